Source: an optimization exercise on an open RTL-to-GDS flow (aim: small area and a short achievable clock period). Production flows keep margins and buffers that such runs may drop. The RTL was checked by simulation tests, not by an equivalence proof against the original design. Runs are listed by start time; runs that overlapped did not see each other's results, and the first one shown may already differ from the original design. Not every run is shown, and edits may drop behaviour that the tests do not exercise. Power is estimated from default activity; no workload was simulated.

### flow/design.v
`timescale 1ns / 1ps
 `timescale 1ns / 1ps
module ysyx_22040365_if(
  input                               clk           ,
  input                               rst           ,
  input	                              B_flush       ,
  input  [63 : 0]     pc_change     ,
  input 	                            stall_mem_ex  ,
  input                               stall_mem_ex1 ,
  input                               stall_mem_ex2 ,
  output                              if_flush      ,
  output reg [63 : 0] pc_12         ,
  output     [31 : 0]                 inst_12       ,
  input      [63 : 0]                 imem_rdata
);
parameter PC_START_RESET = 64'h00000000_80000000 - 4;
reg   B_flush1;
wire  flush_valid_lj;    
wire  stall_valid;
wire  flush_valid_lb; 
wire  ch_pc_valid;
always@(posedge clk)begin
  B_flush1  <=  B_flush;
end
assign flush_valid_lj = (stall_mem_ex2) ? B_flush1 : B_flush;
assign flush_valid_lb = B_flush && stall_mem_ex2;
assign ch_pc_valid    = flush_valid_lj || flush_valid_lb;
assign stall_valid    = (stall_mem_ex == 1'b1)||(stall_mem_ex1 == 1'b1);
assign if_flush       = (stall_mem_ex1)||((stall_mem_ex2)&&(B_flush1));
always@( posedge clk )
begin
  if(rst)
  begin 
    pc_12 <= PC_START_RESET;
  end
  else if(!stall_valid)
  begin
 	 case(ch_pc_valid)
 	 1'b0:   begin    pc_12 <= pc_12 + 4;  end
	 1'b1:   begin    pc_12 <= pc_change;  end
	 default:         pc_12 <= pc_12 + 4;
	 endcase
  end
  else begin
	pc_12 <= pc_12;
  end
end
wire [63:0] rdata = imem_rdata;
assign inst_12 = pc_12[2] ? rdata[63 : 32] : rdata[31 : 0];
endmodule
 `timescale 1ns / 1ps
module ysyx_22040365_ifid_reg( 
  input                               rst,
  input                               clk,
  input                               B_flush, 
  input                               if_flush,
  input                               stall_mem_ex,
  input  [63 : 0]     pc_12,
  input  [31 : 0] 	                  inst_12,
  output reg	                        rs1_en_23,
  output reg [4 : 0]                  rs1_addr_23,
  output reg	                        rs2_en_23,
  output reg [4 : 0]                  rs2_addr_23,
  output reg	                        rd_en_23,
  output reg [4 : 0]                  rd_addr_23,
  output reg [63 : 0] imm_23,
  output reg [63 : 0]	pc_23,
  output reg [31 : 0]	                inst_23,
  output reg [7 : 0]                  inst_opcode_23,
  output reg [6 : 0]                  inst_type_23
);
wire    pc_reset;
assign  pc_reset = B_flush||if_flush;
wire [7  : 0]inst_opcode;  
wire [6  : 0]opcode;
wire [4  : 0]rd;
wire [2  : 0]func3;
wire [4  : 0]rs1;
wire [4  : 0]rs2;
wire [6  : 0]func7;  
wire [6  : 0]inst_type;
assign opcode    = inst_12[6  :  0];
assign rd        = inst_12[11 :  7];
assign func3     = inst_12[14 : 12];
assign rs1       = inst_12[19 : 15];
assign rs2       = inst_12[24 : 20];
assign func7     = inst_12[31 : 25];
assign inst_type = {1'b0, S_type, U_type, J_type, B_type, R_type, I_type}; 
wire [63 : 0]  immI; 
wire [63 : 0]  immB;
wire [63 : 0]  immU;
wire [63 : 0]  immS;
wire [63 : 0]  immJ;
assign immI =( (rst == 1'b1) || (pc_reset == 1'b1) ) ? 0 :(  { {52{inst_12[31]}}, inst_12[31:20]} );
assign immB =( (rst == 1'b1) || (pc_reset == 1'b1) ) ? 0 :(  { {52{inst_12[31]}}, inst_12[7], inst_12[30:25], inst_12[11:8], 1'b0});
assign immU =( (rst == 1'b1) || (pc_reset == 1'b1) ) ? 0 :(  { {33{inst_12[31]}}, inst_12[30:20], inst_12[19:12], {12{1'b0}} });
assign immS =( (rst == 1'b1) || (pc_reset == 1'b1) ) ? 0 :(  { {53{inst_12[31]}}, inst_12[30:25], inst_12[11:7] });
assign immJ =( (rst == 1'b1) || (pc_reset == 1'b1) ) ? 0 :(  { {44{inst_12[31]}}, inst_12[19:12], inst_12[20], inst_12[30:25], inst_12[24:21], 1'b0});
always@(posedge clk) begin
  if(rst || pc_reset)begin
    rs1_addr_23     <= 5'd0;
    rs2_addr_23     <= 5'd0;
    rd_addr_23      <= 5'd0;
    pc_23           <= 64'd0;
    inst_23         <= 32'd0;
    inst_opcode_23  <= 8'd0;
    inst_type_23    <= 7'd0;
  end
  else if(stall_mem_ex)begin
    rs1_addr_23     <= rs1_addr_23   ;
    rs2_addr_23     <= rs2_addr_23   ;
    rd_addr_23      <= rd_addr_23    ;
    pc_23           <= pc_23         ;
    inst_23         <= inst_23       ;
    inst_opcode_23  <= inst_opcode_23;
    inst_type_23    <= inst_type_23  ;
  end
  else begin
    rs1_addr_23     <= rs1;
    rs2_addr_23     <= rs2;
    rd_addr_23      <= rd;
    pc_23           <= pc_12;
    inst_23         <= inst_12;
    inst_opcode_23  <= inst_opcode;
    inst_type_23    <= inst_type;
  end
end
always@(posedge clk) begin
  if(rst || pc_reset) begin
    rs1_en_23       <= 1'b0;
    rs2_en_23       <= 1'b0;
    rd_en_23        <= 1'b0;
    imm_23          <= 64'd0;
  end
  else if(stall_mem_ex)begin
    rs1_en_23       <= rs1_en_23 ;
    rs2_en_23       <= rs2_en_23 ;
    rd_en_23        <= rd_en_23  ;
    imm_23          <= imm_23    ;
  end
  else begin
  case (inst_type)
  7'b0000001: begin  
    rs1_en_23       <= 1'b1;
    rs2_en_23       <= 1'b0;
    rd_en_23        <= 1'b1;
    imm_23          <= immI;
  end
   7'b0000010: begin  
    rs1_en_23       <= 1'b1;
    rs2_en_23       <= 1'b1;
    rd_en_23        <= 1'b1;
    imm_23          <= 64'd0;
  end
   7'b0000100: begin  
    rs1_en_23       <= 1'b1;
    rs2_en_23       <= 1'b1;
    rd_en_23        <= 1'b0;
    imm_23          <= immB;
  end
  7'b0001000: begin  
    rs1_en_23       <= 1'b0;
    rs2_en_23       <= 1'b0;
    rd_en_23        <= 1'b1;
    imm_23          <= immJ;
  end
  7'b0010000: begin  
    rs1_en_23       <= 1'b0;
    rs2_en_23       <= 1'b0;
    rd_en_23        <= 1'b1;
    imm_23          <= immU;
  end
  7'b0100000: begin  
    rs1_en_23       <= 1'b1;
    rs2_en_23       <= 1'b1;
    rd_en_23        <= 1'b0;
    imm_23          <= immS;
  end
  default: begin  
    rs1_en_23       <= 1'b0;
    rs2_en_23       <= 1'b0;
    rd_en_23        <= 1'b0;
    imm_23          <= 64'd0;
  end
  endcase
  end
end
assign inst_opcode[0] = (inst_addi||inst_addiw||inst_bne ||inst_auipc||inst_addw||inst_and  ||inst_bge ||inst_blt||inst_jalr||inst_or   ||inst_slliw
||inst_sll||inst_slti||inst_sltu||inst_sraiw||inst_sraw||inst_srliw||inst_srlw||inst_xor||inst_ld||inst_lbu||inst_lhu||inst_lwu||inst_sw||inst_sb
||inst_mulh||inst_mulhsu||inst_div||inst_rem||inst_divw||inst_remw) ;
assign inst_opcode[1] = (inst_lui ||inst_addiw||inst_jal ||inst_auipc||inst_andi||inst_and  ||inst_bgeu||inst_blt||inst_sub ||inst_or   ||inst_sllw
||inst_sll||inst_sltiu||inst_sltu||inst_sra||inst_sraw||inst_srl||inst_srlw||inst_xori||inst_ld||inst_lh ||inst_lhu  ||inst_sd||inst_sw ||inst_mul
||inst_mulh||inst_mulw||inst_div ||inst_remu||inst_divw||inst_remuw) ;
assign inst_opcode[2] = (inst_slli||inst_bne  ||inst_jal ||inst_auipc||inst_beq ||inst_bge  ||inst_bgeu||inst_blt||inst_ori ||inst_slliw||inst_sllw
||inst_sll||inst_srai||inst_sraiw||inst_sra||inst_sraw||inst_subw||inst_xor||inst_xori||inst_ld||inst_lw||inst_lwu ||inst_sd||inst_sw
||inst_mulhu||inst_mulhsu||inst_mulw||inst_div||inst_divuw||inst_remw||inst_remuw) ;
assign inst_opcode[3] = (inst_add ||inst_addw ||inst_andi||inst_and  ||inst_beq ||inst_bge  ||inst_bgeu||inst_blt||inst_slt ||inst_slti ||inst_sltiu
||inst_sltu||inst_srai||inst_sraiw||inst_sra||inst_sraw||inst_lb||inst_lbu||inst_lh||inst_lhu ||inst_lw||inst_lwu||inst_sd||inst_sw ||inst_divu
||inst_rem ||inst_remu||inst_divw||inst_divuw||inst_remw||inst_remuw) ;
assign inst_opcode[4] = (inst_bltu||inst_jalr ||inst_sub ||inst_or   ||inst_ori ||inst_slliw||inst_sllw||inst_sll||inst_slt ||inst_slti ||inst_sltiu
||inst_sltu||inst_srai||inst_sraiw||inst_sra||inst_sraw||inst_sh||inst_sb||inst_mul||inst_mulh||inst_mulhu||inst_mulhsu||inst_mulw||inst_div||inst_divu
||inst_rem ||inst_remu||inst_divw||inst_divuw||inst_remw||inst_remuw);
assign inst_opcode[5] = (inst_srli||inst_srliw||inst_srl ||inst_srlw ||inst_subw||inst_xor  ||inst_xori||inst_ld ||inst_lb  ||inst_lbu||inst_lh
||inst_lhu||inst_lw||inst_lwu||inst_sd||inst_sw||inst_sh||inst_sb ||inst_mul||inst_mulh||inst_mulhu||inst_mulhsu ||inst_mulw||inst_div||inst_divu
||inst_rem||inst_remu||inst_divw||inst_divuw||inst_remw||inst_remuw);
assign inst_opcode[6] =  0;
assign inst_opcode[7] =  0;
wire U_type   =  (inst_auipc | inst_lui);
wire I_type   =  (inst_addi  | inst_addiw | inst_srli | inst_srliw | inst_srai | inst_sraiw | inst_slli | inst_slliw | inst_xori | inst_ori | inst_andi
                 | inst_slti | inst_sltiu | inst_jalr | inst_lhu | inst_lh | inst_lbu | inst_lb | inst_lw | inst_lwu | inst_ld);
wire B_type   =  (inst_beq | inst_bne | inst_bge | inst_bgeu | inst_blt | inst_bltu);
wire J_type   =  (inst_jal);
wire R_type   =  (inst_add | inst_addw | inst_sub | inst_subw | inst_sraw | inst_srlw | inst_sll | inst_sllw | inst_xor | inst_or | inst_and | inst_sltu
                | inst_slt | inst_srl  | inst_sra | inst_mul  | inst_mulh | inst_mulhu| inst_mulhsu|inst_mulw|inst_div  |inst_divu| inst_rem | inst_remu
                | inst_divw| inst_divuw| inst_remw| inst_remuw);
wire S_type   =  (inst_sd | inst_sw | inst_sb | inst_sh);
wire  inst_ld =    ~opcode[2] & ~opcode[3] & ~opcode[4] & ~opcode[5] & ~opcode[6]
                 & func3[0] & func3[1] & ~func3[2];
wire inst_addi   =   ~opcode[2] & ~opcode[3] & opcode[4] & ~opcode[5] & ~opcode[6]
                 & ~func3[0] & ~func3[1] & ~func3[2];
wire  inst_lui   =    opcode[2] & ~opcode[3] & opcode[4] & opcode[5] & ~opcode[6] ;
wire  inst_addiw =    ~opcode[2] & opcode[3] & opcode[4] & ~opcode[5] & ~opcode[6]
                 & ~func3[0] & ~func3[1] & ~func3[2];
wire  inst_slli  =    ~opcode[2] & ~opcode[3] & opcode[4] & ~opcode[5] & ~opcode[6]
                 & func3[0] & ~func3[1] & ~func3[2]
                 & ~func7[1] & ~func7[2]& ~func7[3]& ~func7[4]& ~func7[5]& ~func7[6];
wire  inst_bne   =    ~opcode[2] & ~opcode[3] & ~opcode[4] & opcode[5] & opcode[6]
                 & func3[0] & ~func3[1] & ~func3[2];
wire  inst_jal	 =     opcode[2] & opcode[3] & ~opcode[4] & opcode[5] & opcode[6] ;
wire  inst_auipc =    opcode[2] & ~opcode[3] & opcode[4] & ~opcode[5] & ~opcode[6] ;
wire  inst_add   =   ~opcode[2] & ~opcode[3] & opcode[4] & opcode[5] & ~opcode[6]
                 & ~func3[0] & ~func3[1] & ~func3[2] 
                 & ~func7[0] & ~func7[1] & ~func7[2]& ~func7[3]& ~func7[4]& ~func7[5]& ~func7[6];
wire  inst_addw  =   ~opcode[2] & opcode[3] & opcode[4] & opcode[5] & ~opcode[6]
                 & ~func3[0] & ~func3[1] & ~func3[2]     
                 & ~func7[0] & ~func7[1] & ~func7[2]& ~func7[3]& ~func7[4]& ~func7[5]& ~func7[6];
wire  inst_andi  =   ~opcode[2] & ~opcode[3] & opcode[4] & ~opcode[5] & ~opcode[6]
                 & func3[0] & func3[1] & func3[2];
wire  inst_and   =   ~opcode[2] & ~opcode[3] & opcode[4] &  opcode[5] & ~opcode[6]
                 & func3[0] & func3[1] & func3[2]
                 & ~func7[0] & ~func7[1] & ~func7[2]& ~func7[3]& ~func7[4]& ~func7[5]& ~func7[6];
wire  inst_beq   =  ~opcode[2] & ~opcode[3] & ~opcode[4] &  opcode[5] & opcode[6]
                 & ~func3[0] & ~func3[1] & ~func3[2];
wire  inst_bge   =  ~opcode[2] & ~opcode[3] & ~opcode[4] &  opcode[5] & opcode[6]
                 & func3[0] & ~func3[1] & func3[2];
wire  inst_bgeu  =  ~opcode[2] & ~opcode[3] & ~opcode[4] &  opcode[5] & opcode[6]
                 & func3[0] & func3[1] & func3[2];
wire  inst_blt   =  ~opcode[2] & ~opcode[3] & ~opcode[4] &  opcode[5] & opcode[6]
                 & ~func3[0] & ~func3[1] & func3[2];
wire  inst_bltu  =  ~opcode[2] & ~opcode[3] & ~opcode[4] &  opcode[5] & opcode[6]
                 & ~func3[0] & func3[1] & func3[2];
wire  inst_jalr  =  opcode[2] & ~opcode[3] & ~opcode[4] &  opcode[5] & opcode[6]
                 & ~func3[0] & ~func3[1] & ~func3[2];
wire  inst_sub   =  ~opcode[2] & ~opcode[3] & opcode[4] &  opcode[5] & ~opcode[6]
                 & ~func3[0] & ~func3[1] & ~func3[2]      
                 & ~func7[0] & ~func7[1] & ~func7[2]& ~func7[3]& ~func7[4]& func7[5]& ~func7[6];
wire  inst_or    =  ~opcode[2] & ~opcode[3] & opcode[4] &  opcode[5] & ~opcode[6]
                 & ~func3[0] & func3[1] & func3[2]   
                 & ~func7[0] & ~func7[1] & ~func7[2]& ~func7[3]& ~func7[4]& ~func7[5]& ~func7[6];
wire  inst_ori   =  ~opcode[2] & ~opcode[3] & opcode[4] &  ~opcode[5] & ~opcode[6]
                 & ~func3[0] & func3[1] & func3[2]        ;
wire  inst_slliw =  ~opcode[2] & opcode[3] & opcode[4] &  ~opcode[5] & ~opcode[6]
                 & func3[0] & ~func3[1] & ~func3[2]       
                 & ~func7[0] & ~func7[1] & ~func7[2]& ~func7[3]& ~func7[4]& ~func7[5]& ~func7[6];
wire  inst_sllw  =  ~opcode[2] & opcode[3] & opcode[4] &  opcode[5] & ~opcode[6]
                 & func3[0] & ~func3[1] & ~func3[2]        
                 & ~func7[0] & ~func7[1] & ~func7[2]& ~func7[3]& ~func7[4]& ~func7[5]& ~func7[6];
wire  inst_sll  =  ~opcode[2] & ~opcode[3] & opcode[4] &  opcode[5] & ~opcode[6]
                 & func3[0] & ~func3[1] & ~func3[2]        
                 & ~func7[0] & ~func7[1] & ~func7[2]& ~func7[3]& ~func7[4]& ~func7[5]& ~func7[6];
wire  inst_slt  =  ~opcode[2] & ~opcode[3] & opcode[4] &  opcode[5] & ~opcode[6]
                 & ~func3[0] & func3[1] & ~func3[2]        
                 & ~func7[0] & ~func7[1] & ~func7[2]& ~func7[3]& ~func7[4]& ~func7[5]& ~func7[6];
wire  inst_slti =  ~opcode[2] & ~opcode[3] & opcode[4] &  ~opcode[5] & ~opcode[6]
                 & ~func3[0] & func3[1] & ~func3[2]        ;
wire  inst_sltiu=  ~opcode[2] & ~opcode[3] & opcode[4] &  ~opcode[5] & ~opcode[6]
                 & func3[0] & func3[1] & ~func3[2]        ;
wire  inst_sltu =  ~opcode[2] & ~opcode[3] & opcode[4] &  opcode[5] & ~opcode[6]
                 & func3[0] & func3[1] & ~func3[2]        
                 & ~func7[0] & ~func7[1] & ~func7[2]& ~func7[3]& ~func7[4]& ~func7[5]& ~func7[6];
wire  inst_srai =  ~opcode[2] & ~opcode[3] & opcode[4] &  ~opcode[5] & ~opcode[6]
                 & func3[0] & ~func3[1] & func3[2] 
                 & ~func7[1] & ~func7[2]& ~func7[3]& ~func7[4]& func7[5]& ~func7[6];
wire  inst_sraiw =  ~opcode[2] & opcode[3] & opcode[4] &  ~opcode[5] & ~opcode[6]
                 & func3[0] & ~func3[1] & func3[2]
                 & ~func7[0] & ~func7[1] & ~func7[2]& ~func7[3]& ~func7[4]& func7[5]& ~func7[6];
wire  inst_sra   =  ~opcode[2] & ~opcode[3] & opcode[4] &  opcode[5] & ~opcode[6]
                 & func3[0] & ~func3[1] & func3[2] & inst_12[30]       ;
wire  inst_sraw  =  ~opcode[2] & opcode[3] & opcode[4] &  opcode[5] & ~opcode[6]
                 & func3[0] & ~func3[1] & func3[2]
                 & ~func7[0]&~func7[1] & ~func7[2]& ~func7[3]& ~func7[4]& func7[5]& ~func7[6];
wire  inst_srli  =  ~opcode[2] & ~opcode[3] & opcode[4] &  ~opcode[5] & ~opcode[6]
                 & func3[0] & ~func3[1] & func3[2] 
                 & ~func7[1] & ~func7[2]& ~func7[3]& ~func7[4]& ~func7[5]& ~func7[6];
wire  inst_srliw =  ~opcode[2] & opcode[3] & opcode[4] &  ~opcode[5] & ~opcode[6]
                 & func3[0] & ~func3[1] & func3[2] 
                 & ~func7[0]& ~func7[1] & ~func7[2]& ~func7[3]& ~func7[4]& ~func7[5]& ~func7[6];
wire  inst_srl   =  ~opcode[2] & ~opcode[3] & opcode[4] &  opcode[5] & ~opcode[6]
                 & func3[0] & ~func3[1] & func3[2] & ~inst_12[30]       ;
wire  inst_srlw  =  ~opcode[2] & opcode[3] & opcode[4] &  opcode[5] & ~opcode[6]
                 & func3[0] & ~func3[1] & func3[2]
                 & ~func7[0]& ~func7[1] & ~func7[2]& ~func7[3]& ~func7[4]& ~func7[5]& ~func7[6];
wire  inst_subw  =  ~opcode[2] & opcode[3] & opcode[4] &  opcode[5] & ~opcode[6]
                 & ~func3[0] & ~func3[1] & ~func3[2]    
                 & ~func7[0] & ~func7[1] & ~func7[2]& ~func7[3]& ~func7[4]& func7[5]& ~func7[6];
wire  inst_xor  =  ~opcode[2] & ~opcode[3] & opcode[4] &  opcode[5] & ~opcode[6]
                 & ~func3[0] & ~func3[1] & func3[2] 
                 & ~func7[0] & ~func7[1] & ~func7[2]& ~func7[3]& ~func7[4]& ~func7[5]& ~func7[6];
wire  inst_xori =  ~opcode[2] & ~opcode[3] & opcode[4] &  ~opcode[5] & ~opcode[6]
                 & ~func3[0] & ~func3[1] & func3[2]     ;
wire  inst_lb =  ~opcode[2] & ~opcode[3] & ~opcode[4] &  ~opcode[5] & ~opcode[6]
                 & ~func3[0] & ~func3[1] & ~func3[2]     ;
wire  inst_lbu =  ~opcode[2] & ~opcode[3] & ~opcode[4] &  ~opcode[5] & ~opcode[6]
                 & ~func3[0] & ~func3[1] & func3[2]     ;
wire  inst_lh =  ~opcode[2] & ~opcode[3] & ~opcode[4] &  ~opcode[5] & ~opcode[6]
                 & func3[0] & ~func3[1] & ~func3[2]     ;
wire  inst_lhu =  ~opcode[2] & ~opcode[3] & ~opcode[4] &  ~opcode[5] & ~opcode[6]
                 & func3[0] & ~func3[1] & func3[2]     ;
wire  inst_lw =  ~opcode[2] & ~opcode[3] & ~opcode[4] &  ~opcode[5] & ~opcode[6]
                 & ~func3[0] & func3[1] & ~func3[2]     ;
wire  inst_lwu =  ~opcode[2] & ~opcode[3] & ~opcode[4] &  ~opcode[5] & ~opcode[6]
                 & ~func3[0] & func3[1] & func3[2]     ;
wire  inst_sd =  ~opcode[2] & ~opcode[3] & ~opcode[4] &  opcode[5] & ~opcode[6]
                 & func3[0] & func3[1] & ~func3[2]     ;
wire  inst_sw =  ~opcode[2] & ~opcode[3] & ~opcode[4] &  opcode[5] & ~opcode[6]
                 & ~func3[0] & func3[1] & ~func3[2]     ;
wire  inst_sh =  ~opcode[2] & ~opcode[3] & ~opcode[4] &  opcode[5] & ~opcode[6]
                 & func3[0] & ~func3[1] & ~func3[2]     ;
wire  inst_sb =  ~opcode[2] & ~opcode[3] & ~opcode[4] &  opcode[5] & ~opcode[6]
                 & ~func3[0] & ~func3[1] & ~func3[2]     ;
wire  inst_mul=  ~opcode[2] & ~opcode[3] & opcode[4] &  opcode[5] & ~opcode[6]
                 & ~func3[0] & ~func3[1] & ~func3[2]     
                 & func7[0]  & ~func7[1] & ~func7[2]& ~func7[3]& ~func7[4]& ~func7[5]& ~func7[6];
wire  inst_mulh= ~opcode[2] & ~opcode[3] & opcode[4] &  opcode[5] & ~opcode[6]
                 & func3[0] & ~func3[1] & ~func3[2]     
                 & func7[0]  & ~func7[1] & ~func7[2]& ~func7[3]& ~func7[4]& ~func7[5]& ~func7[6];
wire  inst_mulhu= ~opcode[2] & ~opcode[3] & opcode[4] &  opcode[5] & ~opcode[6]
                 & func3[0] & func3[1] & ~func3[2]     
                 & func7[0]  & ~func7[1] & ~func7[2]& ~func7[3]& ~func7[4]& ~func7[5]& ~func7[6];                 
wire  inst_mulhsu= ~opcode[2] & ~opcode[3] & opcode[4] &  opcode[5] & ~opcode[6]
                 & ~func3[0] & func3[1] & ~func3[2]     
                 & func7[0]  & ~func7[1] & ~func7[2]& ~func7[3]& ~func7[4]& ~func7[5]& ~func7[6];
wire  inst_mulw= ~opcode[2] & opcode[3] & opcode[4] &  opcode[5] & ~opcode[6]
                 & func3[0] & func3[1]  & func3[2]     
                 & func7[0] & ~func7[1] & ~func7[2]& ~func7[3]& ~func7[4]& ~func7[5]& ~func7[6];
wire  inst_div = ~opcode[2] & ~opcode[3] & opcode[4] &  opcode[5] & ~opcode[6]
                 & ~func3[0] & ~func3[1]  & func3[2]     
                 & func7[0] & ~func7[1] & ~func7[2]& ~func7[3]& ~func7[4]& ~func7[5]& ~func7[6];
wire  inst_divu = ~opcode[2] & ~opcode[3] & opcode[4] &  opcode[5] & ~opcode[6]
                 & func3[0]  & ~func3[1]  & func3[2]     
                 & func7[0] & ~func7[1] & ~func7[2]& ~func7[3]& ~func7[4]& ~func7[5]& ~func7[6];
wire  inst_rem  = ~opcode[2] & ~opcode[3] & opcode[4] &  opcode[5] & ~opcode[6]
                 & ~func3[0]  & func3[1]  & func3[2]     
                 & func7[0] & ~func7[1] & ~func7[2]& ~func7[3]& ~func7[4]& ~func7[5]& ~func7[6];
wire  inst_remu= ~opcode[2] & ~opcode[3] & opcode[4] &  opcode[5] & ~opcode[6]
                 & func3[0] & func3[1]  & func3[2]     
                 & func7[0] & ~func7[1] & ~func7[2]& ~func7[3]& ~func7[4]& ~func7[5]& ~func7[6];
wire  inst_divw= ~opcode[2] & opcode[3] & opcode[4] &  opcode[5] & ~opcode[6]
                 & ~func3[0]  & ~func3[1]  & func3[2]     
                 & func7[0] & ~func7[1] & ~func7[2]& ~func7[3]& ~func7[4]& ~func7[5]& ~func7[6];
wire  inst_divuw= ~opcode[2] & opcode[3] & opcode[4] &  opcode[5] & ~opcode[6]
                 & func3[0] & ~func3[1] & func3[2]     
                 & func7[0] & ~func7[1] & ~func7[2]& ~func7[3]& ~func7[4]& ~func7[5]& ~func7[6];
wire  inst_remw = ~opcode[2] & opcode[3] & opcode[4] &  opcode[5] & ~opcode[6]
                 & ~func3[0] & func3[1]  & func3[2]     
                 & func7[0] & ~func7[1] & ~func7[2]& ~func7[3]& ~func7[4]& ~func7[5]& ~func7[6];
wire  inst_remuw= ~opcode[2] & opcode[3] & opcode[4] &  opcode[5] & ~opcode[6]
                 & func3[0]  & func3[1]  & func3[2]     
                 & func7[0] & ~func7[1] & ~func7[2]& ~func7[3]& ~func7[4]& ~func7[5]& ~func7[6];
endmodule
 `timescale 1ns / 1ps
module ysyx_22040365_regfile  (
  input                                   clk,
	input                                   rst,
	input                                   stall_mem_ex,
  input                                   stall_mem_ex1,
  input   		                            w_ena,  
	input        [4  : 0]                   w_addr, 
	input        [63 : 0]   w_data, 
  input   		                            rs1_en_23,
	input        [4  : 0]                   rs1_addr_23,
  output reg   [4  : 0]                   rs1_addr_34,
  output reg   [63 : 0]   rs1_data_34,
  input   		                            rs2_en_23,
	input        [4  : 0]                   rs2_addr_23,
  output reg   [4  : 0]                   rs2_addr_34,
  output reg   [63 : 0]   rs2_data_34,
  input  	                                 rd_en_23,
  input        [4 : 0]                     rd_addr_23,
  input        [63 : 0]    imm_23,
  input        [63 : 0]	   pc_23,
  input        [31: 0]	                   inst_23,
  input        [7 : 0]                     inst_opcode_23,
  input        [6 : 0]                     inst_type_23,
  output reg                               rd_en_34,
  output reg   [4 : 0]                     rd_addr_34,
  output reg   [63 : 0]    imm_34,
  output reg   [63 : 0]	   pc_34,
  output reg   [31: 0]	                   inst_34,
  output reg   [7 : 0]                     inst_opcode_34,
  output reg   [6 : 0]                     inst_type_34
);
	reg [63 : 0] 	regs[0:31];
  always @(posedge clk) begin
    if(rst) begin
      rs1_data_34 <= 64'h00000000_00000000;
    end
    else if(stall_mem_ex)begin
      rs1_data_34 <= rs1_data_34;
    end
    else if((rs1_en_23==1'b1) &&(rs1_addr_23!=5'd0))begin
      if((w_ena==1'b1)&&(w_addr==rs1_addr_23))begin
        rs1_data_34 <= w_data;
      end
      else begin
        rs1_data_34 <= regs[rs1_addr_23];
      end
    end
    else begin
      rs1_data_34 <= 64'h00000000_00000000;
    end
  end
  always @(posedge clk) begin
    if(rst) begin
      rs2_data_34 <= 64'h00000000_00000000;
    end
    else if(stall_mem_ex)begin
      rs2_data_34 <= rs2_data_34;
    end
    else if((rs2_en_23==1'b1)&&(rs2_addr_23!=5'd0))begin
      if((w_ena==1'b1)&&(w_addr==rs2_addr_23))begin
        rs2_data_34 <= w_data;
      end
      else begin
        rs2_data_34 <= regs[rs2_addr_23];
      end
    end
    else begin
      rs2_data_34 <= 64'h00000000_00000000;
    end
  end
  always @(posedge clk) begin
    if(!stall_mem_ex) begin  
      rd_en_34        <=  rd_en_23;
      rd_addr_34      <=  rd_addr_23;
      imm_34          <=  imm_23;
      pc_34           <=  pc_23;
      inst_34         <=  inst_23;
      inst_opcode_34  <=  inst_opcode_23;
      inst_type_34    <=  inst_type_23;
      rs1_addr_34     <=  rs1_addr_23;
      rs2_addr_34     <=  rs2_addr_23;
    end
    else begin  
      rd_en_34        <=  rd_en_34;
      rd_addr_34      <=  rd_addr_34;
      imm_34          <=  imm_34;
      pc_34           <=  pc_34;
      inst_34         <=  inst_34;
      inst_opcode_34  <=  inst_opcode_34;
      inst_type_34    <=  inst_type_34;
      rs1_addr_34     <=  rs1_addr_34;
      rs2_addr_34     <=  rs2_addr_34;
    end
  end
  always @(posedge clk) begin
    if(rst) begin
    	regs[ 0] <= 64'h00000000_00000000;
			regs[ 1] <= 64'h00000000_00000000;
			regs[ 2] <= 64'h00000000_00000000;
			regs[ 3] <= 64'h00000000_00000000;
			regs[ 4] <= 64'h00000000_00000000;
			regs[ 5] <= 64'h00000000_00000000;
			regs[ 6] <= 64'h00000000_00000000;
			regs[ 7] <= 64'h00000000_00000000;
			regs[ 8] <= 64'h00000000_00000000;
			regs[ 9] <= 64'h00000000_00000000;
			regs[10] <= 64'h00000000_00000000;
			regs[11] <= 64'h00000000_00000000;
			regs[12] <= 64'h00000000_00000000;
			regs[13] <= 64'h00000000_00000000;
			regs[14] <= 64'h00000000_00000000;
			regs[15] <= 64'h00000000_00000000;
			regs[16] <= 64'h00000000_00000000;
			regs[17] <= 64'h00000000_00000000;
			regs[18] <= 64'h00000000_00000000;
			regs[19] <= 64'h00000000_00000000;
			regs[20] <= 64'h00000000_00000000;
			regs[21] <= 64'h00000000_00000000;
			regs[22] <= 64'h00000000_00000000;
			regs[23] <= 64'h00000000_00000000;
			regs[24] <= 64'h00000000_00000000;
			regs[25] <= 64'h00000000_00000000;
			regs[26] <= 64'h00000000_00000000;
			regs[27] <= 64'h00000000_00000000;
			regs[28] <= 64'h00000000_00000000;
			regs[29] <= 64'h00000000_00000000;
			regs[30] <= 64'h00000000_00000000;
			regs[31] <= 64'h00000000_00000000;
    end
    else begin
			if ((w_ena == 1'b1) && (w_addr != 5'h00))	
				regs[w_addr] <= w_data;
		end
  end
endmodule
 `timescale 1ns / 1ps
module ysyx_22040365_idex_reg (
  input  rst,
  input  clk,
  input  B_flush,  
  input  stall_mem_ex,
  input  stall_mem_ex1,  
  input        [63 : 0]   rs1_data_34,
  input        [63 : 0]   rs2_data_34,
  input        [63 : 0]   imm_34,
  input        [63 : 0]   pc_34,
  input        [7 : 0]                    inst_opcode_34,
  input        [6 : 0]                    inst_type_34,
  output  reg  [3 : 0]                    op_type_45,
  output  reg  [63 : 0]   op1_45,
  output  reg  [63 : 0]   op2_45,
  output  reg  [63 : 0]   op3_45,
  output  reg                             bit_w,
  output  reg  [6 : 0]                    inst_type_45,
  input	                            rd_en_34,
  input        [4 : 0]                    rd_addr_34,       
  input        [31: 0]                    inst_34,
  output reg   [7 : 0]                    inst_opcode_45,
  output reg                              rd_en_45,
  output reg   [4 : 0]                    rd_addr_45,       
  output reg   [31: 0]                    inst_45,
  output reg   [63 : 0]   pc_45,         
  input        [4  : 0]                   rs1_addr_34,
  input        [4  : 0]                   rs2_addr_34,
  input                                   rd_en_56,
  input        [4  : 0]                   rd_addr_56,
  input        [63 : 0]   ex_data_56,  
  input        [63 : 0]   result_78,
  input                                   rd_en_78,
  input        [4 : 0]                    rd_addr_78
);
wire    pc_reset;
reg     B_flush1;
always@(posedge clk)begin
  B_flush1    <=    B_flush; 
end
assign  pc_reset = (B_flush||B_flush1)&&(stall_mem_ex1!=1'b1);
reg  [63 : 0]  rs1_data;
reg  [63 : 0]  rs2_data;
wire	                        op1_bypass_ex;
wire	                        op2_bypass_ex;
wire	                        op1_bypass_mem;
wire	                        op2_bypass_mem;
wire                           op1_successive_mem;
wire                           op2_successive_mem;
reg                            op1_bypass_mem_latency;
reg  [63 : 0]  op1_data_mem_latency; 
reg  [4 : 0]                   rs1_addr34_latency;
reg                            op2_bypass_mem_latency;
reg  [63 : 0]  op2_data_mem_latency;
reg  [4 : 0]                   rs2_addr34_latency;
always@(posedge clk)begin
  if(rst)begin
    op1_bypass_mem_latency <= 1'b0;
    op1_data_mem_latency   <=  64'h00000000_00000000;
    rs1_addr34_latency     <= 5'd0;
  end
  else begin
    op1_bypass_mem_latency <= op1_bypass_mem;
    op1_data_mem_latency   <= result_78 ;
    rs1_addr34_latency     <= rs1_addr_34;
  end
end
always@(posedge clk)begin
  if(rst)begin
    op2_bypass_mem_latency <= 1'b0;
    op2_data_mem_latency   <=  64'h00000000_00000000;
    rs2_addr34_latency     <= 5'd0;
  end
  else begin
    op2_bypass_mem_latency <= op2_bypass_mem;
    op2_data_mem_latency   <= result_78 ;
    rs2_addr34_latency     <= rs2_addr_34;
  end
end
assign  op1_successive_mem  = op1_bypass_mem_latency && op2_bypass_mem&&(rs1_addr34_latency==rs1_addr_34);
assign  op2_successive_mem  = op2_bypass_mem_latency && op1_bypass_mem&&(rs2_addr34_latency==rs2_addr_34); 
assign  op1_bypass_mem = ((rd_en_78 == 1'b1) && (rd_addr_78 == rs1_addr_34) && (rd_addr_78 != 5'b00000) ) ? 1'b1 : 1'b0;
assign  op2_bypass_mem = ((rd_en_78 == 1'b1) && (rd_addr_78 == rs2_addr_34) && (rd_addr_78 != 5'b00000) ) ? 1'b1 : 1'b0;
assign  op1_bypass_ex  = ((rd_en_56 == 1'b1) && (rd_addr_56 == rs1_addr_34) && (rd_addr_56 != 5'b00000) ) ? 1'b1 : 1'b0;
assign  op2_bypass_ex  = ((rd_en_56 == 1'b1) && (rd_addr_56 == rs2_addr_34) && (rd_addr_56 != 5'b00000) ) ? 1'b1 : 1'b0;
always@ (*) begin
	if( (rst == 1'b1) || (pc_reset == 1'b1) )begin
                rs1_data = 64'h00000000_00000000;
        end
        else if(op1_bypass_ex == 1'b1  && stall_mem_ex1 !=1'b1)begin
	         rs1_data = ex_data_56; 
	 end
	 else if(op1_bypass_mem == 1'b1 ) begin
		  rs1_data = result_78;  
        end
        else if(op1_successive_mem)begin
                rs1_data = op1_data_mem_latency;     
        end
	 else begin  rs1_data = rs1_data_34;   end
end
always@ (*) begin
        if( (rst == 1'b1) || (pc_reset == 1'b1) )begin
                rs2_data = 64'h00000000_00000000;
        end
        else if(op2_bypass_ex == 1'b1 && stall_mem_ex1 !=1'b1 )begin
                rs2_data = ex_data_56; 
        end
        else if(op2_bypass_mem == 1'b1 )begin
                rs2_data = result_78; 
        end
        else if(op2_successive_mem)begin
                rs2_data = op2_data_mem_latency;     
        end
        else begin  rs2_data = rs2_data_34;  end
end
wire	[63 : 0]   sub_temp;
wire	[63 : 0]   sub_complement;
wire    sub_flag       =  (inst_opcode_34==8'b00010010)||(inst_opcode_34==8'b00100100); 
assign    sub_complement = (rs2_data != 64'h00000000_00000000) ? {~rs2_data[63:0] + 1'b1} : rs2_data[63:0];
always@(*)begin  
  if( (rst == 1'b1) || (pc_reset == 1'b1) )begin
	op1_45      = 64'h00000000_00000000;
	op2_45      = 64'h00000000_00000000;
       op3_45      = 64'h00000000_00000000;
  end
  else begin
	case( inst_type_34 )
        7'b0000001: begin  
        op1_45      =  rs1_data;
        op2_45      =  imm_34;
        op3_45      =  64'h00000000_00000000;
        end
        7'b0000010: begin  
        op1_45      =  rs1_data;
        op3_45      =  64'h00000000_00000000;
            if(sub_flag)begin
            op2_45      =  sub_complement; 
            end
            else begin
            op2_45      =  rs2_data;
            end
        end
        7'b0000100: begin  
        op1_45      =  rs1_data;
        op2_45      =  rs2_data;
        op3_45      =  imm_34;
        end
        7'b0001000: begin  
        op1_45      =  pc_34;
        op2_45      =  imm_34;
        op3_45      =  64'h00000000_00000000;
        end
        7'b0010000: begin  
        op3_45      =  64'h00000000_00000000;
        if(inst_opcode_34==8'b00000111)begin
          op1_45      =  pc_34;
          op2_45      =  imm_34;
        end
        else begin
          op1_45      =  imm_34;
          op2_45      =  64'h00000000_00000000;
        end        
        end
        7'b0100000: begin  
        op1_45      =  rs1_data;
        op2_45      =  rs2_data;
        op3_45      =  imm_34;
        end
        default: begin  
        op1_45      =  64'h00000000_00000000;
        op2_45      =  64'h00000000_00000000;
        op3_45      =  64'h00000000_00000000;
        end
        endcase		
  end
end
wire    sum_type;
wire    div_type;
wire    mul_type;
wire    sl_type;
wire    sr_type;
wire    xor_type;
wire    or_type;
wire    and_type;
wire    set_type;
assign  sum_type =( (inst_opcode_34==8'b00000111)||(inst_opcode_34==8'b00000001)
||(inst_opcode_34==8'b00001000)||(inst_opcode_34==8'b00001001)
||(inst_opcode_34==8'b00000011)||(inst_opcode_34==8'b00010010)
||(inst_opcode_34==8'b00100100)||(inst_opcode_34==8'b00001100)
||(inst_opcode_34==8'b00000101)||(inst_opcode_34==8'b00001101)
||(inst_opcode_34==8'b00001110)||(inst_opcode_34==8'b00001111)
||(inst_opcode_34==8'b00010000)||(inst_opcode_34==8'b00000110)
||(inst_opcode_34==8'b00010001)||(inst_opcode_34==8'b00101011)
||(inst_opcode_34==8'b00101010)||(inst_opcode_34==8'b00101001)
||(inst_opcode_34==8'b00101000)||(inst_opcode_34==8'b00101100)
||(inst_opcode_34==8'b00101101)||(inst_opcode_34==8'b00100111)
||(inst_opcode_34==8'b00101110)||(inst_opcode_34==8'b00101111)
||(inst_opcode_34==8'b00110001)||(inst_opcode_34==8'b00110000)
||(inst_opcode_34==8'b00000010)
);
assign  div_type = ( (inst_opcode_34==8'b00110111)||(inst_opcode_34==8'b00111000)
||(inst_opcode_34==8'b00111001)||(inst_opcode_34==8'b00111010)
||(inst_opcode_34==8'b00111011)||(inst_opcode_34==8'b00111100)
||(inst_opcode_34==8'b00111101)||(inst_opcode_34==8'b00111110)
);
assign  mul_type = ( (inst_opcode_34 == 8'b00110010)||(inst_opcode_34 == 8'b00110011)
||(inst_opcode_34 == 8'b00110101)||(inst_opcode_34 == 8'b00110100) 
||(inst_opcode_34==8'b00110110));
assign  sl_type  = ( (inst_opcode_34==8'b00010111)||(inst_opcode_34==8'b00000100)
||(inst_opcode_34==8'b00010110)||(inst_opcode_34==8'b00010101)
);
assign  sr_type  = ( (inst_opcode_34==8'b00100000)||(inst_opcode_34==8'b00100001)
||(inst_opcode_34==8'b00011100)||(inst_opcode_34==8'b00011101)
||(inst_opcode_34==8'b00011111)||(inst_opcode_34==8'b00100011)
||(inst_opcode_34==8'b00011110)||(inst_opcode_34==8'b00100010)
);
assign  xor_type = ( (inst_opcode_34==8'b00100101)||(inst_opcode_34==8'b00100110)
);
assign  or_type  = ( (inst_opcode_34==8'b00010011)||(inst_opcode_34==8'b00010100)
);
assign  and_type = ( (inst_opcode_34==8'b00001011)||(inst_opcode_34==8'b00001010)
);
assign  set_type = ( (inst_opcode_34==8'b00011001)||(inst_opcode_34==8'b00011010)
||(inst_opcode_34==8'b00011000)||(inst_opcode_34==8'b00011011)
);
always@(*)begin  
  if( (rst == 1'b1) || (pc_reset == 1'b1) )begin
        op_type_45  = 4'b1111;
  end
  else if(sum_type)begin
        op_type_45  = 4'b0000;
  end
  else if(mul_type)begin
         op_type_45 = 4'b0001;
  end
  else if(div_type)begin
         op_type_45 = 4'b0010;
  end
  else if(sl_type)begin
         op_type_45 = 4'b0011;
  end
  else if(sr_type)begin
         op_type_45 = 4'b0100;
  end
  else if(xor_type)begin
         op_type_45 = 4'b0101;
  end
  else if(or_type)begin
         op_type_45 = 4'b0110;
  end
  else if(and_type)begin
         op_type_45 = 4'b0111;
  end
  else if(set_type)begin
         op_type_45 = 4'b1000;
  end
  else begin
         op_type_45 = 4'b1111;  
  end
end
wire bit_w_temp = ( (inst_opcode_34==8'b00000011)||(inst_opcode_34==8'b00001001)
||(inst_opcode_34==8'b00100100)||(inst_opcode_34==8'b00100001)
||(inst_opcode_34==8'b00011111)||(inst_opcode_34==8'b00011101)
||(inst_opcode_34==8'b00100011)||(inst_opcode_34==8'b00010110)
||(inst_opcode_34==8'b00010101)||(inst_opcode_34==8'b00110110)
||(inst_opcode_34==8'b00111011)||(inst_opcode_34==8'b00111100)
||(inst_opcode_34==8'b00111101)||(inst_opcode_34==8'b00111110)
);
always@(*)begin  
    bit_w = bit_w_temp;
end
always@(*)begin 
  if( (rst == 1'b1) || (pc_reset == 1'b1) )begin
        inst_opcode_45  =      8'd0;
        rd_en_45        =      1'b0;     
        rd_addr_45      =      5'd0;     
        inst_45         =      32'd0;
        pc_45           =      64'h00000000_00000000;   
        inst_type_45    =      7'd0;
  end
  else begin
        inst_opcode_45  =      inst_opcode_34;
        rd_en_45        =      rd_en_34;     
        rd_addr_45      =      rd_addr_34;     
        inst_45         =      inst_34;
        pc_45           =      pc_34;
        inst_type_45    =      inst_type_34;
  end
end
endmodule
 `timescale 1ns / 1ps
module ysyx_22040365_ex(
  input                               rst,
  input                               clk,
  input                               stall_mem_ex,
  input                               stall_mem_ex1,
  input  [3 : 0]                      op_type_45,
  input  [63 : 0]     op1_45,
  input  [63 : 0]     op2_45,
  input  [63 : 0]     op3_45,
  input                               bit_w,
  input  [6 : 0]                      inst_type_45,
  input  [7 : 0]                      inst_opcode_45,
  input                               rd_en_45,
  input  [4 : 0]                      rd_addr_45,       
  input  [31: 0]                      inst_45,
  input  [63 : 0]     pc_45,
  output reg [7 : 0]                  inst_opcode_56,
  output reg                          rd_en_56,
  output reg [4 : 0]                  rd_addr_56,       
  output reg [31: 0]                  inst_56,
  output reg [63 : 0] pc_56,
  output reg [63 : 0] ex_data_56,
  output reg [63 : 0] store_data_56,                      
  output reg                          B_flush,
  output reg [63 : 0] pc_change  
);
wire   [5 : 0]                  shamt;
wire   [63 : 0] op1_shamt;
assign shamt = (bit_w==1'b0) ? op2_45[5:0] : {1'b0,op2_45[4:0]};
assign op1_shamt  =  (bit_w==1'b0) ? op1_45[63:0] : op1_45[31:0];
wire   logic_shamt  = ( (inst_opcode_45==8'b00100000)||(inst_opcode_45==8'b00100001)
                    ||(inst_opcode_45==8'b00100011)||(inst_opcode_45==8'b00100010));
wire   arithmetic_w = ( (inst_opcode_45==8'b00011101)||(inst_opcode_45==8'b00011111));
wire   set_valid;
wire   slti_valid,sltiu_valid;
assign slti_valid = ((inst_opcode_45 == 8'b00011001)||(inst_opcode_45 == 8'b00011000))  ? ( ($signed(op1_45) ) < ($signed(op2_45))  ) : 1'b0;
assign sltiu_valid= ((inst_opcode_45 == 8'b00011010)||(inst_opcode_45 == 8'b00011011)) ? ( (op1_45 < op2_45 )  ) : 1'b0;
assign set_valid  = slti_valid || sltiu_valid;
wire [127 : 0]                  extend_data;
wire [63 : 0]   mul_temp; 
wire [63 : 0]   div_temp;
wire [63 : 0]   rem_temp; 
wire [63 : 0]   MDR_op1_su;
wire [63 : 0]   MDR_op2_su;
wire [63 : 0]   MDR_op1;
wire [63 : 0]   MDR_op2;
wire extend_valid;
wire div_valid;
assign div_valid   =( (inst_opcode_45==8'b00110111)||(inst_opcode_45==8'b00111000)
||(inst_opcode_45==8'b00111011)||(inst_opcode_45==8'b00111100)
);
assign MDR_op1_su  = ((inst_opcode_45 == 8'b00110010)||(inst_opcode_45 == 8'b00110011)
||(inst_opcode_45 == 8'b00110101)||(inst_opcode_45==8'b00110111)||(inst_opcode_45 == 8'b00111001)
||(inst_opcode_45 ==8'b00111011)||(inst_opcode_45 ==8'b00111101)) 
? ($signed(op1_45)) : op1_45;
assign MDR_op2_su  = ((inst_opcode_45 == 8'b00110010)||(inst_opcode_45 == 8'b00110011)
||(inst_opcode_45==8'b00110111)||(inst_opcode_45 == 8'b00111001)
||(inst_opcode_45 ==8'b00111011)||(inst_opcode_45 ==8'b00111101))
? ($signed(op2_45)) : op2_45;
assign MDR_op1 = (bit_w==1'b1) ? (MDR_op1_su[31:0]) : MDR_op1_su;
assign MDR_op2 = (bit_w==1'b1) ? (MDR_op2_su[31:0]) : MDR_op2_su;
assign extend_valid= ( (inst_opcode_45 == 8'b00110011)||(inst_opcode_45 == 8'b00110100)||(inst_opcode_45 == 8'b00110101));
assign extend_data = (extend_valid==1'b1) ? (MDR_op1*MDR_op2) : (128'd0);
assign mul_temp    = (extend_valid==1'b1) ? (extend_data[127:64]) : (extend_data[63:0]) ;
assign div_temp    = (MDR_op2 == 64'h00000000_00000000) ? 64'hffffffff_ffffffff : (MDR_op1 / MDR_op2);
assign rem_temp    = (MDR_op2 == 64'h00000000_00000000) ? MDR_op1 : (MDR_op1 % MDR_op2);
reg    [63 : 0]  ex_data_temp; 
wire   [63 : 0]  alu_result;
assign  alu_result  = (bit_w==1'b1) ? {{32{ex_data_temp[31]}},ex_data_temp[31:0]} : ex_data_temp;
always@(*)begin
  if(rst)begin
    ex_data_temp  = 64'h00000000_00000000;
  end
  else begin
    case(op_type_45)
    4'b0000:begin
      if(inst_type_45==7'b0000100)begin 
        ex_data_temp = pc_45  + op3_45;
      end
      else if(inst_opcode_45 == 8'b00010001)begin 
        ex_data_temp = ((op1_45+op2_45) & 64'hfffffffe);
      end
      else if(inst_type_45 == 7'b0100000)begin 
        ex_data_temp = op1_45 + op3_45;
      end
      else begin
        ex_data_temp = op1_45 + op2_45;
      end
    end    
    4'b0001:begin
      ex_data_temp = mul_temp;
    end       
    4'b0010:begin
      if(div_valid)begin
      ex_data_temp = div_temp;
      end
      else begin
      ex_data_temp = rem_temp;
      end
    end           
    4'b0011:begin
      ex_data_temp = op1_45 << shamt;
    end        
    4'b0100:begin
      if(logic_shamt)begin
        ex_data_temp = op1_shamt >> shamt;
      end
      else if(arithmetic_w)begin
         ex_data_temp = ($signed(op1_45[31:0])) >>> shamt;
      end
      else begin
         ex_data_temp = ($signed(op1_shamt)) >>> shamt;
      end
    end 
    4'b1000:begin
        if(set_valid)begin ex_data_temp = 64'd1;end
        else begin         ex_data_temp = 64'd0;end
    end      
    4'b0101:begin
         ex_data_temp = op1_45 ^ op2_45;
    end         
    4'b0110:begin
         ex_data_temp = op1_45 | op2_45;
    end          
    4'b0111:begin
         ex_data_temp = op1_45 & op2_45;
    end         
    default:begin
         ex_data_temp  = 64'h00000000_00000000;
    end 
    endcase      
  end
end
wire   bne_valid;
wire   beq_valid;
wire   bge_valid;
wire   bgeu_valid;
wire   blt_valid;
wire   bltu_valid;
wire   branch_valid;
assign bne_valid    = (inst_opcode_45 == 8'b00000101)  ? ( op1_45 != op2_45 ) : 1'b0;
assign beq_valid    = (inst_opcode_45 == 8'b00001100)  ? ( op1_45 == op2_45 ) : 1'b0;
assign bge_valid    = (inst_opcode_45 == 8'b00001101)  ? ( ($signed(op1_45) ) >= ($signed(op2_45))) : 1'b0;
assign bgeu_valid   = (inst_opcode_45 == 8'b00001110) ? ( op1_45 >= op2_45 ) : 1'b0;
assign blt_valid    = (inst_opcode_45 == 8'b00001111)  ? ( ($signed(op1_45) ) < ($signed(op2_45))  ) : 1'b0;
assign bltu_valid   = (inst_opcode_45 == 8'b00010000) ? ( op1_45 < op2_45  ) : 1'b0;
assign branch_valid = (stall_mem_ex!=1'b1) ? 
                      ((bne_valid==1'b1)||(beq_valid==1'b1)
                      ||(bge_valid==1'b1)||(bgeu_valid==1'b1)
                      ||(blt_valid==1'b1)||(bltu_valid==1'b1))
                      : 1'b0;
wire    bj_valid;
wire    jump;
assign  jump        = ( (inst_opcode_45==8'b00000110)||(inst_opcode_45==8'b00010001) ); 
assign  bj_valid    = ( (branch_valid==1'b1)||(jump==1'b1));
always@(posedge clk)begin
  if(rst) begin
      ex_data_56      <= 64'h00000000_00000000;
      store_data_56   <= 64'h00000000_00000000;
      B_flush         <= 1'b0;
      pc_change       <= 64'h00000000_00000000;
  end
  else if(stall_mem_ex1&&B_flush)begin 
      B_flush         <= 1'b0;
      pc_change       <= alu_result;
      ex_data_56      <= ex_data_56;  
      store_data_56   <= store_data_56;
  end
  else begin
    if(bj_valid == 1'b1)begin
      B_flush         <= 1'b1;
      pc_change       <= alu_result;
      ex_data_56      <= pc_45 + 4;  
      store_data_56   <= 64'h00000000_00000000;
    end
    else begin
      B_flush         <= 1'b0;
      pc_change       <= 64'h00000000_00000000;
      ex_data_56      <= alu_result;
      store_data_56   <= op2_45;
    end
  end
end
always@(posedge clk)begin
  if(rst) begin
    inst_opcode_56  <= 8'd0;
    rd_en_56        <= 1'b0;
    rd_addr_56      <= 5'd0;
    inst_56         <= 32'd0;
    pc_56           <= 64'h00000000_00000000;
  end
  else if(stall_mem_ex1)begin  
    inst_opcode_56  <= inst_opcode_56 ;
    rd_en_56        <= rd_en_56       ;
    rd_addr_56      <= rd_addr_56     ;
    inst_56         <= inst_56        ;
    pc_56           <= pc_56          ;
  end
  else begin
    inst_opcode_56  <= inst_opcode_45;
    rd_en_56        <= rd_en_45;
    rd_addr_56      <= rd_addr_45;
    inst_56         <= inst_45;
    pc_56           <= pc_45; 
  end
end  
endmodule
 `timescale 1ns / 1ps
module ysyx_22040365_exmem_reg(
input                               rst,
input                               clk,
input  [7 : 0]                      inst_opcode_56,
input  [63 : 0]     ex_data_56,
input  [63 : 0]     store_data_56,
output reg                          store_67,
output reg                          load_67,
output reg [63 : 0] wmask_67,
output reg [63 : 0] store_data_67,
output reg [63 : 0] ex_data_67,
input                               rd_en_56,
input  [4 : 0]                      rd_addr_56,
input  [31: 0]                      inst_56,
input  [63 : 0]     pc_56,
output reg [7 : 0]                  inst_opcode_67,
output reg                          rd_en_67,
output reg [4 : 0]                  rd_addr_67,
output reg [31: 0]                  inst_67, 
output reg [63 : 0] pc_67                                            
);
wire store_temp_67  ; 
wire load_temp_67   ;
assign store_temp_67 = ( (inst_opcode_56 == 8'b00101110)||(inst_opcode_56 == 8'b00101111)
                       ||(inst_opcode_56 == 8'b00110000)||(inst_opcode_56 == 8'b00110001)
);
assign load_temp_67  = ( (inst_opcode_56 == 8'b00100111)||(inst_opcode_56 == 8'b00101000)
                       ||(inst_opcode_56 == 8'b00101001)||(inst_opcode_56 == 8'b00101010)
                       ||(inst_opcode_56 == 8'b00101011)||(inst_opcode_56 == 8'b00101100)
                       ||(inst_opcode_56 == 8'b00101101));
reg  [63 : 0]      wmask_temp;
wire [63 : 0]      sw_mask;
reg  [63 : 0]      sh_mask;
reg  [63 : 0]      sb_mask;
assign sw_mask = (ex_data_56[2]==1'b1) ? (64'hffffffff00000000) : (64'h00000000ffffffff); 
always@(*)begin
  if(rst)begin
    sh_mask =  64'h00000000_00000000;
  end
  else begin
    case(ex_data_56[2:1])
    2'b00:begin     sh_mask =  64'h000000000000ffff;end
    2'b01:begin     sh_mask =  64'h00000000ffff0000;end
    2'b10:begin     sh_mask =  64'h0000ffff00000000;end
    default:begin   sh_mask =  64'hffff000000000000;end
    endcase
  end
end
always@(*)begin
  if(rst)begin
    sb_mask =  64'h00000000_00000000;
  end
  else begin
    case (ex_data_56[2:0])
    3'b000:begin  sb_mask = 64'h00000000000000ff;end
    3'b001:begin  sb_mask = 64'h000000000000ff00;end
    3'b010:begin  sb_mask = 64'h0000000000ff0000;end
    3'b011:begin  sb_mask = 64'h00000000ff000000;end
    3'b100:begin  sb_mask = 64'h000000ff00000000;end
    3'b101:begin  sb_mask = 64'h0000ff0000000000;end
    3'b110:begin  sb_mask = 64'h00ff000000000000;end
    default:begin sb_mask = 64'hff00000000000000;end
    endcase
  end
end
always@(*)begin
  if(rst)begin
    wmask_temp = 64'h00000000_00000000;
  end
  else begin
    case(inst_opcode_56)
    8'b00101110:begin wmask_temp = 64'hffffffffffffffff;end
    8'b00101111:begin wmask_temp = sw_mask; end
    8'b00110000:begin wmask_temp = sh_mask; end
    8'b00110001:begin wmask_temp = sb_mask; end
    default:begin  wmask_temp = 64'hffffffffffffffff;end
    endcase
  end
end
reg  [63 : 0]      store_data_temp;
wire [63 : 0]      store_data_temp_sw;
reg  [63 : 0]      store_data_temp_sh;
reg  [63 : 0]      store_data_temp_sb;
assign store_data_temp_sw = (ex_data_56[2]==1'b1) ? ((store_data_56<<32)&sw_mask) : (store_data_56&sw_mask);
always@(*)begin
  if(rst)begin
    store_data_temp_sh =  64'h00000000_00000000;
  end
  else begin
    case(ex_data_56[2:1])
    2'b00:begin     store_data_temp_sh =  store_data_56 & sh_mask;      end
    2'b01:begin     store_data_temp_sh =  (store_data_56<<16) & sh_mask;end
    2'b10:begin     store_data_temp_sh =  (store_data_56<<32) & sh_mask;end
    default:begin   store_data_temp_sh =  (store_data_56<<48) & sh_mask;end
    endcase
  end
end
always@(*)begin
  if(rst)begin
    store_data_temp_sb =  64'h00000000_00000000;
  end
  else begin
    case (ex_data_56[2:0])
    3'b000:begin  store_data_temp_sb = store_data_56 & sb_mask;      end
    3'b001:begin  store_data_temp_sb = (store_data_56<<8) & sb_mask; end
    3'b010:begin  store_data_temp_sb = (store_data_56<<16)& sb_mask; end
    3'b011:begin  store_data_temp_sb = (store_data_56<<24)& sb_mask; end
    3'b100:begin  store_data_temp_sb = (store_data_56<<32)& sb_mask; end
    3'b101:begin  store_data_temp_sb = (store_data_56<<40)& sb_mask; end
    3'b110:begin  store_data_temp_sb = (store_data_56<<48)& sb_mask; end
    default:begin store_data_temp_sb = (store_data_56<<56)& sb_mask; end
    endcase
  end
end
always@(*)begin
  if(rst)begin
    store_data_temp = 64'h00000000_00000000;
  end
  else begin
    case(inst_opcode_56)
    8'b00101110:begin store_data_temp = store_data_56; end
    8'b00101111:begin store_data_temp = store_data_temp_sw; end
    8'b00110000:begin store_data_temp = store_data_temp_sh; end
    8'b00110001:begin store_data_temp = store_data_temp_sb; end
    default:begin  store_data_temp = store_data_56;end
    endcase
  end
end
always@(*)begin
  if(rst)begin
    store_67        = 1'b0;
    load_67         = 1'b0;
    ex_data_67      = 64'h00000000_00000000;
    store_data_67   = 64'h00000000_00000000;
    wmask_67        = 64'h00000000_00000000;
  end
  else if(load_temp_67)begin
    store_67        = 1'b0;
    load_67         = 1'b1;
    ex_data_67      = ex_data_56;
    store_data_67   = 64'h00000000_00000000;
    wmask_67        = 64'h00000000_00000000; 
  end
  else if(store_temp_67)begin
    store_67        = 1'b1;
    load_67         = 1'b0;
    ex_data_67      = ex_data_56;
    store_data_67   = store_data_temp;
    wmask_67        = wmask_temp;
  end
  else begin
    store_67        = 1'b0;
    load_67         = 1'b0;
    ex_data_67      = ex_data_56;
    store_data_67   = 64'h00000000_00000000;
    wmask_67        = 64'h00000000_00000000;
  end
end
always@(*)begin
  if(rst)begin
   rd_en_67         = 1'b0;
   rd_addr_67       = 5'd0;
   inst_67          = 32'd0;
   pc_67            = 64'h00000000_00000000;
   inst_opcode_67   = 8'd0;
  end
  else begin
    rd_en_67        = rd_en_56;
    rd_addr_67      = rd_addr_56;
    inst_67         = inst_56;
    pc_67           = pc_56;
    inst_opcode_67  = inst_opcode_56;
  end
end
endmodule
 `timescale 1ns / 1ps
module ysyx_22040365_mem(
input                               rst,
input                               clk,
input                               store_67,
input                               load_67,
input [63 : 0]      wmask_67,
input [63 : 0]      store_data_67,
input [63 : 0]      ex_data_67,
input [7 : 0]                       inst_opcode_67,
input                               rd_en_67,
input [4 : 0]                       rd_addr_67,
input [31: 0]                       inst_67, 
input [63 : 0]      pc_67,      
output reg [63 : 0] result_78,
output reg                          rd_en_78,
output reg [4 : 0]                  rd_addr_78,
output reg [31: 0]                  inst_78,
output reg [63 : 0] pc_78,
output                              dmem_en,
output                              dmem_wen,
output [63 : 0]     dmem_addr,
output [63 : 0]     dmem_wmask,
output [63 : 0]     dmem_wdata,
input  [63 : 0]     dmem_rdata
);
reg  [63 : 0]  load_data;
wire [63 : 0]  result_temp;
assign result_temp = (load_67==1'b1) ? load_data : ex_data_67;
always@(posedge clk)begin
  if(rst)begin
    result_78       <= 64'h00000000_00000000;
    rd_en_78        <= 1'b0;
    rd_addr_78      <= 5'd0;
    inst_78         <= 32'd0;
    pc_78           <= 64'h00000000_00000000;
  end
  else begin
    result_78       <= result_temp;
    rd_en_78        <= rd_en_67;
    rd_addr_78      <= rd_addr_67;
    inst_78         <= inst_67;
    pc_78           <= pc_67;
  end
end
assign dmem_en    = store_67|load_67;
assign dmem_wen   = store_67;
assign dmem_addr  = ex_data_67;
assign dmem_wmask = wmask_67;
assign dmem_wdata = store_data_67;
wire [63 : 0]  dtcm_data = dmem_rdata;
reg  [63 : 0]  lb_temp;
reg  [63 : 0]  lbu_temp;
reg  [63 : 0]  lh_temp;
reg  [63 : 0]  lhu_temp;
reg  [63 : 0]  lw_temp;
reg  [63 : 0]  lwu_temp;
always@(*)begin
  if(rst)begin
    load_data  = 64'h00000000_00000000;
  end
  else begin
    case(inst_opcode_67)
    8'b00101000 :begin load_data = lb_temp;  end
    8'b00101001:begin load_data = lbu_temp; end
    8'b00101010 :begin load_data = lh_temp;  end
    8'b00101011:begin load_data = lhu_temp; end
    8'b00101100 :begin load_data = lw_temp;  end
    8'b00101101:begin load_data = lwu_temp; end
    8'b00100111 :begin load_data = dtcm_data;end
    default: begin load_data = 64'h00000000_00000000;end  
    endcase
  end
end
always@(*)begin
  if(rst)begin
    lb_temp     = 64'h00000000_00000000;
  end
  else begin
    case(ex_data_67[2:0])
    3'b000:begin lb_temp  = {{56{dtcm_data[7]}}  ,dtcm_data[7:0]  };end
    3'b001:begin lb_temp  = {{56{dtcm_data[15]}} ,dtcm_data[15:8] };end
	  3'b010:begin lb_temp  = {{56{dtcm_data[23]}} ,dtcm_data[23:16]};end
	  3'b011:begin lb_temp  = {{56{dtcm_data[31]}} ,dtcm_data[31:24]};end
	  3'b100:begin lb_temp  = {{56{dtcm_data[39]}} ,dtcm_data[39:32]};end
	  3'b101:begin lb_temp  = {{56{dtcm_data[47]}} ,dtcm_data[47:40]};end
    3'b110:begin lb_temp  = {{56{dtcm_data[55]}} ,dtcm_data[55:48]};end
	  3'b111:begin lb_temp  = {{56{dtcm_data[63]}} ,dtcm_data[63:56]};end
	  default:begin lb_temp = {{56{dtcm_data[7]}}  ,dtcm_data[7:0]  };end
    endcase
  end
end
always@(*)begin
  if(rst)begin
    lbu_temp     = 64'h00000000_00000000;
  end
  else begin
    case(ex_data_67[2:0])
    3'b000:begin lbu_temp  = {{56{1'b0}} ,dtcm_data[7:0] }; end
    3'b001:begin lbu_temp  = {{56{1'b0}} ,dtcm_data[15:8] };end
	  3'b010:begin lbu_temp  = {{56{1'b0}} ,dtcm_data[23:16]};end
	  3'b011:begin lbu_temp  = {{56{1'b0}} ,dtcm_data[31:24]};end
	  3'b100:begin lbu_temp  = {{56{1'b0}} ,dtcm_data[39:32]};end
	  3'b101:begin lbu_temp  = {{56{1'b0}} ,dtcm_data[47:40]};end
    3'b110:begin lbu_temp  = {{56{1'b0}} ,dtcm_data[55:48]};end
	  3'b111:begin lbu_temp  = {{56{1'b0}} ,dtcm_data[63:56]};end
	  default:begin lbu_temp = {{56{1'b0}} ,dtcm_data[7:0]  };end
    endcase
  end
end
always@(*)begin
  if(rst)begin
    lh_temp     = 64'h00000000_00000000;
  end
  else begin
    case(ex_data_67[2:1])
    2'b00:begin lh_temp   = {{48{dtcm_data[15]}} ,dtcm_data[15:0] };end
    2'b01:begin lh_temp   = {{48{dtcm_data[31]}} ,dtcm_data[31:16]};end
    2'b10:begin lh_temp   = {{48{dtcm_data[47]}} ,dtcm_data[47:32]};end
    2'b11:begin lh_temp   = {{48{dtcm_data[63]}} ,dtcm_data[63:48]};end
    default:begin lh_temp = {{48{dtcm_data[15]}} ,dtcm_data[15:0] };end
    endcase
  end
end
always@(*)begin
  if(rst)begin
    lhu_temp     = 64'h00000000_00000000;
  end
  else begin
    case(ex_data_67[2:1])
    2'b00:begin lhu_temp   = {{48{1'b0}} ,dtcm_data[15:0] };end
    2'b01:begin lhu_temp   = {{48{1'b0}} ,dtcm_data[31:16]};end
    2'b10:begin lhu_temp   = {{48{1'b0}} ,dtcm_data[47:32]};end
    2'b11:begin lhu_temp   = {{48{1'b0}} ,dtcm_data[63:48]};end
    default:begin lhu_temp = {{48{1'b0}} ,dtcm_data[15:0] };end
    endcase
  end
end
always@(*)begin
  if(rst)begin
    lw_temp     = 64'h00000000_00000000;
  end
  else begin
    case(ex_data_67[2])
    1'b0: begin lw_temp = {{32{dtcm_data[31]}} ,dtcm_data[31:0]  };end
    1'b1: begin lw_temp = {{32{dtcm_data[63]}} ,dtcm_data[63:32] };end
    default:begin lw_temp = {{32{dtcm_data[31]}} ,dtcm_data[31:0]};end
    endcase
  end
end
always@(*)begin
  if(rst)begin
    lwu_temp     = 64'h00000000_00000000;
  end
  else begin
    case(ex_data_67[2])
    1'b0: begin lwu_temp = {{32{1'b0}} ,dtcm_data[31:0]  };end
    1'b1: begin lwu_temp = {{32{1'b0}} ,dtcm_data[63:32] };end
    default:begin lwu_temp = {{32{1'b0}} ,dtcm_data[31:0]};end
    endcase
  end
end
endmodule
 `timescale 1ns / 1ps
module ysyx_22040365_memwb_reg(
input                                    rst,
input                                    clk,
input [63 : 0]           result_78,
input                                    rd_en_78,
input [4 : 0]                            rd_addr_78,
input [31: 0]                            inst_78,
input [63 : 0]           pc_78,
output reg [63 : 0]      result_83,
output reg                               rd_en_83,
output reg [4 : 0]                       rd_addr_83,
output reg [31: 0]                       inst_83,
output reg [63 : 0]      pc_83
);
always@(*)begin
  if(rst)begin
    result_83       =  64'h00000000_00000000;
    rd_en_83        =  1'b0;
    rd_addr_83      =  5'd0;
    inst_83         =  32'd0;
    pc_83           =  64'h00000000_00000000;
  end
  else begin
    result_83       =  result_78;
    rd_en_83        =  rd_en_78;
    rd_addr_83      =  rd_addr_78;
    inst_83         =  inst_78;
    pc_83           =  pc_78;
  end
end
endmodule
 `timescale 1ns / 1ps
module ysyx_22040365_stall(
  input                                   rst,
  input                                   clk,
  input        [4  : 0]                   rs1_addr_34,
  input        [4  : 0]                   rs2_addr_34,  
  input        [4  : 0]                   rd_addr_56,
  input        [7  : 0]                   inst_opcode_56,
  output reg                              stall_mem_ex,
  output reg                              stall_mem_ex1,
  output reg                              stall_mem_ex2
);
wire   load_type;
assign load_type  = ( (inst_opcode_56 == 8'b00100111)||(inst_opcode_56 == 8'b00101000)
                       ||(inst_opcode_56 == 8'b00101001)||(inst_opcode_56 == 8'b00101010)
                       ||(inst_opcode_56 == 8'b00101011)||(inst_opcode_56 == 8'b00101100)
                       ||(inst_opcode_56 == 8'b00101101));
reg     flag;
wire    stall_mem_ex_temp;
assign  stall_mem_ex_temp = ( (flag==1'b0)&&(rd_addr_56!=5'd0)&&(load_type==1'b1)&&((rs1_addr_34==rd_addr_56)||(rs2_addr_34==rd_addr_56)) )
                           ? 1'b1 : 1'b0;
assign  stall_mem_ex = ( (flag==1'b0) && (stall_mem_ex_temp==1'b1) );
always@(posedge clk)begin
  if(rst)begin
    stall_mem_ex1   <=  1'b0;
    stall_mem_ex2   <=  1'b0;
  end
  else begin
    stall_mem_ex1   <=  stall_mem_ex;
    stall_mem_ex2   <=  stall_mem_ex1;
  end
end
always@(posedge clk)begin
  if(rst)begin
    flag <= 1'b0;
  end
  else if(stall_mem_ex_temp) begin
    flag <= 1'b1;
  end
  else begin
    flag <= 1'b0;
  end
end
endmodule
 `timescale 1ns / 1ps
module ysyx_22040365_cpu_top(
input                                    rst,
input                                    clk,
output [63 : 0]          imem_pc,
input  [63 : 0]          imem_rdata,
output                                   dmem_en,
output                                   dmem_wen,
output [63 : 0]          dmem_addr,
output [63 : 0]          dmem_wmask,
output [63 : 0]          dmem_wdata,
input  [63 : 0]          dmem_rdata,
output                                   wb_en,
output [4 : 0]                           wb_addr,
output [63 : 0]          wb_data
);
wire [63 : 0]           pc_12;
wire [31: 0]                            inst_12;
wire                                    if_flush;
wire                                    rs1_en_23;
wire [4 : 0]                            rs1_addr_23;
wire                                    rs2_en_23;
wire [4 : 0]                            rs2_addr_23;
wire                                    rd_en_23;
wire [4 : 0]                            rd_addr_23;
wire [63 : 0]           imm_23;
wire [63 : 0]           pc_23;
wire [31: 0]                            inst_23;
wire [7 : 0]                            inst_opcode_23;
wire [6 : 0]                            inst_type_23;
wire [63 : 0]           rs1_data_34;
wire [63 : 0]           rs2_data_34;
wire [4 : 0]                            rs1_addr_34;
wire [4 : 0]                            rs2_addr_34;
wire                                    rd_en_34;
wire [4 : 0]                            rd_addr_34;
wire [63 : 0]           imm_34;
wire [63 : 0]           pc_34;
wire [31: 0]                            inst_34;
wire [7 : 0]                            inst_opcode_34;
wire [6 : 0]                            inst_type_34;
wire [3 : 0]                            op_type_45;
wire [63 : 0]           op1_45;
wire [63 : 0]           op2_45;
wire [63 : 0]           op3_45;
wire                                    bit_w;
wire [6 : 0]                            inst_type_45;
wire [7 : 0]                            inst_opcode_45;
wire                                    rd_en_45;
wire [4 : 0]                            rd_addr_45;       
wire [31: 0]                            inst_45;
wire [63 : 0]           pc_45;
wire [7 : 0]                            inst_opcode_56;
wire                                    rd_en_56;
wire [4 : 0]                            rd_addr_56;       
wire [31: 0]                            inst_56;
wire [63 : 0]           pc_56;
wire [63 : 0]           ex_data_56;
wire [63 : 0]           store_data_56;
wire                                    store_67;
wire                                    load_67;
wire [63 : 0]           wmask_67;
wire [63 : 0]           store_data_67;
wire [63 : 0]           ex_data_67;
wire [7 : 0]                            inst_opcode_67;
wire                                    rd_en_67;
wire [4 : 0]                            rd_addr_67;
wire [31: 0]                            inst_67;
wire [63 : 0]           pc_67;           
wire [63 : 0]           result_78;
wire                                    rd_en_78;
wire [4 : 0]                            rd_addr_78;
wire [31: 0]                            inst_78;
wire [63 : 0]           pc_78;
wire [63 : 0]           pc_change;
wire [63 : 0]           result_83;
wire                                    rd_en_83;
wire [4 : 0]                            rd_addr_83;
wire [31: 0]                            inst_83;
wire [63 : 0]           pc_83;
wire                                    stall_mem_ex;
wire                                    stall_mem_ex1;
wire                                    stall_mem_ex2;
wire                                    B_flush;
assign imem_pc = pc_12;
assign wb_en   = rd_en_83;
assign wb_addr = rd_addr_83;
assign wb_data = result_83;
ysyx_22040365_if      u1_ysyx_22040365_if(
    .clk             (clk),
    .rst             (rst),
    .B_flush         (B_flush),
    .pc_change       (pc_change),
    .stall_mem_ex    (stall_mem_ex),
    .stall_mem_ex1   (stall_mem_ex1),
    .stall_mem_ex2   (stall_mem_ex2),
    .if_flush        (if_flush),
    .pc_12           (pc_12),
    .inst_12         (inst_12),
    .imem_rdata      (imem_rdata));
ysyx_22040365_ifid_reg u2_ysyx_22040365_ifid_reg(
    .rst             (rst),
    .clk             (clk),
    .B_flush         (B_flush),
    .if_flush        (if_flush),
    .stall_mem_ex    (stall_mem_ex),
    .pc_12           (pc_12),
    .inst_12         (inst_12),
    .rs1_en_23       (rs1_en_23),
    .rs1_addr_23     (rs1_addr_23),
    .rs2_en_23       (rs2_en_23),
    .rs2_addr_23     (rs2_addr_23),
    .rd_en_23        (rd_en_23),
    .rd_addr_23      (rd_addr_23),
    .imm_23          (imm_23),
    .pc_23           (pc_23),
    .inst_23         (inst_23),
    .inst_opcode_23  (inst_opcode_23),
    .inst_type_23    (inst_type_23));
ysyx_22040365_regfile  u3_ysyx_22040365_regfile(
    .clk             (clk),
    .rst             (rst),
    .stall_mem_ex    (stall_mem_ex),
    .stall_mem_ex1   (stall_mem_ex1),
    .w_ena           (rd_en_83), 
    .w_addr          (rd_addr_83),
    .w_data          (result_83),
    .rs1_en_23       (rs1_en_23),
    .rs1_addr_23     (rs1_addr_23),
    .rs1_addr_34     (rs1_addr_34),
    .rs1_data_34     (rs1_data_34),
    .rs2_en_23       (rs2_en_23),
    .rs2_addr_23     (rs2_addr_23),
    .rs2_addr_34     (rs2_addr_34),
    .rs2_data_34     (rs2_data_34),
    .rd_en_23        (rd_en_23),
    .rd_addr_23      (rd_addr_23),
    .imm_23          (imm_23),
    .pc_23           (pc_23),
    .inst_23         (inst_23),
    .inst_opcode_23  (inst_opcode_23),
    .inst_type_23    (inst_type_23),
    .rd_en_34        (rd_en_34),
    .rd_addr_34      (rd_addr_34),
    .imm_34          (imm_34),
    .pc_34           (pc_34),
    .inst_34         (inst_34),
    .inst_opcode_34  (inst_opcode_34),
    .inst_type_34    (inst_type_34));
ysyx_22040365_idex_reg u4_ysyx_22040365_idex_reg(
    .rst             (rst),
    .clk             (clk),
    .B_flush         (B_flush),  
    .stall_mem_ex    (stall_mem_ex),
    .stall_mem_ex1   (stall_mem_ex1), 
    .rs1_data_34     (rs1_data_34),
    .rs2_data_34     (rs2_data_34),
    .imm_34          (imm_34),
    .pc_34           (pc_34),
    .inst_opcode_34  (inst_opcode_34),
    .inst_type_34    (inst_type_34),
    .op_type_45      (op_type_45),
    .op1_45          (op1_45),
    .op2_45          (op2_45),
    .op3_45          (op3_45),
    .bit_w           (bit_w),
    .inst_type_45    (inst_type_45),
    .rd_en_34        (rd_en_34),
    .rd_addr_34      (rd_addr_34),    
    .inst_34         (inst_34),
    .inst_opcode_45  (inst_opcode_45),
    .rd_en_45        (rd_en_45),
    .rd_addr_45      (rd_addr_45),    
    .inst_45         (inst_45),
    .pc_45           (pc_45), 
    .rs1_addr_34     (rs1_addr_34),
    .rs2_addr_34     (rs2_addr_34),
    .rd_en_56        (rd_en_56),
    .rd_addr_56      (rd_addr_56),
    .ex_data_56      (ex_data_56),  
    .result_78       (result_78),
    .rd_en_78        (rd_en_78),
    .rd_addr_78      (rd_addr_78));
ysyx_22040365_ex    u5_ysyx_22040365_ex(
    .rst             (rst),
    .clk             (clk),
    .stall_mem_ex    (stall_mem_ex),
    .stall_mem_ex1   (stall_mem_ex1),
    .op_type_45      (op_type_45),
    .op1_45          (op1_45),
    .op2_45          (op2_45),
    .op3_45          (op3_45),
    .bit_w           (bit_w),
    .inst_type_45    (inst_type_45),
    .inst_opcode_45  (inst_opcode_45),
    .rd_en_45        (rd_en_45),
    .rd_addr_45      (rd_addr_45),       
    .inst_45         (inst_45),
    .pc_45           (pc_45),
    .inst_opcode_56  (inst_opcode_56),
    .rd_en_56        (rd_en_56),
    .rd_addr_56      (rd_addr_56),       
    .inst_56         (inst_56),
    .pc_56           (pc_56),
    .ex_data_56      (ex_data_56),
    .store_data_56   (store_data_56),     
    .B_flush         (B_flush),
    .pc_change       (pc_change));
ysyx_22040365_exmem_reg u6_ysyx_22040365_exmem_reg(
    .rst             (rst),
    .clk             (clk),
    .inst_opcode_56  (inst_opcode_56),
    .ex_data_56      (ex_data_56    ),
    .store_data_56   (store_data_56 ),
    .store_67        (store_67      ),
    .load_67         (load_67       ),
    .wmask_67        (wmask_67      ),
    .store_data_67   (store_data_67 ),
    .ex_data_67      (ex_data_67    ),
    .rd_en_56        (rd_en_56      ),
    .rd_addr_56      (rd_addr_56    ),
    .inst_56         (inst_56       ),
    .pc_56           (pc_56         ),
    .inst_opcode_67  (inst_opcode_67),
    .rd_en_67        (rd_en_67      ),
    .rd_addr_67      (rd_addr_67    ),
    .inst_67         (inst_67       ), 
    .pc_67           (pc_67         ));    
ysyx_22040365_mem   u7_ysyx_22040365_mem(
    .rst             (rst           ),
    .clk             (clk           ),
    .store_67        (store_67      ),
    .load_67         (load_67       ),
    .wmask_67        (wmask_67      ),
    .store_data_67   (store_data_67 ),
    .ex_data_67      (ex_data_67    ),
    .inst_opcode_67  (inst_opcode_67),
    .rd_en_67        (rd_en_67      ),
    .rd_addr_67      (rd_addr_67    ),
    .inst_67         (inst_67       ), 
    .pc_67           (pc_67         ),      
    .result_78       (result_78     ),
    .rd_en_78        (rd_en_78      ),
    .rd_addr_78      (rd_addr_78    ),
    .inst_78         (inst_78       ),
    .pc_78           (pc_78         ),
    .dmem_en         (dmem_en       ),
    .dmem_wen        (dmem_wen      ),
    .dmem_addr       (dmem_addr     ),
    .dmem_wmask      (dmem_wmask    ),
    .dmem_wdata      (dmem_wdata    ),
    .dmem_rdata      (dmem_rdata    ));
ysyx_22040365_memwb_reg u8_ysyx_22040365_memwb_reg(
    .rst             (rst         ),
    .clk             (clk         ),
    .result_78       (result_78   ),
    .rd_en_78        (rd_en_78    ),
    .rd_addr_78      (rd_addr_78  ),
    .inst_78         (inst_78     ),
    .pc_78           (pc_78       ),
    .result_83       (result_83   ),
    .rd_en_83        (rd_en_83    ),
    .rd_addr_83      (rd_addr_83  ),
    .inst_83         (inst_83     ),
    .pc_83           (pc_83       ));
ysyx_22040365_stall u_ysyx_22040365_stall(
    .rst             (rst           ),
    .clk             (clk           ),
    .rs1_addr_34     (rs1_addr_34   ),
    .rs2_addr_34     (rs2_addr_34   ),  
    .rd_addr_56      (rd_addr_56    ),
    .inst_opcode_56  (inst_opcode_56),
    .stall_mem_ex    (stall_mem_ex  ),
    .stall_mem_ex1   (stall_mem_ex1 ),
    .stall_mem_ex2   (stall_mem_ex2 ));
endmodule
### flow/run.sh
#!/bin/bash
# synth_recipe.tcl (not shown) runs the flow's synth.tcl, then flattens the netlist and writes it again
# the make line also repeats each setting of config.mk as NAME=value (left out here)
make -C /OpenROAD-flow-scripts/flow DESIGN_CONFIG=/design/flow/config.mk WORK_HOME=/design/flow/orfs CLKGATE_MAP_FILE= SYNTH_SCRIPT=/design/flow/synth_recipe.tcl finish
### flow/config.mk
export PLATFORM = sky130hd
export DESIGN_NAME = ysyx_22040365_cpu_top
export DESIGN_NICKNAME = ysyx_22040365_cpu_top
export VERILOG_FILES = /design/flow/design.v
export SDC_FILE = /design/flow/constraint.sdc
export NUM_CORES = 8
export LEC_CHECK = 0
export CAP_MARGIN = 40
export CORE_MARGIN = 2
export CORE_UTILIZATION = 40
export SLEW_MARGIN = 30
### flow/constraint.sdc
create_clock -name core_clock -period 500.0 [get_ports {clk}]
set_input_delay 100.0000 -clock core_clock [delete_from_list [all_inputs] [get_ports {clk}]]
set_output_delay 100.0000 -clock core_clock [all_outputs]
set_load 0.01 [all_outputs]
==> results of run 1 <==
## cell type report
cell class,count,area [um2],share of cell area [%]
multi-input cells,36780,304000,67.6
flip-flops and latches,2855,78900,17.6
repair buffers,2569,22900,5.10
well taps,13578,17000,3.78
inverters,4458,16800,3.73
clock buffers,354,7600,1.69
clock inverters,151,1890,0.420
diodes,326,816,0.181
## kinds of logic after synthesis
logic type               share of synthesized area (%)
AND/OR/NAND/NOR                                   17.6
buffers and inverters                             7.00
other                                         0.000922
multiplexers                                      8.93
adder cells (fa/ha/maj)                           28.3
flip-flops                                        19.4
AO/OA/AOI/OAI                                     15.1
XOR/XNOR                                          3.64
## layer usage
metal  global-route usage, %  routed length, um  vias to the layer above
met5                   0.106               1390                        -
met4                    38.4             248000                      174
met3                    16.9             328000                     6818
met2                    67.2            1010000                    30436
met1                    59.7             936000                   204583
li1                        -                  -                   161722
## synth_stat cells, drive strengths merged (236+ instances only)
cell type     n
a21o        866
fa         3841
nand3       634
o21a        646
clkbuf     2326
xor2        662
nand2b      284
edfxtp     2172
a31oi       420
nand2      6517
nor2       5975
inv        4436
or3         291
a211oi      390
dfxtp       683
and3        374
nor2b       463
buf         670
o21ai      2172
nor3        938
mux2i       529
a22oi       236
ha         3059
and2        410
o211ai      250
mux4       1280
xnor2      1026
a21oi      2486
## sequential cells by signal (all words and copies together), names as in the netlist, 32 cells and up, named ones only
| name | count |
|---|---|
| u5_ysyx_22040365_ex.ex_data_56 | 64 |
| u2_ysyx_22040365_ifid_reg.pc_23 | 64 |
| u3_ysyx_22040365_regfile.regs | 2048 |
| u2_ysyx_22040365_ifid_reg.imm_23 | 32 |
| u3_ysyx_22040365_regfile.rs2_data_34 | 64 |
| u3_ysyx_22040365_regfile.rs1_data_34 | 64 |
| u5_ysyx_22040365_ex.store_data_56 | 64 |
| u1_ysyx_22040365_if.pc_12 | 64 |
| u3_ysyx_22040365_regfile.pc_34 | 64 |
| u7_ysyx_22040365_mem.result_78 | 64 |
| u4_ysyx_22040365_idex_reg.op1_data_mem_latency | 64 |
| u5_ysyx_22040365_ex.pc_change | 64 |
| u3_ysyx_22040365_regfile.imm_34 | 32 |
## per-stage QoR
stage                     util, %  worst slack (ps)  power (mW)
after floorplan                 -            147040        3110
after global placement       42.7             84050        2630
after detailed placement     43.2             89170        2700
after CTS                    44.1             88620        2700
after global routing         44.3             66370        2770
final                        44.3             79580        2680
## layout by cell type (no fill, tap or decap), types with 470 or more instances in the layout
master | synthesis | final
xnor2_1 | 1026 | 1016
mux2i_1 | 527 | 470
a21oi_1 | 2474 | 2441
xor2_1 | 662 | 656
a21o_1 | 866 | 858
inv_1 | 4426 | 4365
nor2_1 | 5972 | 5865
edfxtp_1 | 2172 | 2172
o21a_1 | 645 | 638
buf_4 | 66 | 1811
nor3_1 | 925 | 894
nand2_1 | 6517 | 6382
dfxtp_1 | 683 | 667
nand3_1 | 634 | 624
fa_1 | 3841 | 3841
o21ai_0 | 2055 | 1976
mux4_2 | 1280 | 1280
ha_1 | 3059 | 3058
==> metrics.yaml, run 1 <==
run_status:
  outcome: "no timing/DRC/antenna violations"
logic_synthesis:
  synth.largest_area_cell: "fa_1"
  yosysWarnings: 10
  ys_dominant_reg_cell: "edfxtp_1"
  netlist.area_leader.share_pct: 18.9
  synthCells: 47026
  ys_seq_area_share_pct: 19.4
  syn-mean-instance-area_um2: 8.65
  async_reset_ff_share_pct: 0
  synth.distinct_cells: 130
  ys_seq_elements: 2855
  syn_area_um2: 407000
  synth_edf_count: 2172
  synth.area.top_cells: "fa_1, edfxtp_1, ha_1, mux4_2, nand2_1"
clock_network:
  clkLatencyLatePin_ps: 990
  cts_buffer_depth: 4
  cts_tree: "done"
  cts-root-buf: "clkbuf_16"
  postCtsSetupRepairBufs: 0
  path_clk_slew_ps: 70
  hold_buffers: 0
  cts.sinks: 2855
  htreeDepth: 5
  numCtsBuffers: 282
  cts_resized: 0
floorplan:
  row_count: 370
  dieHeight_mm: 1.01
  die_area_um2: 1020000
  core-area_um2: 1010000
  fp.dieW_mm: 1.01
  ios: 458
  start_util_pct: 40.1
global_routing:
  grt_usage_pct: 48.0
  grt_pass1_wl_mm: 3360
  grt_max_degree: 133
  grt_antenna_before_repair: 406
  grt.overflow.total: 0
  grt_pass1_vias: 387296
timing:
  finalCritPeriodShare_pct: 84.1
  finalHoldViolations: 0
  worstMarginPinSlew_ps: 1300
  fin_skew_ps: 143
  period_needed_ps: 420420
  tns_ps: 0
  maxSlewViolCount: 0
  rsz0062_at_grt: "no"
  relSlewSlack_pct: 13.0
  max_freq_mhz: 2.38
  setup_viol: 0
  holdWs_ps: 346
worst_setup_path:
  regToRegSetupSlack_ps: 176760
  cp.required_ps: 500740
  worst_setup_path_end_kind: "flip-flop"
  worstSetupStartpointType: "primary input"
  slowest_delay_ps: 900
  critPathKind: "primary input to flip-flop"
  critPathBufInv: 73
  cp_top_family: "compound AO/OA/AOI/OAI gates"
  startpoint: "rst"
  cp_common_cell: "o21a_1"
  cpMaxStageDelayCell: "nor3_4"
  cp.arrival_ps: 421160
  worstSetupEndpoint: "u5_ysyx_22040365_ex.pc_change[61]"
  r2r_end: "u5_ysyx_22040365_ex.pc_change[61]"
  cp.depth: 840
  cp_max_fo: 60
  r2r_start: "u7_ysyx_22040365_mem.rd_addr_78[3]"
  r2r_cells: 1118
layout:
  fin_cells: 61071
  syn_to_final_growth_pct: 10.6
  design_area_um2: 450000
  layout.nets: 53976
  layout-drive-gt1-share_pct: 11.1
  fill_cells: 99622
placed_design:
  placed_cells: 60146
  dp_hpwl_mm: 1990
  place_area_um2: 438000
  gp_congestion: 1.11
  io_buffer_count: 453
power:
  powerComb_w: 2.68
  pwr-share-seq_pct: 0
  p_int_w: 1.07
  power_switching_w: 1.61
  powerDensity_nw_per_um2: 5960
  clk-power_uw: 231
  p_comb_share_pct: 100.0
  clkPwrFrac_pct: 0
  leakage_nw: 195
  powerSeq_uw: 270
  ir_drop_mv: 6.54
  power_leader: "combinational logic"
  p_sw_share_pct: 60.0
min_path:
  holdCritPathClass: "flip-flop to flip-flop"
  whs_endpoint: "u3_ysyx_22040365_regfile.pc_34[36]"
  min_path_cells: 0
  hold_start: "u2_ysyx_22040365_ifid_reg.pc_23[36]"
flow_run:
  drv_cap: 0
route:
  wire_per_inst_um: 41.4
  drt_wl_total_mm: 2530
  drc: 0
  drtIter0Drc: 59187
  drt_first_pass_iters: 10
  vias: 403733
  detail-route-antenna-nets: 0
  vias_per_cell: 6.61
==> run 2: changes to the inputs <==
--- a/flow/design.v
+++ b/flow/design.v
@@ -57,21 +57,38 @@
   input                               stall_mem_ex,
   input  [63 : 0]     pc_12,
   input  [31 : 0] 	                  inst_12,
-  output reg	                        rs1_en_23,
-  output reg [4 : 0]                  rs1_addr_23,
-  output reg	                        rs2_en_23,
-  output reg [4 : 0]                  rs2_addr_23,
-  output reg	                        rd_en_23,
-  output reg [4 : 0]                  rd_addr_23,
-  output reg [63 : 0] imm_23,
-  output reg [63 : 0]	pc_23,
-  output reg [31 : 0]	                inst_23,
-  output reg [7 : 0]                  inst_opcode_23,
-  output reg [6 : 0]                  inst_type_23
+  output	                            rs1_en_23,
+  output     [4 : 0]                  rs1_addr_23,
+  output	                            rs2_en_23,
+  output     [4 : 0]                  rs2_addr_23,
+  output	                            rd_en_23,
+  output     [4 : 0]                  rd_addr_23,
+  output     [63 : 0] imm_23,
+  output     [63 : 0]	pc_23,
+  output     [31 : 0]	                inst_23,
+  output     [7 : 0]                  inst_opcode_23,
+  output     [6 : 0]                  inst_type_23
 );
 wire    pc_reset;
 assign  pc_reset = B_flush||if_flush;
-wire [7  : 0]inst_opcode;  
+reg        v_23;
+reg [31:0] ir_23;
+reg [63 : 0] pc_r;
+always@(posedge clk) begin
+  if(rst || pc_reset) begin
+    v_23  <= 1'b0;
+    ir_23 <= 32'd0;
+    pc_r  <= 64'd0;
+  end
+  else if(!stall_mem_ex) begin
+    v_23  <= 1'b1;
+    ir_23 <= inst_12;
+    pc_r  <= pc_12;
+  end
+end
+assign pc_23 = pc_r;
+wire [31:0] inst_d = ir_23;
+wire [7  : 0]inst_opcode;
 wire [6  : 0]opcode;
 wire [4  : 0]rd;
 wire [2  : 0]func3;
@@ -79,112 +96,41 @@
 wire [4  : 0]rs2;
 wire [6  : 0]func7;  
 wire [6  : 0]inst_type;
-assign opcode    = inst_12[6  :  0];
-assign rd        = inst_12[11 :  7];
-assign func3     = inst_12[14 : 12];
-assign rs1       = inst_12[19 : 15];
-assign rs2       = inst_12[24 : 20];
-assign func7     = inst_12[31 : 25];
+assign opcode    = inst_d[6  :  0];
+assign rd        = inst_d[11 :  7];
+assign func3     = inst_d[14 : 12];
+assign rs1       = inst_d[19 : 15];
+assign rs2       = inst_d[24 : 20];
+assign func7     = inst_d[31 : 25];
 assign inst_type = {1'b0, S_type, U_type, J_type, B_type, R_type, I_type}; 
-wire [63 : 0]  immI; 
-wire [63 : 0]  immB;
-wire [63 : 0]  immU;
-wire [63 : 0]  immS;
-wire [63 : 0]  immJ;
-assign immI =( (rst == 1'b1) || (pc_reset == 1'b1) ) ? 0 :(  { {52{inst_12[31]}}, inst_12[31:20]} );
-assign immB =( (rst == 1'b1) || (pc_reset == 1'b1) ) ? 0 :(  { {52{inst_12[31]}}, inst_12[7], inst_12[30:25], inst_12[11:8], 1'b0});
-assign immU =( (rst == 1'b1) || (pc_reset == 1'b1) ) ? 0 :(  { {33{inst_12[31]}}, inst_12[30:20], inst_12[19:12], {12{1'b0}} });
-assign immS =( (rst == 1'b1) || (pc_reset == 1'b1) ) ? 0 :(  { {53{inst_12[31]}}, inst_12[30:25], inst_12[11:7] });
-assign immJ =( (rst == 1'b1) || (pc_reset == 1'b1) ) ? 0 :(  { {44{inst_12[31]}}, inst_12[19:12], inst_12[20], inst_12[30:25], inst_12[24:21], 1'b0});
-always@(posedge clk) begin
-  if(rst || pc_reset)begin
-    rs1_addr_23     <= 5'd0;
-    rs2_addr_23     <= 5'd0;
-    rd_addr_23      <= 5'd0;
-    pc_23           <= 64'd0;
-    inst_23         <= 32'd0;
-    inst_opcode_23  <= 8'd0;
-    inst_type_23    <= 7'd0;
-  end
-  else if(stall_mem_ex)begin
-    rs1_addr_23     <= rs1_addr_23   ;
-    rs2_addr_23     <= rs2_addr_23   ;
-    rd_addr_23      <= rd_addr_23    ;
-    pc_23           <= pc_23         ;
-    inst_23         <= inst_23       ;
-    inst_opcode_23  <= inst_opcode_23;
-    inst_type_23    <= inst_type_23  ;
-  end
-  else begin
-    rs1_addr_23     <= rs1;
-    rs2_addr_23     <= rs2;
-    rd_addr_23      <= rd;
-    pc_23           <= pc_12;
-    inst_23         <= inst_12;
-    inst_opcode_23  <= inst_opcode;
-    inst_type_23    <= inst_type;
-  end
-end
-always@(posedge clk) begin
-  if(rst || pc_reset) begin
-    rs1_en_23       <= 1'b0;
-    rs2_en_23       <= 1'b0;
-    rd_en_23        <= 1'b0;
-    imm_23          <= 64'd0;
-  end
-  else if(stall_mem_ex)begin
-    rs1_en_23       <= rs1_en_23 ;
-    rs2_en_23       <= rs2_en_23 ;
-    rd_en_23        <= rd_en_23  ;
-    imm_23          <= imm_23    ;
-  end
-  else begin
+wire [63 : 0]  immI = { {52{inst_d[31]}}, inst_d[31:20]};
+wire [63 : 0]  immB = { {52{inst_d[31]}}, inst_d[7], inst_d[30:25], inst_d[11:8], 1'b0};
+wire [63 : 0]  immU = { {33{inst_d[31]}}, inst_d[30:20], inst_d[19:12], {12{1'b0}} };
+wire [63 : 0]  immS = { {53{inst_d[31]}}, inst_d[30:25], inst_d[11:7] };
+wire [63 : 0]  immJ = { {44{inst_d[31]}}, inst_d[19:12], inst_d[20], inst_d[30:25], inst_d[24:21], 1'b0};
+reg  en1, en2, enr;
+reg  [63 : 0] imm_d;
+always @(*) begin
   case (inst_type)
-  7'b0000001: begin  
-    rs1_en_23       <= 1'b1;
-    rs2_en_23       <= 1'b0;
-    rd_en_23        <= 1'b1;
-    imm_23          <= immI;
-  end
-   7'b0000010: begin  
-    rs1_en_23       <= 1'b1;
-    rs2_en_23       <= 1'b1;
-    rd_en_23        <= 1'b1;
-    imm_23          <= 64'd0;
-  end
-   7'b0000100: begin  
-    rs1_en_23       <= 1'b1;
-    rs2_en_23       <= 1'b1;
-    rd_en_23        <= 1'b0;
-    imm_23          <= immB;
-  end
-  7'b0001000: begin  
-    rs1_en_23       <= 1'b0;
-    rs2_en_23       <= 1'b0;
-    rd_en_23        <= 1'b1;
-    imm_23          <= immJ;
-  end
-  7'b0010000: begin  
-    rs1_en_23       <= 1'b0;
-    rs2_en_23       <= 1'b0;
-    rd_en_23        <= 1'b1;
-    imm_23          <= immU;
-  end
-  7'b0100000: begin  
-    rs1_en_23       <= 1'b1;
-    rs2_en_23       <= 1'b1;
-    rd_en_23        <= 1'b0;
-    imm_23          <= immS;
-  end
-  default: begin  
-    rs1_en_23       <= 1'b0;
-    rs2_en_23       <= 1'b0;
-    rd_en_23        <= 1'b0;
-    imm_23          <= 64'd0;
-  end
+  7'b0000001: begin en1 = 1'b1; en2 = 1'b0; enr = 1'b1; imm_d = immI; end
+  7'b0000010: begin en1 = 1'b1; en2 = 1'b1; enr = 1'b1; imm_d = 64'd0; end
+  7'b0000100: begin en1 = 1'b1; en2 = 1'b1; enr = 1'b0; imm_d = immB; end
+  7'b0001000: begin en1 = 1'b0; en2 = 1'b0; enr = 1'b1; imm_d = immJ; end
+  7'b0010000: begin en1 = 1'b0; en2 = 1'b0; enr = 1'b1; imm_d = immU; end
+  7'b0100000: begin en1 = 1'b1; en2 = 1'b1; enr = 1'b0; imm_d = immS; end
+  default:    begin en1 = 1'b0; en2 = 1'b0; enr = 1'b0; imm_d = 64'd0; end
   endcase
-  end
 end
+assign rs1_en_23      = v_23 & en1;
+assign rs2_en_23      = v_23 & en2;
+assign rd_en_23       = v_23 & enr;
+assign imm_23         = {64{v_23}} & imm_d;
+assign rs1_addr_23    = {5{v_23}} & rs1;
+assign rs2_addr_23    = {5{v_23}} & rs2;
+assign rd_addr_23     = {5{v_23}} & rd;
+assign inst_23        = ir_23;
+assign inst_opcode_23 = {8{v_23}} & inst_opcode;
+assign inst_type_23   = {7{v_23}} & inst_type;
 assign inst_opcode[0] = (inst_addi||inst_addiw||inst_bne ||inst_auipc||inst_addw||inst_and  ||inst_bge ||inst_blt||inst_jalr||inst_or   ||inst_slliw
 ||inst_sll||inst_slti||inst_sltu||inst_sraiw||inst_sraw||inst_srliw||inst_srlw||inst_xor||inst_ld||inst_lbu||inst_lhu||inst_lwu||inst_sw||inst_sb
 ||inst_mulh||inst_mulhsu||inst_div||inst_rem||inst_divw||inst_remw) ;
@@ -285,7 +231,7 @@
                  & func3[0] & ~func3[1] & func3[2]
                  & ~func7[0] & ~func7[1] & ~func7[2]& ~func7[3]& ~func7[4]& func7[5]& ~func7[6];
 wire  inst_sra   =  ~opcode[2] & ~opcode[3] & opcode[4] &  opcode[5] & ~opcode[6]
-                 & func3[0] & ~func3[1] & func3[2] & inst_12[30]       ;
+                 & func3[0] & ~func3[1] & func3[2] & inst_d[30]       ;
 wire  inst_sraw  =  ~opcode[2] & opcode[3] & opcode[4] &  opcode[5] & ~opcode[6]
                  & func3[0] & ~func3[1] & func3[2]
                  & ~func7[0]&~func7[1] & ~func7[2]& ~func7[3]& ~func7[4]& func7[5]& ~func7[6];
@@ -296,7 +242,7 @@
                  & func3[0] & ~func3[1] & func3[2] 
                  & ~func7[0]& ~func7[1] & ~func7[2]& ~func7[3]& ~func7[4]& ~func7[5]& ~func7[6];
 wire  inst_srl   =  ~opcode[2] & ~opcode[3] & opcode[4] &  opcode[5] & ~opcode[6]
-                 & func3[0] & ~func3[1] & func3[2] & ~inst_12[30]       ;
+                 & func3[0] & ~func3[1] & func3[2] & ~inst_d[30]       ;
 wire  inst_srlw  =  ~opcode[2] & opcode[3] & opcode[4] &  opcode[5] & ~opcode[6]
                  & func3[0] & ~func3[1] & func3[2]
                  & ~func7[0]& ~func7[1] & ~func7[2]& ~func7[3]& ~func7[4]& ~func7[5]& ~func7[6];
@@ -371,138 +317,80 @@
  `timescale 1ns / 1ps
 module ysyx_22040365_regfile  (
   input                                   clk,
-	input                                   rst,
-	input                                   stall_mem_ex,
+  input                                   rst,
+  input                                   stall_mem_ex,
   input                                   stall_mem_ex1,
-  input   		                            w_ena,  
-	input        [4  : 0]                   w_addr, 
-	input        [63 : 0]   w_data, 
-  input   		                            rs1_en_23,
-	input        [4  : 0]                   rs1_addr_23,
+  input                                   w_ena,
+  input        [4  : 0]                   w_addr,
+  input        [63 : 0]   w_data,
+  input                                   rs1_en_23,
+  input        [4  : 0]                   rs1_addr_23,
   output reg   [4  : 0]                   rs1_addr_34,
   output reg   [63 : 0]   rs1_data_34,
-  input   		                            rs2_en_23,
-	input        [4  : 0]                   rs2_addr_23,
+  input                                   rs2_en_23,
+  input        [4  : 0]                   rs2_addr_23,
   output reg   [4  : 0]                   rs2_addr_34,
   output reg   [63 : 0]   rs2_data_34,
-  input  	                                 rd_en_23,
-  input        [4 : 0]                     rd_addr_23,
-  input        [63 : 0]    imm_23,
-  input        [63 : 0]	   pc_23,
-  input        [31: 0]	                   inst_23,
-  input        [7 : 0]                     inst_opcode_23,
-  input        [6 : 0]                     inst_type_23,
-  output reg                               rd_en_34,
-  output reg   [4 : 0]                     rd_addr_34,
-  output reg   [63 : 0]    imm_34,
-  output reg   [63 : 0]	   pc_34,
-  output reg   [31: 0]	                   inst_34,
-  output reg   [7 : 0]                     inst_opcode_34,
-  output reg   [6 : 0]                     inst_type_34
+  input                                   rd_en_23,
+  input        [4 : 0]                    rd_addr_23,
+  input        [63 : 0]   imm_23,
+  input        [63 : 0]   pc_23,
+  input        [31: 0]                    inst_23,
+  input        [7 : 0]                    inst_opcode_23,
+  input        [6 : 0]                    inst_type_23,
+  output reg                              rd_en_34,
+  output reg   [4 : 0]                    rd_addr_34,
+  output reg   [63 : 0]   imm_34,
+  output reg   [63 : 0]   pc_34,
+  output reg   [31: 0]                    inst_34,
+  output reg   [7 : 0]                    inst_opcode_34,
+  output reg   [6 : 0]                    inst_type_34
 );
-	reg [63 : 0] 	regs[0:31];
-  always @(posedge clk) begin
-    if(rst) begin
-      rs1_data_34 <= 64'h00000000_00000000;
-    end
-    else if(stall_mem_ex)begin
-      rs1_data_34 <= rs1_data_34;
-    end
-    else if((rs1_en_23==1'b1) &&(rs1_addr_23!=5'd0))begin
-      if((w_ena==1'b1)&&(w_addr==rs1_addr_23))begin
-        rs1_data_34 <= w_data;
-      end
-      else begin
-        rs1_data_34 <= regs[rs1_addr_23];
-      end
-    end
-    else begin
-      rs1_data_34 <= 64'h00000000_00000000;
-    end
-  end
-  always @(posedge clk) begin
-    if(rst) begin
-      rs2_data_34 <= 64'h00000000_00000000;
-    end
-    else if(stall_mem_ex)begin
-      rs2_data_34 <= rs2_data_34;
-    end
-    else if((rs2_en_23==1'b1)&&(rs2_addr_23!=5'd0))begin
-      if((w_ena==1'b1)&&(w_addr==rs2_addr_23))begin
-        rs2_data_34 <= w_data;
-      end
-      else begin
-        rs2_data_34 <= regs[rs2_addr_23];
-      end
-    end
-    else begin
-      rs2_data_34 <= 64'h00000000_00000000;
-    end
-  end
-  always @(posedge clk) begin
-    if(!stall_mem_ex) begin  
-      rd_en_34        <=  rd_en_23;
-      rd_addr_34      <=  rd_addr_23;
-      imm_34          <=  imm_23;
-      pc_34           <=  pc_23;
-      inst_34         <=  inst_23;
-      inst_opcode_34  <=  inst_opcode_23;
-      inst_type_34    <=  inst_type_23;
-      rs1_addr_34     <=  rs1_addr_23;
-      rs2_addr_34     <=  rs2_addr_23;
-    end
-    else begin  
-      rd_en_34        <=  rd_en_34;
-      rd_addr_34      <=  rd_addr_34;
-      imm_34          <=  imm_34;
-      pc_34           <=  pc_34;
-      inst_34         <=  inst_34;
-      inst_opcode_34  <=  inst_opcode_34;
-      inst_type_34    <=  inst_type_34;
-      rs1_addr_34     <=  rs1_addr_34;
-      rs2_addr_34     <=  rs2_addr_34;
-    end
-  end
-  always @(posedge clk) begin
-    if(rst) begin
-    	regs[ 0] <= 64'h00000000_00000000;
-			regs[ 1] <= 64'h00000000_00000000;
-			regs[ 2] <= 64'h00000000_00000000;
-			regs[ 3] <= 64'h00000000_00000000;
-			regs[ 4] <= 64'h00000000_00000000;
-			regs[ 5] <= 64'h00000000_00000000;
-			regs[ 6] <= 64'h00000000_00000000;
-			regs[ 7] <= 64'h00000000_00000000;
-			regs[ 8] <= 64'h00000000_00000000;
-			regs[ 9] <= 64'h00000000_00000000;
-			regs[10] <= 64'h00000000_00000000;
-			regs[11] <= 64'h00000000_00000000;
-			regs[12] <= 64'h00000000_00000000;
-			regs[13] <= 64'h00000000_00000000;
-			regs[14] <= 64'h00000000_00000000;
-			regs[15] <= 64'h00000000_00000000;
-			regs[16] <= 64'h00000000_00000000;
-			regs[17] <= 64'h00000000_00000000;
-			regs[18] <= 64'h00000000_00000000;
-			regs[19] <= 64'h00000000_00000000;
-			regs[20] <= 64'h00000000_00000000;
-			regs[21] <= 64'h00000000_00000000;
-			regs[22] <= 64'h00000000_00000000;
-			regs[23] <= 64'h00000000_00000000;
-			regs[24] <= 64'h00000000_00000000;
-			regs[25] <= 64'h00000000_00000000;
-			regs[26] <= 64'h00000000_00000000;
-			regs[27] <= 64'h00000000_00000000;
-			regs[28] <= 64'h00000000_00000000;
-			regs[29] <= 64'h00000000_00000000;
-			regs[30] <= 64'h00000000_00000000;
-			regs[31] <= 64'h00000000_00000000;
-    end
-    else begin
-			if ((w_ena == 1'b1) && (w_addr != 5'h00))	
-				regs[w_addr] <= w_data;
-		end
+reg  [63 : 0] regs [1:31];
+wire [63 : 0] w_data_g = w_data & {64{~rst}};
+genvar g;
+generate for (g = 1; g < 32; g = g + 1) begin: wr
+  wire w_sel = rst | (w_ena & (w_addr == g));
+  always @(posedge clk) if (w_sel) regs[g] <= w_data_g;
+end endgenerate
+wire [31:0] sel1 = 32'd1 << rs1_addr_23;
+wire [31:0] sel2 = 32'd1 << rs2_addr_23;
+reg  [63 : 0] rd1, rd2;
+integer k;
+always @(*) begin
+  rd1 = 64'd0; rd2 = 64'd0;
+  for (k = 1; k < 32; k = k + 1) begin
+    rd1 = rd1 | ({64{sel1[k]}} & regs[k]);
+    rd2 = rd2 | ({64{sel2[k]}} & regs[k]);
+  end
+end
+always @(posedge clk) begin
+  if(rst) rs1_data_34 <= 64'h00000000_00000000;
+  else if(stall_mem_ex) rs1_data_34 <= rs1_data_34;
+  else if((rs1_en_23==1'b1) &&(rs1_addr_23!=5'd0))
+    rs1_data_34 <= ((w_ena==1'b1)&&(w_addr==rs1_addr_23)) ? w_data : rd1;
+  else rs1_data_34 <= 64'h00000000_00000000;
+end
+always @(posedge clk) begin
+  if(rst) rs2_data_34 <= 64'h00000000_00000000;
+  else if(stall_mem_ex) rs2_data_34 <= rs2_data_34;
+  else if((rs2_en_23==1'b1)&&(rs2_addr_23!=5'd0))
+    rs2_data_34 <= ((w_ena==1'b1)&&(w_addr==rs2_addr_23)) ? w_data : rd2;
+  else rs2_data_34 <= 64'h00000000_00000000;
+end
+always @(posedge clk) begin
+  if(!stall_mem_ex) begin
+    rd_en_34        <=  rd_en_23;
+    rd_addr_34      <=  rd_addr_23;
+    imm_34          <=  imm_23;
+    pc_34           <=  pc_23;
+    inst_34         <=  inst_23;
+    inst_opcode_34  <=  inst_opcode_23;
+    inst_type_34    <=  inst_type_23;
+    rs1_addr_34     <=  rs1_addr_23;
+    rs2_addr_34     <=  rs2_addr_23;
   end
+end
 endmodule
  `timescale 1ns / 1ps
 module ysyx_22040365_idex_reg (
@@ -591,7 +479,7 @@
 assign  op1_bypass_ex  = ((rd_en_56 == 1'b1) && (rd_addr_56 == rs1_addr_34) && (rd_addr_56 != 5'b00000) ) ? 1'b1 : 1'b0;
 assign  op2_bypass_ex  = ((rd_en_56 == 1'b1) && (rd_addr_56 == rs2_addr_34) && (rd_addr_56 != 5'b00000) ) ? 1'b1 : 1'b0;
 always@ (*) begin
-	if( (rst == 1'b1) || (pc_reset == 1'b1) )begin
+	if( pc_reset == 1'b1 )begin
                 rs1_data = 64'h00000000_00000000;
         end
         else if(op1_bypass_ex == 1'b1  && stall_mem_ex1 !=1'b1)begin
@@ -606,7 +494,7 @@
 	 else begin  rs1_data = rs1_data_34;   end
 end
 always@ (*) begin
-        if( (rst == 1'b1) || (pc_reset == 1'b1) )begin
+        if( pc_reset == 1'b1 )begin
                 rs2_data = 64'h00000000_00000000;
         end
         else if(op2_bypass_ex == 1'b1 && stall_mem_ex1 !=1'b1 )begin
@@ -623,9 +511,8 @@
 wire	[63 : 0]   sub_temp;
 wire	[63 : 0]   sub_complement;
 wire    sub_flag       =  (inst_opcode_34==8'b00010010)||(inst_opcode_34==8'b00100100); 
-assign    sub_complement = (rs2_data != 64'h00000000_00000000) ? {~rs2_data[63:0] + 1'b1} : rs2_data[63:0];
 always@(*)begin  
-  if( (rst == 1'b1) || (pc_reset == 1'b1) )begin
+  if( pc_reset == 1'b1 )begin
 	op1_45      = 64'h00000000_00000000;
 	op2_45      = 64'h00000000_00000000;
        op3_45      = 64'h00000000_00000000;
@@ -640,12 +527,7 @@
         7'b0000010: begin  
         op1_45      =  rs1_data;
         op3_45      =  64'h00000000_00000000;
-            if(sub_flag)begin
-            op2_45      =  sub_complement; 
-            end
-            else begin
-            op2_45      =  rs2_data;
-            end
+            op2_45      =  rs2_data;  
         end
         7'b0000100: begin  
         op1_45      =  rs1_data;
@@ -731,7 +613,7 @@
 ||(inst_opcode_34==8'b00011000)||(inst_opcode_34==8'b00011011)
 );
 always@(*)begin  
-  if( (rst == 1'b1) || (pc_reset == 1'b1) )begin
+  if( pc_reset == 1'b1 )begin
         op_type_45  = 4'b1111;
   end
   else if(sum_type)begin
@@ -777,7 +659,7 @@
     bit_w = bit_w_temp;
 end
 always@(*)begin 
-  if( (rst == 1'b1) || (pc_reset == 1'b1) )begin
+  if( pc_reset == 1'b1 )begin
         inst_opcode_45  =      8'd0;
         rd_en_45        =      1'b0;     
         rd_addr_45      =      5'd0;     
@@ -822,135 +704,69 @@
   output reg                          B_flush,
   output reg [63 : 0] pc_change  
 );
-wire   [5 : 0]                  shamt;
-wire   [63 : 0] op1_shamt;
-assign shamt = (bit_w==1'b0) ? op2_45[5:0] : {1'b0,op2_45[4:0]};
-assign op1_shamt  =  (bit_w==1'b0) ? op1_45[63:0] : op1_45[31:0];
-wire   logic_shamt  = ( (inst_opcode_45==8'b00100000)||(inst_opcode_45==8'b00100001)
-                    ||(inst_opcode_45==8'b00100011)||(inst_opcode_45==8'b00100010));
-wire   arithmetic_w = ( (inst_opcode_45==8'b00011101)||(inst_opcode_45==8'b00011111));
-wire   set_valid;
-wire   slti_valid,sltiu_valid;
-assign slti_valid = ((inst_opcode_45 == 8'b00011001)||(inst_opcode_45 == 8'b00011000))  ? ( ($signed(op1_45) ) < ($signed(op2_45))  ) : 1'b0;
-assign sltiu_valid= ((inst_opcode_45 == 8'b00011010)||(inst_opcode_45 == 8'b00011011)) ? ( (op1_45 < op2_45 )  ) : 1'b0;
-assign set_valid  = slti_valid || sltiu_valid;
-wire [127 : 0]                  extend_data;
-wire [63 : 0]   mul_temp; 
-wire [63 : 0]   div_temp;
-wire [63 : 0]   rem_temp; 
-wire [63 : 0]   MDR_op1_su;
-wire [63 : 0]   MDR_op2_su;
-wire [63 : 0]   MDR_op1;
-wire [63 : 0]   MDR_op2;
-wire extend_valid;
-wire div_valid;
-assign div_valid   =( (inst_opcode_45==8'b00110111)||(inst_opcode_45==8'b00111000)
-||(inst_opcode_45==8'b00111011)||(inst_opcode_45==8'b00111100)
-);
-assign MDR_op1_su  = ((inst_opcode_45 == 8'b00110010)||(inst_opcode_45 == 8'b00110011)
-||(inst_opcode_45 == 8'b00110101)||(inst_opcode_45==8'b00110111)||(inst_opcode_45 == 8'b00111001)
-||(inst_opcode_45 ==8'b00111011)||(inst_opcode_45 ==8'b00111101)) 
-? ($signed(op1_45)) : op1_45;
-assign MDR_op2_su  = ((inst_opcode_45 == 8'b00110010)||(inst_opcode_45 == 8'b00110011)
-||(inst_opcode_45==8'b00110111)||(inst_opcode_45 == 8'b00111001)
-||(inst_opcode_45 ==8'b00111011)||(inst_opcode_45 ==8'b00111101))
-? ($signed(op2_45)) : op2_45;
-assign MDR_op1 = (bit_w==1'b1) ? (MDR_op1_su[31:0]) : MDR_op1_su;
-assign MDR_op2 = (bit_w==1'b1) ? (MDR_op2_su[31:0]) : MDR_op2_su;
-assign extend_valid= ( (inst_opcode_45 == 8'b00110011)||(inst_opcode_45 == 8'b00110100)||(inst_opcode_45 == 8'b00110101));
-assign extend_data = (extend_valid==1'b1) ? (MDR_op1*MDR_op2) : (128'd0);
-assign mul_temp    = (extend_valid==1'b1) ? (extend_data[127:64]) : (extend_data[63:0]) ;
-assign div_temp    = (MDR_op2 == 64'h00000000_00000000) ? 64'hffffffff_ffffffff : (MDR_op1 / MDR_op2);
-assign rem_temp    = (MDR_op2 == 64'h00000000_00000000) ? MDR_op1 : (MDR_op1 % MDR_op2);
-reg    [63 : 0]  ex_data_temp; 
+wire [7:0] opc = inst_opcode_45;
+wire   [5 : 0]                  shamt     = (bit_w==1'b0) ? op2_45[5:0] : {1'b0,op2_45[4:0]};
+wire   [63 : 0] op1_shamt = (bit_w==1'b0) ? op1_45[63:0] : {32'd0, op1_45[31:0]};
+wire   logic_shamt  = (opc==8'b00100000)||(opc==8'b00100001)
+                    ||(opc==8'b00100011)||(opc==8'b00100010);
+wire   arithmetic_w = (opc==8'b00011101)||(opc==8'b00011111);
+wire   lt_u = op1_45 < op2_45;
+wire   lt_s = (op1_45[63] ^ op2_45[63]) ? op1_45[63] : lt_u;
+wire   eq   = op1_45 == op2_45;
+wire   set_valid = (((opc == 8'b00011001)||(opc == 8'b00011000)) & lt_s)
+                 | (((opc == 8'b00011010)||(opc == 8'b00011011)) & lt_u);
+wire   extend_valid = (opc == 8'b00110011)||(opc == 8'b00110100)||(opc == 8'b00110101);
+wire   div_valid    = (opc==8'b00110111)||(opc==8'b00111000)
+                    ||(opc==8'b00111011)||(opc==8'b00111100);
+wire [63 : 0] MDR_op1 = (bit_w==1'b1) ? {32'd0, op1_45[31:0]} : op1_45;
+wire [63 : 0] MDR_op2 = (bit_w==1'b1) ? {32'd0, op2_45[31:0]} : op2_45;
+wire [63 : 0] mulh_hi, div_temp, rem_temp;
+ysyx_22040365_mdu u_mdu(.md(~extend_valid), .a(MDR_op1), .b(MDR_op2), .q(div_temp), .r(rem_temp), .hi(mulh_hi));
+wire   isB    = (inst_type_45 == 7'b0000100);
+wire   isS    = (inst_type_45 == 7'b0100000);
+wire   isJALR = (opc == 8'b00010001);
+wire   isR    = (inst_type_45 == 7'b0000010);
+wire   is_sub = isR & ((opc == 8'b00010010) || (opc == 8'b00100100));
+wire [63 : 0] add_a = isB ? pc_45 : op1_45;
+wire [63 : 0] add_b = (isB | (~isJALR & isS)) ? op3_45 : op2_45;
+wire [63 : 0] add_s = add_a + (add_b ^ {64{is_sub}}) + {63'd0, is_sub};
+wire [63 : 0] add_res = (~isB & isJALR) ? (add_s & 64'h00000000fffffffe) : add_s;
+wire   is_left = (op_type_45 == 4'b0011);
+wire [63 : 0] sr_v = arithmetic_w ? {{32{op1_45[31]}}, op1_45[31:0]} : op1_shamt;
+reg  [63 : 0] op1_rev, sh_out_rev;
+integer b;
+always @(*) for (b = 0; b < 64; b = b + 1) op1_rev[b] = op1_45[63-b];
+wire [63 : 0] sh_in  = is_left ? op1_rev : sr_v;
+wire   sh_fill = ~is_left & ~logic_shamt & sr_v[63];
+wire [64:0] sh_w = $signed({sh_fill, sh_in}) >>> shamt;
+wire [63 : 0] sh_out = sh_w[63:0];
+always @(*) for (b = 0; b < 64; b = b + 1) sh_out_rev[b] = sh_out[63-b];
+reg    [63 : 0]  ex_data_temp;
 wire   [63 : 0]  alu_result;
 assign  alu_result  = (bit_w==1'b1) ? {{32{ex_data_temp[31]}},ex_data_temp[31:0]} : ex_data_temp;
 always@(*)begin
-  if(rst)begin
-    ex_data_temp  = 64'h00000000_00000000;
-  end
-  else begin
     case(op_type_45)
-    4'b0000:begin
-      if(inst_type_45==7'b0000100)begin 
-        ex_data_temp = pc_45  + op3_45;
-      end
-      else if(inst_opcode_45 == 8'b00010001)begin 
-        ex_data_temp = ((op1_45+op2_45) & 64'hfffffffe);
-      end
-      else if(inst_type_45 == 7'b0100000)begin 
-        ex_data_temp = op1_45 + op3_45;
-      end
-      else begin
-        ex_data_temp = op1_45 + op2_45;
-      end
-    end    
-    4'b0001:begin
-      ex_data_temp = mul_temp;
-    end       
-    4'b0010:begin
-      if(div_valid)begin
-      ex_data_temp = div_temp;
-      end
-      else begin
-      ex_data_temp = rem_temp;
-      end
-    end           
-    4'b0011:begin
-      ex_data_temp = op1_45 << shamt;
-    end        
-    4'b0100:begin
-      if(logic_shamt)begin
-        ex_data_temp = op1_shamt >> shamt;
-      end
-      else if(arithmetic_w)begin
-         ex_data_temp = ($signed(op1_45[31:0])) >>> shamt;
-      end
-      else begin
-         ex_data_temp = ($signed(op1_shamt)) >>> shamt;
-      end
-    end 
-    4'b1000:begin
-        if(set_valid)begin ex_data_temp = 64'd1;end
-        else begin         ex_data_temp = 64'd0;end
-    end      
-    4'b0101:begin
-         ex_data_temp = op1_45 ^ op2_45;
-    end         
-    4'b0110:begin
-         ex_data_temp = op1_45 | op2_45;
-    end          
-    4'b0111:begin
-         ex_data_temp = op1_45 & op2_45;
-    end         
-    default:begin
-         ex_data_temp  = 64'h00000000_00000000;
-    end 
+    4'b0000:     ex_data_temp = add_res;
+    4'b0001:    ex_data_temp = extend_valid ? mulh_hi : 64'd0;
+    4'b0010:     ex_data_temp = div_valid ? div_temp : rem_temp;
+    4'b0011:  ex_data_temp = sh_out_rev;
+    4'b0100: ex_data_temp = sh_out;
+    4'b1000:         ex_data_temp = {63'd0, set_valid};
+    4'b0101:   ex_data_temp = op1_45 ^ op2_45;
+    4'b0110:    ex_data_temp = op1_45 | op2_45;
+    4'b0111:   ex_data_temp = op1_45 & op2_45;
+    default:                         ex_data_temp = 64'h00000000_00000000;
     endcase      
-  end
 end
-wire   bne_valid;
-wire   beq_valid;
-wire   bge_valid;
-wire   bgeu_valid;
-wire   blt_valid;
-wire   bltu_valid;
-wire   branch_valid;
-assign bne_valid    = (inst_opcode_45 == 8'b00000101)  ? ( op1_45 != op2_45 ) : 1'b0;
-assign beq_valid    = (inst_opcode_45 == 8'b00001100)  ? ( op1_45 == op2_45 ) : 1'b0;
-assign bge_valid    = (inst_opcode_45 == 8'b00001101)  ? ( ($signed(op1_45) ) >= ($signed(op2_45))) : 1'b0;
-assign bgeu_valid   = (inst_opcode_45 == 8'b00001110) ? ( op1_45 >= op2_45 ) : 1'b0;
-assign blt_valid    = (inst_opcode_45 == 8'b00001111)  ? ( ($signed(op1_45) ) < ($signed(op2_45))  ) : 1'b0;
-assign bltu_valid   = (inst_opcode_45 == 8'b00010000) ? ( op1_45 < op2_45  ) : 1'b0;
-assign branch_valid = (stall_mem_ex!=1'b1) ? 
-                      ((bne_valid==1'b1)||(beq_valid==1'b1)
-                      ||(bge_valid==1'b1)||(bgeu_valid==1'b1)
-                      ||(blt_valid==1'b1)||(bltu_valid==1'b1))
-                      : 1'b0;
-wire    bj_valid;
-wire    jump;
-assign  jump        = ( (inst_opcode_45==8'b00000110)||(inst_opcode_45==8'b00010001) ); 
-assign  bj_valid    = ( (branch_valid==1'b1)||(jump==1'b1));
+wire   branch_any = ((opc == 8'b00000101)  & ~eq)
+                  | ((opc == 8'b00001100)  &  eq)
+                  | ((opc == 8'b00001101)  & ~lt_s)
+                  | ((opc == 8'b00001110) & ~lt_u)
+                  | ((opc == 8'b00001111)  &  lt_s)
+                  | ((opc == 8'b00010000) &  lt_u);
+wire   branch_valid = (stall_mem_ex!=1'b1) & branch_any;
+wire    jump        = (opc==8'b00000110)||(opc==8'b00010001); 
+wire    bj_valid    = branch_valid | jump;
 always@(posedge clk)begin
   if(rst) begin
       ex_data_56      <= 64'h00000000_00000000;
@@ -958,17 +774,17 @@
       B_flush         <= 1'b0;
       pc_change       <= 64'h00000000_00000000;
   end
-  else if(stall_mem_ex1&&B_flush)begin 
+  else if(stall_mem_ex1&&B_flush)begin
       B_flush         <= 1'b0;
       pc_change       <= alu_result;
-      ex_data_56      <= ex_data_56;  
+      ex_data_56      <= ex_data_56;
       store_data_56   <= store_data_56;
   end
   else begin
     if(bj_valid == 1'b1)begin
       B_flush         <= 1'b1;
       pc_change       <= alu_result;
-      ex_data_56      <= pc_45 + 4;  
+      ex_data_56      <= pc_45 + 4;
       store_data_56   <= 64'h00000000_00000000;
     end
     else begin
@@ -987,7 +803,7 @@
     inst_56         <= 32'd0;
     pc_56           <= 64'h00000000_00000000;
   end
-  else if(stall_mem_ex1)begin  
+  else if(stall_mem_ex1)begin
     inst_opcode_56  <= inst_opcode_56 ;
     rd_en_56        <= rd_en_56       ;
     rd_addr_56      <= rd_addr_56     ;
@@ -1003,6 +819,149 @@
   end
 end  
 endmodule
+module ysyx_22040365_mdu (input md, input [63:0] a, input [63:0] b, output [63:0] q, output [63:0] r, output [63:0] hi);
+wire [63:0] nb [0:6];
+wire [5:0] s;
+assign nb[6] = b;
+assign s[5] = ~|nb[6][63:32];
+assign nb[5] = s[5] ? {nb[6][31:0], 32'b0} : nb[6];
+assign s[4] = ~|nb[5][63:48];
+assign nb[4] = s[4] ? {nb[5][47:0], 16'b0} : nb[5];
+assign s[3] = ~|nb[4][63:56];
+assign nb[3] = s[3] ? {nb[4][55:0], 8'b0} : nb[4];
+assign s[2] = ~|nb[3][63:60];
+assign nb[2] = s[2] ? {nb[3][59:0], 4'b0} : nb[3];
+assign s[1] = ~|nb[2][63:62];
+assign nb[1] = s[1] ? {nb[2][61:0], 2'b0} : nb[2];
+assign s[0] = ~|nb[1][63:63];
+assign nb[0] = s[0] ? {nb[1][62:0], 1'b0} : nb[1];
+wire [63:0] d = nb[0];
+wire [127:0] X = {64'b0, a} << s;
+wire bz = ~|b;
+reg signed [6:0] m2, m1, m0, mm1;
+always @(*) begin case (d[62:60])
+  3'd0: begin m2 = 12; m1 = 4; m0 = -4; mm1 = -13; end
+  3'd1: begin m2 = 14; m1 = 5; m0 = -5; mm1 = -15; end
+  3'd2: begin m2 = 15; m1 = 5; m0 = -5; mm1 = -16; end
+  3'd3: begin m2 = 17; m1 = 6; m0 = -5; mm1 = -17; end
+  3'd4: begin m2 = 19; m1 = 7; m0 = -6; mm1 = -19; end
+  3'd5: begin m2 = 20; m1 = 7; m0 = -6; mm1 = -20; end
+  3'd6: begin m2 = 22; m1 = 8; m0 = -6; mm1 = -21; end
+  3'd7: begin m2 = 24; m1 = 9; m0 = -7; mm1 = -23; end
+  default: begin m2 = 0; m1 = 0; m0 = 0; mm1 = 0; end
+endcase end
+wire [67:0] S [0:33];
+wire [67:0] C [0:33];
+wire [65:0] Qp, Qn;
+assign S[0] = {68{md}} & {6'b0, X[127:66]};
+assign C[0] = 68'b0;
+wire [67:0] dd1 = {4'b0, d};
+wire [67:0] dd2 = {3'b0, d, 1'b0};
+wire [63:0] bs = md ? d : a;
+wire [67:0] bb1 = {4'b0, bs};
+wire [67:0] bb2 = {3'b0, bs, 1'b0};
+wire [66:0] yb = {2'b0, b, 1'b0};
+wire [34:1] cc;
+assign cc[1] = 1'b0;
+genvar j;
+generate for (j = 1; j <= 33; j = j + 1) begin: it
+  wire [67:0] sy = md ? {S[j-1][65:0], X[2*(33-j)+1 : 2*(33-j)]} : {2'b00, S[j-1][67:2]};
+  wire [67:0] cy = md ? {C[j-1][65:0], 2'b00} : {2'b00, C[j-1][67:2]};
+  wire [2:0] bd = yb[2*j:2*j-2];
+  wire bone = bd[1] ^ bd[0]; wire btwo = (bd[2] & ~bd[1] & ~bd[0]) | (~bd[2] & bd[1] & bd[0]); wire bneg = bd[2];
+  if (j > 1) begin: ch wire [2:0] cs = {1'b0, S[j-1][1:0]} + {1'b0, C[j-1][1:0]} + {2'b0, cc[j-1]}; assign cc[j] = cs[2]; end
+  wire [7:0] yh;
+  if (j == 1) begin: e1 assign yh = sy[67:60] + cy[67:60]; end
+  else begin: en assign yh = it[j-1].x9[8:1]; end
+  wire [7:0] cA_m2 = {~yh[7], yh[6:0]}; wire [7:0] cB_m2 = ~{~m2[6], m2[6], m2[5:0]};
+  wire [7:0] cg_m2 = cA_m2 & cB_m2; wire [7:0] ct_m2 = cA_m2 | cB_m2;
+  wire k1_m2 = ct_m2[0];
+  wire h21_m2 = cg_m2[2] | ct_m2[2]&cg_m2[1]; wire t21_m2 = ct_m2[2]&ct_m2[1];
+  wire h43_m2 = cg_m2[4] | ct_m2[4]&cg_m2[3]; wire t43_m2 = ct_m2[4]&ct_m2[3];
+  wire h65_m2 = cg_m2[6] | ct_m2[6]&cg_m2[5]; wire t65_m2 = ct_m2[6]&ct_m2[5];
+  wire h7_m2 = cg_m2[7];  wire t7_m2 = ct_m2[7];
+  wire h73_m2 = h7_m2 | t7_m2&h65_m2 | t7_m2&t65_m2&h43_m2; wire t73_m2 = t7_m2&t65_m2&t43_m2;
+  wire k3_m2 = h21_m2 | t21_m2&k1_m2;
+  wire ge_m2 = h73_m2 | t73_m2&k3_m2;
+  wire [7:0] cA_m1 = {~yh[7], yh[6:0]}; wire [7:0] cB_m1 = ~{~m1[6], m1[6], m1[5:0]};
+  wire [7:0] cg_m1 = cA_m1 & cB_m1; wire [7:0] ct_m1 = cA_m1 | cB_m1;
+  wire k1_m1 = ct_m1[0];
+  wire h21_m1 = cg_m1[2] | ct_m1[2]&cg_m1[1]; wire t21_m1 = ct_m1[2]&ct_m1[1];
+  wire h43_m1 = cg_m1[4] | ct_m1[4]&cg_m1[3]; wire t43_m1 = ct_m1[4]&ct_m1[3];
+  wire h65_m1 = cg_m1[6] | ct_m1[6]&cg_m1[5]; wire t65_m1 = ct_m1[6]&ct_m1[5];
+  wire h7_m1 = cg_m1[7];  wire t7_m1 = ct_m1[7];
+  wire h73_m1 = h7_m1 | t7_m1&h65_m1 | t7_m1&t65_m1&h43_m1; wire t73_m1 = t7_m1&t65_m1&t43_m1;
+  wire k3_m1 = h21_m1 | t21_m1&k1_m1;
+  wire ge_m1 = h73_m1 | t73_m1&k3_m1;
+  wire [7:0] cA_m0 = {~yh[7], yh[6:0]}; wire [7:0] cB_m0 = ~{~m0[6], m0[6], m0[5:0]};
+  wire [7:0] cg_m0 = cA_m0 & cB_m0; wire [7:0] ct_m0 = cA_m0 | cB_m0;
+  wire k1_m0 = ct_m0[0];
+  wire h21_m0 = cg_m0[2] | ct_m0[2]&cg_m0[1]; wire t21_m0 = ct_m0[2]&ct_m0[1];
+  wire h43_m0 = cg_m0[4] | ct_m0[4]&cg_m0[3]; wire t43_m0 = ct_m0[4]&ct_m0[3];
+  wire h65_m0 = cg_m0[6] | ct_m0[6]&cg_m0[5]; wire t65_m0 = ct_m0[6]&ct_m0[5];
+  wire h7_m0 = cg_m0[7];  wire t7_m0 = ct_m0[7];
+  wire h73_m0 = h7_m0 | t7_m0&h65_m0 | t7_m0&t65_m0&h43_m0; wire t73_m0 = t7_m0&t65_m0&t43_m0;
+  wire k3_m0 = h21_m0 | t21_m0&k1_m0;
+  wire ge_m0 = h73_m0 | t73_m0&k3_m0;
+  wire [7:0] cA_mm1 = {~yh[7], yh[6:0]}; wire [7:0] cB_mm1 = ~{~mm1[6], mm1[6], mm1[5:0]};
+  wire [7:0] cg_mm1 = cA_mm1 & cB_mm1; wire [7:0] ct_mm1 = cA_mm1 | cB_mm1;
+  wire k1_mm1 = ct_mm1[0];
+  wire h21_mm1 = cg_mm1[2] | ct_mm1[2]&cg_mm1[1]; wire t21_mm1 = ct_mm1[2]&ct_mm1[1];
+  wire h43_mm1 = cg_mm1[4] | ct_mm1[4]&cg_mm1[3]; wire t43_mm1 = ct_mm1[4]&ct_mm1[3];
+  wire h65_mm1 = cg_mm1[6] | ct_mm1[6]&cg_mm1[5]; wire t65_mm1 = ct_mm1[6]&ct_mm1[5];
+  wire h7_mm1 = cg_mm1[7];  wire t7_mm1 = ct_mm1[7];
+  wire h73_mm1 = h7_mm1 | t7_mm1&h65_mm1 | t7_mm1&t65_mm1&h43_mm1; wire t73_mm1 = t7_mm1&t65_mm1&t43_mm1;
+  wire k3_mm1 = h21_mm1 | t21_mm1&k1_mm1;
+  wire ge_mm1 = h73_mm1 | t73_mm1&k3_mm1;
+  wire ge2 = ge_m2; wire ge1 = ge_m1; wire ge0 = ge_m0; wire gem1 = ge_mm1;
+  wire p2 = ge2; wire p1 = ge1 & ~ge2; wire n1 = gem1 & ~ge0; wire n2 = ~gem1;
+  wire pos = ge1;
+  wire one = md ? (p1|n1) : bone; wire two = md ? (p2|n2) : btwo; wire sg = md ? pos : bneg;
+  wire [64:0] m = ({65{one}} & bb1[64:0]) | ({65{two}} & bb2[64:0]);
+  wire [2:0] tp;
+  if (j == 1) begin: t1 assign tp = md ? {3{sg}} : {~sg, sg, sg}; end
+  else begin: tn assign tp = md ? {3{sg}} : {1'b0, 1'b1, ~sg}; end
+  wire [67:0] tt = {tp, m ^ {65{sg}}};
+  assign S[j] = sy ^ cy ^ tt;
+  wire [67:0] mj = (sy & cy) | (sy & tt) | (cy & tt);
+  assign C[j] = {mj[66:0], sg};
+  wire [8:0] ua = sy[65:57]; wire [8:0] ub = cy[65:57];
+  wire [8:0] ap = ua ^ ub; wire [8:0] ag = ua & ub;
+  wire g1_0 = ag[1] | ap[1]&ag[0];
+  wire g3_2 = ag[3] | ap[3]&ag[2]; wire p3_2 = ap[3]&ap[2];
+  wire g5_4 = ag[5] | ap[5]&ag[4]; wire p5_4 = ap[5]&ap[4];
+  wire g7_6 = ag[7] | ap[7]&ag[6]; wire p7_6 = ap[7]&ap[6];
+  wire g2_0 = ag[2] | ap[2]&g1_0; wire g3_0 = g3_2 | p3_2&g1_0;
+  wire g7_4 = g7_6 | p7_6&g5_4; wire p7_4 = p7_6&p5_4;
+  wire g6_4 = ag[6] | ap[6]&g5_4; wire p6_4 = ap[6]&p5_4;
+  wire g4_0 = ag[4] | ap[4]&g3_0; wire g5_0 = g5_4 | p5_4&g3_0; wire g6_0 = g6_4 | p6_4&g3_0; wire g7_0 = g7_4 | p7_4&g3_0;
+  wire [8:0] a9 = ap ^ {g7_0, g6_0, g5_0, g4_0, g3_0, g2_0, g1_0, ag[0], 1'b0};
+  wire [8:0] w1 = dd1[65:57]; wire [8:0] w2 = dd2[65:57];
+  wire zz = ~(p1|p2|n1|n2);
+  wire [8:0] xp = ({9{p2}} & (a9 ^ ~w2)) | ({9{p1}} & (a9 ^ ~w1)) | ({9{zz}} & a9) | ({9{n1}} & (a9 ^ w1)) | ({9{n2}} & (a9 ^ w2));
+  wire [8:0] xg = ({9{p2}} & (a9 & ~w2)) | ({9{p1}} & (a9 & ~w1)) | ({9{n1}} & (a9 & w1)) | ({9{n2}} & (a9 & w2));
+  wire e1_0 = xg[1] | xp[1]&xg[0];
+  wire e3_2 = xg[3] | xp[3]&xg[2]; wire f3_2 = xp[3]&xp[2];
+  wire e5_4 = xg[5] | xp[5]&xg[4]; wire f5_4 = xp[5]&xp[4];
+  wire e7_6 = xg[7] | xp[7]&xg[6]; wire f7_6 = xp[7]&xp[6];
+  wire e2_0 = xg[2] | xp[2]&e1_0; wire e3_0 = e3_2 | f3_2&e1_0;
+  wire e7_4 = e7_6 | f7_6&e5_4; wire f7_4 = f7_6&f5_4;
+  wire e6_4 = xg[6] | xp[6]&e5_4; wire f6_4 = xp[6]&f5_4;
+  wire e4_0 = xg[4] | xp[4]&e3_0; wire e5_0 = e5_4 | f5_4&e3_0; wire e6_0 = e6_4 | f6_4&e3_0; wire e7_0 = e7_4 | f7_4&e3_0;
+  wire [8:0] x9 = xp ^ {e7_0, e6_0, e5_0, e4_0, e3_0, e2_0, e1_0, xg[0], 1'b0};
+  assign Qp[2*(33-j)+1 : 2*(33-j)] = {p2, p1};
+  assign Qn[2*(33-j)+1 : 2*(33-j)] = {n2, n1};
+end endgenerate
+wire [67:0] R = S[33] + C[33] + {67'b0, ~md & cc[33]};
+assign hi = R[63:0];
+wire neg = R[67];
+wire [67:0] R2 = S[33] + C[33] + dd1;
+wire [63:0] Rc = neg ? R2[63:0] : R[63:0];
+wire [63:0] Qv = Qp[63:0] - Qn[63:0] - {63'b0, neg};
+wire [63:0] rr = Rc >> s;
+assign q = bz ? {64{1'b1}} : Qv;
+assign r = bz ? a : rr;
+endmodule
  `timescale 1ns / 1ps
 module ysyx_22040365_exmem_reg(
 input                               rst,
@@ -1034,136 +993,21 @@
                        ||(inst_opcode_56 == 8'b00101001)||(inst_opcode_56 == 8'b00101010)
                        ||(inst_opcode_56 == 8'b00101011)||(inst_opcode_56 == 8'b00101100)
                        ||(inst_opcode_56 == 8'b00101101));
-reg  [63 : 0]      wmask_temp;
-wire [63 : 0]      sw_mask;
-reg  [63 : 0]      sh_mask;
-reg  [63 : 0]      sb_mask;
-assign sw_mask = (ex_data_56[2]==1'b1) ? (64'hffffffff00000000) : (64'h00000000ffffffff); 
-always@(*)begin
-  if(rst)begin
-    sh_mask =  64'h00000000_00000000;
-  end
-  else begin
-    case(ex_data_56[2:1])
-    2'b00:begin     sh_mask =  64'h000000000000ffff;end
-    2'b01:begin     sh_mask =  64'h00000000ffff0000;end
-    2'b10:begin     sh_mask =  64'h0000ffff00000000;end
-    default:begin   sh_mask =  64'hffff000000000000;end
-    endcase
-  end
-end
-always@(*)begin
-  if(rst)begin
-    sb_mask =  64'h00000000_00000000;
-  end
-  else begin
-    case (ex_data_56[2:0])
-    3'b000:begin  sb_mask = 64'h00000000000000ff;end
-    3'b001:begin  sb_mask = 64'h000000000000ff00;end
-    3'b010:begin  sb_mask = 64'h0000000000ff0000;end
-    3'b011:begin  sb_mask = 64'h00000000ff000000;end
-    3'b100:begin  sb_mask = 64'h000000ff00000000;end
-    3'b101:begin  sb_mask = 64'h0000ff0000000000;end
-    3'b110:begin  sb_mask = 64'h00ff000000000000;end
-    default:begin sb_mask = 64'hff00000000000000;end
-    endcase
-  end
-end
+wire st_w = (inst_opcode_56 == 8'b00101111);
+wire st_h = (inst_opcode_56 == 8'b00110000);
+wire st_b = (inst_opcode_56 == 8'b00110001);
+wire [2:0] st_off = {ex_data_56[2] & (st_w | st_h | st_b), ex_data_56[1] & (st_h | st_b), ex_data_56[0] & st_b};
+wire [63 : 0] st_size = st_b ? 64'h00000000000000ff : st_h ? 64'h000000000000ffff
+                                      : st_w ? 64'h00000000ffffffff : 64'hffffffffffffffff;
 always@(*)begin
-  if(rst)begin
-    wmask_temp = 64'h00000000_00000000;
-  end
-  else begin
-    case(inst_opcode_56)
-    8'b00101110:begin wmask_temp = 64'hffffffffffffffff;end
-    8'b00101111:begin wmask_temp = sw_mask; end
-    8'b00110000:begin wmask_temp = sh_mask; end
-    8'b00110001:begin wmask_temp = sb_mask; end
-    default:begin  wmask_temp = 64'hffffffffffffffff;end
-    endcase
-  end
-end
-reg  [63 : 0]      store_data_temp;
-wire [63 : 0]      store_data_temp_sw;
-reg  [63 : 0]      store_data_temp_sh;
-reg  [63 : 0]      store_data_temp_sb;
-assign store_data_temp_sw = (ex_data_56[2]==1'b1) ? ((store_data_56<<32)&sw_mask) : (store_data_56&sw_mask);
-always@(*)begin
-  if(rst)begin
-    store_data_temp_sh =  64'h00000000_00000000;
-  end
-  else begin
-    case(ex_data_56[2:1])
-    2'b00:begin     store_data_temp_sh =  store_data_56 & sh_mask;      end
-    2'b01:begin     store_data_temp_sh =  (store_data_56<<16) & sh_mask;end
-    2'b10:begin     store_data_temp_sh =  (store_data_56<<32) & sh_mask;end
-    default:begin   store_data_temp_sh =  (store_data_56<<48) & sh_mask;end
-    endcase
-  end
+  store_67        = store_temp_67 & ~load_temp_67;
+  load_67         = load_temp_67;
+  ex_data_67      = ex_data_56;
+  wmask_67        = st_size << {st_off, 3'b000};
+  store_data_67   = (store_data_56 << {st_off, 3'b000}) & wmask_67;
 end
 always@(*)begin
-  if(rst)begin
-    store_data_temp_sb =  64'h00000000_00000000;
-  end
-  else begin
-    case (ex_data_56[2:0])
-    3'b000:begin  store_data_temp_sb = store_data_56 & sb_mask;      end
-    3'b001:begin  store_data_temp_sb = (store_data_56<<8) & sb_mask; end
-    3'b010:begin  store_data_temp_sb = (store_data_56<<16)& sb_mask; end
-    3'b011:begin  store_data_temp_sb = (store_data_56<<24)& sb_mask; end
-    3'b100:begin  store_data_temp_sb = (store_data_56<<32)& sb_mask; end
-    3'b101:begin  store_data_temp_sb = (store_data_56<<40)& sb_mask; end
-    3'b110:begin  store_data_temp_sb = (store_data_56<<48)& sb_mask; end
-    default:begin store_data_temp_sb = (store_data_56<<56)& sb_mask; end
-    endcase
-  end
-end
-always@(*)begin
-  if(rst)begin
-    store_data_temp = 64'h00000000_00000000;
-  end
-  else begin
-    case(inst_opcode_56)
-    8'b00101110:begin store_data_temp = store_data_56; end
-    8'b00101111:begin store_data_temp = store_data_temp_sw; end
-    8'b00110000:begin store_data_temp = store_data_temp_sh; end
-    8'b00110001:begin store_data_temp = store_data_temp_sb; end
-    default:begin  store_data_temp = store_data_56;end
-    endcase
-  end
-end
-always@(*)begin
-  if(rst)begin
-    store_67        = 1'b0;
-    load_67         = 1'b0;
-    ex_data_67      = 64'h00000000_00000000;
-    store_data_67   = 64'h00000000_00000000;
-    wmask_67        = 64'h00000000_00000000;
-  end
-  else if(load_temp_67)begin
-    store_67        = 1'b0;
-    load_67         = 1'b1;
-    ex_data_67      = ex_data_56;
-    store_data_67   = 64'h00000000_00000000;
-    wmask_67        = 64'h00000000_00000000; 
-  end
-  else if(store_temp_67)begin
-    store_67        = 1'b1;
-    load_67         = 1'b0;
-    ex_data_67      = ex_data_56;
-    store_data_67   = store_data_temp;
-    wmask_67        = wmask_temp;
-  end
-  else begin
-    store_67        = 1'b0;
-    load_67         = 1'b0;
-    ex_data_67      = ex_data_56;
-    store_data_67   = 64'h00000000_00000000;
-    wmask_67        = 64'h00000000_00000000;
-  end
-end
-always@(*)begin
-  if(rst)begin
+  if(1'b0)begin
    rd_en_67         = 1'b0;
    rd_addr_67       = 5'd0;
    inst_67          = 32'd0;
@@ -1230,116 +1074,19 @@
 assign dmem_wmask = wmask_67;
 assign dmem_wdata = store_data_67;
 wire [63 : 0]  dtcm_data = dmem_rdata;
-reg  [63 : 0]  lb_temp;
-reg  [63 : 0]  lbu_temp;
-reg  [63 : 0]  lh_temp;
-reg  [63 : 0]  lhu_temp;
-reg  [63 : 0]  lw_temp;
-reg  [63 : 0]  lwu_temp;
-always@(*)begin
-  if(rst)begin
-    load_data  = 64'h00000000_00000000;
-  end
-  else begin
-    case(inst_opcode_67)
-    8'b00101000 :begin load_data = lb_temp;  end
-    8'b00101001:begin load_data = lbu_temp; end
-    8'b00101010 :begin load_data = lh_temp;  end
-    8'b00101011:begin load_data = lhu_temp; end
-    8'b00101100 :begin load_data = lw_temp;  end
-    8'b00101101:begin load_data = lwu_temp; end
-    8'b00100111 :begin load_data = dtcm_data;end
-    default: begin load_data = 64'h00000000_00000000;end  
-    endcase
-  end
-end
-always@(*)begin
-  if(rst)begin
-    lb_temp     = 64'h00000000_00000000;
-  end
-  else begin
-    case(ex_data_67[2:0])
-    3'b000:begin lb_temp  = {{56{dtcm_data[7]}}  ,dtcm_data[7:0]  };end
-    3'b001:begin lb_temp  = {{56{dtcm_data[15]}} ,dtcm_data[15:8] };end
-	  3'b010:begin lb_temp  = {{56{dtcm_data[23]}} ,dtcm_data[23:16]};end
-	  3'b011:begin lb_temp  = {{56{dtcm_data[31]}} ,dtcm_data[31:24]};end
-	  3'b100:begin lb_temp  = {{56{dtcm_data[39]}} ,dtcm_data[39:32]};end
-	  3'b101:begin lb_temp  = {{56{dtcm_data[47]}} ,dtcm_data[47:40]};end
-    3'b110:begin lb_temp  = {{56{dtcm_data[55]}} ,dtcm_data[55:48]};end
-	  3'b111:begin lb_temp  = {{56{dtcm_data[63]}} ,dtcm_data[63:56]};end
-	  default:begin lb_temp = {{56{dtcm_data[7]}}  ,dtcm_data[7:0]  };end
-    endcase
-  end
-end
-always@(*)begin
-  if(rst)begin
-    lbu_temp     = 64'h00000000_00000000;
-  end
-  else begin
-    case(ex_data_67[2:0])
-    3'b000:begin lbu_temp  = {{56{1'b0}} ,dtcm_data[7:0] }; end
-    3'b001:begin lbu_temp  = {{56{1'b0}} ,dtcm_data[15:8] };end
-	  3'b010:begin lbu_temp  = {{56{1'b0}} ,dtcm_data[23:16]};end
-	  3'b011:begin lbu_temp  = {{56{1'b0}} ,dtcm_data[31:24]};end
-	  3'b100:begin lbu_temp  = {{56{1'b0}} ,dtcm_data[39:32]};end
-	  3'b101:begin lbu_temp  = {{56{1'b0}} ,dtcm_data[47:40]};end
-    3'b110:begin lbu_temp  = {{56{1'b0}} ,dtcm_data[55:48]};end
-	  3'b111:begin lbu_temp  = {{56{1'b0}} ,dtcm_data[63:56]};end
-	  default:begin lbu_temp = {{56{1'b0}} ,dtcm_data[7:0]  };end
-    endcase
-  end
-end
-always@(*)begin
-  if(rst)begin
-    lh_temp     = 64'h00000000_00000000;
-  end
-  else begin
-    case(ex_data_67[2:1])
-    2'b00:begin lh_temp   = {{48{dtcm_data[15]}} ,dtcm_data[15:0] };end
-    2'b01:begin lh_temp   = {{48{dtcm_data[31]}} ,dtcm_data[31:16]};end
-    2'b10:begin lh_temp   = {{48{dtcm_data[47]}} ,dtcm_data[47:32]};end
-    2'b11:begin lh_temp   = {{48{dtcm_data[63]}} ,dtcm_data[63:48]};end
-    default:begin lh_temp = {{48{dtcm_data[15]}} ,dtcm_data[15:0] };end
-    endcase
-  end
-end
-always@(*)begin
-  if(rst)begin
-    lhu_temp     = 64'h00000000_00000000;
-  end
-  else begin
-    case(ex_data_67[2:1])
-    2'b00:begin lhu_temp   = {{48{1'b0}} ,dtcm_data[15:0] };end
-    2'b01:begin lhu_temp   = {{48{1'b0}} ,dtcm_data[31:16]};end
-    2'b10:begin lhu_temp   = {{48{1'b0}} ,dtcm_data[47:32]};end
-    2'b11:begin lhu_temp   = {{48{1'b0}} ,dtcm_data[63:48]};end
-    default:begin lhu_temp = {{48{1'b0}} ,dtcm_data[15:0] };end
-    endcase
-  end
-end
+wire ld_b  = (inst_opcode_67 == 8'b00101000) | (inst_opcode_67 == 8'b00101001);
+wire ld_h  = (inst_opcode_67 == 8'b00101010) | (inst_opcode_67 == 8'b00101011);
+wire ld_w  = (inst_opcode_67 == 8'b00101100) | (inst_opcode_67 == 8'b00101101);
+wire ld_s  = (inst_opcode_67 == 8'b00101000) | (inst_opcode_67 == 8'b00101010)
+           | (inst_opcode_67 == 8'b00101100);
+wire [2:0] ld_off = {ex_data_67[2] & (ld_b | ld_h | ld_w), ex_data_67[1] & (ld_b | ld_h), ex_data_67[0] & ld_b};
+wire [63 : 0] ld_sh = dtcm_data >> {ld_off, 3'b000};
+wire ld_sign = ld_s & (ld_b ? ld_sh[7] : ld_h ? ld_sh[15] : ld_sh[31]);
 always@(*)begin
-  if(rst)begin
-    lw_temp     = 64'h00000000_00000000;
-  end
-  else begin
-    case(ex_data_67[2])
-    1'b0: begin lw_temp = {{32{dtcm_data[31]}} ,dtcm_data[31:0]  };end
-    1'b1: begin lw_temp = {{32{dtcm_data[63]}} ,dtcm_data[63:32] };end
-    default:begin lw_temp = {{32{dtcm_data[31]}} ,dtcm_data[31:0]};end
-    endcase
-  end
-end
-always@(*)begin
-  if(rst)begin
-    lwu_temp     = 64'h00000000_00000000;
-  end
-  else begin
-    case(ex_data_67[2])
-    1'b0: begin lwu_temp = {{32{1'b0}} ,dtcm_data[31:0]  };end
-    1'b1: begin lwu_temp = {{32{1'b0}} ,dtcm_data[63:32] };end
-    default:begin lwu_temp = {{32{1'b0}} ,dtcm_data[31:0]};end
-    endcase
-  end
+  load_data[7:0]   = ld_sh[7:0];
+  load_data[15:8]  = ld_b ? {8{ld_sign}}  : ld_sh[15:8];
+  load_data[31:16] = (ld_b | ld_h) ? {16{ld_sign}} : ld_sh[31:16];
+  load_data[63:32] = (ld_b | ld_h | ld_w) ? {32{ld_sign}} : ld_sh[63:32];
 end
 endmodule
  `timescale 1ns / 1ps
@@ -1358,7 +1105,7 @@
 output reg [63 : 0]      pc_83
 );
 always@(*)begin
-  if(rst)begin
+  if(1'b0)begin
     result_83       =  64'h00000000_00000000;
     rd_en_83        =  1'b0;
     rd_addr_83      =  5'd0;
==> flow/flow/run.sh (new file) <==
#!/bin/bash
# Own flow: the standard layout (standard synthesis, floorplan, place, CTS, route),
# with the resizer's timing repair asked to leave a setup margin, so that it shortens
# the critical paths below the clock period. The SDC and the period are unchanged.
set -euo pipefail
bash standard.sh SETUP_SLACK_MARGIN=398 finish > standard_flow.log 2>&1
==> flow/standard.sh (new file) <==
#!/bin/bash
# synth_recipe.tcl (not shown) runs the flow's synth.tcl, then flattens the netlist and writes it again
# the make line also repeats each setting of config.mk as NAME=value (left out here)
make -C /OpenROAD-flow-scripts/flow DESIGN_CONFIG=/design/flow/config.mk WORK_HOME=/design/flow/orfs CLKGATE_MAP_FILE= SYNTH_SCRIPT=/design/flow/synth_recipe.tcl "${@:-finish}"
--- a/flow/config.mk
+++ b/flow/config.mk
@@ -5,7 +5,8 @@
 export SDC_FILE = /design/flow/constraint.sdc
 export NUM_CORES = 8
 export LEC_CHECK = 0
-export CAP_MARGIN = 40
+export ABC_AREA = 1
+export CAP_MARGIN = 20
 export CORE_MARGIN = 2
-export CORE_UTILIZATION = 40
-export SLEW_MARGIN = 30
+export CORE_UTILIZATION = 38
+export SLEW_MARGIN = 20
removed: flow/run.sh
==> run 2 against run 1 <==
The layout now fails its checks (max-capacitance violations, max-slew violations). Clock skew shrank 29 ps. Worst hold slack gained 30 ps. First-iteration DRC count grew 0.75%. Critical path depth shrank 205. Sequential share of layout area shrank 0.074 points. Global-route usage shrank 3.0 points. Core utilization grew 0.69 points. Total power grew 86%. Wire length shrank 8.2%. Count of clock-buffer cells in the layout grew 21. Critical path type is now flip-flop to flip-flop.
==> metrics.yaml, run 2 <==
layout:
  layout.nets: 54901  # +1.7%
  fin_cells: 64164  # +5.1%
  largest_register_ffs: 1984  # -3.1%
  design_area_um2: 437000  # -2.8%
  final_cell_mix: "nand2_1, inv_1, o21ai_0, buf_4, o22ai_1"
  syn_to_final_growth_pct: 18.3
  final_common_cell: "nand2_1"
  layout-drive-gt1-share_pct: 19.2  # +8.1 points
  fill_cells: 99007  # -0.62%
  regMostFlops: "u3_ysyx_22040365_regfile.regs"
timing:
  setup_viol: 0  # unchanged
  finalCritPeriodShare_pct: 21.4  # -63 points
  relSlewSlack_pct: -4.19  # -17 points
  maxSlewViolCount: 4  # +4
  tns_ps: 0  # unchanged
  period_needed_ps: 107020  # -313400 ps
  rsz0062_at_grt: "yes"
  finalHoldViolations: 0  # unchanged
  max_freq_mhz: 9.34  # +290%
  fin_skew_ps: 114  # -28.6 ps
  worstMarginPinSlew_ps: 1560  # +252 ps
logic_synthesis:
  muxShareOfSynthArea_pct: 0.564  # -8.4 points
  synth_compound_area_share_pct: 19.3  # +4.2 points
  synth.largest_area_cell: "edfxtp_1"
  synth_edf_count: 2108  # -2.9%
  yosys.area_share.simple_pct: 24.5  # +6.9 points
  ys_dominant_reg_cell: "edfxtp_1"
  syn_area_um2: 370000  # -9.1%
  synth.distinct_cells: 129  # -0.77%
  yosys.area_share.adder_pct: 18.3  # -10 points
  ys_seq_area_share_pct: 20.6  # +1.2 points
  synth_top_family_by_area: "simple AND/OR/NAND/NOR gates"
  synthXorXnorAreaFrac_pct: 6.32  # +2.7 points
  synth.area.top_cells: "edfxtp_1, nand2_1, fa_1, o21ai_0, ha_1"
  yosysMostFrequentCell: "nand2_1"
  synth_common_cells: "nand2_1, inv_1, o21ai_0"
  syn-mean-instance-area_um2: 7.40  # -14%
  async_reset_ff_share_pct: 0  # unchanged
  yosysWarnings: 12  # +2
  netlist.area_leader.share_pct: 17.1  # -1.8 points
  synthCells: 49977  # +6.3%
  ys_seq_elements: 2750  # -3.7%
placed_design:
  placed_cells: 61334  # +2.0%
  gp_congestion: 1.10  # -0.46%
  io_buffer_count: 453  # unchanged
  place_area_um2: 387000  # -12%
  dp_hpwl_mm: 1740  # -13%
clock_network:
  cts_buffer_depth: 4  # unchanged
  htreeDepth: 5  # unchanged
  cts-root-buf: "clkbuf_16"
  path_clk_slew_ps: 70  # about the same
  clkLatencyLatePin_ps: 1040  # +50 ps
  numCtsBuffers: 288  # +2.1%
  cts.sinks: 2750  # -3.7%
  cts_tree: "done"
power:
  p_int_w: 1.85  # +72%
  clkPwrFrac_pct: 0  # unchanged
  pwr-share-seq_pct: 0  # unchanged
  leakage_nw: 187  # -4.1%
  clk-power_uw: 224
  power_leader: "combinational logic"
  ir_drop_mv: 9.97  # +52%
  power_switching_w: 3.14  # +95%
  p_comb_share_pct: 100.0  # about the same
  powerDensity_nw_per_um2: 11400  # +92%
  p_sw_share_pct: 62.9  # +3.0 points
  powerSeq_uw: 285
  powerComb_w: 4.99  # +86%
floorplan:
  fp.dieW_um: 990  # -2.2%
  die_area_um2: 981000  # -4.3%
  dieHeight_um: 990  # -2.2%
  start_util_pct: 38.1  # -2.0 points
  core-area_um2: 971000  # -4.3%
  ios: 458  # unchanged
  row_count: 362  # -2.2%
run_status:
  check.faults: "max-capacitance violations, max-slew violations"
  outcome: "complete, but fails checks"
worst_setup_path:
  cp_top_family: "adder cells"
  cpMaxStageDelayCell: "nor2_1"
  cp_common_cell: "nand2_2"
  r2r_start: "u3_ysyx_22040365_regfile.rs1_addr_34[4]"
  critPathKind: "flip-flop to flip-flop"
  slowest_delay_ps: 1060  # +160 ps
  worstSetupEndpoint: "u5_ysyx_22040365_ex.ex_data_56[54]"
  r2r_end: "u5_ysyx_22040365_ex.ex_data_56[54]"
  startpoint: "u3_ysyx_22040365_regfile.rs1_addr_34[4]"
  r2r_cells: 635  # -43%
  cp.required_ps: 500830  # +90 ps
  worst_setup_path_end_kind: "flip-flop"
  critPathBufInv: 117  # +60%
  regToRegSetupSlack_ps: 392980  # +216220 ps
  cp.arrival_ps: 107860  # -313300 ps
  cp.depth: 635  # -24%
  cp_max_fo: 32  # -47%
  worstSetupStartpointType: "flip-flop"
min_path:
  hold_start: "u2_ysyx_22040365_ifid_reg.pc_r[11]"
  min_path_cells: 0  # unchanged
  whs_endpoint: "u3_ysyx_22040365_regfile.pc_34[11]"
  holdCritPathClass: "flip-flop to flip-flop"
route:
  drt_first_pass_iters: 9  # -1
  wl_met1_mm: 812  # -13%
  detail-route-antenna-nets: 0  # unchanged
  met3WireLength_mm: 272  # -17%
  vias: 402180  # -0.38%
  drt_wl_total_mm: 2320  # -8.2%
  wire_per_inst_um: 36.2  # -13%
  drc: 0  # unchanged
  dr_wl_met2_mm: 956  # -5.8%
  vias_per_cell: 6.27  # -5.2%
  drtIter0Drc: 59630  # +0.75%
  top_layer_used: "met5"
global_routing:
  grt_pass1_vias: 370268  # -4.4%
  grt_max_degree: 186  # +40%
  grt_pass1_wl_mm: 3100  # -7.8%
  grt_usage_pct: 44.9  # -3.0 points
  grt_antenna_before_repair: 346  # -15%
  grt.overflow.total: 0  # unchanged
flow_run:
  drv_cap: 1  # +1
[run 2: timing repair]
| item | 4_1_cts | 5_1_grt |
|---|---|---|
| setup buffers | 950 | 875 |
| pin swaps | 672 | 1600 |
| setup endpoints to repair | 1396 | 920 |
| gates cloned | 125 | 40 |
| gates resized for setup | 3502 | 2271 |
| hold endpoints to repair | 0 | 0 |
| hold buffers | 0 | 0 |
[run 2: layout make-up]
class	instances	area [um2]	area share, %
multi-input combinational	38335	275000	62.9
sequential	2750	76400	17.5
timing repair buffer	3809	37100	8.48
inverter	5503	22100	5.05
tap	12922	16200	3.70
clock buffer	375	7790	1.78
clock inverter	143	1630	0.372
antenna	314	786	0.180
timing repair inverter	13	110	0.0252
[run 2: logic make-up after synthesis]
group | after synthesis
multiplexers | 207
adder cells (fa/ha/maj) | 4071
flip-flops | 2750
AO/OA/AOI/OAI | 11702
AND/OR/NAND/NOR | 19646
buffers and inverters | 8934
XOR/XNOR | 2667
[run 2: per-stage QoR]
step	hold slack (ps)	setup WS [ps]	util, %	power (mW)
after floorplan	384	396860	-	3630
after global placement	413	357910	39.9	3410
after detailed placement	413	358540	39.9	3450
after CTS	385	391610	43.1	4350
after global routing	390	390110	45.0	5160
final	376	392980	45.0	4990
[run 2: per-layer routing]
| layer | vias to the layer above | track usage (%) |
|---|---|---|
| li1 | 170220 | - |
| met1 | 195077 | 52.1 |
| met2 | 28466 | 65.5 |
| met3 | 8273 | 14.2 |
| met4 | 144 | 42.3 |
| met5 | - | 0.228 |
==> run 3: changes to the inputs <==
--- a/flow/design.v
+++ b/flow/design.v
@@ -421,6 +421,8 @@
   output reg   [63 : 0]   pc_45,         
   input        [4  : 0]                   rs1_addr_34,
   input        [4  : 0]                   rs2_addr_34,
+  input        [4  : 0]                   rs1_addr_23,
+  input        [4  : 0]                   rs2_addr_23,
   input                                   rd_en_56,
   input        [4  : 0]                   rd_addr_56,
   input        [63 : 0]   ex_data_56,  
@@ -472,12 +474,29 @@
     rs2_addr34_latency     <= rs2_addr_34;
   end
 end
-assign  op1_successive_mem  = op1_bypass_mem_latency && op2_bypass_mem&&(rs1_addr34_latency==rs1_addr_34);
-assign  op2_successive_mem  = op2_bypass_mem_latency && op1_bypass_mem&&(rs2_addr34_latency==rs2_addr_34); 
-assign  op1_bypass_mem = ((rd_en_78 == 1'b1) && (rd_addr_78 == rs1_addr_34) && (rd_addr_78 != 5'b00000) ) ? 1'b1 : 1'b0;
-assign  op2_bypass_mem = ((rd_en_78 == 1'b1) && (rd_addr_78 == rs2_addr_34) && (rd_addr_78 != 5'b00000) ) ? 1'b1 : 1'b0;
-assign  op1_bypass_ex  = ((rd_en_56 == 1'b1) && (rd_addr_56 == rs1_addr_34) && (rd_addr_56 != 5'b00000) ) ? 1'b1 : 1'b0;
-assign  op2_bypass_ex  = ((rd_en_56 == 1'b1) && (rd_addr_56 == rs2_addr_34) && (rd_addr_56 != 5'b00000) ) ? 1'b1 : 1'b0;
+wire [4:0] n_rs1_34   = stall_mem_ex ? rs1_addr_34 : rs1_addr_23;
+wire [4:0] n_rs2_34   = stall_mem_ex ? rs2_addr_34 : rs2_addr_23;
+wire       n_rd_en_56   = rst ? 1'b0 : stall_mem_ex1 ? rd_en_56   : (pc_reset ? 1'b0 : rd_en_34);
+wire [4:0] n_rd_addr_56 = rst ? 5'd0 : stall_mem_ex1 ? rd_addr_56 : (pc_reset ? 5'd0 : rd_addr_34);
+wire       n_rd_en_78   = rst ? 1'b0 : rd_en_56;
+wire [4:0] n_rd_addr_78 = rst ? 5'd0 : rd_addr_56;
+wire [4:0] n_rs1_lat  = rst ? 5'd0 : rs1_addr_34;
+wire [4:0] n_rs2_lat  = rst ? 5'd0 : rs2_addr_34;
+reg r_b1ex, r_b2ex, r_b1mem, r_b2mem, r_lat1, r_lat2;
+always @(posedge clk) begin
+  r_b1ex  <= n_rd_en_56 && (n_rd_addr_56 == n_rs1_34) && (n_rd_addr_56 != 5'd0);
+  r_b2ex  <= n_rd_en_56 && (n_rd_addr_56 == n_rs2_34) && (n_rd_addr_56 != 5'd0);
+  r_b1mem <= n_rd_en_78 && (n_rd_addr_78 == n_rs1_34) && (n_rd_addr_78 != 5'd0);
+  r_b2mem <= n_rd_en_78 && (n_rd_addr_78 == n_rs2_34) && (n_rd_addr_78 != 5'd0);
+  r_lat1  <= (n_rs1_lat == n_rs1_34);
+  r_lat2  <= (n_rs2_lat == n_rs2_34);
+end
+assign  op1_successive_mem  = op1_bypass_mem_latency && op2_bypass_mem && r_lat1;
+assign  op2_successive_mem  = op2_bypass_mem_latency && op1_bypass_mem && r_lat2;
+assign  op1_bypass_mem = r_b1mem;
+assign  op2_bypass_mem = r_b2mem;
+assign  op1_bypass_ex  = r_b1ex;
+assign  op2_bypass_ex  = r_b2ex;
 always@ (*) begin
 	if( pc_reset == 1'b1 )begin
                 rs1_data = 64'h00000000_00000000;
@@ -926,16 +945,48 @@
   wire [67:0] mj = (sy & cy) | (sy & tt) | (cy & tt);
   assign C[j] = {mj[66:0], sg};
   wire [8:0] ua = sy[65:57]; wire [8:0] ub = cy[65:57];
-  wire [8:0] ap = ua ^ ub; wire [8:0] ag = ua & ub;
-  wire g1_0 = ag[1] | ap[1]&ag[0];
-  wire g3_2 = ag[3] | ap[3]&ag[2]; wire p3_2 = ap[3]&ap[2];
-  wire g5_4 = ag[5] | ap[5]&ag[4]; wire p5_4 = ap[5]&ap[4];
-  wire g7_6 = ag[7] | ap[7]&ag[6]; wire p7_6 = ap[7]&ap[6];
-  wire g2_0 = ag[2] | ap[2]&g1_0; wire g3_0 = g3_2 | p3_2&g1_0;
-  wire g7_4 = g7_6 | p7_6&g5_4; wire p7_4 = p7_6&p5_4;
-  wire g6_4 = ag[6] | ap[6]&g5_4; wire p6_4 = ap[6]&p5_4;
-  wire g4_0 = ag[4] | ap[4]&g3_0; wire g5_0 = g5_4 | p5_4&g3_0; wire g6_0 = g6_4 | p6_4&g3_0; wire g7_0 = g7_4 | p7_4&g3_0;
-  wire [8:0] a9 = ap ^ {g7_0, g6_0, g5_0, g4_0, g3_0, g2_0, g1_0, ag[0], 1'b0};
+  wire [8:0] kp0 = ua ^ ub; wire [8:0] kg0 = ua & ub;
+  wire [8:0] kg1, kp1;
+  assign kg1[0] = kg0[0]; assign kp1[0] = kp0[0];
+  assign kg1[1] = kg0[1] | (kp0[1] & kg0[0]); assign kp1[1] = kp0[1] & kp0[0];
+  assign kg1[2] = kg0[2] | (kp0[2] & kg0[1]); assign kp1[2] = kp0[2] & kp0[1];
+  assign kg1[3] = kg0[3] | (kp0[3] & kg0[2]); assign kp1[3] = kp0[3] & kp0[2];
+  assign kg1[4] = kg0[4] | (kp0[4] & kg0[3]); assign kp1[4] = kp0[4] & kp0[3];
+  assign kg1[5] = kg0[5] | (kp0[5] & kg0[4]); assign kp1[5] = kp0[5] & kp0[4];
+  assign kg1[6] = kg0[6] | (kp0[6] & kg0[5]); assign kp1[6] = kp0[6] & kp0[5];
+  assign kg1[7] = kg0[7] | (kp0[7] & kg0[6]); assign kp1[7] = kp0[7] & kp0[6];
+  assign kg1[8] = kg0[8] | (kp0[8] & kg0[7]); assign kp1[8] = kp0[8] & kp0[7];
+  wire [8:0] kg2, kp2;
+  assign kg2[0] = kg1[0]; assign kp2[0] = kp1[0];
+  assign kg2[1] = kg1[1]; assign kp2[1] = kp1[1];
+  assign kg2[2] = kg1[2] | (kp1[2] & kg1[0]); assign kp2[2] = kp1[2] & kp1[0];
+  assign kg2[3] = kg1[3] | (kp1[3] & kg1[1]); assign kp2[3] = kp1[3] & kp1[1];
+  assign kg2[4] = kg1[4] | (kp1[4] & kg1[2]); assign kp2[4] = kp1[4] & kp1[2];
+  assign kg2[5] = kg1[5] | (kp1[5] & kg1[3]); assign kp2[5] = kp1[5] & kp1[3];
+  assign kg2[6] = kg1[6] | (kp1[6] & kg1[4]); assign kp2[6] = kp1[6] & kp1[4];
+  assign kg2[7] = kg1[7] | (kp1[7] & kg1[5]); assign kp2[7] = kp1[7] & kp1[5];
+  assign kg2[8] = kg1[8] | (kp1[8] & kg1[6]); assign kp2[8] = kp1[8] & kp1[6];
+  wire [8:0] kg3, kp3;
+  assign kg3[0] = kg2[0]; assign kp3[0] = kp2[0];
+  assign kg3[1] = kg2[1]; assign kp3[1] = kp2[1];
+  assign kg3[2] = kg2[2]; assign kp3[2] = kp2[2];
+  assign kg3[3] = kg2[3]; assign kp3[3] = kp2[3];
+  assign kg3[4] = kg2[4] | (kp2[4] & kg2[0]); assign kp3[4] = kp2[4] & kp2[0];
+  assign kg3[5] = kg2[5] | (kp2[5] & kg2[1]); assign kp3[5] = kp2[5] & kp2[1];
+  assign kg3[6] = kg2[6] | (kp2[6] & kg2[2]); assign kp3[6] = kp2[6] & kp2[2];
+  assign kg3[7] = kg2[7] | (kp2[7] & kg2[3]); assign kp3[7] = kp2[7] & kp2[3];
+  assign kg3[8] = kg2[8] | (kp2[8] & kg2[4]); assign kp3[8] = kp2[8] & kp2[4];
+  wire [8:0] kg4, kp4;
+  assign kg4[0] = kg3[0]; assign kp4[0] = kp3[0];
+  assign kg4[1] = kg3[1]; assign kp4[1] = kp3[1];
+  assign kg4[2] = kg3[2]; assign kp4[2] = kp3[2];
+  assign kg4[3] = kg3[3]; assign kp4[3] = kp3[3];
+  assign kg4[4] = kg3[4]; assign kp4[4] = kp3[4];
+  assign kg4[5] = kg3[5]; assign kp4[5] = kp3[5];
+  assign kg4[6] = kg3[6]; assign kp4[6] = kp3[6];
+  assign kg4[7] = kg3[7]; assign kp4[7] = kp3[7];
+  assign kg4[8] = kg3[8] | (kp3[8] & kg3[0]); assign kp4[8] = kp3[8] & kp3[0];
+  wire [8:0] a9 = kp0 ^ {kg4[7:0], 1'b0};
   wire [8:0] w1 = dd1[65:57]; wire [8:0] w2 = dd2[65:57];
   wire zz = ~(p1|p2|n1|n2);
   wire [8:0] xp = ({9{p2}} & (a9 ^ ~w2)) | ({9{p1}} & (a9 ^ ~w1)) | ({9{zz}} & a9) | ({9{n1}} & (a9 ^ w1)) | ({9{n2}} & (a9 ^ w2));
@@ -952,12 +1003,411 @@
   assign Qp[2*(33-j)+1 : 2*(33-j)] = {p2, p1};
   assign Qn[2*(33-j)+1 : 2*(33-j)] = {n2, n1};
 end endgenerate
-wire [67:0] R = S[33] + C[33] + {67'b0, ~md & cc[33]};
+wire cin_m = ~md & cc[33];
+wire [67:0] R = S[33] + C[33] + {67'b0, cin_m};
 assign hi = R[63:0];
 wire neg = R[67];
-wire [67:0] R2 = S[33] + C[33] + dd1;
-wire [63:0] Rc = neg ? R2[63:0] : R[63:0];
-wire [63:0] Qv = Qp[63:0] - Qn[63:0] - {63'b0, neg};
+wire [67:0] R2w = S[33] + C[33] + dd1;
+wire [63:0] R2 = R2w[63:0];
+wire [63:0] Rc = neg ? R2 : R[63:0];
+wire [63:0] qn_n = ~Qn[63:0];
+wire [63:0] qp_l = Qp[63:0];
+  wire [63:0] fq_p = qp_l ^ qn_n; wire [63:0] fq_g = qp_l & qn_n;
+  wire [63:0] fq_G0 = fq_g, fq_P0 = fq_p;
+  wire [63:0] fq_G1, fq_P1;
+  assign fq_G1[0] = fq_G0[0]; assign fq_P1[0] = fq_P0[0];
+  assign fq_G1[1] = fq_G0[1] | (fq_P0[1] & fq_G0[0]); assign fq_P1[1] = fq_P0[1] & fq_P0[0];
+  assign fq_G1[2] = fq_G0[2]; assign fq_P1[2] = fq_P0[2];
+  assign fq_G1[3] = fq_G0[3] | (fq_P0[3] & fq_G0[2]); assign fq_P1[3] = fq_P0[3] & fq_P0[2];
+  assign fq_G1[4] = fq_G0[4]; assign fq_P1[4] = fq_P0[4];
+  assign fq_G1[5] = fq_G0[5] | (fq_P0[5] & fq_G0[4]); assign fq_P1[5] = fq_P0[5] & fq_P0[4];
+  assign fq_G1[6] = fq_G0[6]; assign fq_P1[6] = fq_P0[6];
+  assign fq_G1[7] = fq_G0[7] | (fq_P0[7] & fq_G0[6]); assign fq_P1[7] = fq_P0[7] & fq_P0[6];
+  assign fq_G1[8] = fq_G0[8]; assign fq_P1[8] = fq_P0[8];
+  assign fq_G1[9] = fq_G0[9] | (fq_P0[9] & fq_G0[8]); assign fq_P1[9] = fq_P0[9] & fq_P0[8];
+  assign fq_G1[10] = fq_G0[10]; assign fq_P1[10] = fq_P0[10];
+  assign fq_G1[11] = fq_G0[11] | (fq_P0[11] & fq_G0[10]); assign fq_P1[11] = fq_P0[11] & fq_P0[10];
+  assign fq_G1[12] = fq_G0[12]; assign fq_P1[12] = fq_P0[12];
+  assign fq_G1[13] = fq_G0[13] | (fq_P0[13] & fq_G0[12]); assign fq_P1[13] = fq_P0[13] & fq_P0[12];
+  assign fq_G1[14] = fq_G0[14]; assign fq_P1[14] = fq_P0[14];
+  assign fq_G1[15] = fq_G0[15] | (fq_P0[15] & fq_G0[14]); assign fq_P1[15] = fq_P0[15] & fq_P0[14];
+  assign fq_G1[16] = fq_G0[16]; assign fq_P1[16] = fq_P0[16];
+  assign fq_G1[17] = fq_G0[17] | (fq_P0[17] & fq_G0[16]); assign fq_P1[17] = fq_P0[17] & fq_P0[16];
+  assign fq_G1[18] = fq_G0[18]; assign fq_P1[18] = fq_P0[18];
+  assign fq_G1[19] = fq_G0[19] | (fq_P0[19] & fq_G0[18]); assign fq_P1[19] = fq_P0[19] & fq_P0[18];
+  assign fq_G1[20] = fq_G0[20]; assign fq_P1[20] = fq_P0[20];
+  assign fq_G1[21] = fq_G0[21] | (fq_P0[21] & fq_G0[20]); assign fq_P1[21] = fq_P0[21] & fq_P0[20];
+  assign fq_G1[22] = fq_G0[22]; assign fq_P1[22] = fq_P0[22];
+  assign fq_G1[23] = fq_G0[23] | (fq_P0[23] & fq_G0[22]); assign fq_P1[23] = fq_P0[23] & fq_P0[22];
+  assign fq_G1[24] = fq_G0[24]; assign fq_P1[24] = fq_P0[24];
+  assign fq_G1[25] = fq_G0[25] | (fq_P0[25] & fq_G0[24]); assign fq_P1[25] = fq_P0[25] & fq_P0[24];
+  assign fq_G1[26] = fq_G0[26]; assign fq_P1[26] = fq_P0[26];
+  assign fq_G1[27] = fq_G0[27] | (fq_P0[27] & fq_G0[26]); assign fq_P1[27] = fq_P0[27] & fq_P0[26];
+  assign fq_G1[28] = fq_G0[28]; assign fq_P1[28] = fq_P0[28];
+  assign fq_G1[29] = fq_G0[29] | (fq_P0[29] & fq_G0[28]); assign fq_P1[29] = fq_P0[29] & fq_P0[28];
+  assign fq_G1[30] = fq_G0[30]; assign fq_P1[30] = fq_P0[30];
+  assign fq_G1[31] = fq_G0[31] | (fq_P0[31] & fq_G0[30]); assign fq_P1[31] = fq_P0[31] & fq_P0[30];
+  assign fq_G1[32] = fq_G0[32]; assign fq_P1[32] = fq_P0[32];
+  assign fq_G1[33] = fq_G0[33] | (fq_P0[33] & fq_G0[32]); assign fq_P1[33] = fq_P0[33] & fq_P0[32];
+  assign fq_G1[34] = fq_G0[34]; assign fq_P1[34] = fq_P0[34];
+  assign fq_G1[35] = fq_G0[35] | (fq_P0[35] & fq_G0[34]); assign fq_P1[35] = fq_P0[35] & fq_P0[34];
+  assign fq_G1[36] = fq_G0[36]; assign fq_P1[36] = fq_P0[36];
+  assign fq_G1[37] = fq_G0[37] | (fq_P0[37] & fq_G0[36]); assign fq_P1[37] = fq_P0[37] & fq_P0[36];
+  assign fq_G1[38] = fq_G0[38]; assign fq_P1[38] = fq_P0[38];
+  assign fq_G1[39] = fq_G0[39] | (fq_P0[39] & fq_G0[38]); assign fq_P1[39] = fq_P0[39] & fq_P0[38];
+  assign fq_G1[40] = fq_G0[40]; assign fq_P1[40] = fq_P0[40];
+  assign fq_G1[41] = fq_G0[41] | (fq_P0[41] & fq_G0[40]); assign fq_P1[41] = fq_P0[41] & fq_P0[40];
+  assign fq_G1[42] = fq_G0[42]; assign fq_P1[42] = fq_P0[42];
+  assign fq_G1[43] = fq_G0[43] | (fq_P0[43] & fq_G0[42]); assign fq_P1[43] = fq_P0[43] & fq_P0[42];
+  assign fq_G1[44] = fq_G0[44]; assign fq_P1[44] = fq_P0[44];
+  assign fq_G1[45] = fq_G0[45] | (fq_P0[45] & fq_G0[44]); assign fq_P1[45] = fq_P0[45] & fq_P0[44];
+  assign fq_G1[46] = fq_G0[46]; assign fq_P1[46] = fq_P0[46];
+  assign fq_G1[47] = fq_G0[47] | (fq_P0[47] & fq_G0[46]); assign fq_P1[47] = fq_P0[47] & fq_P0[46];
+  assign fq_G1[48] = fq_G0[48]; assign fq_P1[48] = fq_P0[48];
+  assign fq_G1[49] = fq_G0[49] | (fq_P0[49] & fq_G0[48]); assign fq_P1[49] = fq_P0[49] & fq_P0[48];
+  assign fq_G1[50] = fq_G0[50]; assign fq_P1[50] = fq_P0[50];
+  assign fq_G1[51] = fq_G0[51] | (fq_P0[51] & fq_G0[50]); assign fq_P1[51] = fq_P0[51] & fq_P0[50];
+  assign fq_G1[52] = fq_G0[52]; assign fq_P1[52] = fq_P0[52];
+  assign fq_G1[53] = fq_G0[53] | (fq_P0[53] & fq_G0[52]); assign fq_P1[53] = fq_P0[53] & fq_P0[52];
+  assign fq_G1[54] = fq_G0[54]; assign fq_P1[54] = fq_P0[54];
+  assign fq_G1[55] = fq_G0[55] | (fq_P0[55] & fq_G0[54]); assign fq_P1[55] = fq_P0[55] & fq_P0[54];
+  assign fq_G1[56] = fq_G0[56]; assign fq_P1[56] = fq_P0[56];
+  assign fq_G1[57] = fq_G0[57] | (fq_P0[57] & fq_G0[56]); assign fq_P1[57] = fq_P0[57] & fq_P0[56];
+  assign fq_G1[58] = fq_G0[58]; assign fq_P1[58] = fq_P0[58];
+  assign fq_G1[59] = fq_G0[59] | (fq_P0[59] & fq_G0[58]); assign fq_P1[59] = fq_P0[59] & fq_P0[58];
+  assign fq_G1[60] = fq_G0[60]; assign fq_P1[60] = fq_P0[60];
+  assign fq_G1[61] = fq_G0[61] | (fq_P0[61] & fq_G0[60]); assign fq_P1[61] = fq_P0[61] & fq_P0[60];
+  assign fq_G1[62] = fq_G0[62]; assign fq_P1[62] = fq_P0[62];
+  assign fq_G1[63] = fq_G0[63] | (fq_P0[63] & fq_G0[62]); assign fq_P1[63] = fq_P0[63] & fq_P0[62];
+  wire [63:0] fq_G2, fq_P2;
+  assign fq_G2[0] = fq_G1[0]; assign fq_P2[0] = fq_P1[0];
+  assign fq_G2[1] = fq_G1[1]; assign fq_P2[1] = fq_P1[1];
+  assign fq_G2[2] = fq_G1[2] | (fq_P1[2] & fq_G1[1]); assign fq_P2[2] = fq_P1[2] & fq_P1[1];
+  assign fq_G2[3] = fq_G1[3] | (fq_P1[3] & fq_G1[1]); assign fq_P2[3] = fq_P1[3] & fq_P1[1];
+  assign fq_G2[4] = fq_G1[4]; assign fq_P2[4] = fq_P1[4];
+  assign fq_G2[5] = fq_G1[5]; assign fq_P2[5] = fq_P1[5];
+  assign fq_G2[6] = fq_G1[6] | (fq_P1[6] & fq_G1[5]); assign fq_P2[6] = fq_P1[6] & fq_P1[5];
+  assign fq_G2[7] = fq_G1[7] | (fq_P1[7] & fq_G1[5]); assign fq_P2[7] = fq_P1[7] & fq_P1[5];
+  assign fq_G2[8] = fq_G1[8]; assign fq_P2[8] = fq_P1[8];
+  assign fq_G2[9] = fq_G1[9]; assign fq_P2[9] = fq_P1[9];
+  assign fq_G2[10] = fq_G1[10] | (fq_P1[10] & fq_G1[9]); assign fq_P2[10] = fq_P1[10] & fq_P1[9];
+  assign fq_G2[11] = fq_G1[11] | (fq_P1[11] & fq_G1[9]); assign fq_P2[11] = fq_P1[11] & fq_P1[9];
+  assign fq_G2[12] = fq_G1[12]; assign fq_P2[12] = fq_P1[12];
+  assign fq_G2[13] = fq_G1[13]; assign fq_P2[13] = fq_P1[13];
+  assign fq_G2[14] = fq_G1[14] | (fq_P1[14] & fq_G1[13]); assign fq_P2[14] = fq_P1[14] & fq_P1[13];
+  assign fq_G2[15] = fq_G1[15] | (fq_P1[15] & fq_G1[13]); assign fq_P2[15] = fq_P1[15] & fq_P1[13];
+  assign fq_G2[16] = fq_G1[16]; assign fq_P2[16] = fq_P1[16];
+  assign fq_G2[17] = fq_G1[17]; assign fq_P2[17] = fq_P1[17];
+  assign fq_G2[18] = fq_G1[18] | (fq_P1[18] & fq_G1[17]); assign fq_P2[18] = fq_P1[18] & fq_P1[17];
+  assign fq_G2[19] = fq_G1[19] | (fq_P1[19] & fq_G1[17]); assign fq_P2[19] = fq_P1[19] & fq_P1[17];
+  assign fq_G2[20] = fq_G1[20]; assign fq_P2[20] = fq_P1[20];
+  assign fq_G2[21] = fq_G1[21]; assign fq_P2[21] = fq_P1[21];
+  assign fq_G2[22] = fq_G1[22] | (fq_P1[22] & fq_G1[21]); assign fq_P2[22] = fq_P1[22] & fq_P1[21];
+  assign fq_G2[23] = fq_G1[23] | (fq_P1[23] & fq_G1[21]); assign fq_P2[23] = fq_P1[23] & fq_P1[21];
+  assign fq_G2[24] = fq_G1[24]; assign fq_P2[24] = fq_P1[24];
+  assign fq_G2[25] = fq_G1[25]; assign fq_P2[25] = fq_P1[25];
+  assign fq_G2[26] = fq_G1[26] | (fq_P1[26] & fq_G1[25]); assign fq_P2[26] = fq_P1[26] & fq_P1[25];
+  assign fq_G2[27] = fq_G1[27] | (fq_P1[27] & fq_G1[25]); assign fq_P2[27] = fq_P1[27] & fq_P1[25];
+  assign fq_G2[28] = fq_G1[28]; assign fq_P2[28] = fq_P1[28];
+  assign fq_G2[29] = fq_G1[29]; assign fq_P2[29] = fq_P1[29];
+  assign fq_G2[30] = fq_G1[30] | (fq_P1[30] & fq_G1[29]); assign fq_P2[30] = fq_P1[30] & fq_P1[29];
+  assign fq_G2[31] = fq_G1[31] | (fq_P1[31] & fq_G1[29]); assign fq_P2[31] = fq_P1[31] & fq_P1[29];
+  assign fq_G2[32] = fq_G1[32]; assign fq_P2[32] = fq_P1[32];
+  assign fq_G2[33] = fq_G1[33]; assign fq_P2[33] = fq_P1[33];
+  assign fq_G2[34] = fq_G1[34] | (fq_P1[34] & fq_G1[33]); assign fq_P2[34] = fq_P1[34] & fq_P1[33];
+  assign fq_G2[35] = fq_G1[35] | (fq_P1[35] & fq_G1[33]); assign fq_P2[35] = fq_P1[35] & fq_P1[33];
+  assign fq_G2[36] = fq_G1[36]; assign fq_P2[36] = fq_P1[36];
+  assign fq_G2[37] = fq_G1[37]; assign fq_P2[37] = fq_P1[37];
+  assign fq_G2[38] = fq_G1[38] | (fq_P1[38] & fq_G1[37]); assign fq_P2[38] = fq_P1[38] & fq_P1[37];
+  assign fq_G2[39] = fq_G1[39] | (fq_P1[39] & fq_G1[37]); assign fq_P2[39] = fq_P1[39] & fq_P1[37];
+  assign fq_G2[40] = fq_G1[40]; assign fq_P2[40] = fq_P1[40];
+  assign fq_G2[41] = fq_G1[41]; assign fq_P2[41] = fq_P1[41];
+  assign fq_G2[42] = fq_G1[42] | (fq_P1[42] & fq_G1[41]); assign fq_P2[42] = fq_P1[42] & fq_P1[41];
+  assign fq_G2[43] = fq_G1[43] | (fq_P1[43] & fq_G1[41]); assign fq_P2[43] = fq_P1[43] & fq_P1[41];
+  assign fq_G2[44] = fq_G1[44]; assign fq_P2[44] = fq_P1[44];
+  assign fq_G2[45] = fq_G1[45]; assign fq_P2[45] = fq_P1[45];
+  assign fq_G2[46] = fq_G1[46] | (fq_P1[46] & fq_G1[45]); assign fq_P2[46] = fq_P1[46] & fq_P1[45];
+  assign fq_G2[47] = fq_G1[47] | (fq_P1[47] & fq_G1[45]); assign fq_P2[47] = fq_P1[47] & fq_P1[45];
+  assign fq_G2[48] = fq_G1[48]; assign fq_P2[48] = fq_P1[48];
+  assign fq_G2[49] = fq_G1[49]; assign fq_P2[49] = fq_P1[49];
+  assign fq_G2[50] = fq_G1[50] | (fq_P1[50] & fq_G1[49]); assign fq_P2[50] = fq_P1[50] & fq_P1[49];
+  assign fq_G2[51] = fq_G1[51] | (fq_P1[51] & fq_G1[49]); assign fq_P2[51] = fq_P1[51] & fq_P1[49];
+  assign fq_G2[52] = fq_G1[52]; assign fq_P2[52] = fq_P1[52];
+  assign fq_G2[53] = fq_G1[53]; assign fq_P2[53] = fq_P1[53];
+  assign fq_G2[54] = fq_G1[54] | (fq_P1[54] & fq_G1[53]); assign fq_P2[54] = fq_P1[54] & fq_P1[53];
+  assign fq_G2[55] = fq_G1[55] | (fq_P1[55] & fq_G1[53]); assign fq_P2[55] = fq_P1[55] & fq_P1[53];
+  assign fq_G2[56] = fq_G1[56]; assign fq_P2[56] = fq_P1[56];
+  assign fq_G2[57] = fq_G1[57]; assign fq_P2[57] = fq_P1[57];
+  assign fq_G2[58] = fq_G1[58] | (fq_P1[58] & fq_G1[57]); assign fq_P2[58] = fq_P1[58] & fq_P1[57];
+  assign fq_G2[59] = fq_G1[59] | (fq_P1[59] & fq_G1[57]); assign fq_P2[59] = fq_P1[59] & fq_P1[57];
+  assign fq_G2[60] = fq_G1[60]; assign fq_P2[60] = fq_P1[60];
+  assign fq_G2[61] = fq_G1[61]; assign fq_P2[61] = fq_P1[61];
+  assign fq_G2[62] = fq_G1[62] | (fq_P1[62] & fq_G1[61]); assign fq_P2[62] = fq_P1[62] & fq_P1[61];
+  assign fq_G2[63] = fq_G1[63] | (fq_P1[63] & fq_G1[61]); assign fq_P2[63] = fq_P1[63] & fq_P1[61];
+  wire [63:0] fq_G3, fq_P3;
+  assign fq_G3[0] = fq_G2[0]; assign fq_P3[0] = fq_P2[0];
+  assign fq_G3[1] = fq_G2[1]; assign fq_P3[1] = fq_P2[1];
+  assign fq_G3[2] = fq_G2[2]; assign fq_P3[2] = fq_P2[2];
+  assign fq_G3[3] = fq_G2[3]; assign fq_P3[3] = fq_P2[3];
+  assign fq_G3[4] = fq_G2[4] | (fq_P2[4] & fq_G2[3]); assign fq_P3[4] = fq_P2[4] & fq_P2[3];
+  assign fq_G3[5] = fq_G2[5] | (fq_P2[5] & fq_G2[3]); assign fq_P3[5] = fq_P2[5] & fq_P2[3];
+  assign fq_G3[6] = fq_G2[6] | (fq_P2[6] & fq_G2[3]); assign fq_P3[6] = fq_P2[6] & fq_P2[3];
+  assign fq_G3[7] = fq_G2[7] | (fq_P2[7] & fq_G2[3]); assign fq_P3[7] = fq_P2[7] & fq_P2[3];
+  assign fq_G3[8] = fq_G2[8]; assign fq_P3[8] = fq_P2[8];
+  assign fq_G3[9] = fq_G2[9]; assign fq_P3[9] = fq_P2[9];
+  assign fq_G3[10] = fq_G2[10]; assign fq_P3[10] = fq_P2[10];
+  assign fq_G3[11] = fq_G2[11]; assign fq_P3[11] = fq_P2[11];
+  assign fq_G3[12] = fq_G2[12] | (fq_P2[12] & fq_G2[11]); assign fq_P3[12] = fq_P2[12] & fq_P2[11];
+  assign fq_G3[13] = fq_G2[13] | (fq_P2[13] & fq_G2[11]); assign fq_P3[13] = fq_P2[13] & fq_P2[11];
+  assign fq_G3[14] = fq_G2[14] | (fq_P2[14] & fq_G2[11]); assign fq_P3[14] = fq_P2[14] & fq_P2[11];
+  assign fq_G3[15] = fq_G2[15] | (fq_P2[15] & fq_G2[11]); assign fq_P3[15] = fq_P2[15] & fq_P2[11];
+  assign fq_G3[16] = fq_G2[16]; assign fq_P3[16] = fq_P2[16];
+  assign fq_G3[17] = fq_G2[17]; assign fq_P3[17] = fq_P2[17];
+  assign fq_G3[18] = fq_G2[18]; assign fq_P3[18] = fq_P2[18];
+  assign fq_G3[19] = fq_G2[19]; assign fq_P3[19] = fq_P2[19];
+  assign fq_G3[20] = fq_G2[20] | (fq_P2[20] & fq_G2[19]); assign fq_P3[20] = fq_P2[20] & fq_P2[19];
+  assign fq_G3[21] = fq_G2[21] | (fq_P2[21] & fq_G2[19]); assign fq_P3[21] = fq_P2[21] & fq_P2[19];
+  assign fq_G3[22] = fq_G2[22] | (fq_P2[22] & fq_G2[19]); assign fq_P3[22] = fq_P2[22] & fq_P2[19];
+  assign fq_G3[23] = fq_G2[23] | (fq_P2[23] & fq_G2[19]); assign fq_P3[23] = fq_P2[23] & fq_P2[19];
+  assign fq_G3[24] = fq_G2[24]; assign fq_P3[24] = fq_P2[24];
+  assign fq_G3[25] = fq_G2[25]; assign fq_P3[25] = fq_P2[25];
+  assign fq_G3[26] = fq_G2[26]; assign fq_P3[26] = fq_P2[26];
+  assign fq_G3[27] = fq_G2[27]; assign fq_P3[27] = fq_P2[27];
+  assign fq_G3[28] = fq_G2[28] | (fq_P2[28] & fq_G2[27]); assign fq_P3[28] = fq_P2[28] & fq_P2[27];
+  assign fq_G3[29] = fq_G2[29] | (fq_P2[29] & fq_G2[27]); assign fq_P3[29] = fq_P2[29] & fq_P2[27];
+  assign fq_G3[30] = fq_G2[30] | (fq_P2[30] & fq_G2[27]); assign fq_P3[30] = fq_P2[30] & fq_P2[27];
+  assign fq_G3[31] = fq_G2[31] | (fq_P2[31] & fq_G2[27]); assign fq_P3[31] = fq_P2[31] & fq_P2[27];
+  assign fq_G3[32] = fq_G2[32]; assign fq_P3[32] = fq_P2[32];
+  assign fq_G3[33] = fq_G2[33]; assign fq_P3[33] = fq_P2[33];
+  assign fq_G3[34] = fq_G2[34]; assign fq_P3[34] = fq_P2[34];
+  assign fq_G3[35] = fq_G2[35]; assign fq_P3[35] = fq_P2[35];
+  assign fq_G3[36] = fq_G2[36] | (fq_P2[36] & fq_G2[35]); assign fq_P3[36] = fq_P2[36] & fq_P2[35];
+  assign fq_G3[37] = fq_G2[37] | (fq_P2[37] & fq_G2[35]); assign fq_P3[37] = fq_P2[37] & fq_P2[35];
+  assign fq_G3[38] = fq_G2[38] | (fq_P2[38] & fq_G2[35]); assign fq_P3[38] = fq_P2[38] & fq_P2[35];
+  assign fq_G3[39] = fq_G2[39] | (fq_P2[39] & fq_G2[35]); assign fq_P3[39] = fq_P2[39] & fq_P2[35];
+  assign fq_G3[40] = fq_G2[40]; assign fq_P3[40] = fq_P2[40];
+  assign fq_G3[41] = fq_G2[41]; assign fq_P3[41] = fq_P2[41];
+  assign fq_G3[42] = fq_G2[42]; assign fq_P3[42] = fq_P2[42];
+  assign fq_G3[43] = fq_G2[43]; assign fq_P3[43] = fq_P2[43];
+  assign fq_G3[44] = fq_G2[44] | (fq_P2[44] & fq_G2[43]); assign fq_P3[44] = fq_P2[44] & fq_P2[43];
+  assign fq_G3[45] = fq_G2[45] | (fq_P2[45] & fq_G2[43]); assign fq_P3[45] = fq_P2[45] & fq_P2[43];
+  assign fq_G3[46] = fq_G2[46] | (fq_P2[46] & fq_G2[43]); assign fq_P3[46] = fq_P2[46] & fq_P2[43];
+  assign fq_G3[47] = fq_G2[47] | (fq_P2[47] & fq_G2[43]); assign fq_P3[47] = fq_P2[47] & fq_P2[43];
+  assign fq_G3[48] = fq_G2[48]; assign fq_P3[48] = fq_P2[48];
+  assign fq_G3[49] = fq_G2[49]; assign fq_P3[49] = fq_P2[49];
+  assign fq_G3[50] = fq_G2[50]; assign fq_P3[50] = fq_P2[50];
+  assign fq_G3[51] = fq_G2[51]; assign fq_P3[51] = fq_P2[51];
+  assign fq_G3[52] = fq_G2[52] | (fq_P2[52] & fq_G2[51]); assign fq_P3[52] = fq_P2[52] & fq_P2[51];
+  assign fq_G3[53] = fq_G2[53] | (fq_P2[53] & fq_G2[51]); assign fq_P3[53] = fq_P2[53] & fq_P2[51];
+  assign fq_G3[54] = fq_G2[54] | (fq_P2[54] & fq_G2[51]); assign fq_P3[54] = fq_P2[54] & fq_P2[51];
+  assign fq_G3[55] = fq_G2[55] | (fq_P2[55] & fq_G2[51]); assign fq_P3[55] = fq_P2[55] & fq_P2[51];
+  assign fq_G3[56] = fq_G2[56]; assign fq_P3[56] = fq_P2[56];
+  assign fq_G3[57] = fq_G2[57]; assign fq_P3[57] = fq_P2[57];
+  assign fq_G3[58] = fq_G2[58]; assign fq_P3[58] = fq_P2[58];
+  assign fq_G3[59] = fq_G2[59]; assign fq_P3[59] = fq_P2[59];
+  assign fq_G3[60] = fq_G2[60] | (fq_P2[60] & fq_G2[59]); assign fq_P3[60] = fq_P2[60] & fq_P2[59];
+  assign fq_G3[61] = fq_G2[61] | (fq_P2[61] & fq_G2[59]); assign fq_P3[61] = fq_P2[61] & fq_P2[59];
+  assign fq_G3[62] = fq_G2[62] | (fq_P2[62] & fq_G2[59]); assign fq_P3[62] = fq_P2[62] & fq_P2[59];
+  assign fq_G3[63] = fq_G2[63] | (fq_P2[63] & fq_G2[59]); assign fq_P3[63] = fq_P2[63] & fq_P2[59];
+  wire [63:0] fq_G4, fq_P4;
+  assign fq_G4[0] = fq_G3[0]; assign fq_P4[0] = fq_P3[0];
+  assign fq_G4[1] = fq_G3[1]; assign fq_P4[1] = fq_P3[1];
+  assign fq_G4[2] = fq_G3[2]; assign fq_P4[2] = fq_P3[2];
+  assign fq_G4[3] = fq_G3[3]; assign fq_P4[3] = fq_P3[3];
+  assign fq_G4[4] = fq_G3[4]; assign fq_P4[4] = fq_P3[4];
+  assign fq_G4[5] = fq_G3[5]; assign fq_P4[5] = fq_P3[5];
+  assign fq_G4[6] = fq_G3[6]; assign fq_P4[6] = fq_P3[6];
+  assign fq_G4[7] = fq_G3[7]; assign fq_P4[7] = fq_P3[7];
+  assign fq_G4[8] = fq_G3[8] | (fq_P3[8] & fq_G3[7]); assign fq_P4[8] = fq_P3[8] & fq_P3[7];
+  assign fq_G4[9] = fq_G3[9] | (fq_P3[9] & fq_G3[7]); assign fq_P4[9] = fq_P3[9] & fq_P3[7];
+  assign fq_G4[10] = fq_G3[10] | (fq_P3[10] & fq_G3[7]); assign fq_P4[10] = fq_P3[10] & fq_P3[7];
+  assign fq_G4[11] = fq_G3[11] | (fq_P3[11] & fq_G3[7]); assign fq_P4[11] = fq_P3[11] & fq_P3[7];
+  assign fq_G4[12] = fq_G3[12] | (fq_P3[12] & fq_G3[7]); assign fq_P4[12] = fq_P3[12] & fq_P3[7];
+  assign fq_G4[13] = fq_G3[13] | (fq_P3[13] & fq_G3[7]); assign fq_P4[13] = fq_P3[13] & fq_P3[7];
+  assign fq_G4[14] = fq_G3[14] | (fq_P3[14] & fq_G3[7]); assign fq_P4[14] = fq_P3[14] & fq_P3[7];
+  assign fq_G4[15] = fq_G3[15] | (fq_P3[15] & fq_G3[7]); assign fq_P4[15] = fq_P3[15] & fq_P3[7];
+  assign fq_G4[16] = fq_G3[16]; assign fq_P4[16] = fq_P3[16];
+  assign fq_G4[17] = fq_G3[17]; assign fq_P4[17] = fq_P3[17];
+  assign fq_G4[18] = fq_G3[18]; assign fq_P4[18] = fq_P3[18];
+  assign fq_G4[19] = fq_G3[19]; assign fq_P4[19] = fq_P3[19];
+  assign fq_G4[20] = fq_G3[20]; assign fq_P4[20] = fq_P3[20];
+  assign fq_G4[21] = fq_G3[21]; assign fq_P4[21] = fq_P3[21];
+  assign fq_G4[22] = fq_G3[22]; assign fq_P4[22] = fq_P3[22];
+  assign fq_G4[23] = fq_G3[23]; assign fq_P4[23] = fq_P3[23];
+  assign fq_G4[24] = fq_G3[24] | (fq_P3[24] & fq_G3[23]); assign fq_P4[24] = fq_P3[24] & fq_P3[23];
+  assign fq_G4[25] = fq_G3[25] | (fq_P3[25] & fq_G3[23]); assign fq_P4[25] = fq_P3[25] & fq_P3[23];
+  assign fq_G4[26] = fq_G3[26] | (fq_P3[26] & fq_G3[23]); assign fq_P4[26] = fq_P3[26] & fq_P3[23];
+  assign fq_G4[27] = fq_G3[27] | (fq_P3[27] & fq_G3[23]); assign fq_P4[27] = fq_P3[27] & fq_P3[23];
+  assign fq_G4[28] = fq_G3[28] | (fq_P3[28] & fq_G3[23]); assign fq_P4[28] = fq_P3[28] & fq_P3[23];
+  assign fq_G4[29] = fq_G3[29] | (fq_P3[29] & fq_G3[23]); assign fq_P4[29] = fq_P3[29] & fq_P3[23];
+  assign fq_G4[30] = fq_G3[30] | (fq_P3[30] & fq_G3[23]); assign fq_P4[30] = fq_P3[30] & fq_P3[23];
+  assign fq_G4[31] = fq_G3[31] | (fq_P3[31] & fq_G3[23]); assign fq_P4[31] = fq_P3[31] & fq_P3[23];
+  assign fq_G4[32] = fq_G3[32]; assign fq_P4[32] = fq_P3[32];
+  assign fq_G4[33] = fq_G3[33]; assign fq_P4[33] = fq_P3[33];
+  assign fq_G4[34] = fq_G3[34]; assign fq_P4[34] = fq_P3[34];
+  assign fq_G4[35] = fq_G3[35]; assign fq_P4[35] = fq_P3[35];
+  assign fq_G4[36] = fq_G3[36]; assign fq_P4[36] = fq_P3[36];
+  assign fq_G4[37] = fq_G3[37]; assign fq_P4[37] = fq_P3[37];
+  assign fq_G4[38] = fq_G3[38]; assign fq_P4[38] = fq_P3[38];
+  assign fq_G4[39] = fq_G3[39]; assign fq_P4[39] = fq_P3[39];
+  assign fq_G4[40] = fq_G3[40] | (fq_P3[40] & fq_G3[39]); assign fq_P4[40] = fq_P3[40] & fq_P3[39];
+  assign fq_G4[41] = fq_G3[41] | (fq_P3[41] & fq_G3[39]); assign fq_P4[41] = fq_P3[41] & fq_P3[39];
+  assign fq_G4[42] = fq_G3[42] | (fq_P3[42] & fq_G3[39]); assign fq_P4[42] = fq_P3[42] & fq_P3[39];
+  assign fq_G4[43] = fq_G3[43] | (fq_P3[43] & fq_G3[39]); assign fq_P4[43] = fq_P3[43] & fq_P3[39];
+  assign fq_G4[44] = fq_G3[44] | (fq_P3[44] & fq_G3[39]); assign fq_P4[44] = fq_P3[44] & fq_P3[39];
+  assign fq_G4[45] = fq_G3[45] | (fq_P3[45] & fq_G3[39]); assign fq_P4[45] = fq_P3[45] & fq_P3[39];
+  assign fq_G4[46] = fq_G3[46] | (fq_P3[46] & fq_G3[39]); assign fq_P4[46] = fq_P3[46] & fq_P3[39];
+  assign fq_G4[47] = fq_G3[47] | (fq_P3[47] & fq_G3[39]); assign fq_P4[47] = fq_P3[47] & fq_P3[39];
+  assign fq_G4[48] = fq_G3[48]; assign fq_P4[48] = fq_P3[48];
+  assign fq_G4[49] = fq_G3[49]; assign fq_P4[49] = fq_P3[49];
+  assign fq_G4[50] = fq_G3[50]; assign fq_P4[50] = fq_P3[50];
+  assign fq_G4[51] = fq_G3[51]; assign fq_P4[51] = fq_P3[51];
+  assign fq_G4[52] = fq_G3[52]; assign fq_P4[52] = fq_P3[52];
+  assign fq_G4[53] = fq_G3[53]; assign fq_P4[53] = fq_P3[53];
+  assign fq_G4[54] = fq_G3[54]; assign fq_P4[54] = fq_P3[54];
+  assign fq_G4[55] = fq_G3[55]; assign fq_P4[55] = fq_P3[55];
+  assign fq_G4[56] = fq_G3[56] | (fq_P3[56] & fq_G3[55]); assign fq_P4[56] = fq_P3[56] & fq_P3[55];
+  assign fq_G4[57] = fq_G3[57] | (fq_P3[57] & fq_G3[55]); assign fq_P4[57] = fq_P3[57] & fq_P3[55];
+  assign fq_G4[58] = fq_G3[58] | (fq_P3[58] & fq_G3[55]); assign fq_P4[58] = fq_P3[58] & fq_P3[55];
+  assign fq_G4[59] = fq_G3[59] | (fq_P3[59] & fq_G3[55]); assign fq_P4[59] = fq_P3[59] & fq_P3[55];
+  assign fq_G4[60] = fq_G3[60] | (fq_P3[60] & fq_G3[55]); assign fq_P4[60] = fq_P3[60] & fq_P3[55];
+  assign fq_G4[61] = fq_G3[61] | (fq_P3[61] & fq_G3[55]); assign fq_P4[61] = fq_P3[61] & fq_P3[55];
+  assign fq_G4[62] = fq_G3[62] | (fq_P3[62] & fq_G3[55]); assign fq_P4[62] = fq_P3[62] & fq_P3[55];
+  assign fq_G4[63] = fq_G3[63] | (fq_P3[63] & fq_G3[55]); assign fq_P4[63] = fq_P3[63] & fq_P3[55];
+  wire [63:0] fq_G5, fq_P5;
+  assign fq_G5[0] = fq_G4[0]; assign fq_P5[0] = fq_P4[0];
+  assign fq_G5[1] = fq_G4[1]; assign fq_P5[1] = fq_P4[1];
+  assign fq_G5[2] = fq_G4[2]; assign fq_P5[2] = fq_P4[2];
+  assign fq_G5[3] = fq_G4[3]; assign fq_P5[3] = fq_P4[3];
+  assign fq_G5[4] = fq_G4[4]; assign fq_P5[4] = fq_P4[4];
+  assign fq_G5[5] = fq_G4[5]; assign fq_P5[5] = fq_P4[5];
+  assign fq_G5[6] = fq_G4[6]; assign fq_P5[6] = fq_P4[6];
+  assign fq_G5[7] = fq_G4[7]; assign fq_P5[7] = fq_P4[7];
+  assign fq_G5[8] = fq_G4[8]; assign fq_P5[8] = fq_P4[8];
+  assign fq_G5[9] = fq_G4[9]; assign fq_P5[9] = fq_P4[9];
+  assign fq_G5[10] = fq_G4[10]; assign fq_P5[10] = fq_P4[10];
+  assign fq_G5[11] = fq_G4[11]; assign fq_P5[11] = fq_P4[11];
+  assign fq_G5[12] = fq_G4[12]; assign fq_P5[12] = fq_P4[12];
+  assign fq_G5[13] = fq_G4[13]; assign fq_P5[13] = fq_P4[13];
+  assign fq_G5[14] = fq_G4[14]; assign fq_P5[14] = fq_P4[14];
+  assign fq_G5[15] = fq_G4[15]; assign fq_P5[15] = fq_P4[15];
+  assign fq_G5[16] = fq_G4[16] | (fq_P4[16] & fq_G4[15]); assign fq_P5[16] = fq_P4[16] & fq_P4[15];
+  assign fq_G5[17] = fq_G4[17] | (fq_P4[17] & fq_G4[15]); assign fq_P5[17] = fq_P4[17] & fq_P4[15];
+  assign fq_G5[18] = fq_G4[18] | (fq_P4[18] & fq_G4[15]); assign fq_P5[18] = fq_P4[18] & fq_P4[15];
+  assign fq_G5[19] = fq_G4[19] | (fq_P4[19] & fq_G4[15]); assign fq_P5[19] = fq_P4[19] & fq_P4[15];
+  assign fq_G5[20] = fq_G4[20] | (fq_P4[20] & fq_G4[15]); assign fq_P5[20] = fq_P4[20] & fq_P4[15];
+  assign fq_G5[21] = fq_G4[21] | (fq_P4[21] & fq_G4[15]); assign fq_P5[21] = fq_P4[21] & fq_P4[15];
+  assign fq_G5[22] = fq_G4[22] | (fq_P4[22] & fq_G4[15]); assign fq_P5[22] = fq_P4[22] & fq_P4[15];
+  assign fq_G5[23] = fq_G4[23] | (fq_P4[23] & fq_G4[15]); assign fq_P5[23] = fq_P4[23] & fq_P4[15];
+  assign fq_G5[24] = fq_G4[24] | (fq_P4[24] & fq_G4[15]); assign fq_P5[24] = fq_P4[24] & fq_P4[15];
+  assign fq_G5[25] = fq_G4[25] | (fq_P4[25] & fq_G4[15]); assign fq_P5[25] = fq_P4[25] & fq_P4[15];
+  assign fq_G5[26] = fq_G4[26] | (fq_P4[26] & fq_G4[15]); assign fq_P5[26] = fq_P4[26] & fq_P4[15];
+  assign fq_G5[27] = fq_G4[27] | (fq_P4[27] & fq_G4[15]); assign fq_P5[27] = fq_P4[27] & fq_P4[15];
+  assign fq_G5[28] = fq_G4[28] | (fq_P4[28] & fq_G4[15]); assign fq_P5[28] = fq_P4[28] & fq_P4[15];
+  assign fq_G5[29] = fq_G4[29] | (fq_P4[29] & fq_G4[15]); assign fq_P5[29] = fq_P4[29] & fq_P4[15];
+  assign fq_G5[30] = fq_G4[30] | (fq_P4[30] & fq_G4[15]); assign fq_P5[30] = fq_P4[30] & fq_P4[15];
+  assign fq_G5[31] = fq_G4[31] | (fq_P4[31] & fq_G4[15]); assign fq_P5[31] = fq_P4[31] & fq_P4[15];
+  assign fq_G5[32] = fq_G4[32]; assign fq_P5[32] = fq_P4[32];
+  assign fq_G5[33] = fq_G4[33]; assign fq_P5[33] = fq_P4[33];
+  assign fq_G5[34] = fq_G4[34]; assign fq_P5[34] = fq_P4[34];
+  assign fq_G5[35] = fq_G4[35]; assign fq_P5[35] = fq_P4[35];
+  assign fq_G5[36] = fq_G4[36]; assign fq_P5[36] = fq_P4[36];
+  assign fq_G5[37] = fq_G4[37]; assign fq_P5[37] = fq_P4[37];
+  assign fq_G5[38] = fq_G4[38]; assign fq_P5[38] = fq_P4[38];
+  assign fq_G5[39] = fq_G4[39]; assign fq_P5[39] = fq_P4[39];
+  assign fq_G5[40] = fq_G4[40]; assign fq_P5[40] = fq_P4[40];
+  assign fq_G5[41] = fq_G4[41]; assign fq_P5[41] = fq_P4[41];
+  assign fq_G5[42] = fq_G4[42]; assign fq_P5[42] = fq_P4[42];
+  assign fq_G5[43] = fq_G4[43]; assign fq_P5[43] = fq_P4[43];
+  assign fq_G5[44] = fq_G4[44]; assign fq_P5[44] = fq_P4[44];
+  assign fq_G5[45] = fq_G4[45]; assign fq_P5[45] = fq_P4[45];
+  assign fq_G5[46] = fq_G4[46]; assign fq_P5[46] = fq_P4[46];
+  assign fq_G5[47] = fq_G4[47]; assign fq_P5[47] = fq_P4[47];
+  assign fq_G5[48] = fq_G4[48] | (fq_P4[48] & fq_G4[47]); assign fq_P5[48] = fq_P4[48] & fq_P4[47];
+  assign fq_G5[49] = fq_G4[49] | (fq_P4[49] & fq_G4[47]); assign fq_P5[49] = fq_P4[49] & fq_P4[47];
+  assign fq_G5[50] = fq_G4[50] | (fq_P4[50] & fq_G4[47]); assign fq_P5[50] = fq_P4[50] & fq_P4[47];
+  assign fq_G5[51] = fq_G4[51] | (fq_P4[51] & fq_G4[47]); assign fq_P5[51] = fq_P4[51] & fq_P4[47];
+  assign fq_G5[52] = fq_G4[52] | (fq_P4[52] & fq_G4[47]); assign fq_P5[52] = fq_P4[52] & fq_P4[47];
+  assign fq_G5[53] = fq_G4[53] | (fq_P4[53] & fq_G4[47]); assign fq_P5[53] = fq_P4[53] & fq_P4[47];
+  assign fq_G5[54] = fq_G4[54] | (fq_P4[54] & fq_G4[47]); assign fq_P5[54] = fq_P4[54] & fq_P4[47];
+  assign fq_G5[55] = fq_G4[55] | (fq_P4[55] & fq_G4[47]); assign fq_P5[55] = fq_P4[55] & fq_P4[47];
+  assign fq_G5[56] = fq_G4[56] | (fq_P4[56] & fq_G4[47]); assign fq_P5[56] = fq_P4[56] & fq_P4[47];
+  assign fq_G5[57] = fq_G4[57] | (fq_P4[57] & fq_G4[47]); assign fq_P5[57] = fq_P4[57] & fq_P4[47];
+  assign fq_G5[58] = fq_G4[58] | (fq_P4[58] & fq_G4[47]); assign fq_P5[58] = fq_P4[58] & fq_P4[47];
+  assign fq_G5[59] = fq_G4[59] | (fq_P4[59] & fq_G4[47]); assign fq_P5[59] = fq_P4[59] & fq_P4[47];
+  assign fq_G5[60] = fq_G4[60] | (fq_P4[60] & fq_G4[47]); assign fq_P5[60] = fq_P4[60] & fq_P4[47];
+  assign fq_G5[61] = fq_G4[61] | (fq_P4[61] & fq_G4[47]); assign fq_P5[61] = fq_P4[61] & fq_P4[47];
+  assign fq_G5[62] = fq_G4[62] | (fq_P4[62] & fq_G4[47]); assign fq_P5[62] = fq_P4[62] & fq_P4[47];
+  assign fq_G5[63] = fq_G4[63] | (fq_P4[63] & fq_G4[47]); assign fq_P5[63] = fq_P4[63] & fq_P4[47];
+  wire [63:0] fq_G6, fq_P6;
+  assign fq_G6[0] = fq_G5[0]; assign fq_P6[0] = fq_P5[0];
+  assign fq_G6[1] = fq_G5[1]; assign fq_P6[1] = fq_P5[1];
+  assign fq_G6[2] = fq_G5[2]; assign fq_P6[2] = fq_P5[2];
+  assign fq_G6[3] = fq_G5[3]; assign fq_P6[3] = fq_P5[3];
+  assign fq_G6[4] = fq_G5[4]; assign fq_P6[4] = fq_P5[4];
+  assign fq_G6[5] = fq_G5[5]; assign fq_P6[5] = fq_P5[5];
+  assign fq_G6[6] = fq_G5[6]; assign fq_P6[6] = fq_P5[6];
+  assign fq_G6[7] = fq_G5[7]; assign fq_P6[7] = fq_P5[7];
+  assign fq_G6[8] = fq_G5[8]; assign fq_P6[8] = fq_P5[8];
+  assign fq_G6[9] = fq_G5[9]; assign fq_P6[9] = fq_P5[9];
+  assign fq_G6[10] = fq_G5[10]; assign fq_P6[10] = fq_P5[10];
+  assign fq_G6[11] = fq_G5[11]; assign fq_P6[11] = fq_P5[11];
+  assign fq_G6[12] = fq_G5[12]; assign fq_P6[12] = fq_P5[12];
+  assign fq_G6[13] = fq_G5[13]; assign fq_P6[13] = fq_P5[13];
+  assign fq_G6[14] = fq_G5[14]; assign fq_P6[14] = fq_P5[14];
+  assign fq_G6[15] = fq_G5[15]; assign fq_P6[15] = fq_P5[15];
+  assign fq_G6[16] = fq_G5[16]; assign fq_P6[16] = fq_P5[16];
+  assign fq_G6[17] = fq_G5[17]; assign fq_P6[17] = fq_P5[17];
+  assign fq_G6[18] = fq_G5[18]; assign fq_P6[18] = fq_P5[18];
+  assign fq_G6[19] = fq_G5[19]; assign fq_P6[19] = fq_P5[19];
+  assign fq_G6[20] = fq_G5[20]; assign fq_P6[20] = fq_P5[20];
+  assign fq_G6[21] = fq_G5[21]; assign fq_P6[21] = fq_P5[21];
+  assign fq_G6[22] = fq_G5[22]; assign fq_P6[22] = fq_P5[22];
+  assign fq_G6[23] = fq_G5[23]; assign fq_P6[23] = fq_P5[23];
+  assign fq_G6[24] = fq_G5[24]; assign fq_P6[24] = fq_P5[24];
+  assign fq_G6[25] = fq_G5[25]; assign fq_P6[25] = fq_P5[25];
+  assign fq_G6[26] = fq_G5[26]; assign fq_P6[26] = fq_P5[26];
+  assign fq_G6[27] = fq_G5[27]; assign fq_P6[27] = fq_P5[27];
+  assign fq_G6[28] = fq_G5[28]; assign fq_P6[28] = fq_P5[28];
+  assign fq_G6[29] = fq_G5[29]; assign fq_P6[29] = fq_P5[29];
+  assign fq_G6[30] = fq_G5[30]; assign fq_P6[30] = fq_P5[30];
+  assign fq_G6[31] = fq_G5[31]; assign fq_P6[31] = fq_P5[31];
+  assign fq_G6[32] = fq_G5[32] | (fq_P5[32] & fq_G5[31]); assign fq_P6[32] = fq_P5[32] & fq_P5[31];
+  assign fq_G6[33] = fq_G5[33] | (fq_P5[33] & fq_G5[31]); assign fq_P6[33] = fq_P5[33] & fq_P5[31];
+  assign fq_G6[34] = fq_G5[34] | (fq_P5[34] & fq_G5[31]); assign fq_P6[34] = fq_P5[34] & fq_P5[31];
+  assign fq_G6[35] = fq_G5[35] | (fq_P5[35] & fq_G5[31]); assign fq_P6[35] = fq_P5[35] & fq_P5[31];
+  assign fq_G6[36] = fq_G5[36] | (fq_P5[36] & fq_G5[31]); assign fq_P6[36] = fq_P5[36] & fq_P5[31];
+  assign fq_G6[37] = fq_G5[37] | (fq_P5[37] & fq_G5[31]); assign fq_P6[37] = fq_P5[37] & fq_P5[31];
+  assign fq_G6[38] = fq_G5[38] | (fq_P5[38] & fq_G5[31]); assign fq_P6[38] = fq_P5[38] & fq_P5[31];
+  assign fq_G6[39] = fq_G5[39] | (fq_P5[39] & fq_G5[31]); assign fq_P6[39] = fq_P5[39] & fq_P5[31];
+  assign fq_G6[40] = fq_G5[40] | (fq_P5[40] & fq_G5[31]); assign fq_P6[40] = fq_P5[40] & fq_P5[31];
+  assign fq_G6[41] = fq_G5[41] | (fq_P5[41] & fq_G5[31]); assign fq_P6[41] = fq_P5[41] & fq_P5[31];
+  assign fq_G6[42] = fq_G5[42] | (fq_P5[42] & fq_G5[31]); assign fq_P6[42] = fq_P5[42] & fq_P5[31];
+  assign fq_G6[43] = fq_G5[43] | (fq_P5[43] & fq_G5[31]); assign fq_P6[43] = fq_P5[43] & fq_P5[31];
+  assign fq_G6[44] = fq_G5[44] | (fq_P5[44] & fq_G5[31]); assign fq_P6[44] = fq_P5[44] & fq_P5[31];
+  assign fq_G6[45] = fq_G5[45] | (fq_P5[45] & fq_G5[31]); assign fq_P6[45] = fq_P5[45] & fq_P5[31];
+  assign fq_G6[46] = fq_G5[46] | (fq_P5[46] & fq_G5[31]); assign fq_P6[46] = fq_P5[46] & fq_P5[31];
+  assign fq_G6[47] = fq_G5[47] | (fq_P5[47] & fq_G5[31]); assign fq_P6[47] = fq_P5[47] & fq_P5[31];
+  assign fq_G6[48] = fq_G5[48] | (fq_P5[48] & fq_G5[31]); assign fq_P6[48] = fq_P5[48] & fq_P5[31];
+  assign fq_G6[49] = fq_G5[49] | (fq_P5[49] & fq_G5[31]); assign fq_P6[49] = fq_P5[49] & fq_P5[31];
+  assign fq_G6[50] = fq_G5[50] | (fq_P5[50] & fq_G5[31]); assign fq_P6[50] = fq_P5[50] & fq_P5[31];
+  assign fq_G6[51] = fq_G5[51] | (fq_P5[51] & fq_G5[31]); assign fq_P6[51] = fq_P5[51] & fq_P5[31];
+  assign fq_G6[52] = fq_G5[52] | (fq_P5[52] & fq_G5[31]); assign fq_P6[52] = fq_P5[52] & fq_P5[31];
+  assign fq_G6[53] = fq_G5[53] | (fq_P5[53] & fq_G5[31]); assign fq_P6[53] = fq_P5[53] & fq_P5[31];
+  assign fq_G6[54] = fq_G5[54] | (fq_P5[54] & fq_G5[31]); assign fq_P6[54] = fq_P5[54] & fq_P5[31];
+  assign fq_G6[55] = fq_G5[55] | (fq_P5[55] & fq_G5[31]); assign fq_P6[55] = fq_P5[55] & fq_P5[31];
+  assign fq_G6[56] = fq_G5[56] | (fq_P5[56] & fq_G5[31]); assign fq_P6[56] = fq_P5[56] & fq_P5[31];
+  assign fq_G6[57] = fq_G5[57] | (fq_P5[57] & fq_G5[31]); assign fq_P6[57] = fq_P5[57] & fq_P5[31];
+  assign fq_G6[58] = fq_G5[58] | (fq_P5[58] & fq_G5[31]); assign fq_P6[58] = fq_P5[58] & fq_P5[31];
+  assign fq_G6[59] = fq_G5[59] | (fq_P5[59] & fq_G5[31]); assign fq_P6[59] = fq_P5[59] & fq_P5[31];
+  assign fq_G6[60] = fq_G5[60] | (fq_P5[60] & fq_G5[31]); assign fq_P6[60] = fq_P5[60] & fq_P5[31];
+  assign fq_G6[61] = fq_G5[61] | (fq_P5[61] & fq_G5[31]); assign fq_P6[61] = fq_P5[61] & fq_P5[31];
+  assign fq_G6[62] = fq_G5[62] | (fq_P5[62] & fq_G5[31]); assign fq_P6[62] = fq_P5[62] & fq_P5[31];
+  assign fq_G6[63] = fq_G5[63] | (fq_P5[63] & fq_G5[31]); assign fq_P6[63] = fq_P5[63] & fq_P5[31];
+  wire [63:0] fq_c = {fq_G6[62:0] | (fq_P6[62:0] & {63{~neg}}), ~neg};
+  wire fq_co = fq_G6[63] | (fq_P6[63] & ~neg);
+  wire [63:0] fq_s = fq_p ^ fq_c;
+wire [63:0] Qv = fq_s;
 wire [63:0] rr = Rc >> s;
 assign q = bz ? {64{1'b1}} : Qv;
 assign r = bz ? a : rr;
@@ -1342,6 +1792,8 @@
     .pc_45           (pc_45), 
     .rs1_addr_34     (rs1_addr_34),
     .rs2_addr_34     (rs2_addr_34),
+    .rs1_addr_23     (rs1_addr_23),
+    .rs2_addr_23     (rs2_addr_23),
     .rd_en_56        (rd_en_56),
     .rd_addr_56      (rd_addr_56),
     .ex_data_56      (ex_data_56),  
==> flow/run.sh (new file) <==
#!/bin/bash
# synth_recipe.tcl (not shown) runs the flow's synth.tcl, then flattens the netlist and writes it again
# the make line also repeats each setting of config.mk as NAME=value (left out here)
make -C /OpenROAD-flow-scripts/flow DESIGN_CONFIG=/design/flow/config.mk WORK_HOME=/design/flow/orfs CLKGATE_MAP_FILE= SYNTH_SCRIPT=/design/flow/synth_recipe.tcl finish
--- a/flow/config.mk
+++ b/flow/config.mk
@@ -6,7 +6,7 @@
 export NUM_CORES = 8
 export LEC_CHECK = 0
 export ABC_AREA = 1
-export CAP_MARGIN = 20
+export CAP_MARGIN = 40
 export CORE_MARGIN = 2
 export CORE_UTILIZATION = 38
-export SLEW_MARGIN = 20
+export SLEW_MARGIN = 30
removed: flow/flow/run.sh
removed: flow/standard.sh
==> run 3 against run 2 <==
The run now finishes clean. Core utilization fell by 3.7 points. Worst setup slack lost 34000 ps. Area after synthesis about the same. Combinational power shrank 29%. Global-route usage down 2.9 points. Via count shrank 1.8%. Sequential share of layout area grew 1.5 points. Die area about the same. Worst hold slack improved by 43 ps. Wire length shrank 6.5%. Non-clock buffer count down 1740. First-iteration DRC count grew 11%. Largest cell class unchanged. Highest routed layer unchanged.
==> metrics.yaml, run 3 <==
worst_setup_path:
  r2r_end: "u5_ysyx_22040365_ex.pc_change[3]"
  cp_top_family: "adder cells"
  worstSetupEndpoint: "u5_ysyx_22040365_ex.pc_change[3]"
  cp.arrival_ps: 141900  # +34040 ps
  cp_common_cell: "inv_1"
  startpoint: "u4_ysyx_22040365_idex_reg.r_lat2"
  cp.required_ps: 500790  # -40 ps
  cpMaxStageDelayCell: "dfxtp_1"
  r2r_cells: 637  # +0.31%
  critPathKind: "flip-flop to flip-flop"
  worstSetupStartpointType: "flip-flop"
  cp_max_fo: 67  # +110%
  slowest_delay_ps: 890  # -170 ps
  r2r_start: "u4_ysyx_22040365_idex_reg.r_lat2"
  critPathBufInv: 126  # +7.7%
  cp.depth: 637  # +0.31%
  worst_setup_path_end_kind: "flip-flop"
  regToRegSetupSlack_ps: 358890  # -34090 ps
timing:
  worstMarginPinSlew_ps: 1190  # -362 ps
  max_freq_mhz: 7.09  # -24%
  maxSlewViolCount: 0  # -4
  finalCritPeriodShare_pct: 28.2  # +6.8 points
  holdWs_ps: 419  # +43.2 ps
  finalHoldViolations: 0  # unchanged
  period_needed_ps: 141110  # +34090 ps
  fin_skew_ps: 109  # -5.37 ps
  rsz0062_at_grt: "no"
  relSlewSlack_pct: 20.3  # +25 points
  setup_viol: 0  # unchanged
  setup_ws_ps: 358890  # -34090 ps
  tns_ps: 0  # unchanged
placed_design:
  place_ws_ps: 362430  # +3890 ps
  place_area_um2: 389000  # +0.56%
  dp_hpwl_mm: 1700  # -2.5%
  gp_congestion: 1.11  # +0.72%
  placed_cells: 61791  # +0.75%
  io_buffer_count: 453  # unchanged
logic_synthesis:
  synthXorXnorAreaFrac_pct: 6.49  # +0.17 points
  synth.largest_area_cell: "edfxtp_1"
  yosys.area_share.adder_pct: 17.8  # -0.44 points
  yosysWarnings: 12  # unchanged
  yosys.area_share.simple_pct: 24.4  # -0.14 points
  synth_common_cells: "nand2_1, inv_1, o21ai_0"
  synthCells: 50374  # +0.79%
  synth_edf_count: 2098  # -0.47%
  ys_seq_area_share_pct: 20.5  # -0.061 points
  syn-mean-instance-area_um2: 7.34  # -0.73%
  yosysMostFrequentCell: "nand2_1"
  netlist.area_leader.share_pct: 17.0  # -0.092 points
  synth.area.top_cells: "edfxtp_1, nand2_1, fa_1, o21ai_0, ha_1"
  ys_seq_elements: 2746  # -0.15%
  synth_top_family_by_area: "simple AND/OR/NAND/NOR gates"
  syn_area_um2: 370000  # about the same
  async_reset_ff_share_pct: 0  # unchanged
  synth_compound_area_share_pct: 19.7  # +0.41 points
  muxShareOfSynthArea_pct: 0.485  # -0.079 points
  synth.distinct_cells: 121  # -6.2%
  ys_dominant_reg_cell: "edfxtp_1"
min_path:
  hold_start: "u2_ysyx_22040365_ifid_reg.pc_r[20]"
  min_path_cells: 0  # unchanged
  whs_endpoint: "u3_ysyx_22040365_regfile.pc_34[20]"
  holdCritPathClass: "flip-flop to flip-flop"
layout:
  fin_util_pct: 41.3  # -3.7 points
  syn_to_final_growth_pct: 8.52
  layout-drive-gt1-share_pct: 10.7  # -8.4 points
  final_common_cell: "nand2_1"
  regMostFlops: "u3_ysyx_22040365_regfile.regs"
  design_area_um2: 401000  # -8.2%
  largest_register_ffs: 1984  # unchanged
  fin_cells: 62654  # -2.4%
  layout.nets: 53376  # -2.8%
  final_cell_mix: "nand2_1, inv_1, o21ai_0, o22ai_1, fa_1"
clock_network:
  clkLatencyLatePin_ps: 1030  # about the same
  cts_buffer_depth: 4  # unchanged
  numCtsBuffers: 297  # +3.1%
  cts-root-buf: "clkbuf_16"
  cts_tree: "done"
  hold_buffers: 0  # unchanged
  cts_resized: 0  # -100%
  htreeDepth: 5  # unchanged
  cts.sinks: 2746  # -0.15%
  path_clk_slew_ps: 60  # about the same
  postCtsSetupRepairBufs: 0  # -100%
global_routing:
  grt_pass1_wl_mm: 2930  # -5.5%
  grt_max_degree: 194  # +4.3%
  grt.overflow.total: 0  # unchanged
  grt_usage_pct: 42.1  # -2.9 points
  grt_antenna_before_repair: 291  # -16%
  grt_pass1_vias: 358460  # -3.2%
run_status:
  outcome: "no timing/DRC/antenna violations"
floorplan:
  fp.dieW_um: 991  # about the same
  ios: 458  # unchanged
  core-area_um2: 971000  # about the same
  dieHeight_um: 991  # about the same
  die_area_um2: 981000  # about the same
  row_count: 362  # unchanged
  start_util_pct: 38.1  # about the same
route:
  drc: 0  # unchanged
  drt_wl_total_mm: 2170  # -6.5%
  vias_per_cell: 6.30  # +0.53%
  drtIter0Drc: 66183  # +11%
  detail-route-antenna-nets: 0  # unchanged
  vias: 394791  # -1.8%
  drt_first_pass_iters: 10  # +1
  wire_per_inst_um: 34.6  # -4.3%
power:
  power_switching_w: 2.37  # -25%
  power_leader: "combinational logic"
  pwr-share-seq_pct: 0  # unchanged
  powerComb_w: 3.54  # -29%
  clkPwrFrac_pct: 0  # unchanged
  total_power_w: 3.54  # -29%
  powerDensity_nw_per_um2: 8820  # -23%
  ir_drop_mv: 6.29  # -37%
  leakage_nw: 172  # -7.8%
  clk-power_uw: 227
  powerSeq_uw: 276
  p_comb_share_pct: 100.0  # about the same
  p_int_w: 1.17  # -37%
  p_sw_share_pct: 67.0  # +4.1 points
flow_run:
  drv_cap: 0  # -1
run 3: changes by cell type in the layout (fill, tap and decap cells not counted), sizes merged, moves of 124 or more:
cell / change
xnor2: +139
o211ai: +124
buf: -1795
inv: +134
clkdlybuf4s50: +310
a21oi: +294
dlygate4sd2: -154
run 3: metal layers:
metal  share of wire (%)  up-vias  track usage, %
met2                  38    30415            56.4
met1                  38   191049            54.3
met5                0.11        -           0.971
li1                    -   167435               -
met3                  15     5708            17.7
met4                 8.4      184            28.6
run 3: cell type report:
type	count	area, um2
Antenna cell	233	583
Clock buffer	378	7970
Clock inverter	156	1720
Fill cell	102737	570000
Inverter	5590	21700
Multi-Input combinational cell	38560	258000
Sequential cell	2746	76000
Tap cell	12922	16200
Timing Repair Buffer	2069	19100
run 3: cell families (layout without fill, tap and decap cells):
group           count (synthesis)  in the layout
compound gates              12074          12074
flops                        2746           2746
other cells                     0            233
simple gates                19586          19586
xor+xnor                     2740           2740
buf+inv                      9068           8193
mux                           178            178
fa+ha+maj                    3982           3982

-- re-timing with driven ports --
The results above use ideal ports. As a check the final layouts listed here were re-extracted and re-timed, cells and wires unchanged.
Step 1: set_driving_cell puts a clkbuf_16 on clk and a buf_2 on each other input, an assumption about the parent block.
Step 2 times the ports against the registers' clock, not the clock port: input delays grow and output delays shrink by t, the midpoint of the rising clock arrivals with the driver on.
a / b / c = no drivers / after step 1 / after step 2; a / b = the first two.
run	t (ns)	setup WS [ns]	worst setup path at the end
run 1	1.026	79.584 / 79.642 / 78.616	input to register
run 2	1.092	392.979 / 392.979 / 392.979	register to register
run 3	1.101	358.889 / 358.889 / 358.889	register to register
For run 1, which loses most, drivers alone change the setup slack by +0.058 ns; drivers and shift together by -0.968 ns.
